This is an optimization exercise on Yosys and OpenROAD, whose aim is small area, not a production implementation. In this exercise RTL edits were held to simulation tests only and were not proved equivalent to the original. Runs are listed by start time; runs that overlapped did not see each other's results, and the first one shown may already differ from the original design. Some runs may be left out. An edit can pass the tests and still lose a function that they never use. In runs 9 to 16 the design's own scripts or RTL, not TritonCTS, make the clock network. The flow treats the clock pin as an ideal source. Dropping or thinning the clock tree relies on that and would not hold on a real chip. Power and IR drop assume default switching activity.

==> flow/config.mk <==
export PLATFORM = sky130hd
export DESIGN_NAME = vga_shape_detector
export DESIGN_NICKNAME = vga_shape_detector
export VERILOG_FILES = /design/flow/design.v
export SDC_FILE = /design/flow/constraint.sdc
export NUM_CORES = 4
export LEC_CHECK = 0
export CAP_MARGIN = 20
export CORE_MARGIN = 2
export CORE_UTILIZATION = 40
export PLACE_DENSITY = 0.6
export SLEW_MARGIN = 20
==> flow/constraint.sdc <==
create_clock -name core_clock -period 40.0 [get_ports {clk}]
set_input_delay 8.0000 -clock core_clock [delete_from_list [all_inputs] [get_ports {clk}]]
set_output_delay 8.0000 -clock core_clock [all_outputs]
set_load 0.01 [all_outputs]
==> flow/design.v <==
module VGA_DRIVER (
	RESET,
	CLOCK,
	PIXEL_COLOR_IN,
	PIXEL_X,
	PIXEL_Y,
	PIXEL_COLOR_OUT,
	H_SYNC_NEG,
	V_SYNC_NEG
);
input CLOCK;  
input RESET;
input  [7:0] PIXEL_COLOR_IN;  
output [9:0] PIXEL_X;  
output [9:0] PIXEL_Y;  
output [7:0] PIXEL_COLOR_OUT;  
output       H_SYNC_NEG;  
output       V_SYNC_NEG;  
reg  [9:0] pixel_count;
reg  [9:0] line_count;
assign PIXEL_X    = pixel_count;
assign PIXEL_Y    = line_count;
assign PIXEL_COLOR_OUT = (pixel_count<(640)  )
									? (PIXEL_COLOR_IN) : (8'b00000000) ;  
assign H_SYNC_NEG = (pixel_count>=656 && pixel_count<752) ? (1'b0) : (1'b1);  
assign V_SYNC_NEG = (line_count>=490 && line_count<492) ? (1'b0) : (1'b1);  
always @(posedge CLOCK) begin
	if (RESET) begin
		pixel_count <= 10'b0;
		line_count <= 10'b0;
	end
	else if (pixel_count == (795-1)) begin
		pixel_count <= 0;
		if (line_count == (525-1)) begin
		line_count <= 0;
		end 
		else begin
		line_count <= line_count + 1;
		end
	end 
	else begin
		pixel_count <= pixel_count + 1;
		line_count <= line_count;
	end
end
endmodule
module IMAGE_PROCESSOR (
	PIXEL_IN,
	CLK,
	RESET,
	VGA_PIXEL_X,
	VGA_PIXEL_Y,
	VGA_VSYNC_NEG,
	RESULT
);
input	[7:0]	PIXEL_IN;
input			CLK;
input			RESET;
input [9:0]	VGA_PIXEL_X;
input	[9:0]	VGA_PIXEL_Y;
input			VGA_VSYNC_NEG;
output reg [2:0] RESULT;
reg [15:0] BLUECOUNT;
reg [15:0] BLUECOUNTTEMP;
reg [15:0] REDCOUNT;
reg [15:0] REDCOUNTTEMP;
reg [8:0] BLUECOUNTTOP;
reg [8:0] REDCOUNTTOP;
reg [8:0] REDCOUNTTOPMID;
reg [8:0] BLUECOUNTTOPMID;
reg [8:0] REDCOUNTMID;
reg [8:0] BLUECOUNTMID;
reg [8:0] REDCOUNTBOTMID;
reg [8:0] BLUECOUNTBOTMID;
reg [8:0] BLUECOUNTBOTTOM;
reg [8:0] REDCOUNTBOTTOM;
reg [8:0] REDCOUNTTEMPTOP;
reg [8:0] BLUECOUNTTEMPTOP;
reg [8:0] REDCOUNTTEMPTOPMID;
reg [8:0] BLUECOUNTTEMPTOPMID;
reg [8:0] REDCOUNTTEMPMID;
reg [8:0] BLUECOUNTTEMPMID;
reg [8:0] REDCOUNTTEMPBOTMID;
reg [8:0] BLUECOUNTTEMPBOTMID;
reg [8:0] REDCOUNTTEMPBOTTOM;
reg [8:0] BLUECOUNTTEMPBOTTOM;
always @ (posedge CLK) begin
		if (RESET) begin
			RESULT = 3'b000;
			BLUECOUNT = 0;
			BLUECOUNTTEMP = 0;
			REDCOUNT = 0;
			REDCOUNTTEMP = 0;
			BLUECOUNTTOP = 0;
			REDCOUNTTOP = 0;
			REDCOUNTTOPMID = 0;
			BLUECOUNTTOPMID = 0;
			REDCOUNTMID = 0;
			BLUECOUNTMID = 0;
			REDCOUNTBOTMID = 0;
			BLUECOUNTBOTMID = 0;
			BLUECOUNTBOTTOM = 0;
			REDCOUNTBOTTOM = 0;
			REDCOUNTTEMPTOP = 0;
			BLUECOUNTTEMPTOP = 0;
			REDCOUNTTEMPTOPMID = 0;
			BLUECOUNTTEMPTOPMID = 0;
			REDCOUNTTEMPMID = 0;
			BLUECOUNTTEMPMID = 0;
			REDCOUNTTEMPBOTMID = 0;
			BLUECOUNTTEMPBOTMID = 0;
			REDCOUNTTEMPBOTTOM = 0;
			BLUECOUNTTEMPBOTTOM = 0;
		end
		else if (!VGA_VSYNC_NEG) begin
			if ((BLUECOUNTTEMP) > (REDCOUNTTEMP) && (BLUECOUNTTEMP) > 16'd17000) begin  
				if (BLUECOUNTTEMPTOPMID>BLUECOUNTTEMPTOP && BLUECOUNTTEMPMID>BLUECOUNTTEMPTOPMID && BLUECOUNTTEMPBOTMID>BLUECOUNTTEMPMID && BLUECOUNTTEMPBOTTOM>BLUECOUNTTEMPBOTMID) begin  
					RESULT = 3'b001;  
				end
				else if (BLUECOUNTTEMPTOP<BLUECOUNTTEMPTOPMID && BLUECOUNTTEMPTOP<BLUECOUNTTEMPMID && BLUECOUNTTEMPBOTTOM<BLUECOUNTTEMPMID && BLUECOUNTTEMPBOTTOM<BLUECOUNTTEMPBOTMID) begin
					RESULT = 3'b010;  
				end
				else begin
					RESULT = 3'b011;  
				end
			end
			else if ((REDCOUNTTEMP) > (BLUECOUNTTEMP) && (REDCOUNTTEMP) > 16'd17000) begin  
				if (REDCOUNTTEMPTOPMID>REDCOUNTTEMPTOP && REDCOUNTTEMPMID>REDCOUNTTEMPTOPMID && REDCOUNTTEMPBOTMID>REDCOUNTTEMPMID && REDCOUNTTEMPBOTTOM>REDCOUNTTEMPBOTMID) begin  
					RESULT = 3'b100;  
				end
				else if (REDCOUNTTEMPTOP<REDCOUNTTEMPTOPMID && REDCOUNTTEMPTOP<REDCOUNTTEMPMID && REDCOUNTTEMPBOTTOM<REDCOUNTTEMPMID && REDCOUNTTEMPBOTTOM<REDCOUNTTEMPBOTMID) begin
					RESULT = 3'b101;  
				end
				else begin
					RESULT = 3'b110;  
				end
			end
			else begin
				RESULT = 3'b000;  
			end
			BLUECOUNT = 0;
			REDCOUNT = 0;
			BLUECOUNTTOP = 0;
			REDCOUNTTOP = 0;
			REDCOUNTTOPMID = 0;
			BLUECOUNTTOPMID = 0;
			BLUECOUNTMID = 0;
			REDCOUNTMID = 0;
			BLUECOUNTBOTMID = 0;
			REDCOUNTBOTMID = 0;
			BLUECOUNTBOTTOM = 0;
			REDCOUNTBOTTOM = 0;
		end
		else begin
			RESULT = RESULT;
			if (PIXEL_IN[7:6] > PIXEL_IN[1:0] && PIXEL_IN[7:6] > PIXEL_IN[4:3]) begin
				REDCOUNT = REDCOUNT + 1'b1;
			end
			else if (PIXEL_IN[1:0] > PIXEL_IN[7:6] && PIXEL_IN[1:0] >= PIXEL_IN[4:3]) begin
				BLUECOUNT = BLUECOUNT + 1'b1;
			end
			REDCOUNTTEMP = REDCOUNT;
			BLUECOUNTTEMP = BLUECOUNT;
			if (VGA_PIXEL_Y == 10'd50 && (VGA_PIXEL_X>=10'd48 && VGA_PIXEL_X<=10'd128))begin
				if (PIXEL_IN[7:6] > PIXEL_IN[1:0] && PIXEL_IN[7:6] > PIXEL_IN[4:3]) begin
					REDCOUNTTOP = REDCOUNTTOP + 1'b1;
				end
				else if (PIXEL_IN[1:0] > PIXEL_IN[7:6] && PIXEL_IN[1:0] >= PIXEL_IN[4:3]) begin
					BLUECOUNTTOP = BLUECOUNTTOP + 1'b1;
				end
				REDCOUNTTEMPTOP = REDCOUNTTOP;
				BLUECOUNTTEMPTOP = BLUECOUNTTOP;
			end
			else if (VGA_PIXEL_Y == 10'd60 && (VGA_PIXEL_X>=10'd48 && VGA_PIXEL_X<=10'd128))begin
				if (PIXEL_IN[7:6] > PIXEL_IN[1:0] && PIXEL_IN[7:6] > PIXEL_IN[4:3]) begin
					REDCOUNTTOPMID = REDCOUNTTOPMID + 1'b1;
				end
				else if (PIXEL_IN[1:0] > PIXEL_IN[7:6] && PIXEL_IN[1:0] >= PIXEL_IN[4:3]) begin
					BLUECOUNTTOPMID = BLUECOUNTTOPMID + 1'b1;
				end
				REDCOUNTTEMPTOPMID = REDCOUNTTOPMID;
				BLUECOUNTTEMPTOPMID = BLUECOUNTTOPMID;
			end
			else if (VGA_PIXEL_Y == 10'd72 && (VGA_PIXEL_X>=10'd48 && VGA_PIXEL_X<=10'd128)) begin
				if (PIXEL_IN[7:6] > PIXEL_IN[1:0] && PIXEL_IN[7:6] > PIXEL_IN[4:3]) begin
					REDCOUNTMID = REDCOUNTMID + 1'b1;
				end
				else if (PIXEL_IN[1:0] > PIXEL_IN[7:6] && PIXEL_IN[1:0] >= PIXEL_IN[4:3]) begin
					BLUECOUNTMID = BLUECOUNTMID + 1'b1;
				end
				REDCOUNTTEMPMID = REDCOUNTMID;
				BLUECOUNTTEMPMID = BLUECOUNTMID;
			end
			else if (VGA_PIXEL_Y == 10'd84 && (VGA_PIXEL_X>=10'd48 && VGA_PIXEL_X<=10'd128)) begin
				if (PIXEL_IN[7:6] > PIXEL_IN[1:0] && PIXEL_IN[7:6] > PIXEL_IN[4:3]) begin
					REDCOUNTBOTMID = REDCOUNTBOTMID + 1'b1;
				end
				else if (PIXEL_IN[1:0] > PIXEL_IN[7:6] && PIXEL_IN[1:0] >= PIXEL_IN[4:3]) begin
					BLUECOUNTBOTMID = BLUECOUNTBOTMID + 1'b1;
				end
				REDCOUNTTEMPBOTMID = REDCOUNTBOTMID;
				BLUECOUNTTEMPBOTMID = BLUECOUNTBOTMID;
			end
			else if (VGA_PIXEL_Y == 10'd94 && (VGA_PIXEL_X>=10'd48 && VGA_PIXEL_X<=10'd128)) begin
				if (PIXEL_IN[7:6] > PIXEL_IN[1:0] && PIXEL_IN[7:6] > PIXEL_IN[4:3]) begin
					REDCOUNTBOTTOM = REDCOUNTBOTTOM + 1'b1;
				end
				else if (PIXEL_IN[1:0] > PIXEL_IN[7:6] && PIXEL_IN[1:0] >= PIXEL_IN[4:3]) begin
					BLUECOUNTBOTTOM = BLUECOUNTBOTTOM + 1'b1;
				end
				REDCOUNTTEMPBOTTOM = REDCOUNTBOTTOM;
				BLUECOUNTTEMPBOTTOM = BLUECOUNTBOTTOM;
			end
		end
end
endmodule
module vga_shape_detector (
	clk,
	reset,
	mem_rdata,
	mem_raddr,
	vga_color,
	vga_hsync_n,
	vga_vsync_n,
	result
);
localparam SCREEN_WIDTH = 176;
localparam SCREEN_HEIGHT = 144;
localparam BLUE = 8'b000_000_11;
input clk;
input reset;
input [7:0] mem_rdata;
output [14:0] mem_raddr;
output [7:0] vga_color;
output vga_hsync_n;
output vga_vsync_n;
output [2:0] result;
wire [9:0] VGA_PIXEL_X;
wire [9:0] VGA_PIXEL_Y;
wire       VGA_VSYNC_NEG;
reg [14:0] READ_ADDRESS;
reg        VGA_READ_MEM_EN;
assign mem_raddr = READ_ADDRESS;
assign vga_vsync_n = VGA_VSYNC_NEG;
VGA_DRIVER driver (
	.RESET(reset),
	.CLOCK(clk),
	.PIXEL_COLOR_IN(VGA_READ_MEM_EN ? mem_rdata : BLUE),
	.PIXEL_X(VGA_PIXEL_X),
	.PIXEL_Y(VGA_PIXEL_Y),
	.PIXEL_COLOR_OUT(vga_color),
	.H_SYNC_NEG(vga_hsync_n),
	.V_SYNC_NEG(VGA_VSYNC_NEG)
);
IMAGE_PROCESSOR proc (
	.PIXEL_IN(mem_rdata),
	.CLK(clk),
	.RESET(reset),
	.VGA_PIXEL_X(VGA_PIXEL_X),
	.VGA_PIXEL_Y(VGA_PIXEL_Y),
	.VGA_VSYNC_NEG(VGA_VSYNC_NEG),
	.RESULT(result)
);
always @ (VGA_PIXEL_X, VGA_PIXEL_Y) begin
		READ_ADDRESS = (VGA_PIXEL_X + VGA_PIXEL_Y*SCREEN_WIDTH);
		if((VGA_PIXEL_X>SCREEN_WIDTH-1) || VGA_PIXEL_Y>(SCREEN_HEIGHT-1)) begin
				VGA_READ_MEM_EN = 1'b0;
		end
		else begin
				VGA_READ_MEM_EN = 1'b1;
		end
end
endmodule
==> flow/run.sh <==
#!/bin/bash
# synth_recipe.tcl (not shown) runs the flow's synth.tcl, then flattens the netlist and writes it again
# the make line also repeats each setting of config.mk as NAME=value (left out here)
make -C /OpenROAD-flow-scripts/flow DESIGN_CONFIG=/design/flow/config.mk WORK_HOME=/design/flow/orfs CLKGATE_MAP_FILE= SYNTH_SCRIPT=/design/flow/synth_recipe.tcl finish
==> flow_metrics.env, run 1 <==
export IMPL_cp_required_ps=32000
export IMPL_finalHoldViolCount=0
export IMPL_synth_fp_nets=2005
export IMPL_timing_slew_headroom=0.323
export IMPL_cts_resized=0
export IMPL_ys_seq_area_frac=0.344
export IMPL_avgSynthCellArea_sq_um=8.54
export IMPL_antenna_cells=0
export IMPL_min_path_cells=1
export IMPL_finalSetupTns_ps=0
export IMPL_h_tree_depth=1
export IMPL_grt_overflow=0
export IMPL_start_kind="input pin"
export IMPL_async_reset_ff_frac=0
export IMPL_wl_per_cell_um=14.5
export IMPL_layout_common_cells="nor2_1, dfxtp_1, ha_1, inv_1, xor2_1"
export IMPL_setup_violations=0
export IMPL_timing_final_crit_period_ps=17270
export IMPL_core_area_sq_mm=0.0385
export IMPL_drive_above_1_share=0.0525
export IMPL_start_util=0.404
export IMPL_crit_fanout=3
export IMPL_fillCellCount=3811
export IMPL_numCtsBuffers=31
export IMPL_ys_ff_latch=267
export IMPL_synth_cell_types=68
export IMPL_cts_tree="yes"
export IMPL_report_final_slew_viol_count=0
export IMPL_final_antenna_net_count=0
export IMPL_drc=0
export IMPL_gp_congestion=0.813
export IMPL_r2r_cells=7
export IMPL_die_h_um=201
export IMPL_row_count=72
export IMPL_layout_commonest_cell="nor2_1"
export IMPL_insertion_delay_ps=580
export IMPL_placement_io_buffers=37
export IMPL_register_area_sq_mm=0.00535
export IMPL_worstSetupEndpointType="output port"
export IMPL_nNetsFinal=2009
export IMPL_grt_pass1_wl_um=58200
export IMPL_synth_warnings=3
export IMPL_rsz0062_at_grt="false"
export IMPL_hold_worst_slack_ps=467
export IMPL_max_clock_path_buffers=3
export IMPL_critPathArrivalTime_ps=9270
export IMPL_worstMarginPinSlew_ps=1020
export IMPL_p_per_area_mw_per_mm2=32.6
export IMPL_drv_cap=0
export IMPL_cp_common_cell="clkdlybuf4s50_1"
export IMPL_status="finished clean"
export IMPL_crit_end="vga_color[1]"
export IMPL_p_leak_nw=6.71
export IMPL_dr_total_vias=12227
export IMPL_ios=38
export IMPL_peakVddDrop_mv=0.0348
export IMPL_place_hpwl_um=24800
export IMPL_r2r_slack_ps=37110
export IMPL_syn_to_final_growth_pct=11.5
export IMPL_synth_edf_count=0
export IMPL_finalWirelength_um=34200
export IMPL_clock_sinks=267
export IMPL_hold_buffers=0
export IMPL_cts_setup_buffers=0
export IMPL_period_share=0.432
export IMPL_multi_input_area_sq_mm=0.00940
export IMPL_first_pass_iters=7
export IMPL_synth_main_ff_cell="dfxtp_1"
export IMPL_die_width_um=201
export IMPL_worst_setup_hold_path_clk_slew_ps=60
export IMPL_criticalPathCategory="input pin to output port"
export IMPL_finClkSkew_ps=18.4
export IMPL_fmax_mhz=57.9
export IMPL_critPathSlowestCell="clkdlybuf4s50_1"
export IMPL_syn_cell_area_sq_mm=0.0155
export IMPL_drt_iter0_drc=608
export IMPL_hp_class="flip-flop to flip-flop"
export IMPL_netlist_instances=1821
export IMPL_crit_start="mem_rdata[1]"
export IMPL_antenna_found_initial=0
export IMPL_floorplan_die_area_sq_mm=0.0405
export IMPL_root_buffer="clkbuf_16"
export IMPL_worstReg2RegEnd="proc.RESULT[1]$_SDFFE_PP0P_"
export IMPL_grt_max_degree=103
export IMPL_viasPerCell=5.17
export IMPL_grt_pass1_vias=11955
export IMPL_grt_usage=0.169
export IMPL_critical_path_max_stage_delay_ps=560
export IMPL_crit_chain="clkdlybuf4s50_1, inv_1, a21boi_0, clkdlybuf4s50_1"
export IMPL_worstReg2RegStart="driver.line_count[3]$_SDFFE_PP0P_"
==> Yosys cell counts, types with 6 or more instances <==
| master | instances | area, sq um |
|---|---|---|
| clkbuf_1 | 35 | 131 |
| inv_1 | 120 | 450 |
| nor3_1 | 24 | 120 |
| o21ai_0 | 58 | 290 |
| a21oi_1 | 61 | 305 |
| xnor2_1 | 84 | 736 |
| and3_1 | 26 | 163 |
| nor2_1 | 278 | 1040 |
| dfxtp_1 | 267 | 5350 |
| and2_1 | 10 | 62.6 |
| nor2b_1 | 13 | 81.3 |
| buf_4 | 9 | 67.6 |
| buf_2 | 31 | 155 |
| or2_2 | 6 | 37.5 |
| nand4_1 | 45 | 282 |
| a211oi_1 | 105 | 788 |
| nand3_1 | 65 | 325 |
| a21o_1 | 27 | 203 |
| a311oi_1 | 7 | 61.3 |
| and4_1 | 13 | 114 |
| nand2b_1 | 9 | 56.3 |
| or3_1 | 21 | 131 |
| nand2_1 | 115 | 432 |
| ha_1 | 166 | 2080 |
| fa_1 | 8 | 160 |
| mux2i_1 | 11 | 110 |
| xor2_1 | 117 | 1020 |
| nor4_1 | 9 | 56.3 |
==> worst min path at each step <==
stage,from,to
floorplan,proc.BLUECOUNTTEMP[13]$_SDFFE_PP0N_,proc.BLUECOUNTTEMP[13]$_SDFFE_PP0N_
global placement,proc.BLUECOUNTTEMP[12]$_SDFFE_PP0N_,proc.BLUECOUNTTEMP[12]$_SDFFE_PP0N_
detailed placement,proc.BLUECOUNTTEMP[12]$_SDFFE_PP0N_,proc.BLUECOUNTTEMP[12]$_SDFFE_PP0N_
CTS,proc.BLUECOUNTTEMP[12]$_SDFFE_PP0N_,proc.BLUECOUNTTEMP[12]$_SDFFE_PP0N_
global route,proc.BLUECOUNTTEMP[12]$_SDFFE_PP0N_,proc.BLUECOUNTTEMP[12]$_SDFFE_PP0N_
finish,proc.BLUECOUNTTEMP[12]$_SDFFE_PP0N_,proc.BLUECOUNTTEMP[12]$_SDFFE_PP0N_
==> area by class of cell <==
class,instances,share of cell area
well taps,518,0.0374
multi-input cells,1354,0.543
clock inverters,9,0.00462
flip-flops and latches,267,0.308
clock buffers,47,0.0523
repair buffers,51,0.0287
inverters,120,0.0260
==> worst max-delay path, delay by kind of cell <==
family	cells	cell delay (ps)
buffers and inverters	3	1130
AO/OA/AOI/OAI	1	140
==> cell families after synthesis <==
kind of cell               Yosys count  synth area share
buffers and inverters              200            0.0530
DFF                                267             0.344
adders and majority gates          174             0.144
AOI/OAI and AO/OA                  310             0.135
xor gates and xnor gates           201             0.113
muxes                               11           0.00708
and+or+nand+nor                    658             0.204
==> metrics by stage <==
stage          worst slack [ps]  instances  total power, mW  cell area [sq um]   util
2_1_floorplan             23670       1821            0.288              15500      -
3_3_place_gp              22720       2309            0.296              16300  0.424
3_5_place_dp              22730       2309            0.296              16300  0.424
4_1_cts                   22730       2365            0.572              17300  0.450
5_1_grt                   22670       2366            0.585              17300  0.450
6_report                  22730       2366            0.565              17300  0.450
==> sequential cells by signal (all words and copies together), names as in the netlist, 10 cells and up <==
| register | flops |
|---|---|
| proc.BLUECOUNT | 16 |
| proc.BLUECOUNTTEMP | 16 |
| driver.pixel_count | 10 |
| proc.REDCOUNTTEMP | 16 |
| proc.REDCOUNT | 16 |
| driver.line_count | 10 |
==> where the power goes <==
group | switching [mW] | internal (mW) | leakage (nW)
clock | 0.113 | 0.162 | 0.486
sequential | 0.00127 | 0.267 | 2.15
combinational | 0.0142 | 0.00722 | 4.07
total | 0.129 | 0.436 | 6.71
==> per-layer routing <==
metal | global-route usage | up-vias | wire length, um
met4 | 0.0431 | 0 | 750
met2 | 0.286 | 133 | 15700
met3 | 0.0225 | 49 | 996
met1 | 0.226 | 5701 | 16800
li1 | - | 6344 | -
met5 | 0 | - | 0
==> run 2, diff against run 1 <==
==> flow/design.v (replaced) <==
module VGA_DRIVER (
	input         CLOCK,
	input         RESET,
	input  [7:0]  PIXEL_COLOR_IN,
	output reg [9:0]  PIXEL_X,
	output reg [12:0] PIXEL_YL,
	output [14:0] ADDRESS,
	output [7:0]  PIXEL_COLOR_OUT,
	output        H_SYNC_NEG,
	output        V_SYNC_NEG,
	output        X_END
);
wire [9:0]  x  = PIXEL_X;
wire [12:0] yl = PIXEL_YL;
assign X_END = x[9] & x[8] & x[4] & x[3] & x[1];           
wire   y_end = yl[12] & yl[10] & yl[9] & yl[7];            
assign ADDRESS = {x[9:4] + yl[10:0], x[3:0]};
assign PIXEL_COLOR_OUT = (x < 10'd640) ? PIXEL_COLOR_IN : 8'b0;
assign H_SYNC_NEG = !(x >= 10'd656 && x < 10'd752);
assign V_SYNC_NEG = !(yl[12] & yl[10] & yl[8] & !yl[7] & !yl[6] & !yl[5] & yl[3]);
always @(posedge CLOCK) begin
	if (RESET) begin
		PIXEL_X  <= 10'd0;
		PIXEL_YL <= 13'd0;
	end else if (X_END) begin
		PIXEL_X  <= 10'd0;
		PIXEL_YL <= y_end ? 13'd0 : PIXEL_YL + 13'd11;
	end else begin
		PIXEL_X  <= PIXEL_X + 10'd1;
	end
end
endmodule
module ZONE_CMP (
	input      CLK,
	input      CNT,        
	input      LINE_END,   
	input      [4:0] ZE,   
	output reg TRI,
	output reg DIA
);
reg [6:0] C;     
reg [6:0] P1;    
reg [6:0] P2;    
wire lt1 = P1 < C;
wire lt2 = P2 < C;
wire gt1 = C < P1;
wire gt2 = C < P2;
always @(posedge CLK) begin
	C <= LINE_END ? 7'd0 : C + CNT;
	if (|ZE) begin
		P1 <= C;
		P2 <= P1;
	end
	if (ZE[1]) begin
		TRI <= lt1;
		DIA <= lt1;
	end
	if (ZE[2]) begin
		TRI <= TRI & lt1;
		DIA <= DIA & lt2;
	end
	if (ZE[3]) TRI <= TRI & lt1;
	if (ZE[4]) begin
		TRI <= TRI & lt1;
		DIA <= DIA & gt1 & gt2;
	end
end
endmodule
module IMAGE_PROCESSOR (
	input        CLK,
	input        RESET,
	input  [7:0] PIXEL_IN,
	input  [9:0] VGA_PIXEL_X,
	input [12:0] VGA_PIXEL_YL,    
	input        X_END,
	input        VGA_VSYNC_NEG,
	output reg [2:0] RESULT
);
wire [1:0] pr = PIXEL_IN[7:6];
wire [1:0] pg = PIXEL_IN[4:3];
wire [1:0] pb = PIXEL_IN[1:0];
wire is_red  = (pr > pb) && (pr > pg);
wire is_blue = (pb > pr) && (pb >= pg);
wire [9:0]  x  = VGA_PIXEL_X;
wire [12:0] yl = VGA_PIXEL_YL;
wire [4:0] zl;
assign zl[0] = yl[9] & !yl[7] & !yl[6] & !yl[4] & !yl[3] & yl[2] & yl[1];
assign zl[1] = yl[9] & yl[7] & !yl[6] & !yl[5] & yl[4] & !yl[3] & yl[2];
assign zl[2] = yl[9] & yl[8] & !yl[7] & !yl[6] & !yl[5] & yl[4] & !yl[2];
assign zl[3] = yl[9] & yl[8] & yl[7] & !yl[6] & !yl[5] & yl[4] & yl[2];
assign zl[4] = !yl[9] & !yl[7] & !yl[6] & !yl[5] & !yl[4] & !yl[2] & yl[1] & !yl[0];
wire in_zone = (|zl) && (x >= 10'd48) && (x <= 10'd128);
wire [4:0] ze = zl & {5{X_END}};
wire red_tri, red_dia, blue_tri, blue_dia;
ZONE_CMP zr (.CLK(CLK), .CNT(is_red & in_zone), .LINE_END(X_END), .ZE(ze),
	.TRI(red_tri), .DIA(red_dia));
ZONE_CMP zb (.CLK(CLK), .CNT(is_blue & in_zone), .LINE_END(X_END), .ZE(ze),
	.TRI(blue_tri), .DIA(blue_dia));
reg [15:0] RED, BLUE;
wire vs = !VGA_VSYNC_NEG;
wire clear = RESET | (vs & X_END & yl[0]);
always @(posedge CLK) begin
	RED  <= clear ? 16'd0 : RED  + (is_red  & !vs);
	BLUE <= clear ? 16'd0 : BLUE + (is_blue & !vs);
	if (RESET)
		RESULT <= 3'd0;
	else if (vs) begin
		if (BLUE > RED && BLUE > 16'd17000)
			RESULT <= blue_tri ? 3'd1 : blue_dia ? 3'd2 : 3'd3;
		else if (RED > BLUE && RED > 16'd17000)
			RESULT <= red_tri ? 3'd4 : red_dia ? 3'd5 : 3'd6;
		else
			RESULT <= 3'd0;
	end
end
endmodule
module vga_shape_detector (
	input         clk,
	input         reset,
	input  [7:0]  mem_rdata,
	output [14:0] mem_raddr,
	output [7:0]  vga_color,
	output        vga_hsync_n,
	output        vga_vsync_n,
	output [2:0]  result
);
localparam BLUE = 8'b000_000_11;
wire [9:0]  x;
wire [12:0] yl;    
wire        x_end;
wire in_image = (x < 10'd176) && (yl < 13'd1584);
VGA_DRIVER driver (
	.CLOCK(clk),
	.RESET(reset),
	.PIXEL_COLOR_IN(in_image ? mem_rdata : BLUE),
	.PIXEL_X(x),
	.PIXEL_YL(yl),
	.ADDRESS(mem_raddr),
	.PIXEL_COLOR_OUT(vga_color),
	.H_SYNC_NEG(vga_hsync_n),
	.V_SYNC_NEG(vga_vsync_n),
	.X_END(x_end)
);
IMAGE_PROCESSOR proc (
	.CLK(clk),
	.RESET(reset),
	.PIXEL_IN(mem_rdata),
	.VGA_PIXEL_X(x),
	.VGA_PIXEL_YL(yl),
	.X_END(x_end),
	.VGA_VSYNC_NEG(vga_vsync_n),
	.RESULT(result)
);
endmodule
==> flow_metrics.env, run 2 <==
export IMPL_status="finished clean"
export IMPL_combinationalPowerShare=0.047
export IMPL_max_clock_path_buffers=2
export IMPL_cp_required_ps=32000
export IMPL_report_final_slew_viol_count=0
export IMPL_drc=0
export IMPL_peakVddDrop_mv=0.0233
export IMPL_gp_congestion=0.852
export IMPL_finalHoldViolCount=0
export IMPL_critPathArrivalTime_ps=9280
export IMPL_final_cell_area_sq_mm=0.00683
export IMPL_clock_sinks=104
export IMPL_root_buffer="clkbuf_16"
export IMPL_numCtsBuffers=9
export IMPL_grt_pass1_wl_um=21800
export IMPL_crit_start="mem_rdata[1]"
export IMPL_finalWirelength_um=12700
export IMPL_h_tree_depth=3
export IMPL_ys_seq_area_frac=0.399
export IMPL_avgSynthCellArea_sq_um=8.89
export IMPL_layout_common_cells="nor2_1, inv_1, dfxtp_1, ha_1, xnor2_1"
export IMPL_placement_io_buffers=37
export IMPL_netlist_top_cells_area="dfxtp_1, edfxtp_1, ha_1, xnor2_1, nor2_1"
export IMPL_synth_most_common_cell="nor2_1"
export IMPL_period_share=0.432
export IMPL_viasPerCell=5.19
export IMPL_crit_end="vga_color[1]"
export IMPL_top_layer="met4"
export IMPL_synth_main_ff_cell="dfxtp_1"
export IMPL_finClkSkew_ps=8.54
export IMPL_grt_overflow=0
export IMPL_cts_resized=0
export IMPL_synth_xor_area_frac=0.0815
export IMPL_worstSetupEndpointType="output port"
export IMPL_cts_setup_buffers=0
export IMPL_grt_max_degree=33
export IMPL_reg_top3="proc.BLUE (16), proc.RED (16), driver.PIXEL_YL (13)"
export IMPL_ios=38
export IMPL_hold_buffers=0
export IMPL_layout_commonest_cell="nor2_1"
export IMPL_place_hpwl_um=9590
export IMPL_pwr_share_seq=0.536
export IMPL_clock_power_share=0.416
export IMPL_fmax_mhz=57.9
export IMPL_synth_warnings=3
export IMPL_ys_ff_latch=104
export IMPL_floorplan_die_area_sq_mm=0.0160
export IMPL_nNetsFinal=786
export IMPL_synth_simple_gate_area_frac=0.216
export IMPL_final_antenna_net_count=0
export IMPL_r2r_cells=12
export IMPL_intPower_uw=159
export IMPL_yosys_area_top_type_share=0.240
export IMPL_finalSetupTns_ps=0
export IMPL_synth_compound_area_frac=0.0961
export IMPL_wl_met1_um=5880
export IMPL_grt_usage=0.168
export IMPL_start_kind="input pin"
export IMPL_timing_slew_headroom=0.203
export IMPL_rsz0062_at_grt="false"
export IMPL_synth_edf_count=32
export IMPL_switchingPower_uw=44.8
export IMPL_synthAdderAreaFrac=0.143
export IMPL_fillCellCount=1386
export IMPL_antenna_found_initial=0
export IMPL_start_util=0.412
export IMPL_worstReg2RegEnd="proc.zb.C[6]$_SDFF_PP0_"
export IMPL_hp_class="flip-flop to flip-flop"
export IMPL_synth_top_family_by_area="simple AND/OR/NAND/NOR gates"
export IMPL_synthMuxAreaShare=0.00166
export IMPL_timing_final_crit_period_ps=17280
export IMPL_row_count=44
export IMPL_cts_tree="yes"
export IMPL_die_h_um=127
export IMPL_synth_top_cell_by_area="dfxtp_1"
export IMPL_setup_violations=0
export IMPL_criticalPathCategory="input pin to output port"
export IMPL_drv_cap=0
export IMPL_p_per_area_mw_per_mm2=29.9
export IMPL_placed_area_sq_mm=0.00654
export IMPL_hp_start="proc.zb.P1[0]$_DFFE_PP_"
export IMPL_syn_to_final_growth_pct=13.5
export IMPL_drive_above_1_share=0.0379
export IMPL_worst_setup_hold_path_clk_slew_ps=70
export IMPL_r2r_slack_ps=36890
export IMPL_worstReg2RegStart="driver.PIXEL_X[1]$_SDFF_PP0_"
export IMPL_crit_fanout=3
export IMPL_die_width_um=127
export IMPL_wl_per_cell_um=14.1
export IMPL_core_area_sq_mm=0.0146
export IMPL_netlist_instances=677
export IMPL_grt_pass1_vias=4554
export IMPL_worstMarginPinSlew_ps=1160
export IMPL_yosys_top_cells_count="nor2_1, inv_1, dfxtp_1"
export IMPL_dr_total_vias=4651
export IMPL_first_pass_iters=5
export IMPL_synth_cell_types=52
export IMPL_drt_iter0_drc=174
export IMPL_synth_fp_nets=755
export IMPL_insertion_delay_ps=350
export IMPL_p_leak_nw=2.77
export IMPL_p_sw_frac=0.219
export IMPL_wl_met3_um=519
export IMPL_wl_met2_um=6020
export IMPL_syn_cell_area_sq_mm=0.00602
export IMPL_antenna_cells=0
export IMPL_async_reset_ff_frac=0
export IMPL_min_path_cells=0
run 2: power groups by stage:
stage               combinational, mW  sequential (mW)  clock (mW)
global placement              0.00956            0.112           0
detailed placement            0.00972            0.112           0
global route                   0.0110            0.110      0.0917
floorplan                     0.00618            0.112           0
CTS                           0.00981            0.109      0.0870
finish                        0.00965            0.109      0.0849
run 2: cell families after synthesis:
family | count (synthesis)
simple gates | 259
compound gates | 94
xor+xnor | 56
buf+inv | 95
flops | 104
mux | 1
fa+ha+maj | 68
run 2: critical path, cell delays in order:
cell,delay (ps)
clkdlybuf4s50_1,510
inv_1,60
a21boi_0,140
clkdlybuf4s50_1,570
run 2: cell type report:
| cell class | count | area [sq um] | area share |
|---|---|---|---|
| Sequential cell | 104 | 2400 | 0.352 |
| Tap cell | 184 | 230 | 0.0337 |
| Clock inverter | 4 | 27.5 | 0.00403 |
| Inverter | 76 | 285 | 0.0418 |
| Timing Repair Buffer | 39 | 385 | 0.0564 |
| Multi-Input combinational cell | 478 | 3240 | 0.475 |
| Clock buffer | 12 | 258 | 0.0377 |
run 2: routing by layer:
layer,up-vias,GRT usage
li1,2383,-
met1,2168,0.210
met2,84,0.284
met3,16,0.0401
met4,0,0.0569
met5,-,0
run 2: stage by stage:
step,total power [mW],setup slack [ps],utilization,hold WS [ps],std cells
floorplan,0.118,23670,-,426,677
global placement,0.121,22730,0.449,432,881
detailed placement,0.122,22710,0.449,443,881
CTS,0.206,22710,0.468,460,897
global route,0.212,22620,0.468,468,897
finish,0.204,22720,0.468,456,897
run 2: how the worst min path moves through the flow:
stage,slack (ps),endpoint
6_report,460,proc.zb.P2[0]$_DFFE_PP_
5_1_grt,470,proc.zb.P2[0]$_DFFE_PP_
4_1_cts,460,proc.zb.P2[0]$_DFFE_PP_
3_5_place_dp,440,proc.zr.P2[6]$_DFFE_PP_
3_3_place_gp,430,proc.zb.P2[0]$_DFFE_PP_
2_1_floorplan,430,proc.zb.P2[0]$_DFFE_PP_
==> run 3, diff against run 2 <==
--- a/flow/config.mk
+++ b/flow/config.mk
@@ -7,6 +7,6 @@
 export LEC_CHECK = 0
 export CAP_MARGIN = 20
 export CORE_MARGIN = 2
-export CORE_UTILIZATION = 40
-export PLACE_DENSITY = 0.6
+export CORE_UTILIZATION = 70
+export PLACE_DENSITY = 0.8
 export SLEW_MARGIN = 20
==> flow_metrics.env, run 3 <==
export IMPL_status="finished clean"
export IMPL_timing_final_crit_period_ps=17330
export IMPL_numCtsBuffers=9
export IMPL_fin_ws_ps=22670
export IMPL_antenna_found_initial=0
export IMPL_final_antenna_net_count=0
export IMPL_grt_usage=0.282
export IMPL_async_reset_ff_frac=0
export IMPL_synth_top_cell_by_area="dfxtp_1"
export IMPL_viasPerCell=5.84
export IMPL_rsz0062_at_grt="false"
export IMPL_first_pass_iters=6
export IMPL_netlist_instances=677
export IMPL_dp_cells=802
export IMPL_h_tree_depth=3
export IMPL_placed_area_sq_mm=0.00644
export IMPL_row_count=33
export IMPL_finClkSkew_ps=5.73
export IMPL_antenna_cells=0
export IMPL_finalWirelength_um=12600
export IMPL_hold_buffers=0
export IMPL_worstMarginPinSlew_ps=784
export IMPL_grt_overflow=0
export IMPL_layout_commonest_cell="nor2_1"
export IMPL_dr_total_vias=4775
export IMPL_core_area_sq_mm=0.00826
export IMPL_period_share=0.433
export IMPL_drc=0
export IMPL_final_cell_area_sq_mm=0.00664
export IMPL_die_h_um=96.7
export IMPL_clock_sinks=104
export IMPL_timing_slew_headroom=0.477
export IMPL_synth_xor_area_frac=0.0815
export IMPL_worstSetupEndpointType="output port"
export IMPL_fillCellCount=562
export IMPL_peakVddDrop_mv=0.0227
export IMPL_synth_fp_nets=755
export IMPL_post_place_ws_ps=22670
export IMPL_grt_max_degree=33
export IMPL_die_width_um=96.7
export IMPL_floorplan_die_area_sq_mm=0.00935
export IMPL_finalSetupTns_ps=0
export IMPL_yosys_area_top_type_share=0.240
export IMPL_drt_iter0_drc=225
export IMPL_layout_common_cells="nor2_1, inv_1, dfxtp_1, ha_1, xnor2_1"
export IMPL_gp_congestion=0.884
export IMPL_synth_most_common_cell="nor2_1"
export IMPL_start_util=0.729
export IMPL_cp_required_ps=32000
export IMPL_synth_cell_types=52
export IMPL_grt_pass1_wl_um=22000
export IMPL_place_hpwl_um=9510
export IMPL_avgSynthCellArea_sq_um=8.89
export IMPL_reg_top3="proc.BLUE (16), proc.RED (16), driver.PIXEL_YL (13)"
export IMPL_max_clock_path_buffers=2
export IMPL_hold_worst_slack_ps=464
export IMPL_syn_to_final_growth_pct=10.3
export IMPL_syn_cell_area_sq_mm=0.00602
export IMPL_cts_tree="yes"
export IMPL_finalHoldViolCount=0
export IMPL_drv_cap=0
export IMPL_netlist_top_cells_area="dfxtp_1, edfxtp_1, ha_1, xnor2_1, nor2_1"
export IMPL_wl_per_cell_um=15.4
export IMPL_grt_pass1_vias=4795
export IMPL_hp_class="flip-flop to flip-flop"
export IMPL_stdcell_count=818
export IMPL_report_final_slew_viol_count=0
export IMPL_crit_fanout=3
export IMPL_synth_main_ff_cell="dfxtp_1"
export IMPL_synth_edf_count=32
export IMPL_setup_violations=0
export IMPL_p_per_area_mw_per_mm2=27.5
export IMPL_synth_compound_area_frac=0.0961
export IMPL_synth_top_family_by_area="simple AND/OR/NAND/NOR gates"
export IMPL_p_leak_nw=2.73
export IMPL_ios=38
export IMPL_ys_seq_area_frac=0.399
export IMPL_cts_resized=0
export IMPL_yosys_top_cells_count="nor2_1, inv_1, dfxtp_1"
export IMPL_synthAdderAreaFrac=0.143
export IMPL_drive_above_1_share=0.0393
export IMPL_criticalPathCategory="input pin to output port"
export IMPL_ys_ff_latch=104
export IMPL_root_buffer="clkbuf_8"
export IMPL_worst_setup_hold_path_clk_slew_ps=100
export IMPL_placement_io_buffers=37
export IMPL_start_kind="input pin"
export IMPL_insertion_delay_ps=370
export IMPL_cts_setup_buffers=0
export IMPL_synth_warnings=3
export IMPL_fmax_mhz=57.7
export IMPL_synth_simple_gate_area_frac=0.216
export IMPL_synthMuxAreaShare=0.00166
export IMPL_critPathArrivalTime_ps=9330
export IMPL_nNetsFinal=786
-- run 3: cell counts after synthesis --
No cell type changed its count.
-- run 3: cell families (layout without fill, tap and decap cells) --
| group | count (synthesis) | after routing |
|---|---|---|
| DFF | 104 | 104 |
| adders and majority gates | 68 | 68 |
| AOI/OAI and AO/OA | 94 | 94 |
| and+or+nand+nor | 259 | 259 |
| buffers and inverters | 95 | 131 |
| muxes | 1 | 1 |
| xor gates and xnor gates | 56 | 56 |
-- run 3: layout make-up --
type / count / area, sq um / area share
Tap cell: 105 / 131 / 0.0198
Sequential cell: 104 / 2400 / 0.362
Inverter: 76 / 285 / 0.0430
Clock inverter: 6 / 62.6 / 0.00943
Clock buffer: 10 / 128 / 0.0192
Multi-Input combinational cell: 478 / 3240 / 0.488
Timing Repair Buffer: 39 / 385 / 0.0581
-- run 3: power breakdown --
part	switching [mW]	internal [mW]	total [mW]
Sequential	0.000784	0.109	0.109
Combinational	0.00533	0.00458	0.00991
Clock	0.0390	0.0243	0.0633
-- run 3: path summary, 6_finish.rpt --
check	from	to	slack [ps]	depth (start not counted)
worst max-delay path	mem_rdata[1]	vga_color[1]	22670	4
worst min-delay path	proc.zb.P1[0]$_DFFE_PP_	proc.zb.P2[0]$_DFFE_PP_	460	0
worst max register to register	driver.PIXEL_X[1]$_SDFF_PP0_	proc.zb.C[6]$_SDFF_PP0_	36910	12
worst min register to register	proc.zb.P1[0]$_DFFE_PP_	proc.zb.P2[0]$_DFFE_PP_	460	0
-- run 3: routing by layer --
| layer | vias up | global-route usage | share of wire |
|---|---|---|---|
| met3 | 27 | 0.0571 | 0.047 |
| li1 | 2382 | - | - |
| met1 | 2235 | 0.360 | 0.44 |
| met4 | 0 | 0.0769 | 0.018 |
| met2 | 131 | 0.487 | 0.49 |
| met5 | - | 0 | 0 |
-- run 3: worst max-delay path: stages --
cell             delay, ps
clkdlybuf4s50_1        510
inv_1                   60
a21boi_0               190
clkdlybuf4s50_1        570
-- run 3: stage by stage --
| step | util | power (mW) |
|---|---|---|
| 6_report | 0.803 | 0.183 |
| 3_5_place_dp | 0.780 | 0.122 |
| 2_1_floorplan | - | 0.118 |
| 4_1_cts | 0.803 | 0.183 |
| 3_3_place_gp | 0.780 | 0.121 |
| 5_1_grt | 0.803 | 0.189 |
==> run 4, diff against run 3 <==
==> flow/flow/run.sh (new file) <==
#!/bin/bash
# Layout flow: the standard ORFS flow (standard.sh) with three changes:
#  - synthesis: ORFS's own synth.tcl, but without the Kogge-Stone carry
#    lookahead map and the full/half-adder extraction, and with an area-
#    oriented ABC script (flow/area.script). Registers are mapped exactly as
#    in the standard synthesis (same passes up to and including dfflibmap).
#  - port buffers: buf_1 on every input and output port.
#  - clock tree: no dummy loads.
# Each tool's output goes to a log file in the work folder.
set -euo pipefail
W=$(pwd)
F=$W/flow

# synthesis script: the standard flow's wrapper around ORFS's synth.tcl, pointed at a
# modified copy of synth.tcl
python3 - "$FLOW_HOME/scripts/synth.tcl" "$W/synth_recipe.tcl" "$F" "$W" <<'PY'
import sys
synth, bench, fdir, work = sys.argv[1:]
s = open(synth).read()
def sub(old, new):
    global s
    if old not in s:
        sys.exit("synth.tcl: pattern not found: " + old)
    s = s.replace(old, new, 1)
sub('source $::env(SCRIPTS_DIR)/synth_preamble.tcl\n',
    'source $::env(SCRIPTS_DIR)/synth_preamble.tcl\n'
    'set abc_args [list -script %s/area.script {*}$lib_args {*}$lib_dont_use_args'
    ' -constr $::env(OBJECTS_DIR)/abc.constr]\n' % fdir)
sub('"-extra-map $::env(FLOW_HOME)/platforms/common/lcu_kogge_stone.v"', '')
sub('[dont_use_adder_kinds] ne "none"', '[dont_use_adder_kinds] ne "none" && 0')
open(work + '/my_synth_core.tcl', 'w').write(s)
b = open(bench).read()
old = 'source $::env(SCRIPTS_DIR)/synth.tcl'
if old not in b:
    sys.exit("synth_recipe.tcl: pattern not found")
open(work + '/my_synth.tcl', 'w').write(b.replace(old, 'source ' + work + '/my_synth_core.tcl'))
PY

# The standard flow's layout command with the synthesis script swapped and the extra
# port-buffer and CTS arguments
CTS_ARGS="-sink_clustering_enable -repair_clock_nets -dont_use_dummy_load"
sed -e "s#SYNTH_SCRIPT=[^ ]*#SYNTH_SCRIPT=$W/my_synth.tcl 'BUFFER_PORTS_ARGS=-buffer_cell sky130_fd_sc_hd__buf_1' 'CTS_ARGS=$CTS_ARGS'#" \
    standard.sh > my_standard.sh
grep -q "my_synth.tcl" my_standard.sh

bash my_standard.sh synth > $W/synth.log 2>&1
bash my_standard.sh > $W/layout.log 2>&1
test -f $W/out/final.def
==> flow/flow/area.script (new file) <==
strash
balance
rewrite
refactor
balance
rewrite
rewrite -z
balance
refactor -z
rewrite -z
balance
balance
rewrite
refactor
balance
rewrite
rewrite -z
balance
refactor -z
rewrite -z
balance
dch -f
map -a
topo
==> flow/standard.sh (new file) <==
#!/bin/bash
# synth_recipe.tcl (not shown) runs the flow's synth.tcl, then flattens the netlist and writes it again
# the make line also repeats each setting of config.mk as NAME=value (left out here)
make -C /OpenROAD-flow-scripts/flow DESIGN_CONFIG=/design/flow/config.mk WORK_HOME=/design/flow/orfs CLKGATE_MAP_FILE= SYNTH_SCRIPT=/design/flow/synth_recipe.tcl "${@:-finish}"
removed: flow/run.sh
==> flow_metrics.env, run 4 <==
export IMPL_first_pass_iters=5
export IMPL_worstSetupEndpointType="output port"
export IMPL_grt_overflow=0
export IMPL_synth_edf_count=32
export IMPL_synth_most_common_cell="nor2_1"
export IMPL_avgSynthCellArea_sq_um=7.55
export IMPL_nNetsFinal=735
export IMPL_numCtsBuffers=9
export IMPL_timing_final_crit_period_ps=16610
export IMPL_setup_violations=0
export IMPL_synth_top_cell_by_area="dfxtp_1"
export IMPL_stdcell_count=822
export IMPL_yosys_top_cells_count="nor2_1, clkinv_1, dfxtp_1"
export IMPL_start_kind="input pin"
export IMPL_synth_main_ff_cell="dfxtp_1"
export IMPL_status="finished clean"
export IMPL_hold_buffers=0
export IMPL_netlist_instances=677
export IMPL_p_total_uw=169
export IMPL_r2r_cells=18
export IMPL_gp_congestion=0.887
export IMPL_ios=38
export IMPL_grt_pass1_vias=4205
export IMPL_worstMarginPinSlew_ps=636
export IMPL_synth_warnings=3
export IMPL_finalWirelength_um=11100
export IMPL_ys_ff_latch=104
export IMPL_floorplan_die_area_sq_mm=0.00800
export IMPL_async_reset_ff_frac=0
export IMPL_die_h_um=89.5
export IMPL_insertion_delay_ps=380
export IMPL_drive_above_1_share=0.0277
export IMPL_report_final_slew_viol_count=0
export IMPL_viasPerCell=5.79
export IMPL_period_share=0.415
export IMPL_peakVddDrop_mv=0.0222
export IMPL_syn_cell_area_sq_mm=0.00511
export IMPL_min_path_cells=1
export IMPL_layout_common_cells="nor2_1, clkinv_1, dfxtp_1, nor3_1"
export IMPL_final_antenna_net_count=0
export IMPL_clock_sinks=104
export IMPL_worst_setup_hold_path_clk_slew_ps=90
export IMPL_hp_class="flip-flop to flip-flop"
export IMPL_drv_cap=0
export IMPL_p_leak_nw=1.64
export IMPL_wl_per_cell_um=13.5
export IMPL_ys_seq_area_frac=0.470
export IMPL_core_area_sq_mm=0.00718
export IMPL_die_width_um=89.5
export IMPL_drt_iter0_drc=223
export IMPL_synth_fp_nets=687
export IMPL_p_per_area_mw_per_mm2=30.6
export IMPL_post_place_ws_ps=23420
export IMPL_grt_max_degree=29
export IMPL_row_count=31
export IMPL_dr_total_vias=4756
export IMPL_crit_fanout=4
export IMPL_fmax_mhz=60.2
export IMPL_finalSetupTns_ps=0
export IMPL_criticalPathCategory="input pin to output port"
export IMPL_cp_required_ps=32000
export IMPL_grt_pass1_wl_um=18300
export IMPL_antenna_found_initial=0
export IMPL_cts_setup_buffers=0
export IMPL_netlist_top_cells_area="dfxtp_1, edfxtp_1, nor2_1, clkinv_1, nor3_1"
export IMPL_dp_cells=813
export IMPL_yosys_area_top_type_share=0.282
export IMPL_finClkSkew_ps=36.3
export IMPL_timing_slew_headroom=0.574
export IMPL_reg_top3="proc.BLUE (16), proc.RED (16), driver.PIXEL_YL (13)"
export IMPL_cts_tree="yes"
export IMPL_root_buffer="clkbuf_8"
export IMPL_rsz0062_at_grt="false"
export IMPL_grt_usage=0.291
export IMPL_antenna_cells=0
export IMPL_h_tree_depth=3
export IMPL_start_util=0.712
export IMPL_drc=0
export IMPL_layout_commonest_cell="nor2_1"
export IMPL_fin_ws_ps=23390
export IMPL_finalHoldViolCount=0
export IMPL_syn_to_final_growth_pct=7.81
export IMPL_cts_resized=0
export IMPL_hold_worst_slack_ps=467
export IMPL_place_hpwl_um=8460
export IMPL_critPathArrivalTime_ps=8610
export IMPL_placement_io_buffers=37
export IMPL_synth_cell_types=30
export IMPL_max_clock_path_buffers=2
run 4: cell types whose count changed in the layout (fill, tap and decap cells not counted), moves of 24 or more:
cell / previous run / this run
clkinv_1: 0 / 114
clkdlybuf4s50_1: 37 / 0
buf_1: 0 / 37
ha_1: 67 / 0
inv_1: 76 / 0
xnor2_1: 41 / 3
nor3_1: 14 / 59
o21ai_0: 27 / 51
nor2_1: 94 / 144
run 4: power breakdown:
group          leakage [nW]  internal (mW)  switching (mW)  total, mW
logic                 0.792        0.00252         0.00440    0.00692
registers             0.783          0.109         0.00103      0.110
clock network        0.0647         0.0203          0.0317     0.0519
run 4: critical path, cell delays in order:
cell and delay (ps):
buf_1 160, clkinv_1 130, a21oi_1 160, buf_1 160
run 4: layer usage:
layer,GRT usage,vias to the layer above,part of all wire
li1,-,2426,-
met1,0.365,2155,0.43
met2,0.500,152,0.49
met3,0.0646,23,0.056
met4,0.0896,0,0.016
met5,0,-,0
run 4: kinds of logic (layout without fill, tap and decap cells):
family,Yosys count,count (layout),synth area share
buffers and inverters,118,164,0.0896
DFF,104,104,0.470
AOI/OAI and AO/OA,162,162,0.191
xor gates and xnor gates,9,9,0.0154
and+or+nand+nor,284,284,0.234
run 4: worst paths after layout:
kind	start	to	slack, ps
worst max-delay path	mem_rdata[1]	vga_color[1]	23390
worst max register to register	driver.PIXEL_YL[5]$_SDFFE_PP0P_	proc.BLUE[15]$_SDFF_PP0_	35960
worst min register to register	driver.PIXEL_X[0]$_SDFF_PP0_	driver.PIXEL_X[0]$_SDFF_PP0_	470
worst min-delay path	driver.PIXEL_X[0]$_SDFF_PP0_	driver.PIXEL_X[0]$_SDFF_PP0_	470
run 4: final cells by class:
cell class / instances / area (sq um)
flip-flops and latches: 104 / 2400
multi-input cells: 455 / 2260
fillers: 550 / 1660
inverters: 114 / 428
repair buffers: 41 / 176
clock buffers: 9 / 124
well taps: 99 / 124
run 4: through the flow:
step / cell area, sq um / utilization
finish: 5510 / 0.768
CTS: 5510 / 0.768
global placement: 5370 / 0.748
global route: 5510 / 0.768
detailed placement: 5390 / 0.751
floorplan: 5110 / -
==> run 5, diff against run 4 <==
--- a/flow/flow/run.sh
+++ b/flow/flow/run.sh
@@ -8,6 +8,8 @@
 #  - clock tree: no dummy loads.
 # Each tool's output goes to a log file in the work folder.
 set -euo pipefail
+# clock tree: buffer cells and sink clusters
+CTS_EXTRA=""
 W=$(pwd)
 F=$W/flow
 
@@ -38,7 +40,7 @@
 
 # The standard flow's layout command with the synthesis script swapped and the extra
 # port-buffer and CTS arguments
-CTS_ARGS="-sink_clustering_enable -repair_clock_nets -dont_use_dummy_load"
+CTS_ARGS="-sink_clustering_enable -repair_clock_nets -dont_use_dummy_load ${CTS_EXTRA:-}"
 sed -e "s#SYNTH_SCRIPT=[^ ]*#SYNTH_SCRIPT=$W/my_synth.tcl 'BUFFER_PORTS_ARGS=-buffer_cell sky130_fd_sc_hd__buf_1' 'CTS_ARGS=$CTS_ARGS'#" \
     standard.sh > my_standard.sh
 grep -q "my_synth.tcl" my_standard.sh
--- a/flow/config.mk
+++ b/flow/config.mk
@@ -7,6 +7,6 @@
 export LEC_CHECK = 0
 export CAP_MARGIN = 20
 export CORE_MARGIN = 2
-export CORE_UTILIZATION = 70
-export PLACE_DENSITY = 0.8
+export CORE_UTILIZATION = 85
+export PLACE_DENSITY = 0.92
 export SLEW_MARGIN = 20
==> flow_metrics.env, run 5 <==
export IMPL_ys_seq_area_frac=0.470
export IMPL_netlist_top_cells_area="dfxtp_1, edfxtp_1, nor2_1, clkinv_1, nor3_1"
export IMPL_die_h_um=81.6
export IMPL_failed_stage="global placement without I/O (3_1_place_gp_skip_io)"
export IMPL_die_width_um=81.6
export IMPL_synth_main_ff_cell="dfxtp_1"
export IMPL_synth_cell_types=30
export IMPL_syn_cell_area_sq_mm=0.00511
export IMPL_yosys_area_top_type_share=0.282
export IMPL_synth_warnings=3
export IMPL_ys_ff_latch=104
export IMPL_row_count=28
export IMPL_avgSynthCellArea_sq_um=7.55
export IMPL_netlist_instances=677
export IMPL_yosys_top_cells_count="nor2_1, clkinv_1, dfxtp_1"
export IMPL_start_util=0.874
export IMPL_synth_top_cell_by_area="dfxtp_1"
export IMPL_async_reset_ff_frac=0
export IMPL_synth_most_common_cell="nor2_1"
export IMPL_status="aborted with a tool error"
export IMPL_synth_fp_nets=687
export IMPL_synth_edf_count=32
export IMPL_error_line="[ERROR GPL-0301] Utilization 100.728 % exceeds 100%."
run 5: cell counts after synthesis:
Identical to the previous run, type by type.
run 5: cell families after synthesis:
logic type / after synthesis / share of synthesized area
XOR/XNOR: 9 / 0.0154
buffers and inverters: 118 / 0.0896
flip-flops: 104 / 0.470
AO/OA/AOI/OAI: 162 / 0.191
AND/OR/NAND/NOR: 284 / 0.234
==> run 6, diff against run 5 <==
==> flow/flow/area.script (replaced) <==
strash
ifraig
scorr
dc2
strash
balance -l
resub -K 6 -l
rewrite -l
resub -K 6 -N 2 -l
refactor -l
resub -K 8 -l
balance -l
resub -K 8 -N 2 -l
rewrite -l
resub -K 10 -l
rewrite -z -l
resub -K 10 -N 2 -l
balance -l
resub -K 12 -l
refactor -z -l
resub -K 12 -N 2 -l
rewrite -z -l
balance -l
balance
rewrite
refactor
balance
rewrite
rewrite -z
balance
refactor -z
rewrite -z
balance
dch -f
amap
topo
--- a/flow/config.mk
+++ b/flow/config.mk
@@ -7,6 +7,6 @@
 export LEC_CHECK = 0
 export CAP_MARGIN = 20
 export CORE_MARGIN = 2
-export CORE_UTILIZATION = 85
-export PLACE_DENSITY = 0.92
+export CORE_UTILIZATION = 70
+export PLACE_DENSITY = 0.8
 export SLEW_MARGIN = 20
==> flow_metrics.env, run 6 <==
export IMPL_layout_commonest_cell="nor2_1"
export IMPL_async_reset_ff_frac=0
export IMPL_fmax_mhz=60.1
export IMPL_nNetsFinal=659
export IMPL_grt_overflow=0
export IMPL_grt_pass1_wl_um=17400
export IMPL_p_per_area_mw_per_mm2=31.2
export IMPL_p_total_uw=166
export IMPL_synth_fp_nets=613
export IMPL_drt_iter0_drc=219
export IMPL_syn_to_final_growth_pct=7.62
export IMPL_status="finished clean"
export IMPL_viasPerCell=6.06
export IMPL_hold_buffers=0
export IMPL_timing_final_crit_period_ps=16650
export IMPL_drv_cap=0
export IMPL_cts_resized=0
export IMPL_dr_total_vias=4502
export IMPL_hp_class="flip-flop to flip-flop"
export IMPL_worstSetupEndpointType="output port"
export IMPL_finClkSkew_ps=29.3
export IMPL_crit_fanout=4
export IMPL_grt_usage=0.284
export IMPL_synth_main_ff_cell="dfxtp_1"
export IMPL_cp_common_cell="buf_1"
export IMPL_place_hpwl_um=7870
export IMPL_timing_slew_headroom=0.382
export IMPL_die_width_um=88.0
export IMPL_yosys_area_top_type_share=0.291
export IMPL_critPathArrivalTime_ps=8650
export IMPL_cp_required_ps=32000
export IMPL_peakVddDrop_mv=0.0312
export IMPL_netlist_top_cells_area="dfxtp_1, edfxtp_1, nor2_1, clkinv_1, a211oi_1"
export IMPL_crit_family="buffers and inverters"
export IMPL_drc=0
export IMPL_worst_setup_hold_path_clk_slew_ps=90
export IMPL_row_count=30
export IMPL_final_antenna_net_count=0
export IMPL_synth_cell_types=42
export IMPL_wl_per_cell_um=14.1
export IMPL_crit_buf_inv=3
export IMPL_floorplan_die_area_sq_mm=0.00775
export IMPL_reg_top3="proc.BLUE (16), proc.RED (16), driver.PIXEL_YL (13)"
export IMPL_cts_setup_buffers=0
export IMPL_period_share=0.416
export IMPL_synth_most_common_cell="nor2_1"
export IMPL_yosys_top_cells_count="nor2_1, clkinv_1, dfxtp_1"
export IMPL_h_tree_depth=3
export IMPL_avgSynthCellArea_sq_um=8.20
export IMPL_syn_cell_area_sq_mm=0.00494
export IMPL_criticalPathCategory="input pin to output port"
export IMPL_worstMarginPinSlew_ps=917
export IMPL_layout_common_cells="nor2_1, clkinv_1, dfxtp_1, nand2_1, o21ai_0"
export IMPL_placement_io_buffers=37
export IMPL_p_leak_nw=1.76
export IMPL_start_kind="input pin"
export IMPL_critPathSlowestCell="buf_1"
export IMPL_ys_ff_latch=104
export IMPL_synth_edf_count=32
export IMPL_drive_above_1_share=0.0201
export IMPL_clock_sinks=104
export IMPL_synth_warnings=3
export IMPL_die_h_um=88.0
export IMPL_critical_path_max_stage_delay_ps=180
export IMPL_rsz0062_at_grt="false"
export IMPL_core_area_sq_mm=0.00683
export IMPL_antenna_found_initial=0
export IMPL_grt_pass1_vias=3979
export IMPL_gp_congestion=0.948
export IMPL_root_buffer="clkbuf_8"
export IMPL_crit_chain="buf_1, clkinv_1, nor2_1, buf_1"
export IMPL_cts_tree="yes"
export IMPL_finalSetupTns_ps=0
export IMPL_numCtsBuffers=9
export IMPL_setup_violations=0
export IMPL_report_final_slew_viol_count=0
export IMPL_max_clock_path_buffers=2
export IMPL_netlist_instances=603
export IMPL_fillCellCount=515
export IMPL_insertion_delay_ps=360
export IMPL_start_util=0.724
export IMPL_ys_seq_area_frac=0.486
export IMPL_synth_top_cell_by_area="dfxtp_1"
export IMPL_finalWirelength_um=10500
export IMPL_finalHoldViolCount=0
export IMPL_antenna_cells=0
export IMPL_first_pass_iters=5
export IMPL_grt_max_degree=29
export IMPL_ios=38
==> run 6: report_power, final <==
| part | total (mW) | switching [mW] | internal [mW] |
|---|---|---|---|
| registers | 0.109 | 0.000581 | 0.109 |
| clock network | 0.0509 | 0.0306 | 0.0203 |
| logic | 0.00631 | 0.00414 | 0.00217 |
==> run 6: per-layer routing <==
| layer | vias up | routed length, um | global-route usage | share of wire |
|---|---|---|---|---|
| li1 | 2260 | - | - | - |
| met1 | 2086 | 4700 | 0.372 | 0.45 |
| met2 | 138 | 5080 | 0.479 | 0.48 |
| met3 | 18 | 597 | 0.0622 | 0.057 |
| met4 | 0 | 138 | 0.0758 | 0.013 |
| met5 | - | 0 | 0 | 0 |
==> run 6: worst paths after layout <==
check	start	endpoint	slack, ps	cells after the start
max reg2reg	driver.PIXEL_YL[10]$_SDFFE_PP0P_	proc.RED[15]$_SDFF_PP0_	36310	17
max	mem_rdata[7]	vga_color[7]	23350	4
min reg2reg	proc.zb.C[1]$_SDFF_PP0_	proc.zb.P1[1]$_DFFE_PP_	420	0
min	proc.zb.C[1]$_SDFF_PP0_	proc.zb.P1[1]$_DFFE_PP_	420	0
==> run 6: cell type report <==
class                           count  area [sq um]  area share
Timing Repair Buffer               39           154      0.0289
Tap cell                           96           120      0.0226
Inverter                           73           274      0.0515
Sequential cell                   104          2400       0.451
Clock buffer                        9           124      0.0233
Multi-Input combinational cell    422          2250       0.422
==> run 6: cells by family after synthesis <==
group,count (synthesis),synth area share
buffers and inverters,77,0.0615
and+or+nand+nor,231,0.200
DFF,104,0.486
AOI/OAI and AO/OA,191,0.253
==> run 6: per-stage QoR <==
step,hold slack [ps],cell area (sq um),setup WS [ps],util,std cells
2_1_floorplan,416,4940,23750,-,603
3_3_place_gp,417,5190,23500,0.760,734
3_5_place_dp,424,5190,23410,0.760,734
4_1_cts,424,5320,23400,0.778,743
5_1_grt,443,5320,23320,0.779,743
6_report,421,5320,23350,0.779,743
==> run 6: worst reg2reg max path: cells and delay by family, from the launching register on <==
family                 cells  cell delay [ps]
flip-flops                 1              370
buffers and inverters      2              330
AO/OA/AOI/OAI              1              200
AND/OR/NAND/NOR           14             2680
==> run 7, diff against run 6 <==
--- a/flow/design.v
+++ b/flow/design.v
@@ -34,35 +34,47 @@
 	input      CLK,
 	input      CNT,        
 	input      LINE_END,   
-	input      [4:0] ZE,   
+	input      [2:0] BIT,  
+	input      W1, W2, W3,
+	input      FIRST,      
+	input      LAST,       
+	input      [4:0] ZL,   
 	output reg TRI,
 	output reg DIA
 );
-reg [6:0] C;     
-reg [6:0] P1;    
-reg [6:0] P2;    
-wire lt1 = P1 < C;
-wire lt2 = P2 < C;
-wire gt1 = C < P1;
-wire gt2 = C < P2;
+reg [6:0] C;
+reg [7:0] P1, P2;
+reg u1, u2;    
+wire c  = BIT == 3'd7 ? 1'b0 : C[BIT];
+wire p1 = (ZL[1] | ZL[4]) ? P1[5] : P1[3];
+wire p2 = P2[0];
+wire und1 = FIRST | u1;
+wire und2 = FIRST | u2;
+wire dec1 = und1 & (c ^ p1);       
+wire dec2 = und2 & (c ^ p2);
+wire eq1  = LAST & und1 & !(c ^ p1);
+wire eq2  = LAST & und2 & !(c ^ p2);
+wire fail_lt1 = (dec1 & !c) | eq1;    
+wire fail_gt1 = (dec1 & c) | eq1;     
+wire fail_lt2 = (dec2 & !c) | eq2;    
+wire fail_gt2 = (dec2 & c) | eq2;     
+wire kill_tri = fail_lt1;
+wire kill_dia = (ZL[1] & fail_lt1) | (ZL[2] & fail_lt2) |
+                (ZL[4] & (fail_gt1 | fail_gt2));
 always @(posedge CLK) begin
-	C <= LINE_END ? 7'd0 : C + CNT;
-	if (|ZE) begin
-		P1 <= C;
-		P2 <= P1;
-	end
-	if (ZE[1]) begin
-		TRI <= lt1;
-		DIA <= lt1;
-	end
-	if (ZE[2]) begin
-		TRI <= TRI & lt1;
-		DIA <= DIA & lt2;
-	end
-	if (ZE[3]) TRI <= TRI & lt1;
-	if (ZE[4]) begin
-		TRI <= TRI & lt1;
-		DIA <= DIA & gt1 & gt2;
+	C  <= LINE_END ? 7'd0 : C + CNT;
+	P1 <= {P1[6:0], W3 ? c : P1[7]};
+	P2 <= {P2[6:0], W2 ? P1[0] : P2[7]};
+	if (W1) begin
+		u1 <= und1 & !(c ^ p1);
+		u2 <= und2 & !(c ^ p2);
+		if (ZL[1] & FIRST) begin
+			TRI <= !kill_tri;
+			DIA <= !kill_dia;
+		end else begin
+			if (kill_tri) TRI <= 1'b0;
+			if (kill_dia) DIA <= 1'b0;
+		end
 	end
 end
 endmodule
@@ -89,12 +101,19 @@
 assign zl[2] = yl[9] & yl[8] & !yl[7] & !yl[6] & !yl[5] & yl[4] & !yl[2];
 assign zl[3] = yl[9] & yl[8] & yl[7] & !yl[6] & !yl[5] & yl[4] & yl[2];
 assign zl[4] = !yl[9] & !yl[7] & !yl[6] & !yl[5] & !yl[4] & !yl[2] & yl[1] & !yl[0];
-wire in_zone = (|zl) && (x >= 10'd48) && (x <= 10'd128);
-wire [4:0] ze = zl & {5{X_END}};
+wire zline = |zl;
+wire in_zone = zline && (x >= 10'd48) && (x <= 10'd128);
+wire w1 = zline && x[9:3] == 7'd17;    
+wire w2 = zline && x[9:3] == 7'd18;    
+wire w3 = zline && x[9:3] == 7'd19;    
+wire first = x[2:0] == 3'd0;
+wire last  = x[2:0] == 3'd7;
 wire red_tri, red_dia, blue_tri, blue_dia;
-ZONE_CMP zr (.CLK(CLK), .CNT(is_red & in_zone), .LINE_END(X_END), .ZE(ze),
+ZONE_CMP zr (.CLK(CLK), .CNT(is_red & in_zone), .LINE_END(X_END), .BIT(~x[2:0]),
+	.W1(w1), .W2(w2), .W3(w3), .FIRST(first), .LAST(last), .ZL(zl),
 	.TRI(red_tri), .DIA(red_dia));
-ZONE_CMP zb (.CLK(CLK), .CNT(is_blue & in_zone), .LINE_END(X_END), .ZE(ze),
+ZONE_CMP zb (.CLK(CLK), .CNT(is_blue & in_zone), .LINE_END(X_END), .BIT(~x[2:0]),
+	.W1(w1), .W2(w2), .W3(w3), .FIRST(first), .LAST(last), .ZL(zl),
 	.TRI(blue_tri), .DIA(blue_dia));
 reg [15:0] RED, BLUE;
 wire vs = !VGA_VSYNC_NEG;
==> flow_metrics.env, run 7 <==
export IMPL_status="finished clean"
export IMPL_worstMarginPinSlew_ps=800
export IMPL_critPathArrivalTime_ps=8550
export IMPL_numCtsBuffers=9
export IMPL_core_area_sq_mm=0.00668
export IMPL_root_buffer="clkbuf_8"
export IMPL_grt_pass1_wl_um=17700
export IMPL_dp_cells=717
export IMPL_drive_above_1_share=0.0201
export IMPL_synth_main_ff_cell="dfxtp_1"
export IMPL_fmax_mhz=60.4
export IMPL_period_share=0.414
export IMPL_max_clock_path_buffers=2
export IMPL_synth_fp_nets=614
export IMPL_synth_cell_types=43
export IMPL_crit_fanout=4
export IMPL_syn_cell_area_sq_mm=0.00477
export IMPL_gp_congestion=0.929
export IMPL_hp_class="flip-flop to flip-flop"
export IMPL_start_util=0.714
export IMPL_synth_warnings=3
export IMPL_antenna_cells=0
export IMPL_cp_common_cell="buf_1"
export IMPL_critPathSlowestCell="buf_1"
export IMPL_avgSynthCellArea_sq_um=7.90
export IMPL_criticalPathCategory="input pin to output port"
export IMPL_yosys_top_cells_count="nor2_1, dfxtp_1, clkinv_1"
export IMPL_crit_family="buffers and inverters"
export IMPL_row_count=30
export IMPL_die_h_um=86.6
export IMPL_p_total_uw=176
export IMPL_wl_per_cell_um=14.3
export IMPL_netlist_top_cells_area="dfxtp_1, nor2_1, clkinv_1, edfxtp_1, o21ai_0"
export IMPL_grt_usage=0.293
export IMPL_drt_iter0_drc=312
export IMPL_layout_common_cells="nor2_1, dfxtp_1, clkinv_1, nand2_1, o21ai_0"
export IMPL_drv_cap=0
export IMPL_grt_pass1_vias=3981
export IMPL_synth_edf_count=8
export IMPL_grt_overflow=0
export IMPL_crit_chain="buf_1, clkinv_1, nor2_1, buf_1"
export IMPL_stdcell_count=727
export IMPL_insertion_delay_ps=370
export IMPL_floorplan_die_area_sq_mm=0.00750
export IMPL_use_met3=0.0705
export IMPL_cts_setup_buffers=0
export IMPL_hold_buffers=0
export IMPL_synth_most_common_cell="nor2_1"
export IMPL_worst_setup_hold_path_clk_slew_ps=110
export IMPL_drc=0
export IMPL_placement_io_buffers=37
export IMPL_finClkSkew_ps=38.2
export IMPL_yosys_area_top_type_share=0.436
export IMPL_ys_seq_area_frac=0.487
export IMPL_grtUsageMet1=0.384
export IMPL_timing_slew_headroom=0.463
export IMPL_peakVddDrop_mv=0.0379
export IMPL_netlist_instances=604
export IMPL_start_kind="input pin"
export IMPL_setup_violations=0
export IMPL_final_antenna_net_count=0
export IMPL_p_leak_nw=1.72
export IMPL_timing_final_crit_period_ps=16550
export IMPL_rsz0062_at_grt="false"
export IMPL_met2_usage=0.492
export IMPL_finalSetupTns_ps=0
export IMPL_grt_max_degree=23
export IMPL_post_place_ws_ps=23450
export IMPL_nNetsFinal=659
export IMPL_first_pass_iters=7
export IMPL_syn_to_final_growth_pct=7.37
export IMPL_cts_resized=0
export IMPL_antenna_found_initial=0
export IMPL_ios=38
export IMPL_finalWirelength_um=10400
export IMPL_reg_top3="proc.BLUE (16), proc.RED (16), driver.PIXEL_YL (13)"
export IMPL_async_reset_ff_frac=0
export IMPL_worstSetupEndpointType="output port"
export IMPL_synth_top_cell_by_area="dfxtp_1"
export IMPL_layout_commonest_cell="nor2_1"
export IMPL_place_hpwl_um=7840
export IMPL_p_per_area_mw_per_mm2=34.3
export IMPL_report_final_slew_viol_count=0
export IMPL_cp_required_ps=32000
export IMPL_finalHoldViolCount=0
export IMPL_fin_ws_ps=23450
export IMPL_ys_ff_latch=112
export IMPL_clock_sinks=112
export IMPL_viasPerCell=6.07
export IMPL_h_tree_depth=3
export IMPL_top_usage_layer="met2"
export IMPL_die_width_um=86.6
export IMPL_critical_path_max_stage_delay_ps=150
export IMPL_dr_total_vias=4410
export IMPL_crit_buf_inv=3
export IMPL_cts_tree="yes"
run 7: through the flow:
| stage | hold slack (ps) | area [sq um] | util |
|---|---|---|---|
| after floorplan | 310 | 4770 | - |
| after global placement | 311 | 5000 | 0.748 |
| after detailed placement | 314 | 5000 | 0.748 |
| after CTS | 321 | 5120 | 0.766 |
| after global routing | 324 | 5120 | 0.767 |
| final | 325 | 5120 | 0.767 |
run 7: cell type report:
| type | instances | area (sq um) |
|---|---|---|
| Timing Repair Buffer | 40 | 159 |
| Multi-Input combinational cell | 401 | 2100 |
| Inverter | 85 | 319 |
| Clock buffer | 9 | 124 |
| Fill cell | 507 | 1560 |
| Tap cell | 80 | 100 |
| Sequential cell | 112 | 2320 |
run 7: where the power goes:
part           internal [mW]  total [mW]  switching, mW  leakage, nW
Combinational        0.00283     0.00908        0.00625        0.749
Clock                 0.0203      0.0525         0.0322       0.0647
Sequential             0.113       0.114       0.000741        0.903
run 7: worst register-to-register path, stage by stage, from the launching register on:
cell and delay, ps:
dfxtp_1 410, clkinv_1 160, or4_1 520, nor3_1 400
nor2_1 170, clkinv_1 140, nor4_1 90, o21bai_1 200
nor2_1 180, and2_0 260, nand2_1 120, nor2_1 180
and2_0 270, nand2_1 110, nor2_1 160, o21ai_0 100
a21oi_1 120
run 7: final timing paths:
check / startpoint / endpoint / slack, ps / cells after the start
max: mem_rdata[7] / vga_color[7] / 23450 / 4
min reg2reg: proc.zb.P2[1]$_DFF_P_ / proc.zb.P2[2]$_DFF_P_ / 320 / 0
min: proc.zb.P2[1]$_DFF_P_ / proc.zb.P2[2]$_DFF_P_ / 320 / 0
max reg2reg: driver.PIXEL_YL[1]$_SDFFE_PP0P_ / proc.zr.C[6]$_SDFF_PP0_ / 36400 / 16
run 7: kinds of logic after synthesis:
group / after synthesis / share of synthesized area
AOI/OAI and AO/OA: 175 / 0.235
buffers and inverters: 91 / 0.0747
DFF: 112 / 0.487
and+or+nand+nor: 226 / 0.204
run 7: metal layers:
metal,vias to the layer above,share of wire
met2,155,0.48
met1,2029,0.45
met3,17,0.062
met5,-,0
met4,0,0.012
li1,2209,-
==> run 8, diff against run 7 <==
--- a/flow/design.v
+++ b/flow/design.v
@@ -3,7 +3,8 @@
 	input         RESET,
 	input  [7:0]  PIXEL_COLOR_IN,
 	output reg [9:0]  PIXEL_X,
-	output reg [12:0] PIXEL_YL,
+	output reg [10:0] PIXEL_YL,
+	output reg    TOP,
 	output [14:0] ADDRESS,
 	output [7:0]  PIXEL_COLOR_OUT,
 	output        H_SYNC_NEG,
@@ -11,20 +12,24 @@
 	output        X_END
 );
 wire [9:0]  x  = PIXEL_X;
-wire [12:0] yl = PIXEL_YL;
-assign X_END = x[9] & x[8] & x[4] & x[3] & x[1];           
-wire   y_end = yl[12] & yl[10] & yl[9] & yl[7];            
-assign ADDRESS = {x[9:4] + yl[10:0], x[3:0]};
+wire [10:0] yl = PIXEL_YL;
+assign X_END = x[9] & x[8] & x[4] & x[3] & x[1];                           
+wire y_end = yl[10] & yl[9] & !yl[8] & yl[7] & !yl[4] & yl[2] & !yl[1];    
+wire y_143 = yl[10] & !yl[6] & yl[5] & !yl[4] & !yl[3] & yl[2] & !yl[1] & yl[0];
+assign ADDRESS = {x[9:4] + yl, x[3:0]};
 assign PIXEL_COLOR_OUT = (x < 10'd640) ? PIXEL_COLOR_IN : 8'b0;
 assign H_SYNC_NEG = !(x >= 10'd656 && x < 10'd752);
-assign V_SYNC_NEG = !(yl[12] & yl[10] & yl[8] & !yl[7] & !yl[6] & !yl[5] & yl[3]);
+assign V_SYNC_NEG = !((yl[10] & !yl[9] & yl[8] & !yl[5] & yl[3] & yl[1] & !yl[0]) |
+                      (!yl[9] & !yl[7] & !yl[6] & yl[4] & yl[3] & !yl[2] & !yl[1]));
 always @(posedge CLOCK) begin
 	if (RESET) begin
 		PIXEL_X  <= 10'd0;
-		PIXEL_YL <= 13'd0;
+		PIXEL_YL <= 11'd0;
+		TOP      <= 1'b1;
 	end else if (X_END) begin
 		PIXEL_X  <= 10'd0;
-		PIXEL_YL <= y_end ? 13'd0 : PIXEL_YL + 13'd11;
+		PIXEL_YL <= y_end ? 11'd0 : PIXEL_YL + 11'd11;
+		TOP      <= y_end | (TOP & !y_143);
 	end else begin
 		PIXEL_X  <= PIXEL_X + 10'd1;
 	end
@@ -65,9 +70,9 @@
 	C  <= LINE_END ? 7'd0 : C + CNT;
 	P1 <= {P1[6:0], W3 ? c : P1[7]};
 	P2 <= {P2[6:0], W2 ? P1[0] : P2[7]};
+	u1 <= und1 & !(c ^ p1);
+	u2 <= und2 & !(c ^ p2);
 	if (W1) begin
-		u1 <= und1 & !(c ^ p1);
-		u2 <= und2 & !(c ^ p2);
 		if (ZL[1] & FIRST) begin
 			TRI <= !kill_tri;
 			DIA <= !kill_dia;
@@ -83,7 +88,7 @@
 	input        RESET,
 	input  [7:0] PIXEL_IN,
 	input  [9:0] VGA_PIXEL_X,
-	input [12:0] VGA_PIXEL_YL,    
+	input [10:0] VGA_PIXEL_YL,    
 	input        X_END,
 	input        VGA_VSYNC_NEG,
 	output reg [2:0] RESULT
@@ -94,7 +99,7 @@
 wire is_red  = (pr > pb) && (pr > pg);
 wire is_blue = (pb > pr) && (pb >= pg);
 wire [9:0]  x  = VGA_PIXEL_X;
-wire [12:0] yl = VGA_PIXEL_YL;
+wire [10:0] yl = VGA_PIXEL_YL;
 wire [4:0] zl;
 assign zl[0] = yl[9] & !yl[7] & !yl[6] & !yl[4] & !yl[3] & yl[2] & yl[1];
 assign zl[1] = yl[9] & yl[7] & !yl[6] & !yl[5] & yl[4] & !yl[3] & yl[2];
@@ -145,15 +150,17 @@
 );
 localparam BLUE = 8'b000_000_11;
 wire [9:0]  x;
-wire [12:0] yl;    
+wire [10:0] yl;    
+wire        top;   
 wire        x_end;
-wire in_image = (x < 10'd176) && (yl < 13'd1584);
+wire in_image = (x < 10'd176) && top;
 VGA_DRIVER driver (
 	.CLOCK(clk),
 	.RESET(reset),
 	.PIXEL_COLOR_IN(in_image ? mem_rdata : BLUE),
 	.PIXEL_X(x),
 	.PIXEL_YL(yl),
+	.TOP(top),
 	.ADDRESS(mem_raddr),
 	.PIXEL_COLOR_OUT(vga_color),
 	.H_SYNC_NEG(vga_hsync_n),
==> flow_metrics.env, run 8 <==
export IMPL_worstReg2RegEnd="proc.BLUE[15]$_SDFF_PP0_"
export IMPL_timing_final_crit_period_ps=16600
export IMPL_ys_ff_latch=111
export IMPL_drc=0
export IMPL_p_per_area_mw_per_mm2=34.9
export IMPL_h_tree_depth=3
export IMPL_r2r_slack_ps=35740
export IMPL_clock_sinks=111
export IMPL_fin_ws_ps=23400
export IMPL_insertion_delay_ps=380
export IMPL_finClkSkew_ps=40.1
export IMPL_report_final_slew_viol_count=0
export IMPL_cts_setup_buffers=0
export IMPL_wl_per_cell_um=14.4
export IMPL_finalSetupTns_ps=0
export IMPL_p_leak_nw=1.65
export IMPL_period_share=0.415
export IMPL_rsz0062_at_grt="false"
export IMPL_status="finished clean"
export IMPL_yosys_area_top_type_share=0.456
export IMPL_syn_to_final_growth_pct=7.08
export IMPL_row_count=29
export IMPL_async_reset_ff_frac=0
export IMPL_netlist_instances=596
export IMPL_r2r_cells=22
export IMPL_drt_iter0_drc=286
export IMPL_drive_above_1_share=0.0173
export IMPL_synth_edf_count=4
export IMPL_viasPerCell=6.02
export IMPL_grt_pass1_vias=3980
export IMPL_antenna_found_initial=0
export IMPL_timing_slew_headroom=0.529
export IMPL_place_hpwl_um=7890
export IMPL_grt_overflow=0
export IMPL_dp_cells=705
export IMPL_netlist_top_cells_area="dfxtp_1, nor2_1, clkinv_1, a211oi_1, o21ai_0"
export IMPL_register_area_sq_mm=0.00226
export IMPL_hold_buffers=0
export IMPL_synth_warnings=3
export IMPL_criticalPathCategory="input pin to output port"
export IMPL_layout_commonest_cell="nor2_1"
export IMPL_die_width_um=85.9
export IMPL_root_buffer="clkbuf_8"
export IMPL_synth_main_ff_cell="dfxtp_1"
export IMPL_finalHoldViolCount=0
export IMPL_max_clock_path_buffers=2
export IMPL_post_place_ws_ps=23400
export IMPL_avgSynthCellArea_sq_um=7.89
export IMPL_ys_seq_area_frac=0.481
export IMPL_reg_top3="proc.BLUE (16), proc.RED (16), driver.PIXEL_YL (11)"
export IMPL_yosys_top_cells_count="nor2_1, dfxtp_1, clkinv_1"
export IMPL_placement_io_buffers=37
export IMPL_floorplan_die_area_sq_mm=0.00738
export IMPL_min_path_cells=0
export IMPL_start_kind="input pin"
export IMPL_hp_class="flip-flop to flip-flop"
export IMPL_grt_max_degree=33
export IMPL_core_area_sq_mm=0.00642
export IMPL_fmax_mhz=60.2
export IMPL_synth_fp_nets=606
export IMPL_syn_cell_area_sq_mm=0.00470
export IMPL_stdcell_count=714
export IMPL_worstReg2RegStart="driver.PIXEL_YL[2]$_SDFFE_PP0P_"
export IMPL_fillCellCount=477
export IMPL_finalWirelength_um=10300
export IMPL_critPathArrivalTime_ps=8600
export IMPL_cts_tree="yes"
export IMPL_worst_setup_hold_path_clk_slew_ps=80
export IMPL_start_util=0.732
export IMPL_first_pass_iters=6
export IMPL_antenna_cells=0
export IMPL_drv_cap=0
export IMPL_grt_usage=0.292
export IMPL_p_total_uw=175
export IMPL_gp_congestion=0.908
export IMPL_cts_resized=0
export IMPL_utilization=0.784
export IMPL_synth_cell_types=45
export IMPL_final_antenna_net_count=0
export IMPL_grt_pass1_wl_um=17300
export IMPL_synth_top_cell_by_area="dfxtp_1"
export IMPL_layout_common_cells="nor2_1, dfxtp_1, clkinv_1, nand2_1, buf_1"
export IMPL_worstSetupEndpointType="output port"
export IMPL_ios=38
export IMPL_nNetsFinal=649
export IMPL_dr_total_vias=4301
export IMPL_peakVddDrop_mv=0.0402
export IMPL_worstMarginPinSlew_ps=700
export IMPL_crit_fanout=4
export IMPL_multi_input_area_sq_mm=0.00210
export IMPL_holdPathEnd="proc.zr.P1[5]$_DFF_P_"
export IMPL_hp_start="proc.zr.P1[4]$_DFF_P_"
export IMPL_synth_most_common_cell="nor2_1"
export IMPL_setup_violations=0
export IMPL_cp_required_ps=32000
export IMPL_numCtsBuffers=9
export IMPL_die_h_um=85.9
[run 8: cell count changes after synthesis, sizes merged, moves of 3 or more]
cell     change
dfxtp        +3
a2111oi      -3
or4          -3
nor3b       +11
nor2        +16
edfxtp       -4
a21oi       -17
clkinv       -5
nand2        -5
a211oi       +3
o21ai       -10
[run 8: worst max path at each step]
stage	startpoint	to	slack, ps	depth (start not counted)
after floorplan	mem_rdata[7]	vga_color[7]	23730	2
after global placement	mem_rdata[7]	vga_color[7]	23480	4
after detailed placement	mem_rdata[7]	vga_color[7]	23400	4
after CTS	mem_rdata[7]	vga_color[7]	23400	4
after global routing	mem_rdata[7]	vga_color[7]	23300	4
final	mem_rdata[7]	vga_color[7]	23400	4
[run 8: critical path, cell delays in order]
cell and delay, ps:
buf_1 160, clkinv_1 150, nor2_1 130, buf_1 160
[run 8: power breakdown]
| group | switching, mW | total, mW | internal, mW | leakage (nW) |
|---|---|---|---|---|
| Sequential | 0.00101 | 0.114 | 0.113 | 0.892 |
| Clock | 0.0313 | 0.0516 | 0.0203 | 0.0647 |
| Combinational | 0.00696 | 0.0103 | 0.00332 | 0.692 |
| Total | 0.0393 | 0.175 | 0.136 | 1.65 |
[run 8: cell families after synthesis]
family                 share of synthesized area
AO/OA/AOI/OAI                              0.213
buffers and inverters                     0.0719
flip-flops                                 0.481
AND/OR/NAND/NOR                            0.234
[run 8: cell type report]
cell class,count,area share
well taps,77,0.0191
flip-flops and latches,111,0.450
repair buffers,38,0.0291
multi-input cells,399,0.418
clock buffers,9,0.0246
inverters,80,0.0597
[run 8: per-layer routing]
metal,GRT usage,vias up,routed length [um]
li1,-,2164,-
met1,0.367,1973,4570
met2,0.486,142,4940
met3,0.0712,22,577
met4,0.108,0,215
met5,0,-,0
[run 8: per-stage QoR]
stage,hold slack (ps),cell area (sq um)
6_report,334,5030
5_1_grt,330,5030
4_1_cts,335,5030
3_5_place_dp,313,4910
3_3_place_gp,313,4910
2_1_floorplan,310,4700
==> run 9, diff against run 8 <==
--- a/flow/flow/run.sh
+++ b/flow/flow/run.sh
@@ -1,15 +1,14 @@
 #!/bin/bash
-# Layout flow: the standard ORFS flow (standard.sh) with three changes:
+# Layout flow: the standard ORFS flow (standard.sh) with these changes:
 #  - synthesis: ORFS's own synth.tcl, but without the Kogge-Stone carry
 #    lookahead map and the full/half-adder extraction, and with an area-
 #    oriented ABC script (flow/area.script). Registers are mapped exactly as
 #    in the standard synthesis (same passes up to and including dfflibmap).
 #  - port buffers: buf_1 on every input and output port.
-#  - clock tree: no dummy loads.
+#  - clock tree: flow/cts.tcl (a root buffer and a grid of leaf buffers) in
+#    place of ORFS's CTS step.
 # Each tool's output goes to a log file in the work folder.
 set -euo pipefail
-# clock tree: buffer cells and sink clusters
-CTS_EXTRA=""
 W=$(pwd)
 F=$W/flow
 
@@ -38,13 +37,17 @@
 open(work + '/my_synth.tcl', 'w').write(b.replace(old, 'source ' + work + '/my_synth_core.tcl'))
 PY
 
-# The standard flow's layout command with the synthesis script swapped and the extra
-# port-buffer and CTS arguments
-CTS_ARGS="-sink_clustering_enable -repair_clock_nets -dont_use_dummy_load ${CTS_EXTRA:-}"
-sed -e "s#SYNTH_SCRIPT=[^ ]*#SYNTH_SCRIPT=$W/my_synth.tcl 'BUFFER_PORTS_ARGS=-buffer_cell sky130_fd_sc_hd__buf_1' 'CTS_ARGS=$CTS_ARGS'#" \
+# The standard flow's layout command with the synthesis script swapped and port buffers
+# of buf_1
+sed -e "s#SYNTH_SCRIPT=[^ ]*#SYNTH_SCRIPT=$W/my_synth.tcl 'BUFFER_PORTS_ARGS=-buffer_cell sky130_fd_sc_hd__buf_1' 'CTS_ARGS=-sink_clustering_enable -repair_clock_nets -dont_use_dummy_load'#" \
     standard.sh > my_standard.sh
 grep -q "my_synth.tcl" my_standard.sh
 
 bash my_standard.sh synth > $W/synth.log 2>&1
+bash my_standard.sh place > $W/place.log 2>&1
+export MY_CTS_PORT=clk MY_CTS_ROOT=sky130_fd_sc_hd__clkbuf_8
+export MY_CTS_BUF=sky130_fd_sc_hd__clkbuf_8 MY_CTS_KX=3 MY_CTS_KY=2
+bash my_standard.sh run RUN_SCRIPT=$F/cts.tcl RUN_LOG_NAME_STEM=4_1_cts > $W/cts.log 2>&1
+test -f $W/orfs/results/*/vga_shape_detector/base/4_1_cts.odb
 bash my_standard.sh > $W/layout.log 2>&1
 test -f $W/out/final.def
--- a/flow/flow/area.script
+++ b/flow/flow/area.script
@@ -31,6 +31,9 @@
 refactor -z
 rewrite -z
 balance
+&get -n
+&deepsyn -J 30 -T 200
+&put
 dch -f
 amap
 topo
==> flow/flow/cts.tcl (new file) <==
# Clock tree, in place of ORFS's CTS step (reads 3_place, writes 4_1_cts.odb
# and 4_cts.sdc as that step does). The clock port drives one root buffer;
# the root drives MY_CTS_KX x MY_CTS_KY leaf buffers, one per cell of a grid
# of the flip-flops with about equal counts, each placed at the centre of its
# flip-flops. Every flip-flop's clock goes through the same two buffer types,
# so the tree is balanced: no register's clock is made early or late on
# purpose. Then ORFS's usual legalisation and timing repair.
source $::env(SCRIPTS_DIR)/load.tcl
erase_non_stage_variables cts
load_design 3_place.odb 3_place.sdc

set bufname $::env(MY_CTS_BUF)
set db [ord::get_db]
set block [ord::get_db_block]
set master [$db findMaster $bufname]
set clk_port [$block findBTerm $::env(MY_CTS_PORT)]
set clk_net [$clk_port getNet]

# sinks sorted by x
set sinks {}
foreach it [$clk_net getITerms] {
  set inst [$it getInst]
  set bb [$inst getBBox]
  lappend sinks [list [expr {([$bb xMin] + [$bb xMax]) / 2}] [expr {([$bb yMin] + [$bb yMax]) / 2}] $it]
}
# root buffer: the clock port drives only this buffer, which drives the leaves
set root_master [$db findMaster $::env(MY_CTS_ROOT)]
set root [odb::dbInst_create $block $root_master "clkbuf_manual_root"]
set root_net [odb::dbNet_create $block "clknet_manual_root"]
$root_net setSigType CLOCK
set leaf_pins {}
foreach it [$clk_net getITerms] { lappend leaf_pins $it }
[$root findITerm A] connect $clk_net
[$root findITerm X] connect $root_net
foreach it $leaf_pins { $it disconnect; $it connect $root_net }
set clk_net $root_net
set core [$block getCoreArea]
$root setLocation [expr {([$core xMin] + [$core xMax]) / 2}] [expr {([$core yMin] + [$core yMax]) / 2}]
$root setPlacementStatus PLACED

# grid of KX columns by KY rows of about equal sink counts
set KX $::env(MY_CTS_KX)
set KY $::env(MY_CTS_KY)
set sinks [lsort -integer -index 0 $sinks]
set n [llength $sinks]
puts "manual CTS: $n sinks, $KX x $KY x $bufname"
set k 0
for {set i 0} {$i < $KX} {incr i} {
  set col [lrange $sinks [expr {($n * $i) / $KX}] [expr {($n * ($i + 1)) / $KX - 1}]]
  set col [lsort -integer -index 1 $col]
  set m [llength $col]
  for {set j 0} {$j < $KY} {incr j} {
    set group [lrange $col [expr {($m * $j) / $KY}] [expr {($m * ($j + 1)) / $KY - 1}]]
    set sx 0; set sy 0
    foreach s $group { set sx [expr {$sx + [lindex $s 0]}]; set sy [expr {$sy + [lindex $s 1]}] }
    set cx [expr {$sx / [llength $group]}]
    set cy [expr {$sy / [llength $group]}]
    set inst [odb::dbInst_create $block $master "clkbuf_manual_$k"]
    set net [odb::dbNet_create $block "clknet_manual_$k"]
    $net setSigType CLOCK
    [$inst findITerm A] connect $clk_net
    [$inst findITerm X] connect $net
    foreach s $group {
      set it [lindex $s 2]
      $it disconnect
      $it connect $net
    }
    $inst setLocation $cx $cy
    $inst setPlacementStatus PLACED
    puts "  buffer $k: [llength $group] sinks at ($cx, $cy)"
    incr k
  }
}

set_propagated_clock [all_clocks]
detailed_placement
estimate_parasitics -placement
repair_timing_helper
detailed_placement
check_placement -verbose
report_clock_skew
report_worst_slack -max
report_worst_slack -min

orfs_write_db $::env(RESULTS_DIR)/4_1_cts.odb
orfs_write_sdc $::env(RESULTS_DIR)/4_cts.sdc
==> flow_metrics.env, run 9 <==
export IMPL_die_h_um=85.4
export IMPL_insertion_delay_ps=370
export IMPL_dp_cells=700
export IMPL_synth_cell_types=42
export IMPL_antenna_cells=0
export IMPL_fmax_mhz=60.4
export IMPL_viasPerCell=5.95
export IMPL_core_area_sq_mm=0.00639
export IMPL_synth_top_cell_by_area="dfxtp_1"
export IMPL_netlist_top_cells_area="dfxtp_1, nor2_1, clkinv_1, a211oi_1, nand2_1"
export IMPL_grt_pass1_vias=4048
export IMPL_ys_ff_latch=111
export IMPL_worstMarginPinSlew_ps=711
export IMPL_switchingPower_uw=44.0
export IMPL_layout_commonest_cell="nor2_1"
export IMPL_worstSetupEndpointType="output port"
export IMPL_synth_edf_count=4
export IMPL_rsz0062_at_grt="false"
export IMPL_critPathArrivalTime_ps=8560
export IMPL_finClkSkew_ps=18.7
export IMPL_hp_class="flip-flop to flip-flop"
export IMPL_synth_most_common_cell="nor2_1"
export IMPL_grt_max_degree=33
export IMPL_p_per_area_mw_per_mm2=36.3
export IMPL_synth_fp_nets=602
export IMPL_timing_final_crit_period_ps=16560
export IMPL_floorplan_die_area_sq_mm=0.00729
export IMPL_nNetsFinal=642
export IMPL_crit_fanout=4
export IMPL_cts_resized=0
export IMPL_worst_setup_hold_path_clk_slew_ps=120
export IMPL_drive_above_1_share=0.0127
export IMPL_post_place_ws_ps=23500
export IMPL_layout_common_cells="nor2_1, dfxtp_1, clkinv_1, nand2_1, buf_1"
export IMPL_peakVddDrop_mv=0.0420
export IMPL_antenna_found_initial=0
export IMPL_yosys_top_cells_count="nor2_1, dfxtp_1, clkinv_1"
export IMPL_ys_seq_area_frac=0.488
export IMPL_status="finished clean"
export IMPL_drc=0
export IMPL_cp_common_cell="buf_1"
export IMPL_first_pass_iters=5
export IMPL_drt_iter0_drc=243
export IMPL_ios=38
export IMPL_syn_cell_area_sq_mm=0.00464
export IMPL_grt_pass1_wl_um=17200
export IMPL_finalHoldViolCount=0
export IMPL_stdcell_count=707
export IMPL_reg_top3="proc.BLUE (16), proc.RED (16), driver.PIXEL_YL (11)"
export IMPL_start_util=0.726
export IMPL_report_final_slew_viol_count=0
export IMPL_criticalPathCategory="input pin to output port"
export IMPL_grt_overflow=0
export IMPL_drv_cap=0
export IMPL_pwr_share_seq=0.646
export IMPL_syn_to_final_growth_pct=6.50
export IMPL_p_leak_nw=1.67
export IMPL_grt_usage=0.284
export IMPL_avgSynthCellArea_sq_um=7.83
export IMPL_row_count=29
export IMPL_period_share=0.414
export IMPL_die_width_um=85.4
export IMPL_place_hpwl_um=7840
export IMPL_dr_total_vias=4205
export IMPL_synth_warnings=3
export IMPL_critical_path_max_stage_delay_ps=200
export IMPL_gp_congestion=0.897
export IMPL_netlist_instances=592
export IMPL_utilization=0.773
export IMPL_wl_per_cell_um=14.8
export IMPL_cp_required_ps=32000
export IMPL_setup_violations=0
export IMPL_fillCellCount=468
export IMPL_crit_chain="buf_1, clkinv_1, nor2_1, buf_1"
export IMPL_critPathSlowestCell="buf_1"
export IMPL_finalWirelength_um=10400
export IMPL_async_reset_ff_frac=0
export IMPL_synth_main_ff_cell="dfxtp_1"
export IMPL_yosys_area_top_type_share=0.462
export IMPL_timing_slew_headroom=0.525
export IMPL_final_antenna_net_count=0
export IMPL_combinationalPowerShare=0.088
export IMPL_fin_ws_ps=23440
export IMPL_hold_buffers=0
export IMPL_p_sw_frac=0.245
export IMPL_placement_io_buffers=37
export IMPL_intPower_uw=135
export IMPL_clock_power_share=0.266
export IMPL_finalSetupTns_ps=0
export IMPL_cts_setup_buffers=0
export IMPL_start_kind="input pin"
-- run 9: cell types whose count changed in the layout (fill, tap and decap cells not counted), moves of 4 or more --
cell,before,now
a21oi_1,21,25
o22ai_1,9,14
a211oi_1,32,28
nand2_1,45,51
o21ai_0,33,28
clkinv_1,80,85
nor3_1,23,18
-- run 9: stage by stage --
stage / instance area (sq um) / hold slack [ps] / total power [mW]
3_5_place_dp: 4840 / 312 / 0.134
6_report: 4940 / 324 / 0.179
3_3_place_gp: 4840 / 310 / 0.133
5_1_grt: 4940 / 336 / 0.186
2_1_floorplan: 4640 / 310 / 0.129
-- run 9: worst paths after layout --
check                                  end  slack (ps)                       startpoint  cells past startpoint
hold reg to reg      proc.zb.P1[5]$_DFF_P_         320            proc.zb.P1[4]$_DFF_P_                      0
hold / removal       proc.zb.P1[5]$_DFF_P_         320            proc.zb.P1[4]$_DFF_P_                      0
setup reg to reg  proc.BLUE[15]$_SDFF_PP0_       35990  driver.PIXEL_YL[2]$_SDFFE_PP0P_                     23
setup / recovery              vga_color[6]       23440                     mem_rdata[6]                      4
-- run 9: worst max-delay path, delay by kind of cell --
kind / cells / cell delay, ps
and+or+nand+nor: 1 / 150
buffers and inverters: 3 / 410
-- run 9: final cells by class --
class | count | area [sq um] | share of cell area
plain buffers | 7 | 96.3 | 0.0195
inverters | 85 | 319 | 0.0646
multi-input cells | 390 | 2030 | 0.410
flip-flops and latches | 111 | 2260 | 0.458
well taps | 77 | 96.3 | 0.0195
repair buffers | 37 | 139 | 0.0281
-- run 9: power by group through the flow --
| stage | Sequential [mW] | Combinational [mW] | Clock, mW |
|---|---|---|---|
| 6_report | 0.116 | 0.0158 | 0.0477 |
| 3_5_place_dp | 0.118 | 0.0154 | 0 |
| 2_1_floorplan | 0.118 | 0.0116 | 0 |
| 5_1_grt | 0.116 | 0.0175 | 0.0527 |
| 3_3_place_gp | 0.118 | 0.0146 | 0 |
-- run 9: logic make-up (layout without fill, tap and decap cells) --
| group | Yosys count | after routing | synth area share |
|---|---|---|---|
| simple gates | 247 | 247 | 0.231 |
| compound gates | 143 | 143 | 0.204 |
| flops | 111 | 111 | 0.488 |
| buf+inv | 91 | 129 | 0.0769 |
-- run 9: metal layers --
layer | GRT usage | vias to the layer above | wire length (um) | share of wire
met5 | 0 | - | 0 | 0
met3 | 0.0370 | 30 | 567 | 0.054
met2 | 0.540 | 149 | 5390 | 0.52
li1 | - | 2121 | - | -
met4 | 0.102 | 0 | 315 | 0.030
met1 | 0.320 | 1905 | 4160 | 0.40
==> run 10, diff against run 9 <==
--- a/flow/design.v
+++ b/flow/design.v
@@ -40,7 +40,7 @@
 	input      CNT,        
 	input      LINE_END,   
 	input      [2:0] BIT,  
-	input      W1, W2, W3,
+	input      WA, WB, W2, W3,
 	input      FIRST,      
 	input      LAST,       
 	input      [4:0] ZL,   
@@ -49,37 +49,28 @@
 );
 reg [6:0] C;
 reg [7:0] P1, P2;
-reg u1, u2;    
+reg u;    
 wire c  = BIT == 3'd7 ? 1'b0 : C[BIT];
-wire p1 = (ZL[1] | ZL[4]) ? P1[5] : P1[3];
-wire p2 = P2[0];
-wire und1 = FIRST | u1;
-wire und2 = FIRST | u2;
-wire dec1 = und1 & (c ^ p1);       
-wire dec2 = und2 & (c ^ p2);
-wire eq1  = LAST & und1 & !(c ^ p1);
-wire eq2  = LAST & und2 & !(c ^ p2);
-wire fail_lt1 = (dec1 & !c) | eq1;    
-wire fail_gt1 = (dec1 & c) | eq1;     
-wire fail_lt2 = (dec2 & !c) | eq2;    
-wire fail_gt2 = (dec2 & c) | eq2;     
-wire kill_tri = fail_lt1;
-wire kill_dia = (ZL[1] & fail_lt1) | (ZL[2] & fail_lt2) |
-                (ZL[4] & (fail_gt1 | fail_gt2));
+wire p  = WA ? ((ZL[1] | ZL[4]) ? P1[5] : P1[3]) : P2[0];
+wire und = FIRST | u;
+wire dec = und & (c ^ p);             
+wire eq  = LAST & und & !(c ^ p);     
+wire fail_lt = (dec & !c) | eq;       
+wire fail_gt = (dec & c) | eq;        
+wire kill_tri = WA & fail_lt;
+wire kill_dia = (WA & ((ZL[1] & fail_lt) | (ZL[4] & fail_gt))) |
+                (WB & ((ZL[2] & fail_lt) | (ZL[4] & fail_gt)));
 always @(posedge CLK) begin
 	C  <= LINE_END ? 7'd0 : C + CNT;
 	P1 <= {P1[6:0], W3 ? c : P1[7]};
 	P2 <= {P2[6:0], W2 ? P1[0] : P2[7]};
-	u1 <= und1 & !(c ^ p1);
-	u2 <= und2 & !(c ^ p2);
-	if (W1) begin
-		if (ZL[1] & FIRST) begin
-			TRI <= !kill_tri;
-			DIA <= !kill_dia;
-		end else begin
-			if (kill_tri) TRI <= 1'b0;
-			if (kill_dia) DIA <= 1'b0;
-		end
+	u  <= und & !(c ^ p);
+	if (WA & ZL[1] & FIRST) begin
+		TRI <= !kill_tri;
+		DIA <= !kill_dia;
+	end else begin
+		if (kill_tri) TRI <= 1'b0;
+		if (kill_dia) DIA <= 1'b0;
 	end
 end
 endmodule
@@ -108,30 +99,33 @@
 assign zl[4] = !yl[9] & !yl[7] & !yl[6] & !yl[5] & !yl[4] & !yl[2] & yl[1] & !yl[0];
 wire zline = |zl;
 wire in_zone = zline && (x >= 10'd48) && (x <= 10'd128);
-wire w1 = zline && x[9:3] == 7'd17;    
-wire w2 = zline && x[9:3] == 7'd18;    
-wire w3 = zline && x[9:3] == 7'd19;    
+wire wa = zline && x[9:3] == 7'd17;    
+wire wb = zline && x[9:3] == 7'd18;    
+wire w2 = zline && x[9:3] == 7'd19;    
+wire w3 = zline && x[9:3] == 7'd20;    
 wire first = x[2:0] == 3'd0;
 wire last  = x[2:0] == 3'd7;
 wire red_tri, red_dia, blue_tri, blue_dia;
 ZONE_CMP zr (.CLK(CLK), .CNT(is_red & in_zone), .LINE_END(X_END), .BIT(~x[2:0]),
-	.W1(w1), .W2(w2), .W3(w3), .FIRST(first), .LAST(last), .ZL(zl),
+	.WA(wa), .WB(wb), .W2(w2), .W3(w3), .FIRST(first), .LAST(last), .ZL(zl),
 	.TRI(red_tri), .DIA(red_dia));
 ZONE_CMP zb (.CLK(CLK), .CNT(is_blue & in_zone), .LINE_END(X_END), .BIT(~x[2:0]),
-	.W1(w1), .W2(w2), .W3(w3), .FIRST(first), .LAST(last), .ZL(zl),
+	.WA(wa), .WB(wb), .W2(w2), .W3(w3), .FIRST(first), .LAST(last), .ZL(zl),
 	.TRI(blue_tri), .DIA(blue_dia));
 reg [15:0] RED, BLUE;
 wire vs = !VGA_VSYNC_NEG;
 wire clear = RESET | (vs & X_END & yl[0]);
+wire b_gt_r = BLUE > RED;
+wire b_eq_r = BLUE == RED;
 always @(posedge CLK) begin
 	RED  <= clear ? 16'd0 : RED  + (is_red  & !vs);
 	BLUE <= clear ? 16'd0 : BLUE + (is_blue & !vs);
 	if (RESET)
 		RESULT <= 3'd0;
 	else if (vs) begin
-		if (BLUE > RED && BLUE > 16'd17000)
+		if (b_gt_r && BLUE > 16'd17000)
 			RESULT <= blue_tri ? 3'd1 : blue_dia ? 3'd2 : 3'd3;
-		else if (RED > BLUE && RED > 16'd17000)
+		else if (!b_gt_r && !b_eq_r && RED > 16'd17000)
 			RESULT <= red_tri ? 3'd4 : red_dia ? 3'd5 : 3'd6;
 		else
 			RESULT <= 3'd0;
==> flow_metrics.env, run 10 <==
export IMPL_critPathArrivalTime_ps=8500
export IMPL_criticalPathCategory="input pin to output port"
export IMPL_crit_buf_inv=3
export IMPL_die_h_um=84.8
export IMPL_ys_seq_area_frac=0.486
export IMPL_status="finished clean"
export IMPL_reg_top3="proc.BLUE (16), proc.RED (16), driver.PIXEL_YL (11)"
export IMPL_row_count=29
export IMPL_nNetsFinal=638
export IMPL_finalWirelength_um=9890
export IMPL_synth_cell_types=41
export IMPL_drv_cap=0
export IMPL_async_reset_ff_frac=0
export IMPL_pwr_share_seq=0.671
export IMPL_peakVddDrop_mv=0.0495
export IMPL_drive_above_1_share=0.0192
export IMPL_first_pass_iters=5
export IMPL_synth_main_ff_cell="dfxtp_1"
export IMPL_grt_pass1_wl_um=16900
export IMPL_hp_class="flip-flop to flip-flop"
export IMPL_insertion_delay_ps=370
export IMPL_layout_commonest_cell="nor2_1"
export IMPL_layout_common_cells="nor2_1, dfxtp_1, clkinv_1, nand2_1, o21ai_0"
export IMPL_antenna_found_initial=0
export IMPL_avgSynthCellArea_sq_um=7.81
export IMPL_worstSetupEndpointType="output port"
export IMPL_worst_setup_hold_path_clk_slew_ps=90
export IMPL_register_area_sq_mm=0.00222
export IMPL_gp_congestion=0.894
export IMPL_synth_top_cell_by_area="dfxtp_1"
export IMPL_p_total_uw=165
export IMPL_final_cell_area_sq_mm=0.00491
export IMPL_worstMarginPinSlew_ps=818
export IMPL_crit_family="buffers and inverters"
export IMPL_netlist_instances=585
export IMPL_grt_usage=0.278
export IMPL_grt_overflow=0
export IMPL_placement_io_buffers=37
export IMPL_grt_max_degree=21
export IMPL_synth_warnings=3
export IMPL_rsz0062_at_grt="false"
export IMPL_timing_final_crit_period_ps=16500
export IMPL_clock_power_share=0.279
export IMPL_fillCellCount=462
export IMPL_die_width_um=84.8
export IMPL_finalHoldViolCount=0
export IMPL_antenna_cells=0
export IMPL_viasPerCell=5.92
export IMPL_intPower_uw=129
export IMPL_p_sw_frac=0.221
export IMPL_syn_to_final_growth_pct=7.45
export IMPL_netlist_top_cells_area="dfxtp_1, nor2_1, clkinv_1, a211oi_1, o21ai_0"
export IMPL_setup_violations=0
export IMPL_start_util=0.724
export IMPL_fin_ws_ps=23500
export IMPL_place_hpwl_um=7640
export IMPL_timing_slew_headroom=0.454
export IMPL_report_final_slew_viol_count=0
export IMPL_drc=0
export IMPL_crit_chain="buf_1, clkinv_1, nor2_1, buf_1"
export IMPL_placed_area_sq_mm=0.00481
export IMPL_final_antenna_net_count=0
export IMPL_ios=38
export IMPL_post_place_ws_ps=23500
export IMPL_period_share=0.413
export IMPL_combinationalPowerShare=0.049
export IMPL_p_per_area_mw_per_mm2=33.6
export IMPL_critPathSlowestCell="buf_1"
export IMPL_cts_setup_buffers=0
export IMPL_floorplan_die_area_sq_mm=0.00719
export IMPL_finClkSkew_ps=16.8
export IMPL_hold_buffers=0
export IMPL_yosys_top_cells_count="nor2_1, dfxtp_1, clkinv_1"
export IMPL_core_area_sq_mm=0.00631
export IMPL_wl_per_cell_um=14.1
export IMPL_p_leak_nw=1.62
export IMPL_drt_iter0_drc=231
export IMPL_grt_pass1_vias=3884
export IMPL_cts_resized=0
export IMPL_cp_required_ps=32000
export IMPL_switchingPower_uw=36.5
export IMPL_yosys_area_top_type_share=0.460
export IMPL_cp_common_cell="buf_1"
export IMPL_synth_most_common_cell="nor2_1"
export IMPL_dr_total_vias=4164
export IMPL_crit_fanout=4
export IMPL_synth_fp_nets=595
export IMPL_fmax_mhz=60.6
export IMPL_multi_input_area_sq_mm=0.00198
export IMPL_syn_cell_area_sq_mm=0.00457
export IMPL_ys_ff_latch=109
export IMPL_critical_path_max_stage_delay_ps=160
export IMPL_start_kind="input pin"
export IMPL_synth_edf_count=4
export IMPL_finalSetupTns_ps=0
export IMPL_hold_worst_slack_ps=335
[run 10: worst reg2reg max path, cell delays in order, from the launching register on]
cell      delay (ps)
dfxtp_1          410
nor2_1           180
clkinv_1         100
nor2_1           140
nand2_1           70
nor3_1           240
a31oi_1          140
clkinv_1         130
a311oi_1          90
nor3_1           370
nand3_1          120
nor3_1           520
clkinv_1         310
o22ai_1          260
nor2_1            90
nor3_1           220
nand2_1           80
a21oi_1          180
[run 10: path summary, 6_finish.rpt]
kind	startpoint	end	slack, ps	cells past startpoint
max reg2reg	driver.PIXEL_YL[2]$_SDFFE_PP0P_	proc.zr.DIA$_SDFFCE_PN0P_	36040	17
max	mem_rdata[4]	vga_color[4]	23500	4
min	proc.zr.P1[6]$_DFF_P_	proc.zr.P1[7]$_DFF_P_	330	0
min reg2reg	proc.zr.P1[6]$_DFF_P_	proc.zr.P1[7]$_DFF_P_	330	0
[run 10: cell families (layout without fill, tap and decap cells)]
kind of cell / count (synthesis) / in the layout / synth area share
AO/OA/AOI/OAI: 167 / 167 / 0.237
buffers and inverters: 99 / 140 / 0.0846
flip-flops: 109 / 109 / 0.486
AND/OR/NAND/NOR: 210 / 210 / 0.192
[run 10: cell type report]
class,count,share of cell area
multi-input cells,377,0.403
inverters,93,0.0711
repair buffers,40,0.0336
well taps,77,0.0196
flip-flops and latches,109,0.453
plain buffers,7,0.0196
[run 10: routing by layer]
| layer | global-route usage | wire [um] |
|---|---|---|
| met2 | 0.485 | 4790 |
| met4 | 0.0895 | 245 |
| met5 | 0 | 0 |
| met1 | 0.360 | 4310 |
| met3 | 0.0324 | 553 |
[run 10: power groups by stage]
stage               combinational [mW]  sequential [mW]  clock [mW]
floorplan                      0.00570            0.113           0
global placement               0.00755            0.113           0
detailed placement             0.00799            0.113           0
global route                   0.00904            0.111      0.0507
finish                         0.00814            0.111      0.0461
[run 10: per-stage QoR]
stage | util | cells
after detailed placement | 0.762 | 696
after floorplan | - | 585
after global routing | 0.778 | 703
after global placement | 0.761 | 695
final | 0.778 | 703
==> run 11, diff against run 10 <==
--- a/flow/config.mk
+++ b/flow/config.mk
@@ -8,5 +8,6 @@
 export CAP_MARGIN = 20
 export CORE_MARGIN = 2
 export CORE_UTILIZATION = 70
+export GPL_TIMING_DRIVEN = 0
 export PLACE_DENSITY = 0.8
 export SLEW_MARGIN = 20
==> flow_metrics.env, run 11 <==
export IMPL_fin_ws_ps=23470
export IMPL_finalSetupTns_ps=0
export IMPL_gp_congestion=0.923
export IMPL_row_count=29
export IMPL_avgSynthCellArea_sq_um=7.81
export IMPL_syn_to_final_growth_pct=8.46
export IMPL_cp_required_ps=32000
export IMPL_ys_ff_latch=109
export IMPL_holdPathEnd="proc.zr.P2[4]$_DFF_P_"
export IMPL_peakVddDrop_mv=0.0455
export IMPL_finalWirelength_um=10000
export IMPL_utilization=0.785
export IMPL_status="finished clean"
export IMPL_hold_buffers=0
export IMPL_critPathArrivalTime_ps=8530
export IMPL_cts_resized=0
export IMPL_start_util=0.724
export IMPL_hp_start="proc.zr.P2[3]$_DFF_P_"
export IMPL_viasPerCell=5.92
export IMPL_setup_violations=0
export IMPL_p_per_area_mw_per_mm2=33.5
export IMPL_grt_overflow=0
export IMPL_syn_cell_area_sq_mm=0.00457
export IMPL_async_reset_ff_frac=0
export IMPL_finalHoldViolCount=0
export IMPL_crit_chain="buf_1, clkinv_1, nor2_1, buf_1"
export IMPL_first_pass_iters=5
export IMPL_netlist_instances=585
export IMPL_multi_input_area_sq_mm=0.00199
export IMPL_dp_cells=702
export IMPL_wl_per_cell_um=14.1
export IMPL_register_area_sq_mm=0.00222
export IMPL_fmax_mhz=60.5
export IMPL_synth_edf_count=4
export IMPL_p_total_uw=166
export IMPL_p_leak_nw=1.65
export IMPL_layout_common_cells="nor2_1, dfxtp_1, clkinv_1, nand2_1, buf_1"
export IMPL_antenna_found_initial=0
export IMPL_ys_seq_area_frac=0.486
export IMPL_worst_setup_hold_path_clk_slew_ps=90
export IMPL_floorplan_die_area_sq_mm=0.00719
export IMPL_layout_commonest_cell="nor2_1"
export IMPL_drive_above_1_share=0.0269
export IMPL_cp_common_cell="buf_1"
export IMPL_critPathSlowestCell="buf_1"
export IMPL_final_antenna_net_count=0
export IMPL_crit_fanout=3
export IMPL_drt_iter0_drc=140
export IMPL_drv_cap=0
export IMPL_worstMarginPinSlew_ps=759
export IMPL_reg_top3="proc.BLUE (16), proc.RED (16), driver.PIXEL_YL (11)"
export IMPL_start_kind="input pin"
export IMPL_synth_main_ff_cell="dfxtp_1"
export IMPL_grt_usage=0.284
export IMPL_fillCellCount=490
export IMPL_synth_top_cell_by_area="dfxtp_1"
export IMPL_dr_total_vias=4194
export IMPL_antenna_cells=0
export IMPL_finClkSkew_ps=14.7
export IMPL_synth_fp_nets=595
export IMPL_placement_io_buffers=37
export IMPL_period_share=0.413
export IMPL_die_width_um=84.8
export IMPL_min_path_cells=0
export IMPL_synth_most_common_cell="nor2_1"
export IMPL_grt_pass1_vias=3991
export IMPL_critical_path_max_stage_delay_ps=160
export IMPL_crit_start="mem_rdata[3]"
export IMPL_core_area_sq_mm=0.00631
export IMPL_grt_pass1_wl_um=17300
export IMPL_stdcell_count=709
export IMPL_synth_cell_types=41
export IMPL_worstReg2RegStart="driver.PIXEL_X[9]$_SDFF_PP0_"
export IMPL_netlist_top_cells_area="dfxtp_1, nor2_1, clkinv_1, a211oi_1, o21ai_0"
export IMPL_hp_class="flip-flop to flip-flop"
export IMPL_report_final_slew_viol_count=0
export IMPL_yosys_top_cells_count="nor2_1, dfxtp_1, clkinv_1"
export IMPL_grt_max_degree=20
export IMPL_r2r_slack_ps=35780
export IMPL_synth_warnings=3
export IMPL_nNetsFinal=644
export IMPL_timing_final_crit_period_ps=16530
export IMPL_insertion_delay_ps=370
export IMPL_post_place_ws_ps=23480
export IMPL_worstReg2RegEnd="driver.PIXEL_YL[10]$_SDFFE_PP0P_"
export IMPL_cts_setup_buffers=0
export IMPL_r2r_cells=17
export IMPL_place_hpwl_um=7670
export IMPL_drc=0
export IMPL_criticalPathCategory="input pin to output port"
export IMPL_timing_slew_headroom=0.490
export IMPL_worstSetupEndpointType="output port"
export IMPL_rsz0062_at_grt="false"
export IMPL_die_h_um=84.8
export IMPL_yosys_area_top_type_share=0.460
export IMPL_ios=38
## run 11: stage by stage
stage | hold WS (ps) | area (sq um)
global route | 340 | 4960
detailed placement | 313 | 4860
global placement | 311 | 4800
finish | 335 | 4960
floorplan | 310 | 4570
## run 11: cell type report
type / count / area share
sequential: 109 / 0.448
tap: 77 / 0.0194
timing repair buffer: 40 / 0.0336
inverter: 93 / 0.0704
buffer: 13 / 0.0270
multi-input combinational: 377 / 0.401
## run 11: layer usage
layer	vias up	wire length (um)	share of wire	global-route usage
met5	-	0	0	0
met4	0	354	0.035	0.0909
met3	34	589	0.059	0.0334
met2	112	4870	0.49	0.510
met1	1920	4220	0.42	0.354
li1	2128	-	-	-
## run 11: how the worst max path moves through the flow
stage	cells after the start	slack [ps]	to
after floorplan	2	23720	vga_color[7]
after global placement	4	23520	vga_color[4]
after detailed placement	4	23480	vga_color[3]
after global routing	4	23430	vga_color[4]
final	4	23470	vga_color[3]
## run 11: critical path: cells and delay by family
kind	cells	cell delay [ps]
buffers and inverters	3	410
AND/OR/NAND/NOR	1	120
## run 11: logic make-up after synthesis
logic type,synth area share
simple gates,0.192
compound gates,0.237
flops,0.486
buf+inv,0.0846
## run 11: report_power, final
| group | switching, mW | leakage, nW | internal (mW) |
|---|---|---|---|
| logic | 0.00556 | 0.718 | 0.00299 |
| clock network | 0.0307 | 0.0503 | 0.0160 |
| registers | 0.000939 | 0.880 | 0.110 |
==> run 12, diff against run 11 <==
--- a/flow/config.mk
+++ b/flow/config.mk
@@ -5,9 +5,9 @@
 export SDC_FILE = /design/flow/constraint.sdc
 export NUM_CORES = 4
 export LEC_CHECK = 0
-export CAP_MARGIN = 20
+export CAP_MARGIN = 0
 export CORE_MARGIN = 2
 export CORE_UTILIZATION = 70
 export GPL_TIMING_DRIVEN = 0
 export PLACE_DENSITY = 0.8
-export SLEW_MARGIN = 20
+export SLEW_MARGIN = 0
==> flow_metrics.env, run 12 <==
export IMPL_hp_class="flip-flop to flip-flop"
export IMPL_synth_top_cell_by_area="dfxtp_1"
export IMPL_syn_to_final_growth_pct=8.35
export IMPL_finalWirelength_um=10100
export IMPL_worstMarginPinSlew_ps=923
export IMPL_placement_io_buffers=37
export IMPL_floorplan_die_area_sq_mm=0.00719
export IMPL_gp_congestion=0.923
export IMPL_fmax_mhz=60.6
export IMPL_hold_buffers=0
export IMPL_timing_final_crit_period_ps=16510
export IMPL_cts_resized=0
export IMPL_layout_common_cells="nor2_1, dfxtp_1, clkinv_1, nand2_1, buf_1"
export IMPL_synth_simple_gate_area_frac=0.192
export IMPL_worst_setup_hold_path_clk_slew_ps=90
export IMPL_crit_family="buffers and inverters"
export IMPL_avgSynthCellArea_sq_um=7.81
export IMPL_layout_commonest_cell="nor2_1"
export IMPL_finalSetupTns_ps=0
export IMPL_cp_required_ps=32000
export IMPL_reg_top3="proc.BLUE (16), proc.RED (16), driver.PIXEL_YL (11)"
export IMPL_synth_compound_area_frac=0.237
export IMPL_cp_common_cell="buf_1"
export IMPL_grt_pass1_wl_um=17100
export IMPL_nNetsFinal=643
export IMPL_synth_fp_nets=595
export IMPL_finalHoldViolCount=0
export IMPL_die_h_um=84.8
export IMPL_grt_usage=0.283
export IMPL_period_share=0.413
export IMPL_crit_chain="buf_1, clkinv_1, nor2_1, buf_1"
export IMPL_drt_iter0_drc=200
export IMPL_critPathArrivalTime_ps=8510
export IMPL_syn_cell_area_sq_mm=0.00457
export IMPL_post_place_ws_ps=23490
export IMPL_viasPerCell=5.92
export IMPL_synth_top_family_by_area="compound AO/OA/AOI/OAI gates"
export IMPL_final_antenna_net_count=0
export IMPL_antenna_found_initial=0
export IMPL_synth_xor_area_frac=0
export IMPL_status="finished clean"
export IMPL_p_per_area_mw_per_mm2=33.5
export IMPL_p_leak_nw=1.64
export IMPL_synth_cell_types=41
export IMPL_start_kind="input pin"
export IMPL_crit_fanout=3
export IMPL_finClkSkew_ps=13.9
export IMPL_netlist_top_cells_area="dfxtp_1, nor2_1, clkinv_1, a211oi_1, o21ai_0"
export IMPL_ys_ff_latch=109
export IMPL_start_util=0.724
export IMPL_synth_most_common_cell="nor2_1"
export IMPL_ios=38
export IMPL_async_reset_ff_frac=0
export IMPL_core_area_sq_mm=0.00631
export IMPL_row_count=29
export IMPL_drv_cap=0
export IMPL_grt_overflow=0
export IMPL_ys_seq_area_frac=0.486
export IMPL_yosys_top_cells_count="nor2_1, dfxtp_1, clkinv_1"
export IMPL_yosys_area_top_type_share=0.460
export IMPL_timing_slew_headroom=0.378
export IMPL_fin_ws_ps=23490
export IMPL_grt_pass1_vias=3956
export IMPL_crit_buf_inv=3
export IMPL_synthAdderAreaFrac=0
export IMPL_grt_max_degree=27
export IMPL_wl_per_cell_um=14.2
export IMPL_die_width_um=84.8
export IMPL_drc=0
export IMPL_rsz0062_at_grt="false"
export IMPL_dr_total_vias=4193
export IMPL_place_hpwl_um=7670
export IMPL_critPathSlowestCell="buf_1"
export IMPL_report_final_slew_viol_count=0
export IMPL_first_pass_iters=5
export IMPL_synth_main_ff_cell="dfxtp_1"
export IMPL_synth_warnings=3
export IMPL_synth_edf_count=4
export IMPL_antenna_cells=0
export IMPL_synthMuxAreaShare=0
export IMPL_insertion_delay_ps=370
export IMPL_drive_above_1_share=0.0254
export IMPL_criticalPathCategory="input pin to output port"
export IMPL_critical_path_max_stage_delay_ps=160
export IMPL_setup_violations=0
export IMPL_netlist_instances=585
export IMPL_cts_setup_buffers=0
export IMPL_worstSetupEndpointType="output port"
export IMPL_peakVddDrop_mv=0.0469
## run 12: cell counts after synthesis
No cell type changed its count.
## run 12: layer usage
metal  GRT usage  share of wire
met4       0.105          0.039
met1       0.356           0.42
met2       0.504           0.49
met5           0              0
met3      0.0265          0.049
## run 12: layout make-up
| type | count | area (sq um) |
|---|---|---|
| plain buffers | 13 | 134 |
| well taps | 77 | 96.3 |
| repair buffers | 39 | 161 |
| multi-input cells | 377 | 1990 |
| inverters | 93 | 349 |
| fillers | 473 | 1360 |
| flip-flops and latches | 109 | 2220 |
## run 12: final timing paths
path	startpoint	to	slack (ps)	depth (start not counted)
hold / removal	proc.zr.P2[3]$_DFF_P_	proc.zr.P2[4]$_DFF_P_	340	0
setup reg to reg	driver.PIXEL_YL[2]$_SDFFE_PP0P_	proc.zb.DIA$_SDFFCE_PN0P_	35960	19
setup / recovery	mem_rdata[3]	vga_color[3]	23490	4
hold reg to reg	proc.zr.P2[3]$_DFF_P_	proc.zr.P2[4]$_DFF_P_	340	0
## run 12: kinds of logic after synthesis
kind of cell / after synthesis
compound gates: 167
buf+inv: 99
flops: 109
simple gates: 210
## run 12: metrics by stage
step / instances / util / hold slack, ps / area [sq um] / power [mW]
6_report: 708 / 0.784 / 335 / 4950 / 0.166
3_3_place_gp: 699 / 0.761 / 311 / 4800 / 0.121
5_1_grt: 708 / 0.784 / 339 / 4950 / 0.171
2_1_floorplan: 585 / - / 310 / 4570 / 0.119
3_5_place_dp: 701 / 0.769 / 313 / 4850 / 0.122
## run 12: where the power goes
| part | switching, mW | internal, mW |
|---|---|---|
| Clock | 0.0305 | 0.0160 |
| Combinational | 0.00549 | 0.00296 |
| Sequential | 0.000895 | 0.110 |
| Total | 0.0369 | 0.129 |
==> run 13, diff against run 12 <==
--- a/flow/config.mk
+++ b/flow/config.mk
@@ -8,6 +8,5 @@
 export CAP_MARGIN = 0
 export CORE_MARGIN = 2
 export CORE_UTILIZATION = 70
-export GPL_TIMING_DRIVEN = 0
 export PLACE_DENSITY = 0.8
 export SLEW_MARGIN = 0
==> flow_metrics.env, run 13 <==
export IMPL_status="finished clean"
export IMPL_combinationalPowerShare=0.049
export IMPL_reg_top3="proc.BLUE (16), proc.RED (16), driver.PIXEL_YL (11)"
export IMPL_hold_buffers=0
export IMPL_grt_max_degree=33
export IMPL_synth_cell_types=41
export IMPL_synth_edf_count=4
export IMPL_rsz0062_at_grt="false"
export IMPL_fillCellCount=464
export IMPL_grt_usage=0.278
export IMPL_p_sw_frac=0.222
export IMPL_grt_overflow=0
export IMPL_crit_fanout=4
export IMPL_final_antenna_net_count=0
export IMPL_p_per_area_mw_per_mm2=33.8
export IMPL_dr_total_vias=4193
export IMPL_switchingPower_uw=36.7
export IMPL_avgSynthCellArea_sq_um=7.81
export IMPL_p_total_uw=165
export IMPL_report_final_slew_viol_count=0
export IMPL_finalHoldViolCount=0
export IMPL_drt_iter0_drc=258
export IMPL_viasPerCell=5.97
export IMPL_first_pass_iters=4
export IMPL_setup_violations=0
export IMPL_fmax_mhz=60.6
export IMPL_cts_resized=0
export IMPL_floorplan_die_area_sq_mm=0.00719
export IMPL_synth_top_cell_by_area="dfxtp_1"
export IMPL_grt_pass1_vias=3954
export IMPL_pwr_share_seq=0.671
export IMPL_clock_power_share=0.280
export IMPL_nNetsFinal=637
export IMPL_synth_most_common_cell="nor2_1"
export IMPL_peakVddDrop_mv=0.0485
export IMPL_wl_per_cell_um=14.4
export IMPL_timing_final_crit_period_ps=16510
export IMPL_ios=38
export IMPL_worstMarginPinSlew_ps=1210
export IMPL_syn_to_final_growth_pct=7.20
export IMPL_finalWirelength_um=10100
export IMPL_hp_class="flip-flop to flip-flop"
export IMPL_register_area_sq_mm=0.00222
export IMPL_drive_above_1_share=0.0176
export IMPL_min_path_cells=0
export IMPL_multi_input_area_sq_mm=0.00198
export IMPL_yosys_area_top_type_share=0.460
export IMPL_finClkSkew_ps=16.6
export IMPL_drv_cap=0
export IMPL_start_util=0.724
export IMPL_netlist_instances=585
export IMPL_netlist_top_cells_area="dfxtp_1, nor2_1, clkinv_1, a211oi_1, o21ai_0"
export IMPL_core_area_sq_mm=0.00631
export IMPL_ys_ff_latch=109
export IMPL_synth_warnings=3
export IMPL_place_hpwl_um=7560
export IMPL_start_kind="input pin"
export IMPL_layout_common_cells="nor2_1, dfxtp_1, clkinv_1, nand2_1, o21ai_0"
export IMPL_antenna_cells=0
export IMPL_die_h_um=84.8
export IMPL_worstSetupEndpointType="output port"
export IMPL_critPathArrivalTime_ps=8510
export IMPL_worst_setup_hold_path_clk_slew_ps=100
export IMPL_gp_congestion=0.894
export IMPL_cp_required_ps=32000
export IMPL_period_share=0.413
export IMPL_insertion_delay_ps=370
export IMPL_timing_slew_headroom=0.193
export IMPL_drc=0
export IMPL_intPower_uw=129
export IMPL_synth_main_ff_cell="dfxtp_1"
export IMPL_criticalPathCategory="input pin to output port"
export IMPL_synth_fp_nets=595
export IMPL_ys_seq_area_frac=0.486
export IMPL_syn_cell_area_sq_mm=0.00457
export IMPL_layout_commonest_cell="nor2_1"
export IMPL_finalSetupTns_ps=0
export IMPL_die_width_um=84.8
export IMPL_async_reset_ff_frac=0
export IMPL_r2r_cells=17
export IMPL_placement_io_buffers=37
export IMPL_p_leak_nw=1.62
export IMPL_r2r_slack_ps=36060
export IMPL_antenna_found_initial=0
export IMPL_grt_pass1_wl_um=16900
export IMPL_row_count=29
export IMPL_yosys_top_cells_count="nor2_1, dfxtp_1, clkinv_1"
export IMPL_cts_setup_buffers=0
## run 13: kinds of logic (layout without fill, tap and decap cells)
group	count (synthesis)	after routing	synth area share
AOI/OAI and AO/OA	167	167	0.237
and+or+nand+nor	210	210	0.192
DFF	109	109	0.486
buffers and inverters	99	139	0.0846
## run 13: path summary, 6_finish.rpt
path / endpoint / startpoint
setup / recovery: vga_color[4] / mem_rdata[4]
hold reg to reg: proc.zr.P1[7]$_DFF_P_ / proc.zr.P1[6]$_DFF_P_
hold / removal: proc.zr.P1[7]$_DFF_P_ / proc.zr.P1[6]$_DFF_P_
setup reg to reg: proc.zr.DIA$_SDFFCE_PN0P_ / driver.PIXEL_YL[2]$_SDFFE_PP0P_
## run 13: area by class of cell
class	instances	share of cell area
Multi-Input combinational cell	377	0.404
Buffer	7	0.0197
Sequential cell	109	0.454
Inverter	93	0.0713
Timing Repair Buffer	39	0.0314
Tap cell	77	0.0197
## run 13: metrics by stage
step	instances	util	hold slack [ps]	worst slack, ps	instance area, sq um
after floorplan	585	-	310	23720	4570
after global placement	695	0.761	311	23530	4800
after detailed placement	695	0.761	312	23500	4800
after global routing	702	0.776	339	23430	4900
final	702	0.776	335	23490	4900
## run 13: worst max-delay path, stage by stage
cell and delay, ps:
buf_1 100, clkinv_1 130, nor2_1 120, buf_1 160
## run 13: power groups by stage
stage	combinational (mW)	sequential (mW)	clock [mW]
floorplan	0.00570	0.113	0
global placement	0.00755	0.113	0
detailed placement	0.00786	0.113	0
global route	0.00892	0.111	0.0508
finish	0.00811	0.111	0.0463
## run 13: layer usage
metal  vias to the layer above  share of wire  track usage
li1                       2122              -            -
met1                      1904           0.43        0.353
met2                       134           0.49        0.497
met3                        33          0.055       0.0315
met4                         0          0.027       0.0851
met5                         -              0            0
==> run 14, diff against run 13 <==
--- a/flow/design.v
+++ b/flow/design.v
@@ -35,43 +35,26 @@
 	end
 end
 endmodule
-module ZONE_CMP (
+module ZONE_STORE (
 	input      CLK,
 	input      CNT,        
 	input      LINE_END,   
 	input      [2:0] BIT,  
-	input      WA, WB, W2, W3,
-	input      FIRST,      
-	input      LAST,       
-	input      [4:0] ZL,   
-	output reg TRI,
-	output reg DIA
+	input      W2, W3,
+	input      TAP2,       
+	output     C_BIT,      
+	output     P1_BIT,     
+	output     P2_BIT      
 );
 reg [6:0] C;
 reg [7:0] P1, P2;
-reg u;    
-wire c  = BIT == 3'd7 ? 1'b0 : C[BIT];
-wire p  = WA ? ((ZL[1] | ZL[4]) ? P1[5] : P1[3]) : P2[0];
-wire und = FIRST | u;
-wire dec = und & (c ^ p);             
-wire eq  = LAST & und & !(c ^ p);     
-wire fail_lt = (dec & !c) | eq;       
-wire fail_gt = (dec & c) | eq;        
-wire kill_tri = WA & fail_lt;
-wire kill_dia = (WA & ((ZL[1] & fail_lt) | (ZL[4] & fail_gt))) |
-                (WB & ((ZL[2] & fail_lt) | (ZL[4] & fail_gt)));
+assign C_BIT  = BIT == 3'd7 ? 1'b0 : C[BIT];
+assign P1_BIT = TAP2 ? P1[5] : P1[3];
+assign P2_BIT = P2[0];
 always @(posedge CLK) begin
 	C  <= LINE_END ? 7'd0 : C + CNT;
-	P1 <= {P1[6:0], W3 ? c : P1[7]};
+	P1 <= {P1[6:0], W3 ? C_BIT : P1[7]};
 	P2 <= {P2[6:0], W2 ? P1[0] : P2[7]};
-	u  <= und & !(c ^ p);
-	if (WA & ZL[1] & FIRST) begin
-		TRI <= !kill_tri;
-		DIA <= !kill_dia;
-	end else begin
-		if (kill_tri) TRI <= 1'b0;
-		if (kill_dia) DIA <= 1'b0;
-	end
 end
 endmodule
 module IMAGE_PROCESSOR (
@@ -99,19 +82,54 @@
 assign zl[4] = !yl[9] & !yl[7] & !yl[6] & !yl[5] & !yl[4] & !yl[2] & yl[1] & !yl[0];
 wire zline = |zl;
 wire in_zone = zline && (x >= 10'd48) && (x <= 10'd128);
-wire wa = zline && x[9:3] == 7'd17;    
-wire wb = zline && x[9:3] == 7'd18;    
-wire w2 = zline && x[9:3] == 7'd19;    
-wire w3 = zline && x[9:3] == 7'd20;    
+wire [6:0] xw = x[9:3];
+wire wa_r = zline && xw == 7'd17;    
+wire wb_r = zline && xw == 7'd18;    
+wire wa_b = zline && xw == 7'd19;    
+wire wb_b = zline && xw == 7'd20;    
+wire w2   = zline && xw == 7'd21;    
+wire w3   = zline && xw == 7'd22;    
 wire first = x[2:0] == 3'd0;
 wire last  = x[2:0] == 3'd7;
-wire red_tri, red_dia, blue_tri, blue_dia;
-ZONE_CMP zr (.CLK(CLK), .CNT(is_red & in_zone), .LINE_END(X_END), .BIT(~x[2:0]),
-	.WA(wa), .WB(wb), .W2(w2), .W3(w3), .FIRST(first), .LAST(last), .ZL(zl),
-	.TRI(red_tri), .DIA(red_dia));
-ZONE_CMP zb (.CLK(CLK), .CNT(is_blue & in_zone), .LINE_END(X_END), .BIT(~x[2:0]),
-	.WA(wa), .WB(wb), .W2(w2), .W3(w3), .FIRST(first), .LAST(last), .ZL(zl),
-	.TRI(blue_tri), .DIA(blue_dia));
+wire tap2 = zl[1] | zl[4];
+wire cr, p1r, p2r, cb, p1b, p2b;
+ZONE_STORE zr (.CLK(CLK), .CNT(is_red & in_zone), .LINE_END(X_END), .BIT(~x[2:0]),
+	.W2(w2), .W3(w3), .TAP2(tap2), .C_BIT(cr), .P1_BIT(p1r), .P2_BIT(p2r));
+ZONE_STORE zb (.CLK(CLK), .CNT(is_blue & in_zone), .LINE_END(X_END), .BIT(~x[2:0]),
+	.W2(w2), .W3(w3), .TAP2(tap2), .C_BIT(cb), .P1_BIT(p1b), .P2_BIT(p2b));
+wire blue = wa_b | wb_b;
+wire wa = wa_r | wa_b;
+wire wb = wb_r | wb_b;
+wire c = blue ? cb : cr;
+wire p = blue ? (wa ? p1b : p2b) : (wa ? p1r : p2r);
+reg u;    
+wire und = first | u;
+wire dec = und & (c ^ p);             
+wire eq  = last & und & !(c ^ p);     
+wire fail_lt = (dec & !c) | eq;       
+wire fail_gt = (dec & c) | eq;        
+wire kill_tri = wa & fail_lt;
+wire kill_dia = (wa & ((zl[1] & fail_lt) | (zl[4] & fail_gt))) |
+                (wb & ((zl[2] & fail_lt) | (zl[4] & fail_gt)));
+wire start = zl[1] & first;    
+reg red_tri, red_dia, blue_tri, blue_dia;
+always @(posedge CLK) begin
+	u <= und & !(c ^ p);
+	if (wa_r & start) begin
+		red_tri <= !kill_tri;
+		red_dia <= !kill_dia;
+	end else if (!blue) begin
+		if (kill_tri) red_tri <= 1'b0;
+		if (kill_dia) red_dia <= 1'b0;
+	end
+	if (wa_b & start) begin
+		blue_tri <= !kill_tri;
+		blue_dia <= !kill_dia;
+	end else if (blue) begin
+		if (kill_tri) blue_tri <= 1'b0;
+		if (kill_dia) blue_dia <= 1'b0;
+	end
+end
 reg [15:0] RED, BLUE;
 wire vs = !VGA_VSYNC_NEG;
 wire clear = RESET | (vs & X_END & yl[0]);
--- a/flow/config.mk
+++ b/flow/config.mk
@@ -5,8 +5,8 @@
 export SDC_FILE = /design/flow/constraint.sdc
 export NUM_CORES = 4
 export LEC_CHECK = 0
-export CAP_MARGIN = 0
+export CAP_MARGIN = 20
 export CORE_MARGIN = 2
 export CORE_UTILIZATION = 70
 export PLACE_DENSITY = 0.8
-export SLEW_MARGIN = 0
+export SLEW_MARGIN = 20
==> flow_metrics.env, run 14 <==
export IMPL_status="finished clean"
export IMPL_die_width_um=84.2
export IMPL_insertion_delay_ps=360
export IMPL_synth_most_common_cell="dfxtp_1"
export IMPL_critical_path_max_stage_delay_ps=150
export IMPL_synth_fp_nets=578
export IMPL_dp_cells=677
export IMPL_period_share=0.412
export IMPL_start_util=0.717
export IMPL_timing_final_crit_period_ps=16480
export IMPL_post_place_ws_ps=23520
export IMPL_worstMarginPinSlew_ps=728
export IMPL_layout_common_cells="dfxtp_1, nor2_1, clkinv_1, nand2_1, o21ai_0"
export IMPL_die_h_um=84.2
export IMPL_synth_cell_types=36
export IMPL_ys_ff_latch=108
export IMPL_p_per_area_mw_per_mm2=35.3
export IMPL_hp_class="flip-flop to flip-flop"
export IMPL_synth_main_ff_cell="dfxtp_1"
export IMPL_p_leak_nw=1.56
export IMPL_place_hpwl_um=7290
export IMPL_row_count=29
export IMPL_timing_slew_headroom=0.510
export IMPL_drv_cap=0
export IMPL_netlist_top_cells_area="dfxtp_1, nor2_1, clkinv_1, o21ai_0, nand2_1"
export IMPL_worst_setup_hold_path_clk_slew_ps=100
export IMPL_final_antenna_net_count=0
export IMPL_criticalPathCategory="input pin to output port"
export IMPL_switchingPower_uw=39.7
export IMPL_netlist_instances=568
export IMPL_finClkSkew_ps=15.8
export IMPL_start_kind="input pin"
export IMPL_yosys_area_top_type_share=0.463
export IMPL_crit_chain="buf_1, clkinv_1, nor2_1, buf_1"
export IMPL_grt_pass1_vias=3625
export IMPL_worstSetupEndpointType="output port"
export IMPL_grt_usage=0.274
export IMPL_dr_total_vias=4014
export IMPL_placement_io_buffers=37
export IMPL_finalWirelength_um=9660
export IMPL_ys_seq_area_frac=0.489
export IMPL_drt_iter0_drc=203
export IMPL_finalSetupTns_ps=0
export IMPL_wl_per_cell_um=14.1
export IMPL_crit_fanout=3
export IMPL_cp_required_ps=32000
export IMPL_antenna_found_initial=0
export IMPL_fillCellCount=459
export IMPL_p_sw_frac=0.234
export IMPL_reg_top3="proc.BLUE (16), proc.RED (16), driver.PIXEL_YL (11)"
export IMPL_synth_warnings=3
export IMPL_critPathArrivalTime_ps=8480
export IMPL_cp_common_cell="buf_1"
export IMPL_avgSynthCellArea_sq_um=7.92
export IMPL_first_pass_iters=5
export IMPL_critPathSlowestCell="buf_1"
export IMPL_grt_max_degree=33
export IMPL_synth_top_cell_by_area="dfxtp_1"
export IMPL_viasPerCell=5.87
export IMPL_antenna_cells=0
export IMPL_floorplan_die_area_sq_mm=0.00708
export IMPL_synth_edf_count=4
export IMPL_async_reset_ff_frac=0
export IMPL_fin_ws_ps=23520
export IMPL_gp_congestion=0.954
export IMPL_synth_top_family_by_area="compound AO/OA/AOI/OAI gates"
export IMPL_rsz0062_at_grt="false"
export IMPL_intPower_uw=130
export IMPL_stdcell_count=684
export IMPL_combinationalPowerShare=0.078
export IMPL_nNetsFinal=619
export IMPL_layout_commonest_cell="dfxtp_1"
export IMPL_fmax_mhz=60.7
export IMPL_cts_resized=0
export IMPL_syn_cell_area_sq_mm=0.00450
export IMPL_synthAdderAreaFrac=0
export IMPL_setup_violations=0
export IMPL_synth_simple_gate_area_frac=0.207
export IMPL_cts_setup_buffers=0
export IMPL_hold_buffers=0
export IMPL_syn_to_final_growth_pct=6.79
export IMPL_peakVddDrop_mv=0.0433
export IMPL_synthMuxAreaShare=0
export IMPL_synth_xor_area_frac=0
export IMPL_grt_pass1_wl_um=16500
export IMPL_ios=38
export IMPL_yosys_top_cells_count="dfxtp_1, nor2_1, clkinv_1"
export IMPL_report_final_slew_viol_count=0
export IMPL_drc=0
export IMPL_clock_power_share=0.268
export IMPL_grt_overflow=0
export IMPL_finalHoldViolCount=0
export IMPL_pwr_share_seq=0.653
export IMPL_core_area_sq_mm=0.00628
export IMPL_synth_compound_area_frac=0.230
export IMPL_p_total_uw=170
export IMPL_drive_above_1_share=0.0148
==> run 14: through the flow <==
stage | cell area [sq um] | hold slack, ps | util
2_1_floorplan | 4500 | 310 | -
3_3_place_gp | 4710 | 311 | 0.750
3_5_place_dp | 4710 | 313 | 0.750
5_1_grt | 4800 | 336 | 0.765
6_report | 4800 | 328 | 0.765
==> run 14: cell families after synthesis <==
kind of cell           after synthesis
AOI/OAI and AO/OA                  161
and+or+nand+nor                    215
DFF                                108
buffers and inverters               84
==> run 14: area by class of cell <==
class	instances	area (sq um)	area share
timing repair buffer	38	146	0.0305
tap	77	96.3	0.0201
sequential	108	2200	0.458
inverter	78	293	0.0609
buffer	7	96.3	0.0201
multi-input combinational	376	1970	0.410
==> run 14: power by group through the flow <==
| stage | registers, mW | logic [mW] | clock network [mW] |
|---|---|---|---|
| after floorplan | 0.113 | 0.00949 | 0 |
| after global placement | 0.113 | 0.0128 | 0 |
| after detailed placement | 0.113 | 0.0131 | 0 |
| after global routing | 0.111 | 0.0149 | 0.0507 |
| final | 0.111 | 0.0133 | 0.0456 |
==> run 14: routing by layer <==
| metal | up-vias | GRT usage | part of all wire |
|---|---|---|---|
| met4 | 0 | 0.0499 | 0.019 |
| li1 | 2072 | - | - |
| met3 | 17 | 0.0265 | 0.055 |
| met1 | 1795 | 0.391 | 0.45 |
| met2 | 130 | 0.462 | 0.48 |
| met5 | - | 0 | 0 |
==> run 14: critical path: cells and delay by family <==
| kind | cells | cell delay, ps |
|---|---|---|
| buffers and inverters | 3 | 380 |
| and+or+nand+nor | 1 | 100 |
==> run 14: worst paths after layout <==
path                                   start                          end  slack (ps)  depth (start not counted)
min reg2reg            proc.zb.P1[4]$_DFF_P_        proc.zb.P1[5]$_DFF_P_         330                          0
min                    proc.zb.P1[4]$_DFF_P_        proc.zb.P1[5]$_DFF_P_         330                          0
max                             mem_rdata[4]                 vga_color[4]       23520                          4
max reg2reg  driver.PIXEL_YL[7]$_SDFFE_PP0P_  proc.blue_dia$_SDFFCE_PN0P_       35560                         18
==> run 15, diff against run 14 <==
--- a/flow/config.mk
+++ b/flow/config.mk
@@ -5,8 +5,8 @@
 export SDC_FILE = /design/flow/constraint.sdc
 export NUM_CORES = 4
 export LEC_CHECK = 0
-export CAP_MARGIN = 20
+export CAP_MARGIN = 10
 export CORE_MARGIN = 2
 export CORE_UTILIZATION = 70
 export PLACE_DENSITY = 0.8
-export SLEW_MARGIN = 20
+export SLEW_MARGIN = 10
==> flow_metrics.env, run 15 <==
export IMPL_status="finished clean"
export IMPL_wl_per_cell_um=14.1
export IMPL_async_reset_ff_frac=0
export IMPL_report_final_slew_viol_count=0
export IMPL_final_antenna_net_count=0
export IMPL_ys_seq_area_frac=0.489
export IMPL_syn_to_final_growth_pct=6.79
export IMPL_setup_violations=0
export IMPL_synth_edf_count=4
export IMPL_finalWirelength_um=9660
export IMPL_avgSynthCellArea_sq_um=7.92
export IMPL_yosys_area_top_type_share=0.463
export IMPL_grt_overflow=0
export IMPL_fmax_mhz=60.7
export IMPL_finClkSkew_ps=15.8
export IMPL_syn_cell_area_sq_mm=0.00450
export IMPL_period_share=0.412
export IMPL_placement_io_buffers=37
export IMPL_drt_iter0_drc=203
export IMPL_die_width_um=84.2
export IMPL_worstMarginPinSlew_ps=728
export IMPL_synth_most_common_cell="dfxtp_1"
export IMPL_synth_cell_types=36
export IMPL_antenna_cells=0
export IMPL_netlist_instances=568
export IMPL_peakVddDrop_mv=0.0433
export IMPL_row_count=29
export IMPL_hold_worst_slack_ps=328
export IMPL_rsz0062_at_grt="false"
export IMPL_reg_top3="proc.BLUE (16), proc.RED (16), driver.PIXEL_YL (11)"
export IMPL_nNetsFinal=619
export IMPL_grt_max_degree=33
export IMPL_cts_resized=0
export IMPL_p_total_uw=170
export IMPL_netlist_top_cells_area="dfxtp_1, nor2_1, clkinv_1, o21ai_0, nand2_1"
export IMPL_synth_main_ff_cell="dfxtp_1"
export IMPL_ys_ff_latch=108
export IMPL_viasPerCell=5.87
export IMPL_place_hpwl_um=7290
export IMPL_grt_pass1_wl_um=16500
export IMPL_drv_cap=0
export IMPL_yosys_top_cells_count="dfxtp_1, nor2_1, clkinv_1"
export IMPL_cts_setup_buffers=0
export IMPL_drc=0
export IMPL_synth_top_cell_by_area="dfxtp_1"
export IMPL_multi_input_area_sq_mm=0.00197
export IMPL_critPathArrivalTime_ps=8480
export IMPL_cp_required_ps=32000
export IMPL_worstSetupEndpointType="output port"
export IMPL_antenna_found_initial=0
export IMPL_grt_pass1_vias=3625
export IMPL_dr_total_vias=4014
export IMPL_finalSetupTns_ps=0
export IMPL_hp_class="flip-flop to flip-flop"
export IMPL_drive_above_1_share=0.0148
export IMPL_grt_usage=0.274
export IMPL_ios=38
export IMPL_synth_warnings=3
export IMPL_worst_setup_hold_path_clk_slew_ps=100
export IMPL_first_pass_iters=5
export IMPL_finalHoldViolCount=0
export IMPL_timing_final_crit_period_ps=16480
export IMPL_insertion_delay_ps=360
export IMPL_register_area_sq_mm=0.00220
export IMPL_core_area_sq_mm=0.00628
export IMPL_start_kind="input pin"
export IMPL_die_h_um=84.2
export IMPL_floorplan_die_area_sq_mm=0.00708
export IMPL_synth_fp_nets=578
export IMPL_fillCellCount=459
export IMPL_p_leak_nw=1.56
export IMPL_criticalPathCategory="input pin to output port"
export IMPL_layout_common_cells="dfxtp_1, nor2_1, clkinv_1, nand2_1, o21ai_0"
export IMPL_timing_slew_headroom=0.510
export IMPL_gp_congestion=0.954
export IMPL_crit_fanout=3
export IMPL_hold_buffers=0
export IMPL_start_util=0.717
export IMPL_layout_commonest_cell="dfxtp_1"
export IMPL_p_per_area_mw_per_mm2=35.3
[run 15: cell counts in the layout (fill, tap and decap cells not counted)]
No cell type changed its count.
[run 15: logic make-up (layout without fill, tap and decap cells)]
| family | after synthesis | after routing | share of synthesized area |
|---|---|---|---|
| flip-flops | 108 | 108 | 0.489 |
| AND/OR/NAND/NOR | 215 | 215 | 0.207 |
| AO/OA/AOI/OAI | 161 | 161 | 0.230 |
| buffers and inverters | 84 | 123 | 0.0734 |
[run 15: worst paths after layout]
path | from | end | slack, ps | depth (start not counted)
max reg2reg | driver.PIXEL_YL[7]$_SDFFE_PP0P_ | proc.blue_dia$_SDFFCE_PN0P_ | 35560 | 18
min | proc.zb.P1[4]$_DFF_P_ | proc.zb.P1[5]$_DFF_P_ | 330 | 0
min reg2reg | proc.zb.P1[4]$_DFF_P_ | proc.zb.P1[5]$_DFF_P_ | 330 | 0
max | mem_rdata[4] | vga_color[4] | 23520 | 4
[run 15: layer usage]
layer  vias up  global-route usage  share of wire
li1       2072                   -              -
met5         -                   0              0
met1      1795               0.391           0.45
met2       130               0.462           0.48
met4         0              0.0499          0.019
met3        17              0.0265          0.055
[run 15: critical path: stages]
cell and delay, ps:
buf_1 130, clkinv_1 100, nor2_1 100, buf_1 150
[run 15: final cells by class]
class | instances | share of cell area
Tap cell | 77 | 0.0201
Sequential cell | 108 | 0.458
Timing Repair Buffer | 38 | 0.0305
Inverter | 78 | 0.0609
Buffer | 7 | 0.0201
Multi-Input combinational cell | 376 | 0.410
[run 15: where the power goes]
part	switching [mW]	total, mW	internal, mW
Clock	0.0296	0.0456	0.0160
Sequential	0.00155	0.111	0.109
Combinational	0.00852	0.0133	0.00481
[run 15: per-stage QoR]
stage / utilization / worst slack, ps / area [sq um] / std cells
final: 0.765 / 23520 / 4800 / 684
after global routing: 0.765 / 23480 / 4800 / 684
after detailed placement: 0.750 / 23520 / 4710 / 677
after global placement: 0.750 / 23550 / 4710 / 677
after floorplan: - / 23770 / 4500 / 568
==> run 16, diff against run 15 <==
--- a/flow/flow/area.script
+++ b/flow/flow/area.script
@@ -32,7 +32,7 @@
 rewrite -z
 balance
 &get -n
-&deepsyn -J 30 -T 200
+&deepsyn -J 100 -T 600
 &put
 dch -f
 amap
--- a/flow/config.mk
+++ b/flow/config.mk
@@ -5,8 +5,8 @@
 export SDC_FILE = /design/flow/constraint.sdc
 export NUM_CORES = 4
 export LEC_CHECK = 0
-export CAP_MARGIN = 10
+export CAP_MARGIN = 20
 export CORE_MARGIN = 2
 export CORE_UTILIZATION = 70
 export PLACE_DENSITY = 0.8
-export SLEW_MARGIN = 10
+export SLEW_MARGIN = 20
==> flow_metrics.env, run 16 <==
export IMPL_status="finished clean"
export IMPL_first_pass_iters=5
export IMPL_worstMarginPinSlew_ps=611
export IMPL_report_final_slew_viol_count=0
export IMPL_insertion_delay_ps=360
export IMPL_drive_above_1_share=0.0165
export IMPL_reg_top3="proc.BLUE (16), proc.RED (16), driver.PIXEL_YL (11)"
export IMPL_finClkSkew_ps=16.2
export IMPL_synth_most_common_cell="nor2_1"
export IMPL_pwr_share_seq=0.669
export IMPL_grt_usage=0.269
export IMPL_row_count=29
export IMPL_nNetsFinal=618
export IMPL_drt_iter0_drc=173
export IMPL_utilization=0.764
export IMPL_start_kind="input pin"
export IMPL_layout_commonest_cell="nor2_1"
export IMPL_start_util=0.714
export IMPL_viasPerCell=5.90
export IMPL_place_hpwl_um=7200
export IMPL_post_place_ws_ps=23470
export IMPL_crit_fanout=4
export IMPL_grt_pass1_wl_um=16200
export IMPL_finalSetupTns_ps=0
export IMPL_ys_seq_area_frac=0.491
export IMPL_worstSetupEndpointType="output port"
export IMPL_fmax_mhz=60.5
export IMPL_cp_common_cell="buf_1"
export IMPL_synth_warnings=3
export IMPL_register_area_sq_mm=0.00220
export IMPL_synth_top_cell_by_area="dfxtp_1"
export IMPL_p_total_uw=164
export IMPL_crit_buf_inv=3
export IMPL_yosys_top_cells_count="nor2_1, dfxtp_1, clkinv_1"
export IMPL_clock_power_share=0.282
export IMPL_placement_io_buffers=37
export IMPL_syn_to_final_growth_pct=6.98
export IMPL_ys_ff_latch=108
export IMPL_synth_cell_types=41
export IMPL_floorplan_die_area_sq_mm=0.00706
export IMPL_drv_cap=0
export IMPL_final_antenna_net_count=0
export IMPL_crit_start="mem_rdata[4]"
export IMPL_dr_total_vias=4027
export IMPL_ios=38
export IMPL_finalWirelength_um=9680
export IMPL_netlist_top_cells_area="dfxtp_1, nor2_1, clkinv_1, a211oi_1, o21ai_0"
export IMPL_period_share=0.413
export IMPL_netlist_instances=566
export IMPL_switchingPower_uw=36.1
export IMPL_cts_resized=0
export IMPL_layout_common_cells="nor2_1, dfxtp_1, clkinv_1, nand2_1, o21ai_0"
export IMPL_synth_main_ff_cell="dfxtp_1"
export IMPL_grt_overflow=0
export IMPL_synth_fp_nets=576
export IMPL_die_h_um=84.0
export IMPL_critPathArrivalTime_ps=8540
export IMPL_fin_ws_ps=23460
export IMPL_cp_required_ps=32000
export IMPL_cts_setup_buffers=0
export IMPL_wl_per_cell_um=14.2
export IMPL_synth_edf_count=4
export IMPL_worst_setup_hold_path_clk_slew_ps=100
export IMPL_multi_input_area_sq_mm=0.00196
export IMPL_timing_slew_headroom=0.588
export IMPL_combinationalPowerShare=0.048
export IMPL_grt_max_degree=33
export IMPL_crit_chain="buf_1, clkinv_1, nor2_1, buf_1"
export IMPL_critPathSlowestCell="buf_1"
export IMPL_peakVddDrop_mv=0.0421
export IMPL_p_per_area_mw_per_mm2=34.1
export IMPL_p_leak_nw=1.60
export IMPL_rsz0062_at_grt="false"
export IMPL_yosys_area_top_type_share=0.464
export IMPL_avgSynthCellArea_sq_um=7.92
export IMPL_drc=0
export IMPL_worstReg2RegStart="driver.PIXEL_YL[2]$_SDFFE_PP0P_"
export IMPL_timing_final_crit_period_ps=16540
export IMPL_async_reset_ff_frac=0
export IMPL_crit_family="buffers and inverters"
export IMPL_critical_path_max_stage_delay_ps=160
export IMPL_criticalPathCategory="input pin to output port"
export IMPL_syn_cell_area_sq_mm=0.00448
export IMPL_hold_buffers=0
export IMPL_hp_start="proc.zb.P1[6]$_DFF_P_"
export IMPL_intPower_uw=128
export IMPL_core_area_sq_mm=0.00628
export IMPL_fillCellCount=476
export IMPL_setup_violations=0
export IMPL_antenna_found_initial=0
export IMPL_hp_class="flip-flop to flip-flop"
export IMPL_hold_worst_slack_ps=329
export IMPL_gp_congestion=0.870
export IMPL_antenna_cells=0
export IMPL_finalHoldViolCount=0
export IMPL_die_width_um=84.0
export IMPL_p_sw_frac=0.221
export IMPL_grt_pass1_vias=3784
[run 16: cells by family (layout without fill, tap and decap cells)]
| kind of cell | Yosys count | after routing | share of synthesized area |
|---|---|---|---|
| simple gates | 216 | 216 | 0.206 |
| compound gates | 159 | 159 | 0.230 |
| buf+inv | 83 | 123 | 0.0728 |
| flops | 108 | 108 | 0.491 |
[run 16: path summary, 6_finish.rpt]
| check | to | slack [ps] | cells after the start |
|---|---|---|---|
| hold / removal | proc.zb.P1[7]$_DFF_P_ | 330 | 0 |
| setup reg to reg | proc.red_tri$_SDFFCE_PN0P_ | 35380 | 18 |
| setup / recovery | vga_color[4] | 23460 | 4 |
| hold reg to reg | proc.zb.P1[7]$_DFF_P_ | 330 | 0 |
[run 16: area by class of cell]
cell class / instances / share of cell area
Buffer: 7 / 0.0201
Timing Repair Buffer: 39 / 0.0321
Multi-Input combinational cell: 375 / 0.408
Sequential cell: 108 / 0.459
Tap cell: 77 / 0.0201
Inverter: 77 / 0.0603
[run 16: power by group through the flow]
stage	Combinational (mW)	Sequential, mW	Clock, mW
finish	0.00790	0.110	0.0462
global route	0.00864	0.110	0.0501
detailed placement	0.00770	0.112	0
global placement	0.00743	0.112	0
floorplan	0.00555	0.112	0
[run 16: metrics by stage]
| step | instances | cell area (sq um) |
|---|---|---|
| 3_3_place_gp | 676 | 4700 |
| 6_report | 683 | 4800 |
| 5_1_grt | 683 | 4800 |
| 3_5_place_dp | 676 | 4700 |
| 2_1_floorplan | 566 | 4480 |
[run 16: layer usage]
| layer | wire (um) | track usage | share of wire | up-vias |
|---|---|---|---|---|
| li1 | - | - | - | 2058 |
| met3 | 428 | 0.0317 | 0.044 | 26 |
| met1 | 4070 | 0.323 | 0.42 | 1856 |
| met5 | 0 | 0 | 0 | - |
| met2 | 4900 | 0.499 | 0.51 | 87 |
| met4 | 274 | 0.0806 | 0.028 | 0 |
[run 16: worst register-to-register path, cell delays in order, from the launching register on]
cell	delay [ps]
dfxtp_1	460
clkinv_1	220
nor2_1	180
a21oi_1	50
or4_1	510
o21ai_0	520
o21ai_0	270
or3_1	410
nor2_1	160
o21ai_0	210
clkinv_1	130
nor2_1	50
o32ai_1	310
and2_0	220
nor2_1	70
a21oi_1	190
o21a_1	160
or2_0	160
nor2_1	70

[what the ideal ports hide]
The results above use ideal ports. As a check the final layouts listed here were re-extracted and re-timed, cells and wires unchanged. Step 1: set_driving_cell puts a clkbuf_16 on clk and a buf_2 on each other input, an assumption about the parent block. Step 2 moves the port delays by t, midway between the first and last clock arrival at a register: inputs arrive t later, outputs are due t later. That takes back most of the time a late clock gives input paths. a / b / c = no drivers / after step 1 / after step 2; a / b = the first two.
| run | t, ns | slack for setup (ns) | hold WS [ns] |
|---|---|---|---|
| run 1 | 0.619 | 22.731 / 22.706 / 22.706 | 0.467 / 0.467 / 0.467 |
| run 2 | 0.393 | 22.725 / 22.692 / 22.692 | 0.456 / 0.456 / 0.456 |
| run 3 | 0.404 | 22.675 / 22.651 / 22.651 | 0.464 / 0.464 / 0.464 |
| run 4 | 0.394 | 23.386 / 23.348 / 23.348 | 0.467 / 0.467 / 0.467 |
| run 6 | 0.381 | 23.354 / 23.319 / 23.319 | 0.421 / 0.421 / 0.421 |
| run 7 | 0.385 | 23.454 / 23.431 / 23.431 | 0.325 / 0.325 / 0.325 |
| run 8 | 0.389 | 23.396 / 23.356 / 23.356 | 0.334 / 0.334 / 0.334 |
| run 9 | 0.392 | 23.436 / 23.399 / 23.399 | 0.324 / 0.324 / 0.324 |
| run 10 | 0.388 | 23.496 / 23.472 / 23.472 | 0.335 / 0.335 / 0.335 |
| run 11 | 0.396 | 23.469 / 23.447 / 23.447 | 0.335 / 0.335 / 0.335 |
| run 12 | 0.396 | 23.487 / 23.465 / 23.465 | 0.335 / 0.335 / 0.335 |
| run 13 | 0.394 | 23.489 / 23.466 / 23.466 | 0.335 / 0.335 / 0.335 |
| run 14 | 0.381 | 23.520 / 23.498 / 23.498 | 0.328 / 0.328 / 0.328 |
| run 15 | 0.381 | 23.520 / 23.498 / 23.498 | 0.328 / 0.328 / 0.328 |
| run 16 | 0.382 | 23.461 / 23.433 / 23.433 | 0.329 / 0.329 / 0.329 |
After both steps every run listed still meets setup and hold. For run 8, which loses most, drivers alone change the setup slack by -0.040 ns; drivers and shift together by -0.040 ns.
